Source: an optimization exercise on an open RTL-to-GDS flow (aim: small area and a short achievable clock period). Production flows keep margins and buffers that such runs may drop.
Only simulation tests tie the RTL to the original design; equivalence was not proved.
Order is by start time. A run may have started before the one above it ended, and the first run may already hold edits.
The series may have gaps, and a smaller design here may also do less where the tests do not look.
Power is estimated from default activity; no workload was simulated.

==> flow/design.v <==
module MedianFilter#
  (parameter row = 430, col = 554)
  (input            clk,
  input signed[31:0]pixel,
  input       [7:0] data_in_0, data_in_1, data_in_2,
  input       [7:0] data_in_3, data_in_4, data_in_5,
  input       [7:0] data_in_6, data_in_7, data_in_8,
  output            done,
  output reg  [7:0]data_filtered);
  parameter angle0=0, angle1=1, angle2=2, angle3=3, 
            top_edge=4, bot_edge=5, left_edge=6, right_edge=7, 
            full_area=8;
  reg         [3:0]area;
  function [7:0] filter_3;
    input  [7:0]e_0;
    input  [7:0]e_1;
    input  [7:0]e_2;
    begin
      filter_3 = e_2;
      if(e_0 >= e_2 && e_0 <= e_1)
		    filter_3 = e_0;
		  else if(e_0 >= e_1 && e_0 <= e_2)
		    filter_3 = e_0;
	    else if(e_1 >= e_0 && e_1 <= e_2)
		    filter_3 = e_1;
	    else if(e_1 >= e_2 && e_1 <= e_0)
		    filter_3 = e_1;
	    else if(e_2 >= e_0 && e_2 <= e_1)
		    filter_3 = e_2;
	    else if(e_2 >= e_1 && e_2 <= e_0)
		    filter_3 = e_2;
    end
  endfunction
  function  [7:0] filter_9;
    input	  [7:0] e0_0;
    input	  [7:0] e0_1;
    input	  [7:0] e0_2;
    input	  [7:0] e1_0;
    input	  [7:0] e1_1;
    input	  [7:0] e1_2;
    input	  [7:0] e2_0;
    input	  [7:0] e2_1;
    input	  [7:0] e2_2;
    reg   	 [7:0] median_1;
    reg     [7:0] median_2;
    reg     [7:0] median_3;
    begin
      median_1 = filter_3(e0_0, e0_1, e0_2);
      median_2 = filter_3(e1_0, e1_1, e1_2);
      median_3 = filter_3(e2_0, e2_1, e2_2);
      filter_9 = filter_3(median_1, median_2, median_3);
    end
  endfunction 
  always@(posedge clk)
  begin
    if( pixel==0 ) 
      begin
        area = angle0;
      end
    else begin
      if( pixel==(row-1) )
        begin
          area = angle1;
        end
      else begin
        if( pixel==(row*(col-1)) )
          begin
            area = angle2;
          end
        else begin
          if( pixel==(row*col-1) )
            begin
              area = angle3;
            end
          else begin
            if( (pixel%row)==0 && pixel>0 && pixel<(row*(col-1)) )
              begin
                area = top_edge;
              end
            else begin
              if( ((pixel+1)%row)==0 && pixel>(row-1) && pixel<(row*col-1) )
                begin
                  area = bot_edge;
                end
              else begin
                if( pixel>=1 && pixel<=(row-2) )
                  begin
                   	area = left_edge;
                 	end
                else begin
                  if( pixel>=(row*(col-1)+1) && pixel<=(row*col-2) )
                    begin
                      area = right_edge;
                    end
                  else begin
                      area = full_area;
                    end
                end
              end
            end
          end
        end
      end
    end
    case (area)
      angle0:
      begin
        data_filtered = filter_9(data_in_4, data_in_4, data_in_5,
                                 data_in_4, data_in_4, data_in_5,
                                 data_in_7, data_in_7, data_in_8);
      end
      angle1:
      begin
        data_filtered = filter_9(data_in_1, data_in_1, data_in_2,
                                 data_in_4, data_in_4, data_in_5,
                                 data_in_4, data_in_4, data_in_5);
      end
      angle2:
      begin
        data_filtered = filter_9(data_in_3, data_in_4, data_in_4,
                                 data_in_3, data_in_4, data_in_4,
                                 data_in_6, data_in_7, data_in_7);
      end
      angle3:
      begin
        data_filtered = filter_9(data_in_0, data_in_1, data_in_1,
                                 data_in_3, data_in_4, data_in_4,
                                 data_in_3, data_in_4, data_in_4);
      end
      top_edge:
      begin
        data_filtered = filter_9(data_in_3, data_in_4, data_in_5,
                                 data_in_3, data_in_4, data_in_5,
                                 data_in_6, data_in_7, data_in_8);
      end
      bot_edge:
      begin
        data_filtered = filter_9(data_in_0, data_in_1, data_in_2,
                                 data_in_3, data_in_4, data_in_5,
                                 data_in_3, data_in_4, data_in_5);
      end
      left_edge:
      begin
        data_filtered = filter_9(data_in_1, data_in_1, data_in_2,
                                 data_in_4, data_in_4, data_in_5,
                                 data_in_7, data_in_7, data_in_8);
      end
      right_edge:
      begin
        data_filtered = filter_9(data_in_0, data_in_1, data_in_1,
                                 data_in_3, data_in_4, data_in_4,
                                 data_in_6, data_in_7, data_in_7);
      end
      full_area:
      begin
        data_filtered = filter_9(data_in_0, data_in_1, data_in_2,
                                 data_in_3, data_in_4, data_in_5,
                                 data_in_6, data_in_7, data_in_8);
      end
    endcase 
  end
    assign done = (pixel>=row*col-1) ? 1 : 0;           
endmodule
==> flow/run.sh <==
#!/bin/bash
# synth_recipe.tcl (not shown) runs the flow's synth.tcl, then flattens the netlist and writes it again
# the make line also repeats each setting of config.mk as NAME=value (left out here)
make -C /OpenROAD-flow-scripts/flow DESIGN_CONFIG=/design/flow/config.mk WORK_HOME=/design/flow/orfs CLKGATE_MAP_FILE= SYNTH_SCRIPT=/design/flow/synth_recipe.tcl finish
==> flow/config.mk <==
export PLATFORM = sky130hd
export DESIGN_NAME = MedianFilter
export DESIGN_NICKNAME = MedianFilter
export VERILOG_FILES = /design/flow/design.v
export SDC_FILE = /design/flow/constraint.sdc
export NUM_CORES = 4
export LEC_CHECK = 0
export CAP_MARGIN = 20
export CORE_MARGIN = 2
export CORE_UTILIZATION = 40
export SLEW_MARGIN = 20
==> flow/constraint.sdc <==
create_clock -name core_clock -period 33.0 [get_ports {clk}]
set_input_delay 6.6000 -clock core_clock [delete_from_list [all_inputs] [get_ports {clk}]]
set_output_delay 6.6000 -clock core_clock [all_outputs]
set_load 0.01 [all_outputs]
==> summary.txt, run 1 <==
Status
  – Status: timing/DRC/antenna clean

Clock network
  – CTS tree: done
  – Num CTS Buffers: 3
  – H-Tree Depth: 1
  – CTS root buf: clkbuf_16
  – Clock transition at path regs: 0.04 ns
  – Hold Buf Count CTS: 0
  – CTS max path bufs: 2
  – Clock net sink count: 8

Global route
  – Initial antenna violation count: 9
  – Gr usage total: 24.8%
  – GR Overflow Total: 0
  – Vias in the first global route: 28644
  – First-pass GRT wire length: 150 mm
  – Largest net degree at the start of global routing: 49

STA
  – Tmin final: 31.61 ns
  – Final count of negative-setup-slack endpoints: 0
  – Slew @ Worst Pin: 1.07 ns
  – Rel. slew slack: 27.7%
  – Final Hold Vio Count: 0
  – Final period util: 95.8%
  – Max-slew violations: 0
  – Fmax: 0.0316 GHz
  – Setup TNS: 0 ns

Critical path
  – Most frequent cell on the critical path: o21ai_2
  – Top delay family on crit path: compound AO/OA/AOI/OAI gates
  – Setup Crit Path Kind: in -> reg
  – Startpoint types: input port
  – Critical-path top delay cell: or4_4
  – Req. time, crit path: 33.04 ns
  – Worst Setup End Kind: flip-flop
  – WP buf/inv: 3
  – CP max stage delay: 0.60 ns
  – Crit path arrival time: 31.65 ns
  – Worst-path fanout max: 13

Die
  – Die Span Y: 267 um
  – Initial Util: 40.3%
  – Die extent in x: 267 um
  – # rows: 96
  – Die area: 0.0710 sq mm
  – Ports: 114
  – Core area: 0.0685 sq mm

Layout
  – Share of cells above drive strength 1: 16.1%
  – Synthesis-to-layout area growth: 11.5%
  – Max FFs per register: 8
  – Utilization after layout: 44.9%
  – Nets: 4407
  – Post-Layout Cell Count: 5032

Synthesis
  – Yosys warnings: 1
  – Synth Area in Compound Gates: 41.7%
  – Number of synthesized flops with an enable pin: 8
  – Synth unique cells: 178
  – Ys flop type: edfxtp_1
  – Mapped Cells: 3997
  – Largest family of logic cells by synthesized area: compound AO/OA/AOI/OAI gates
  – Async set or reset register ratio after synthesis: 0%
  – Mapped Avg Cell Area: 6.90 sq um
  – Top-count cell post-synth: nand2_1
  – Share of Yosys cell area claimed by the top area cell type: 6.99%
  – Leading area contributor after synthesis: ha_1
  – Post-synthesis xor/xnor area fraction: 9.33%
  – Ranking of synthesized cells by area: ha_1, xnor2_1, a21oi_1, nand2_1, nor2_1
  – Simple logic cell fraction of the synthesized area: 29.3%
  – Seq/Total Area, Yosys: 0.871%
  – Post-Syn Area: 0.0276 sq mm
  – Adder-cell area share of the yosys netlist: 7.92%
  – Post-synth top cells: nand2_1, nor2_1, a21oi_1
  – Seq cells post-synth: 8
  – Mux share of post-synthesis cell area: 4.62%

Route
  – Vias: 31821
  – Routed wire length: 93.3 mm
  – ANT nets after route: 0
  – Wire per inst: 18.5 um
  – Detailed Route Iter0 Violations: 2603
  – Detailed-route DRC error count: 0
  – Router iterations before antenna repair: 6
  – Via density: 6.32

Run
  – Max Cap Violations: 0

Placement
  – RePlAce Congestion: 0.944
  – Hpwl dp: 75.9 mm
  – Input/output buffers: 113
  – Placed insts: 4993

Hold path
  – Hold WC Path Type: in -> reg
==> timing repair <==
item,4_1_cts,5_1_grt
resized for setup,0,100
setup endpoints to repair,0,8
buffers inserted,0,31
==> layer usage <==
layer	routed length, um	track usage (%)	vias up
li1	-	-	15783
met1	43100	34.4	14913
met2	42500	41.4	946
met3	4760	1.80	169
met4	2790	6.51	10
met5	63	0	-
==> cells in the final DEF, fill, tap and decap left out, types with 80 or more instances in the layout <==
master and n:
nand2_1 354, nor2_1 352, a21oi_1 289, o21ai_0 246
buf_4 182, xnor2_1 179, ha_1 153, inv_1 142
nand3_1 128, nor3_1 115, clkdlybuf4s50_1 110, nand4_1 108
xor2_1 83, mux2i_1 80
==> worst min-delay path, stage by stage <==
cell,delay [ns]
clkdlybuf4s50_1,0.40
buf_4,0.19
nor2_1,0.11
o31ai_1,0.06
==> stage by stage <==
step | instance area, sq um | worst slack (ns) | hold WS (ns)
after floorplan | 27600 | 4.47 | 6.82
after global placement | 29800 | 0.594 | 7.50
after detailed placement | 29800 | 0.0688 | 7.47
after CTS | 29900 | 0.228 | 7.31
after global routing | 30700 | -0.110 | 7.33
final | 30700 | 1.39 | 7.31
==> logic make-up (layout without fill, tap and decap cells) <==
group                      after synthesis  count (layout)
and+or+nand+nor                       1553            1553
AOI/OAI and AO/OA                     1546            1546
buffers and inverters                  304             446
xor gates and xnor gates               285             285
adders and majority gates              179             179
muxes                                  121             121
DFF                                      8               8
other                                    1              12
==> path summary, 6_finish.rpt <==
kind	start	to	cells after the start
hold / removal	data_in_4[2]	data_filtered[2]	4
setup / recovery	pixel[1]	data_filtered[0]	89
==> area by class of cell <==
type,count,area [sq um]
fillers,7152,37700
multi-input cells,3692,26200
repair buffers,298,2540
well taps,882,1100
inverters,145,544
flip-flops and latches,8,240
clock buffers,3,75.1
diodes,4,10.0
Power of run 1 is not shown: default switching activity piles up to over one toggle a cycle in this logic, so the estimate is an artifact.
==> inputs of run 2 (changes only) <==
==> flow/design.v (replaced) <==
module MedianFilter#
  (parameter row = 430, col = 554)
  (input            clk,
  input signed[31:0]pixel,
  input       [7:0] data_in_0, data_in_1, data_in_2,
  input       [7:0] data_in_3, data_in_4, data_in_5,
  input       [7:0] data_in_6, data_in_7, data_in_8,
  output            done,
  output reg  [7:0]data_filtered);
  function ge8;
    input [7:0] a, b;
    integer i;
    reg g;
    begin
      g = 1'b1;
      for (i = 0; i < 8; i = i + 1)
        g = (a[i] & ~b[i]) | (a[i] & g) | (~b[i] & g);
      ge8 = g;
    end
  endfunction
  function [7:0] med3;
    input [7:0] a, b, c;
    input       mid;
    reg gab, gbc, gac, sa, sb, sc;
    begin
      gab = ge8(a, b);
      gbc = ge8(b, c);
      gac = ge8(a, c);
      sa  = ~mid & (gab ^ gac);
      sb  = mid | ~(gab ^ gbc);
      sc  = ~mid & (gac ^ gbc);
      med3 = ({8{sa}} & a) | ({8{sb}} & b) | ({8{sc}} & c);
    end
  endfunction
  wire [17:0] s = pixel[17:0];
  wire lo18 = ~pixel[31] & ~|pixel[30:18];    
  wire inimg = lo18 & (s <= 18'd238219);      
  wire fl = ~pixel[31] & ~|pixel[30:9] & (pixel[8:0] < 9'd430);
  wire fr = inimg & (s >= 18'd237790);
  wire lr = fl | fr;
  wire [8:0] w = s[7:1] + {2'b0, ~s[14:8]} + s[17:15] + s[0];
  wire z43 = (w == 9'd41) | (w == 9'd84) | (w == 9'd127) |
             (w == 9'd170) | (w == 9'd213) | (w == 9'd256);
  wire [5:0] h = s[4:1] + s[8:5] + s[12:9] + s[16:13] + s[17] + s[0];
  wire z5 = (h == 6'd0) | (h == 6'd5) | (h == 6'd10) | (h == 6'd15) |
            (h == 6'd20) | (h == 6'd25) | (h == 6'd30) | (h == 6'd35) |
            (h == 6'd40) | (h == 6'd45) | (h == 6'd50) | (h == 6'd55) |
            (h == 6'd60);
  wire tb = inimg & z43 & z5;
  wire [7:0] m0 = med3(data_in_0, data_in_1, data_in_2, lr);
  wire [7:0] m1 = med3(data_in_3, data_in_4, data_in_5, lr);
  wire [7:0] m2 = med3(data_in_6, data_in_7, data_in_8, lr);
  always @(posedge clk)
    data_filtered <= med3(m0, m1, m2, tb);
  assign done = (pixel >= row*col-1) ? 1'b1 : 1'b0;
endmodule
==> run 2 against run 1 <==
Synthesized cell count shrank 86%. Still clean on timing, DRC and antenna. Die area down 84%. Global-route usage fell by 2.0 points. Design area down 82%.
==> summary.txt, run 2 <==
Synthesis
  – Async set or reset register ratio after synthesis: 0% (unchanged)
  – Top-count cell post-synth: inv_1 (was nand2_1)
  – Synth unique cells: 105 (was 178)
  – Mapped Cells: 543 (was 3997)
  – Leading area contributor after synthesis: fa_1 (was ha_1)
  – Share of Yosys cell area claimed by the top area cell type: 6.33% (was 6.99%)
  – Post-Syn Area: 0.00411 sq mm (was 0.0276 sq mm)
  – Mapped Avg Cell Area: 7.57 sq um (was 6.90 sq um)
  – Yosys warnings: 1 (unchanged)
  – Number of synthesized flops with an enable pin: 0 (was 8)
  – Seq cells post-synth: 8 (unchanged)
  – Post-synth top cells: inv_1, a21oi_1, nand2_1 (was nand2_1, nor2_1, a21oi_1)
  – Seq/Total Area, Yosys: 3.90% (was 0.871%)
  – Ys flop type: dfxtp_1 (was edfxtp_1)
  – Ranking of synthesized cells by area: fa_1, inv_1, ha_1, a21oi_1, dfxtp_1 (was ha_1, xnor2_1, a21oi_1, nand2_1, nor2_1)

Layout
  – Synthesis-to-layout area growth: 31.1% (was 11.5%)
  – Sequential Area: 160 sq um (was 240 sq um)
  – Post-Layout Inst Area: 0.00539 sq mm (was 0.0307 sq mm)
  – Commonest non-fill, non-tap cell in the layout: clkdlybuf4s50_1 (was nand2_1)
  – Most frequent cells in the layout: clkdlybuf4s50_1, inv_1, a21oi_1 (was nand2_1, nor2_1, a21oi_1)
  – Share of cells above drive strength 1: 8.28% (was 16.1%)
  – Utilization after layout: 54.6% (was 44.9%)
  – Multi-input gate area: 0.00366 sq mm (was 0.0262 sq mm)
  – Fill cells: 959 (was 7152)
  – Antenna diodes: 0 (was 4)
  – Nets: 789 (was 4407)
  – Max FFs per register: 8 (unchanged)

Route
  – ANT nets after route: 0 (unchanged)
  – Routed wire length: 13.2 mm (was 93.3 mm)
  – Detailed-route DRC error count: 0 (unchanged)
  – Vias: 4836 (was 31821)
  – DR WL met3: 901 um (was 4.76 mm)
  – Wire per inst: 16.8 um (was 18.5 um)
  – Metal2 WL: 6.11 mm (was 42.5 mm)
  – Max layer used: met3 (was met5)
  – Detailed Route Iter0 Violations: 303 (was 2603)
  – Router iterations before antenna repair: 6 (unchanged)
  – Via density: 6.16 (was 6.32)
  – Routed metal-1 wirelength: 6.20 mm (was 43.1 mm)

Global route
  – Initial antenna violation count: 0 (was 9)
  – Largest net degree at the start of global routing: 15 (was 49)
  – GR Overflow Total: 0 (unchanged)
  – First-pass GRT wire length: 21.8 mm (was 150 mm)
  – Gr usage total: 22.8% (was 24.8%)
  – Vias in the first global route: 4528 (was 28644)

Die
  – Die Span Y: 105 um (was 267 um)
  – Core area: 0.00986 sq mm (was 0.0685 sq mm)
  – Die extent in x: 105 um (was 267 um)
  – Initial Util: 41.7% (was 40.3%)
  – # rows: 36 (was 96)
  – Ports: 114 (unchanged)
  – Die area: 0.0111 sq mm (was 0.0710 sq mm)

Critical path
  – Worst Setup End Kind: output pin (was flip-flop)
  – Startpoint types: input port (unchanged)
  – Crit path arrival time: 8.64 ns (was 31.65 ns)
  – Setup Crit Path Kind: in -> out (was in -> reg)
  – Req. time, crit path: 26.40 ns (was 33.04 ns)
  – Worst-path fanout max: 6 (was 13)

STA
  – Final count of negative-setup-slack endpoints: 0 (unchanged)
  – Tmin final: 15.24 ns (was 31.61 ns)
  – Max-slew violations: 0 (unchanged)
  – Fmax: 0.0656 GHz (was 0.0316 GHz)
  – Slew @ Worst Pin: 0.992 ns (was 1.07 ns)
  – Rel. slew slack: 33.9% (was 27.7%)
  – Final period util: 46.2% (was 95.8%)
  – Setup TNS: 0 ns (unchanged)
  – Unrepaired setup endpoints after global routing: no
  – Final Hold Vio Count: 0 (unchanged)

Clock network
  – Hold Buf Count CTS: 0 (unchanged)
  – Clock transition at path regs: 0.04 ns (about the same)
  – CTS max path bufs: 2 (unchanged)
  – CTS root buf: clkbuf_8 (was clkbuf_16)
  – H-Tree Depth: 1 (unchanged)
  – Clock net sink count: 8 (unchanged)
  – Post_cts resized: 0 (unchanged)
  – Post-CTS setup buffers: 0 (unchanged)
  – Num CTS Buffers: 3 (unchanged)
  – CTS tree: done (unchanged)

Run
  – Max Cap Violations: 0 (unchanged)

Pwr
  – P per Cell Area: 39.5 mW/mm^2
  – Leak Pwr: 0.00206 uW
  – Overall power: 213 uW
  – Worst IR drop on VDD: 0.0495 mV

Placement
  – Hpwl dp: 10.8 mm (was 75.9 mm)
  – Input/output buffers: 113 (unchanged)
  – Dpl cell area: 0.00535 sq mm (was 0.0298 sq mm)
  – RePlAce Congestion: 0.893 (was 0.944)

Hold path
  – Hold WC Path Type: in -> reg (unchanged)

Status
  – Status: timing/DRC/antenna clean (unchanged)
==> run 2: cell count changes after synthesis, moves of 81 or more <==
cell,before,now
a21oi_1,294,38
ha_1,154,17
inv_1,142,58
mux2i_1,84,3
nand2_1,354,37
nand3_1,129,12
nand4_1,108,2
nor2_1,352,30
nor3_1,122,8
o21ai_0,250,22
xnor2_1,186,10
xor2_1,89,5
==> run 2: metal layers <==
layer	global-route usage [%]	vias to the layer above
li1	-	2374
met1	33.1	2271
met2	37.7	191
met3	2.10	0
met4	2.48	0
met5	0	-
==> run 2: path summary, 6_finish.rpt <==
kind                          from          endpoint  slack, ns  depth (start not counted)
worst min-delay path  data_in_5[2]  data_filtered[2]       7.33                          3
worst max-delay path     pixel[14]              done      17.76                          6
==> run 2: cell type report <==
| type | instances | area share, % |
|---|---|---|
| Multi-Input combinational cell | 468 | 67.9 |
| Tap cell | 133 | 3.09 |
| Inverter | 59 | 4.11 |
| Sequential cell | 8 | 2.97 |
| Clock buffer | 3 | 0.766 |
| Timing Repair Buffer | 114 | 21.1 |
==> run 2: metrics by stage <==
| stage | instances | setup slack (ns) | hold slack [ns] |
|---|---|---|---|
| 6_report | 785 | 17.76 | 7.33 |
| 5_1_grt | 785 | 17.63 | 7.34 |
| 4_1_cts | 785 | 17.76 | 7.30 |
| 3_5_place_dp | 782 | 17.76 | 7.33 |
| 3_3_place_gp | 782 | 17.78 | 7.35 |
| 2_1_floorplan | 543 | 18.86 | 6.82 |
==> run 2: cells by family after synthesis <==
| group | count (synthesis) | share of synthesized area [%] |
|---|---|---|
| compound gates | 235 | 46.6 |
| simple gates | 165 | 21.8 |
| buf+inv | 67 | 7.03 |
| fa+ha+maj | 48 | 16.1 |
| xor+xnor | 16 | 3.59 |
| flops | 8 | 3.90 |
| mux | 4 | 1.00 |
==> run 2: critical path, stage by stage <==
cell	delay [ns]
clkdlybuf4s50_1	0.52
or4_4	0.59
o211a_2	0.16
a31oi_2	0.19
a21oi_1	0.10
clkdlybuf4s50_1	0.48
==> run 2: report_power, final <==
| group | switching (uW) | internal [uW] | total, uW | leakage (uW) |
|---|---|---|---|---|
| combinational | 102 | 83.4 | 185 | 0.00197 |
| clock | 3.49 | 7.87 | 11.4 | 0.0000216 |
| sequential | 1.38 | 14.9 | 16.3 | 0.0000673 |
| total | 107 | 106 | 213 | 0.00206 |
==> inputs of run 3 (changes only) <==
==> flow/flow/run.sh (new file) <==
#!/bin/bash
# Layout flow: the standard flow, except that
#  - synthesis maps the logic with an area-oriented ABC script (flow/area.abc);
#    everything else in synthesis, registers included, is as standard.sh synth does it;
#  - the port buffers are the smallest buffer, sky130_fd_sc_hd__buf_1.
# Each tool's output goes to a log file of its own in this folder.
set -euo pipefail
W=$PWD
R=$W/orfs/results/$FLOW_PLATFORM/MedianFilter/base

# 1. The standard synthesis, kept for reference.
bash standard.sh synth > 1_standard_synth.log 2>&1
cp $R/1_2_yosys.v $W/standard_1_2_yosys.v

# 2. The same synthesis with the area ABC script; it replaces 1_2_yosys.v.
MY_ABC_SCRIPT=$W/flow/area.abc make -C $FLOW_HOME DESIGN_CONFIG=$W/config.mk \
  WORK_HOME=$W/orfs CLKGATE_MAP_FILE= SYNTH_SCRIPT=$W/flow/my_synth.tcl \
  do-yosys > 2_area_synth.log 2>&1
cp $W/orfs/logs/$FLOW_PLATFORM/MedianFilter/base/1_2_yosys.log $W/2_area_synth_yosys.log

regs() { grep -E '^\s*sky130_fd_sc_hd__(df|ed|sd)[a-z0-9_]*\s' "$1" | awk '{print $1, $2}' | sort; }
if ! diff <(regs $W/standard_1_2_yosys.v) <(regs $R/1_2_yosys.v) > 3_register_check.log 2>&1; then
  echo "register mismatch" >> 3_register_check.log
  exit 1
fi

# 3. The rest of the standard flow, from 1_synth.odb to the final DEF.
BUFFER_PORTS_ARGS="-buffer_cell sky130_fd_sc_hd__buf_1" bash standard.sh finish > 4_layout.log 2>&1
==> flow/flow/area.abc (new file) <==
strash
&get -n
&fraig -x
&put
scorr
dc2
dretime
strash
&get -n
&dch -f
&nf -a
&put
==> flow/flow/my_synth.tcl (new file) <==
# The standard synthesis (synth_recipe.tcl), with ABC run on this flow's own
# script in place of ORFS's abc_speed/abc_area script.
proc synth {args} { yosys synth -nofsm -noshare {*}$args }
proc abc {args} {
  set i [lsearch -exact $args -script]
  if {$i >= 0} { lset args [expr {$i + 1}] $::env(MY_ABC_SCRIPT) }
  set j [lsearch -exact $args -D]
  if {$j >= 0} { set args [lreplace $args $j [expr {$j + 1}]] }
  yosys abc {*}$args
}
source $::env(SCRIPTS_DIR)/synth.tcl
# left out here: clear keep_hierarchy, flatten, clean up, hide names made inside functions, write 1_2_yosys.v
==> flow/standard.sh (new file) <==
#!/bin/bash
# synth_recipe.tcl (not shown) runs the flow's synth.tcl, then flattens the netlist and writes it again
# the make line also repeats each setting of config.mk as NAME=value (left out here)
make -C /OpenROAD-flow-scripts/flow DESIGN_CONFIG=/design/flow/config.mk WORK_HOME=/design/flow/orfs CLKGATE_MAP_FILE= SYNTH_SCRIPT=/design/flow/synth_recipe.tcl "${@:-finish}"
removed: flow/run.sh
==> run 3 against run 2 <==
First-iteration DRC count is 17% lower. Wire length is 30% lower. Still clean. Clock power hardly changed. Flip-flop and latch count stayed put. Sequential share of layout area is 1.5 points higher. Largest cell class unchanged.
==> summary.txt, run 3 <==
Hold path
  – Worst hold path startpoint: data_in_6[0] (was data_in_5[2])
  – Worst-case hold path end point: data_filtered[0] (was data_filtered[2])
  – Hold Path Depth: 4 (was 3)
  – Hold WC Path Type: in -> reg (unchanged)

Pwr
  – Flop pwr share: 10.2% (was 7.7%)
  – Cell Int Power: 75.9 uW (was 106 uW)
  – Leak Pwr: 0.00118 uW (was 0.00206 uW)
  – P per Cell Area: 43.7 mW/mm^2 (was 39.5 mW/mm^2)
  – Share of total power in combinational logic: 82.5% (was 87.0%)
  – Switching share of power: 51.4% (was 50.1%)
  – Overall power: 156 uW (was 213 uW)
  – Clock power share: 7.4% (was 5.3%)
  – P_sw: 80.3 uW (was 107 uW)
  – Worst IR drop on VDD: 0.0191 mV (was 0.0495 mV)

Clock network
  – Num CTS Buffers: 3 (unchanged)
  – H-Tree Depth: 1 (unchanged)
  – Post-CTS setup buffers: 0 (unchanged)
  – Clock net sink count: 8 (unchanged)
  – Clock transition at path regs: 0.04 ns (about the same)
  – Hold Buf Count CTS: 0 (unchanged)
  – Post_cts resized: 0 (unchanged)
  – CTS max path bufs: 2 (unchanged)
  – CTS root buf: clkbuf_8 (unchanged)
  – CTS tree: done (unchanged)

Layout
  – Max FFs per register: 8 (unchanged)
  – Most frequent cells in the layout: buf_1, clkinv_1, o22ai_1 (was clkdlybuf4s50_1, inv_1, a21oi_1)
  – Post-Layout Cell Count: 628 (was 785)
  – Nets: 666 (was 789)
  – Antenna diodes: 0 (unchanged)
  – Share of cells above drive strength 1: 0.756% (was 8.28%)
  – Multi-input gate area: 0.00258 sq mm (was 0.00366 sq mm)
  – Commonest non-fill, non-tap cell in the layout: buf_1 (was clkdlybuf4s50_1)
  – Fill cells: 796 (was 959)
  – Sequential Area: 160 sq um (unchanged)
  – Synthesis-to-layout area growth: 20.0% (was 31.1%)

Critical path
  – Req. time, crit path: 26.40 ns (about the same)
  – WP buf/inv: 2 (unchanged)
  – Top delay family on crit path: compound AO/OA/AOI/OAI gates (was buffers and inverters)
  – Critical-path top delay cell: a2111oi_0 (was or4_4)
  – Crit-path cells: buf_1 > a2111oi_0 > o221ai_1 > o211ai_1 > nand2_1 > nand3_1 > a21oi_1 > buf_1 (was clkdlybuf4s50_1 > or4_4 > o211a_2 > a31oi_2 > a21oi_1 > clkdlybuf4s50_1)
  – CP max stage delay: 0.51 ns (was 0.59 ns)
  – Worst-path fanout max: 5 (was 6)
  – Worst Setup End Kind: output pin (unchanged)
  – Most frequent cell on the critical path: buf_1 (was clkdlybuf4s50_1)
  – Setup Crit Path Kind: in -> out (unchanged)
  – Crit path arrival time: 8.08 ns (was 8.64 ns)
  – Startpoint types: input port (unchanged)

STA
  – Slew @ Worst Pin: 0.810 ns (was 0.992 ns)
  – Rel. slew slack: 46.0% (was 33.9%)
  – Tmin final: 14.68 ns (was 15.24 ns)
  – Final period util: 44.5% (was 46.2%)
  – Fmax: 0.0681 GHz (was 0.0656 GHz)
  – Setup TNS: 0 ns (unchanged)
  – Max-slew violations: 0 (unchanged)
  – Final count of negative-setup-slack endpoints: 0 (unchanged)
  – Final Hold Vio Count: 0 (unchanged)
  – Unrepaired setup endpoints after global routing: no (unchanged)

Synthesis
  – Post-synth top cells: clkinv_1, o22ai_1, a21oi_1 (was inv_1, a21oi_1, nand2_1)
  – Post-synthesis xor/xnor area fraction: 5.88% (was 3.59%)
  – Synth Area in Compound Gates: 46.2% (was 46.6%)
  – Simple logic cell fraction of the synthesized area: 18.7% (was 21.8%)
  – Top-count cell post-synth: clkinv_1 (was inv_1)
  – Mapped Avg Cell Area: 7.23 sq um (was 7.57 sq um)
  – Seq/Total Area, Yosys: 5.37% (was 3.90%)
  – Synth unique cells: 41 (was 105)
  – Mapped Cells: 412 (was 543)
  – Number of synthesized flops with an enable pin: 0 (unchanged)
  – Seq cells post-synth: 8 (unchanged)
  – Leading area contributor after synthesis: fa_1 (unchanged)
  – Adder-cell area share of the yosys netlist: 15.9% (was 16.1%)
  – Post-Syn Area: 0.00298 sq mm (was 0.00411 sq mm)
  – Largest family of logic cells by synthesized area: compound AO/OA/AOI/OAI gates (unchanged)
  – Yosys warnings: 1 (unchanged)
  – Share of Yosys cell area claimed by the top area cell type: 8.73% (was 6.33%)
  – Ranking of synthesized cells by area: fa_1, clkinv_1, o22ai_1, ha_1, a222oi_1 (was fa_1, inv_1, ha_1, a21oi_1, dfxtp_1)
  – Ys flop type: dfxtp_1 (unchanged)
  – Async set or reset register ratio after synthesis: 0% (unchanged)
  – Mux share of post-synthesis cell area: 0% (was 1.00%)

Route
  – Vias: 3785 (was 4836)
  – Router iterations before antenna repair: 5 (was 6)
  – Via density: 6.03 (was 6.16)
  – Wire per inst: 14.8 um (was 16.8 um)
  – Detailed-route DRC error count: 0 (unchanged)
  – Detailed Route Iter0 Violations: 252 (was 303)
  – ANT nets after route: 0 (unchanged)
  – Routed wire length: 9.30 mm (was 13.2 mm)

Global route
  – Largest net degree at the start of global routing: 20 (was 15)
  – Gr usage total: 22.8% (about the same)
  – GR Overflow Total: 0 (unchanged)
  – Vias in the first global route: 3374 (was 4528)
  – Initial antenna violation count: 0 (unchanged)
  – First-pass GRT wire length: 15.9 mm (was 21.8 mm)

Placement
  – Hpwl dp: 7.93 mm (was 10.8 mm)
  – RePlAce Congestion: 0.888 (was 0.893)
  – Placed insts: 625 (was 782)
  – Input/output buffers: 113 (unchanged)

Die
  – Core area: 0.00725 sq mm (was 0.00986 sq mm)
  – Die area: 0.00816 sq mm (was 0.0111 sq mm)
  – Die extent in x: 90.3 um (was 105 um)
  – Initial Util: 41.1% (was 41.7%)
  – Die Span Y: 90.3 um (was 105 um)
  – Ports: 114 (unchanged)
  – # rows: 31 (was 36)

Status
  – Status: timing/DRC/antenna clean (unchanged)

Run
  – Max Cap Violations: 0 (unchanged)
-- run 3: cell types whose count changed after synthesis, sizes merged, moves of 13 or more --
cell | previous run | this run
inv | 58 | 0
o221ai | 17 | 4
o21ai | 27 | 14
clkinv | 1 | 63
a221o | 2 | 19
nor2 | 30 | 14
nand2 | 39 | 17
o22ai | 12 | 35
maj3 | 18 | 0
-- run 3: how the worst max path moves through the flow --
stage              from   end  depth (start not counted)
6_report       pixel[2]  done                          8
5_1_grt        pixel[2]  done                          8
4_1_cts        pixel[2]  done                          8
3_5_place_dp   pixel[2]  done                          8
3_3_place_gp   pixel[2]  done                          8
2_1_floorplan  pixel[2]  done                          6
-- run 3: layout make-up --
| type | count | share of cell area (%) |
|---|---|---|
| flip-flops and latches | 8 | 4.48 |
| inverters | 63 | 6.61 |
| well taps | 99 | 3.46 |
| clock buffers | 3 | 1.15 |
| multi-input cells | 341 | 72.2 |
| repair buffers | 114 | 12.1 |
-- run 3: cells by family (layout without fill, tap and decap cells) --
logic type,Yosys count,in the layout
simple gates,103,103
fa+ha+maj,30,30
xor+xnor,20,20
compound gates,188,188
buf+inv,63,180
flops,8,8
-- run 3: power by group through the flow --
stage | registers, uW | clock network, uW | logic (uW)
after detailed placement | 16.2 | 0 | 127
after CTS | 16.0 | 11.9 | 127
after global routing | 16.7 | 12.5 | 145
after global placement | 15.9 | 0 | 125
final | 15.9 | 11.5 | 129
after floorplan | 18.6 | 0 | 91.2
-- run 3: worst min-delay path, stage by stage --
cell	delay, ns
buf_1	0.11
a222oi_1	0.16
clkinv_1	0.08
a221o_1	0.16
-- run 3: per-stage QoR --
stage / hold WS (ns) / utilization [%] / area, sq um / setup WS (ns)
floorplan: 6.87 / - / 2980 / 18.83
global placement: 6.99 / 48.7 / 3540 / 18.31
detailed placement: 6.99 / 48.7 / 3540 / 18.33
CTS: 6.91 / 49.3 / 3580 / 18.31
global route: 6.96 / 49.3 / 3580 / 18.07
finish: 6.92 / 49.3 / 3580 / 18.32
-- run 3: metal layers --
metal,part of all wire (%),GRT usage [%]
met5,0,0
met4,0.75,3.97
met1,47,32.6
met2,46,38.2
met3,5.6,1.59
==> inputs of run 4 (changes only) <==
==> flow/design.v (replaced) <==
module MedianFilter#
  (parameter row = 430, col = 554)
  (input            clk,
  input signed[31:0]pixel,
  input       [7:0] data_in_0, data_in_1, data_in_2,
  input       [7:0] data_in_3, data_in_4, data_in_5,
  input       [7:0] data_in_6, data_in_7, data_in_8,
  output            done,
  output reg  [7:0]data_filtered);
  function [1:0] fa;
    input a, b, c;
    fa = {~((~a & ~b) | (~a & ~c) | (~b & ~c)), ~(~a ^ b ^ c)};
  endfunction
  function gek;
    input [17:0] x;
    input [17:0] k;
    integer i;
    reg g;
    begin
      g = 1'b1;
      for (i = 0; i < 18; i = i + 1)
        g = k[i] ? (x[i] & g) : (x[i] | g);
      gek = g;
    end
  endfunction
  function ge8;
    input [7:0] a, b;
    integer i;
    reg g;
    begin
      g = 1'b1;
      for (i = 0; i < 8; i = i + 1)
        g = (a[i] & ~b[i]) | (a[i] & g) | (~b[i] & g);
      ge8 = g;
    end
  endfunction
  function [7:0] med3;
    input [7:0] a, b, c;
    input       mid;
    reg gab, gbc, gac, sa, sb, sc;
    begin
      gab = ge8(a, b);
      gbc = ge8(b, c);
      gac = ge8(a, c);
      sa  = ~mid & (gab ^ gac);
      sb  = mid | ~(gab ^ gbc);
      sc  = ~mid & (gac ^ gbc);
      med3 = ({8{sa}} & a) | ({8{sb}} & b) | ({8{sc}} & c);
    end
  endfunction
  wire [17:0] s = pixel[17:0];
  wire lo18 = ~pixel[31] & ~|pixel[30:18];      
  wire inimg = lo18 & ~gek(s, 18'd238220);      
  wire fl = ~pixel[31] & ~|pixel[30:9] & ~gek({9'd0, pixel[8:0]}, 18'd430);
  wire fr = inimg & gek(s, 18'd237790);
  wire lr = fl | fr;
  wire [1:0] l0 = fa(s[1], s[5], s[9]);
  wire [1:0] l1 = fa(s[13], s[17], s[0]);
  wire [1:0] l2 = fa(s[2], s[6], s[10]);
  wire [1:0] l3 = fa(s[3], s[7], s[11]);
  wire [1:0] l4 = fa(s[4], s[8], s[12]);
  wire [1:0] m0 = fa(l0[0], l1[0], l4[1]);
  wire [1:0] m1 = fa(l2[0], s[14], l0[1]);
  wire [1:0] m2 = fa(l3[0], s[15], l2[1]);
  wire [1:0] m3 = fa(l4[0], s[16], l3[1]);
  wire [1:0] r0 = fa(m0[0], m3[1], 1'b0);
  wire [1:0] r1 = fa(m1[0], m0[1], l1[1]);
  wire [1:0] r2 = fa(m2[0], m1[1], r1[1]);
  wire [1:0] r3 = fa(m3[0], m2[1], r2[1]);
  wire [1:0] u1 = fa(r1[0], r0[1], 1'b0);
  wire [1:0] u2 = fa(r2[0], u1[1], 1'b0);
  wire [1:0] u3 = fa(r3[0], u2[1], 1'b0);
  wire [1:0] u4 = fa(r3[1], u3[1], 1'b0);
  wire [5:0] t5 = {u4[1], u4[0], u3[0], u2[0], u1[0], r0[0]};
  wire z5 = (t5 == 6'd0) | (t5 == 6'd5) | (t5 == 6'd10) | (t5 == 6'd15) |
            (t5 == 6'd20) | (t5 == 6'd25) | (t5 == 6'd30);
  wire [1:0] p0 = fa(s[1], s[15], s[0]);
  wire [1:0] p1 = fa(s[2], s[16], p0[1]);
  wire [1:0] p2 = fa(s[3], s[17], p1[1]);
  wire [1:0] p3 = fa(s[4], 1'b0, p2[1]);
  wire [1:0] p4 = fa(s[5], 1'b0, p3[1]);
  wire [1:0] p5 = fa(s[6], 1'b0, p4[1]);
  wire [1:0] p6 = fa(s[7], 1'b0, p5[1]);
  wire [7:0] x43 = {p6[1], p6[0], p5[0], p4[0], p3[0], p2[0], p1[0], p0[0]};
  wire [1:0] q0 = fa(x43[0], ~s[8], 1'b0);
  wire [1:0] q1 = fa(x43[1], ~s[9], q0[1]);
  wire [1:0] q2 = fa(x43[2], ~s[10], q1[1]);
  wire [1:0] q3 = fa(x43[3], ~s[11], q2[1]);
  wire [1:0] q4 = fa(x43[4], ~s[12], q3[1]);
  wire [1:0] q5 = fa(x43[5], ~s[13], q4[1]);
  wire [1:0] q6 = fa(x43[6], ~s[14], q5[1]);
  wire [1:0] q7 = fa(x43[7], 1'b0, q6[1]);
  wire [8:0] w43 = {q7[1], q7[0], q6[0], q5[0], q4[0], q3[0], q2[0], q1[0], q0[0]};
  wire z43 = (w43 == 9'd41) | (w43 == 9'd84) | (w43 == 9'd127) |
             (w43 == 9'd170) | (w43 == 9'd213) | (w43 == 9'd256);
  wire tb = inimg & z43 & z5;
  wire [7:0] m0r = med3(data_in_0, data_in_1, data_in_2, lr);
  wire [7:0] m1r = med3(data_in_3, data_in_4, data_in_5, lr);
  wire [7:0] m2r = med3(data_in_6, data_in_7, data_in_8, lr);
  always @(posedge clk)
    data_filtered <= med3(m0r, m1r, m2r, tb);
  MedianFilter_done u_done (.pixel(pixel), .done(done));
endmodule
module MedianFilter_done
  (input signed [31:0] pixel,
   output              done);
  wire ge = pixel[17] & pixel[16] & pixel[15] &
            (pixel[14] | pixel[13] & (pixel[12] | pixel[11] | pixel[10] |
             pixel[9] & (pixel[8] | pixel[7] & (pixel[6] | pixel[5] | pixel[4] |
             pixel[3] & (pixel[2] | pixel[1] & pixel[0])))));
  assign done = ~pixel[31] & (|pixel[30:18] | ge);
endmodule
--- a/flow/flow/run.sh
+++ b/flow/flow/run.sh
@@ -2,6 +2,8 @@
 # Layout flow: the standard flow, except that
 #  - synthesis maps the logic with an area-oriented ABC script (flow/area.abc);
 #    everything else in synthesis, registers included, is as standard.sh synth does it;
+#  - the helper module MedianFilter_done (the done output) is mapped for speed
+#    with ORFS's own speed script, apart from the rest;
 #  - the port buffers are the smallest buffer, sky130_fd_sc_hd__buf_1.
 # Each tool's output goes to a log file of its own in this folder.
 set -euo pipefail
@@ -13,7 +15,7 @@
 cp $R/1_2_yosys.v $W/standard_1_2_yosys.v
 
 # 2. The same synthesis with the area ABC script; it replaces 1_2_yosys.v.
-MY_ABC_SCRIPT=$W/flow/area.abc make -C $FLOW_HOME DESIGN_CONFIG=$W/config.mk \
+MY_ABC_SCRIPT=$W/flow/area.abc MY_FAST_MODULE=MedianFilter_done SYNTH_KEEP_MODULES=MedianFilter_done make -C $FLOW_HOME DESIGN_CONFIG=$W/config.mk \
   WORK_HOME=$W/orfs CLKGATE_MAP_FILE= SYNTH_SCRIPT=$W/flow/my_synth.tcl \
   do-yosys > 2_area_synth.log 2>&1
 cp $W/orfs/logs/$FLOW_PLATFORM/MedianFilter/base/1_2_yosys.log $W/2_area_synth_yosys.log
==> flow/flow/my_synth.tcl (replaced) <==
# The standard synthesis (synth_recipe.tcl), except for ABC: the top module is
# mapped with this flow's area script (MY_ABC_SCRIPT), and the module named in
# MY_FAST_MODULE, if any (kept apart by SYNTH_KEEP_MODULES), with ORFS's own
# speed script and delay target.
proc synth {args} { yosys synth -nofsm -noshare {*}$args }
proc abc {args} {
  set area $args
  set i [lsearch -exact $area -script]
  lset area [expr {$i + 1}] $::env(MY_ABC_SCRIPT)
  set j [lsearch -exact $area -D]
  if {$j >= 0} { set area [lreplace $area $j [expr {$j + 1}]] }
  if {[info exists ::env(MY_FAST_MODULE)] && $::env(MY_FAST_MODULE) ne ""} {
    yosys abc {*}$args $::env(MY_FAST_MODULE)
    yosys abc {*}$area $::env(DESIGN_NAME)
  } else {
    yosys abc {*}$area
  }
}
source $::env(SCRIPTS_DIR)/synth.tcl
# left out here: clear keep_hierarchy, flatten, clean up, hide names made inside functions, write 1_2_yosys.v
--- a/flow/config.mk
+++ b/flow/config.mk
@@ -8,4 +8,5 @@
 export CAP_MARGIN = 20
 export CORE_MARGIN = 2
 export CORE_UTILIZATION = 40
+export CTS_BUF_LIST = sky130_fd_sc_hd__clkbuf_2
 export SLEW_MARGIN = 20
==> run 4 against run 3 <==
Critical path type unchanged. Cell count decreased by 4.1%. Via count decreased by 5.2%. Die area decreased by 2.5%. Combinational power about the same. Maximum frequency increased by 2.9%. First-iteration DRC count decreased by 21%.
==> summary.txt, run 4 <==
Status
  – Status: timing/DRC/antenna clean (unchanged)

Run
  – Max Cap Violations: 0 (unchanged)

Route
  – Wire per inst: 14.8 um (about the same)
  – Detailed-route DRC error count: 0 (unchanged)
  – Via density: 5.96 (was 6.03)
  – Routed wire length: 8.91 mm (was 9.30 mm)
  – ANT nets after route: 0 (unchanged)
  – Vias: 3587 (was 3785)
  – Router iterations before antenna repair: 6 (was 5)
  – Detailed Route Iter0 Violations: 200 (was 252)

Die
  – # rows: 31 (unchanged)
  – Die area: 0.00796 sq mm (was 0.00816 sq mm)
  – Die extent in x: 89.2 um (was 90.3 um)
  – Die Span Y: 89.2 um (was 90.3 um)
  – Ports: 114 (unchanged)
  – Initial Util: 40.7% (was 41.1%)
  – Core area: 0.00714 sq mm (was 0.00725 sq mm)

Synthesis
  – Post-synth top cells: clkinv_1, o22ai_1, nand2b_1 (was clkinv_1, o22ai_1, a21oi_1)
  – Share of Yosys cell area claimed by the top area cell type: 14.5% (was 8.73%)
  – Top-count cell post-synth: clkinv_1 (unchanged)
  – Yosys warnings: 1 (unchanged)
  – Ranking of synthesized cells by area: fa_1, clkinv_1, a222oi_1, o22ai_1, a221o_1 (was fa_1, clkinv_1, o22ai_1, ha_1, a222oi_1)
  – Async set or reset register ratio after synthesis: 0% (unchanged)
  – Mapped Cells: 385 (was 412)
  – Synth unique cells: 47 (was 41)
  – Seq/Total Area, Yosys: 5.51% (was 5.37%)
  – Post-Syn Area: 0.00290 sq mm (was 0.00298 sq mm)
  – Ys flop type: dfxtp_1 (unchanged)
  – Mapped Avg Cell Area: 7.54 sq um (was 7.23 sq um)
  – Leading area contributor after synthesis: fa_1 (unchanged)
  – Seq cells post-synth: 8 (unchanged)
  – Number of synthesized flops with an enable pin: 0 (unchanged)

Clock network
  – CTS max path bufs: 2 (unchanged)
  – Num CTS Buffers: 3 (unchanged)
  – H-Tree Depth: 1 (unchanged)
  – Post-CTS setup buffers: 0 (unchanged)
  – Post_cts resized: 0 (unchanged)
  – CTS tree: done (unchanged)
  – Clock net sink count: 8 (unchanged)
  – Clock transition at path regs: 0.07 ns (was 0.04 ns)
  – CTS root buf: clkbuf_2 (was clkbuf_8)
  – Hold Buf Count CTS: 0 (unchanged)

Placement
  – RePlAce Congestion: 0.881 (was 0.888)
  – Hpwl dp: 7.64 mm (was 7.93 mm)
  – Input/output buffers: 113 (unchanged)

Layout
  – Nets: 642 (was 666)
  – Antenna diodes: 0 (unchanged)
  – Most frequent cells in the layout: buf_1, clkinv_1, o22ai_1 (unchanged)
  – Utilization after layout: 48.9% (was 49.3%)
  – Fill cells: 768 (was 796)
  – Max FFs per register: 8 (unchanged)
  – Share of cells above drive strength 1: 1.59% (was 0.756%)
  – Commonest non-fill, non-tap cell in the layout: buf_1 (unchanged)
  – Synthesis-to-layout area growth: 20.1% (was 20.0%)

Critical path
  – Worst-path fanout max: 7 (was 5)
  – Crit-path cells: buf_1 > nor4_2 > o211ai_1 > a311oi_1 > nor3_1 > buf_1 (was buf_1 > a2111oi_0 > o221ai_1 > o211ai_1 > nand2_1 > nand3_1 > a21oi_1 > buf_1)
  – WP buf/inv: 2 (unchanged)
  – Setup Crit Path Kind: in -> out (unchanged)
  – Crit path arrival time: 7.67 ns (was 8.08 ns)
  – Req. time, crit path: 26.40 ns (about the same)
  – Most frequent cell on the critical path: buf_1 (unchanged)
  – Top delay family on crit path: compound AO/OA/AOI/OAI gates (unchanged)
  – CP max stage delay: 0.28 ns (was 0.51 ns)
  – Worst Setup End Kind: output pin (unchanged)
  – Startpoint types: input port (unchanged)
  – Critical-path top delay cell: nor4_2 (was a2111oi_0)

Global route
  – Gr usage total: 22.0% (was 22.8%)
  – GR Overflow Total: 0 (unchanged)
  – Vias in the first global route: 3225 (was 3374)
  – Largest net degree at the start of global routing: 20 (unchanged)
  – First-pass GRT wire length: 14.4 mm (was 15.9 mm)
  – Initial antenna violation count: 0 (unchanged)

STA
  – Final period util: 43.2% (was 44.5%)
  – Rel. slew slack: 39.6% (was 46.0%)
  – Setup TNS: 0 ns (unchanged)
  – Final Hold Vio Count: 0 (unchanged)
  – Slew @ Worst Pin: 0.906 ns (was 0.810 ns)
  – Unrepaired setup endpoints after global routing: no (unchanged)
  – Tmin final: 14.27 ns (was 14.68 ns)
  – Final count of negative-setup-slack endpoints: 0 (unchanged)
  – Fmax: 0.0701 GHz (was 0.0681 GHz)
  – Max-slew violations: 0 (unchanged)

Hold path
  – Worst hold path startpoint: data_in_0[4] (was data_in_6[0])
  – Hold WC Path Type: in -> reg (unchanged)
  – Hold Path Depth: 4 (unchanged)
  – Worst-case hold path end point: data_filtered[4] (was data_filtered[0])

Pwr
  – P per Cell Area: 43.1 mW/mm^2 (was 43.7 mW/mm^2)
  – Leak Pwr: 0.00113 uW (was 0.00118 uW)
  – Worst IR drop on VDD: 0.0217 mV (was 0.0191 mV)
-- run 4: changes by cell type in the layout (fill, tap and decap cells not counted), moves of 5 or more --
cell,delta
nand2_1,-5
a21oi_1,-19
fa_1,+8
nor3_1,+7
nand4_1,-5
nor2_1,-6
ha_1,-6
a22oi_1,-6
xnor2_1,-7
clkinv_1,+10
-- run 4: cell families after synthesis --
family / after synthesis / share of synthesized area, %
AOI/OAI and AO/OA: 161 / 42.7
xor gates and xnor gates: 13 / 3.92
adders and majority gates: 32 / 19.2
buffers and inverters: 74 / 9.56
DFF: 8 / 5.51
muxes: 1 / 0.345
and+or+nand+nor: 96 / 18.8
-- run 4: worst max-delay path by stage --
stage | start | end | slack, ns | cells after the start
5_1_grt | pixel[6] | done | 18.68 | 6
4_1_cts | pixel[6] | done | 18.73 | 6
2_1_floorplan | pixel[5] | done | 19.09 | 4
6_report | pixel[6] | done | 18.73 | 6
3_3_place_gp | pixel[6] | done | 18.75 | 6
3_5_place_dp | pixel[6] | done | 18.73 | 6
-- run 4: Yosys stat by module, one instance, submodules excluded --
| module | area, sq um | flip-flops and latches |
|---|---|---|
| MedianFilter_done | 95.1 | 0 |
| MedianFilter | 2810 | 8 |
-- run 4: layer usage --
metal | global-route usage [%] | routed length (um)
met2 | 38.7 | 4420
met3 | 1.20 | 576
met5 | 0 | 0
met4 | 2.17 | 0
met1 | 30.9 | 3920
-- run 4: final cells by class --
| class | count | area, sq um | area share, % |
|---|---|---|---|
| Multi-Input combinational cell | 303 | 2470 | 70.9 |
| Inverter | 74 | 278 | 7.96 |
| Timing Repair Buffer | 115 | 439 | 12.6 |
| Tap cell | 99 | 124 | 3.55 |
| Clock buffer | 3 | 15.0 | 0.430 |
| Sequential cell | 8 | 160 | 4.59 |
-- run 4: where the power goes --
part | switching, uW | internal, uW
registers | 1.05 | 15.2
logic | 74.8 | 53.8
clock network | 3.02 | 2.48
-- run 4: per-stage QoR --
stage	area (sq um)	std cells	hold WS (ns)	setup WS [ns]	total power, uW
2_1_floorplan	2900	385	6.87	19.09	108
3_3_place_gp	3470	599	6.99	18.75	141
3_5_place_dp	3470	599	6.99	18.73	143
4_1_cts	3490	602	6.91	18.73	150
5_1_grt	3490	602	6.93	18.68	168
6_report	3490	602	6.93	18.73	150
==> inputs of run 5 (changes only) <==
--- a/flow/design.v
+++ b/flow/design.v
@@ -54,45 +54,41 @@
   wire fl = ~pixel[31] & ~|pixel[30:9] & ~gek({9'd0, pixel[8:0]}, 18'd430);
   wire fr = inimg & gek(s, 18'd237790);
   wire lr = fl | fr;
-  wire [1:0] l0 = fa(s[1], s[5], s[9]);
-  wire [1:0] l1 = fa(s[13], s[17], s[0]);
-  wire [1:0] l2 = fa(s[2], s[6], s[10]);
-  wire [1:0] l3 = fa(s[3], s[7], s[11]);
-  wire [1:0] l4 = fa(s[4], s[8], s[12]);
-  wire [1:0] m0 = fa(l0[0], l1[0], l4[1]);
-  wire [1:0] m1 = fa(l2[0], s[14], l0[1]);
-  wire [1:0] m2 = fa(l3[0], s[15], l2[1]);
-  wire [1:0] m3 = fa(l4[0], s[16], l3[1]);
-  wire [1:0] r0 = fa(m0[0], m3[1], 1'b0);
-  wire [1:0] r1 = fa(m1[0], m0[1], l1[1]);
-  wire [1:0] r2 = fa(m2[0], m1[1], r1[1]);
-  wire [1:0] r3 = fa(m3[0], m2[1], r2[1]);
-  wire [1:0] u1 = fa(r1[0], r0[1], 1'b0);
-  wire [1:0] u2 = fa(r2[0], u1[1], 1'b0);
-  wire [1:0] u3 = fa(r3[0], u2[1], 1'b0);
-  wire [1:0] u4 = fa(r3[1], u3[1], 1'b0);
-  wire [5:0] t5 = {u4[1], u4[0], u3[0], u2[0], u1[0], r0[0]};
-  wire z5 = (t5 == 6'd0) | (t5 == 6'd5) | (t5 == 6'd10) | (t5 == 6'd15) |
-            (t5 == 6'd20) | (t5 == 6'd25) | (t5 == 6'd30);
-  wire [1:0] p0 = fa(s[1], s[15], s[0]);
-  wire [1:0] p1 = fa(s[2], s[16], p0[1]);
-  wire [1:0] p2 = fa(s[3], s[17], p1[1]);
-  wire [1:0] p3 = fa(s[4], 1'b0, p2[1]);
-  wire [1:0] p4 = fa(s[5], 1'b0, p3[1]);
-  wire [1:0] p5 = fa(s[6], 1'b0, p4[1]);
-  wire [1:0] p6 = fa(s[7], 1'b0, p5[1]);
-  wire [7:0] x43 = {p6[1], p6[0], p5[0], p4[0], p3[0], p2[0], p1[0], p0[0]};
-  wire [1:0] q0 = fa(x43[0], ~s[8], 1'b0);
-  wire [1:0] q1 = fa(x43[1], ~s[9], q0[1]);
-  wire [1:0] q2 = fa(x43[2], ~s[10], q1[1]);
-  wire [1:0] q3 = fa(x43[3], ~s[11], q2[1]);
-  wire [1:0] q4 = fa(x43[4], ~s[12], q3[1]);
-  wire [1:0] q5 = fa(x43[5], ~s[13], q4[1]);
-  wire [1:0] q6 = fa(x43[6], ~s[14], q5[1]);
-  wire [1:0] q7 = fa(x43[7], 1'b0, q6[1]);
-  wire [8:0] w43 = {q7[1], q7[0], q6[0], q5[0], q4[0], q3[0], q2[0], q1[0], q0[0]};
-  wire z43 = (w43 == 9'd41) | (w43 == 9'd84) | (w43 == 9'd127) |
-             (w43 == 9'd170) | (w43 == 9'd213) | (w43 == 9'd256);
+  wire [1:0] l0 = fa(s[1], s[5], s[9]);        
+  wire [1:0] l1 = fa(s[13], s[17], s[0]);      
+  wire [1:0] l2 = fa(s[2], s[6], s[10]);       
+  wire [1:0] l3 = fa(s[3], s[7], s[11]);       
+  wire [1:0] l4 = fa(s[4], s[8], s[12]);       
+  wire [1:0] m0 = fa(l0[0], l1[0], l4[1]);     
+  wire [1:0] m1 = fa(l2[0], s[14], l0[1]);     
+  wire [1:0] m2 = fa(l3[0], s[15], l2[1]);     
+  wire [1:0] m3 = fa(l4[0], s[16], l3[1]);     
+  wire [1:0] n1 = fa(m1[0], l1[1], m0[1]);     
+  wire [1:0] n2 = fa(m2[0], m1[1], n1[1]);     
+  wire [1:0] n3 = fa(m3[0], m2[1], n2[1]);     
+  wire [1:0] n0 = fa(m0[0], m3[1], n3[1]);     
+  wire z5 = (~n3[0] & ~n2[0] & ~n1[0] & ~n0[1] & ~n0[0]) |
+             (~n3[0] & ~n2[0] & n1[0] & n0[1] & n0[0]) |
+             (~n3[0] & n2[0] & ~n1[0] & ~n0[1] & n0[0]) |
+             (n3[0] & ~n2[0] & ~n1[0] & n0[1] & ~n0[0]) |
+             (n3[0] & ~n2[0] & n1[0] & ~n0[1] & ~n0[0]) |
+             (n3[0] & n2[0] & ~n1[0] & n0[1] & n0[0]) |
+             (n3[0] & n2[0] & n1[0] & ~n0[1] & n0[0]);
+  wire [1:0] f0 = fa(s[1], ~s[8], s[15]);      
+  wire [1:0] f1 = fa(s[2], ~s[9], s[16]);      
+  wire [1:0] f2 = fa(s[3], ~s[10], s[17]);     
+  wire [1:0] g3 = fa(s[4], ~s[11], f2[1]);     
+  wire [1:0] g4 = fa(s[5], ~s[12], g3[1]);     
+  wire [1:0] g5 = fa(s[6], ~s[13], g4[1]);     
+  wire [1:0] g6 = fa(s[7], ~s[14], g5[1]);     
+  wire [1:0] h0 = fa(f0[0], s[0], ~g6[1]);     
+  wire [1:0] h1 = fa(f1[0], f0[1], h0[1]);     
+  wire [1:0] h2 = fa(f2[0], f1[1], h1[1]);     
+  wire z43 = (~g6[0] & g5[0] & ~g4[0] & ~g3[0] & h2[1] & ~h2[0] & h1[0] & ~h0[0]) |
+              (~g6[0] & g5[0] & ~g4[0] & g3[0] & ~h2[1] & ~h2[0] & h1[0] & ~h0[0]) |
+              (g6[0] & ~g5[0] & ~g4[0] & g3[0] & h2[1] & h2[0] & ~h1[0] & h0[0]) |
+              (g6[0] & ~g5[0] & g4[0] & ~g3[0] & ~h2[1] & h2[0] & ~h1[0] & h0[0]) |
+              (g6[0] & g5[0] & g4[0] & g3[0] & h2[1] & ~h2[0] & ~h1[0] & ~h0[0]);
   wire tb = inimg & z43 & z5;
   wire [7:0] m0r = med3(data_in_0, data_in_1, data_in_2, lr);
   wire [7:0] m1r = med3(data_in_3, data_in_4, data_in_5, lr);
==> flow/flow/area.abc (replaced) <==
strash
&get -n
&fraig -x
&put
scorr
dc2
dretime
strash
&get -n
&st
&syn3
&dch -f
&nf -a -R 1000 -E 100
&put
==> run 5 against run 4 <==
Critical path type unchanged. Cell count decreased by 8.3%. Clock-buffer cell count unchanged. Design area decreased by 8.4%. Critical path depth unchanged. Critical endpoint unchanged. Global-route usage decreased by 0.63 points. Sequential share of layout area increased by 0.42 points. Sequential power increased by 2%. Non-clock buffer count decreased by 1. Synthesized area decreased by 8.7%.
==> summary.txt, run 5 <==
Die
  – Ports: 114 (unchanged)
  – Die extent in x: 85.4 um (was 89.2 um)
  – Die Span Y: 85.4 um (was 89.2 um)
  – Core area: 0.00639 sq mm (was 0.00714 sq mm)
  – Initial Util: 41.5% (was 40.7%)
  – Die area: 0.00730 sq mm (was 0.00796 sq mm)
  – # rows: 29 (was 31)

Synthesis
  – Number of synthesized flops with an enable pin: 0 (unchanged)
  – Mapped Cells: 358 (was 385)
  – Post-Syn Area: 0.00265 sq mm (was 0.00290 sq mm)
  – Synth unique cells: 36 (was 47)
  – Post-synth top cells: clkinv_1, maj3_1, nand2_1 (was clkinv_1, o22ai_1, nand2b_1)
  – Async set or reset register ratio after synthesis: 0% (unchanged)
  – Seq/Total Area, Yosys: 6.04% (was 5.51%)
  – Mapped Avg Cell Area: 7.41 sq um (was 7.54 sq um)
  – Leading area contributor after synthesis: fa_1 (unchanged)
  – Ys flop type: dfxtp_1 (unchanged)
  – Share of Yosys cell area claimed by the top area cell type: 17.4% (was 14.5%)
  – Ranking of synthesized cells by area: fa_1, maj3_1, a222oi_1, clkinv_1, dfxtp_1 (was fa_1, clkinv_1, a222oi_1, o22ai_1, a221o_1)
  – Top-count cell post-synth: clkinv_1 (unchanged)
  – Seq cells post-synth: 8 (unchanged)
  – Yosys warnings: 1 (unchanged)

Layout
  – Max FFs per register: 8 (unchanged)
  – Share of cells above drive strength 1: 1.26% (was 1.59%)
  – Commonest non-fill, non-tap cell in the layout: buf_1 (unchanged)
  – Most frequent cells in the layout: buf_1, clkinv_1, maj3_1 (was buf_1, clkinv_1, o22ai_1)
  – Utilization after layout: 50.0% (was 48.9%)
  – Synthesis-to-layout area growth: 20.5% (was 20.1%)
  – Nets: 605 (was 642)
  – Antenna diodes: 0 (unchanged)

STA
  – Unrepaired setup endpoints after global routing: no (unchanged)
  – Final count of negative-setup-slack endpoints: 0 (unchanged)
  – Fmax: 0.0702 GHz (was 0.0701 GHz)
  – Setup TNS: 0 ns (unchanged)
  – Tmin final: 14.25 ns (was 14.27 ns)
  – Rel. slew slack: 42.8% (was 39.6%)
  – Final Hold Vio Count: 0 (unchanged)
  – Slew @ Worst Pin: 0.849 ns (was 0.906 ns)
  – Final period util: 43.2% (about the same)
  – Max-slew violations: 0 (unchanged)

Status
  – Status: timing/DRC/antenna clean (unchanged)

Critical path
  – Worst Setup End Kind: output pin (unchanged)
  – Setup Crit Path Kind: in -> out (unchanged)
  – Startpoint types: input port (unchanged)
  – Req. time, crit path: 26.40 ns (about the same)
  – Crit path arrival time: 7.65 ns (was 7.67 ns)
  – Worst-path fanout max: 5 (was 7)

Clock network
  – CTS max path bufs: 2 (unchanged)
  – CTS tree: done (unchanged)
  – Post-CTS setup buffers: 0 (unchanged)
  – Hold Buf Count CTS: 0 (unchanged)
  – Clock transition at path regs: 0.09 ns (was 0.07 ns)
  – Num CTS Buffers: 3 (unchanged)
  – Post_cts resized: 0 (unchanged)
  – H-Tree Depth: 1 (unchanged)
  – Clock net sink count: 8 (unchanged)
  – CTS root buf: clkbuf_2 (unchanged)

Placement
  – RePlAce Congestion: 0.845 (was 0.881)
  – Hpwl dp: 6.92 mm (was 7.64 mm)
  – Input/output buffers: 113 (unchanged)

Global route
  – First-pass GRT wire length: 13.0 mm (was 14.4 mm)
  – Largest net degree at the start of global routing: 10 (was 20)
  – Gr usage total: 21.4% (was 22.0%)
  – GR Overflow Total: 0 (unchanged)
  – Vias in the first global route: 2978 (was 3225)
  – Initial antenna violation count: 0 (unchanged)

Route
  – Detailed-route DRC error count: 0 (unchanged)
  – Router iterations before antenna repair: 6 (unchanged)
  – Vias: 3209 (was 3587)
  – Detailed Route Iter0 Violations: 181 (was 200)
  – Via density: 5.81 (was 5.96)
  – Wire per inst: 14.1 um (was 14.8 um)
  – ANT nets after route: 0 (unchanged)
  – Routed wire length: 7.79 mm (was 8.91 mm)

Hold path
  – Hold WC Path Type: in -> reg (unchanged)

Pwr
  – Worst IR drop on VDD: 0.0207 mV (was 0.0217 mV)
  – Leak Pwr: 0.000999 uW (was 0.00113 uW)
  – P per Cell Area: 40.7 mW/mm^2 (was 43.1 mW/mm^2)

Run
  – Max Cap Violations: 0 (unchanged)
run 5: changes by cell type after synthesis, sizes merged, moves of 9 or more:
| cell | delta |
|---|---|
| nor2 | +17 |
| maj3 | +33 |
| nand2 | +17 |
| ha | -11 |
| a22oi | -9 |
| o22ai | -19 |
| nor2b | -15 |
| nand2b | -18 |
| a221o | -12 |
| o21ai | +9 |
| a221oi | -12 |
run 5: worst paths after layout:
check | startpoint | to | slack, ns | cells after the start
worst max-delay path | pixel[6] | done | 18.75 | 6
worst min-delay path | data_in_7[0] | data_filtered[0] | 6.79 | 3
run 5: cell families after synthesis:
| kind of cell | synth area share, % |
|---|---|
| xor gates and xnor gates | 3.96 |
| buffers and inverters | 9.48 |
| adders and majority gates | 29.8 |
| DFF | 6.04 |
| and+or+nand+nor | 15.4 |
| AOI/OAI and AO/OA | 35.3 |
run 5: critical path, cell delays in order:
cell and delay, ns:
buf_1 0.16, nor4_2 0.28, o211ai_1 0.13, a311oi_1 0.27, nor3_1 0.08, buf_1 0.13
run 5: final cells by class:
cell class	count	area, sq um
Multi-Input combinational cell	283	2240
Inverter	67	251
Tap cell	77	96.3
Timing Repair Buffer	114	432
Fill cell	650	3190
Clock buffer	3	15.0
Sequential cell	8	160
run 5: layer usage:
metal  global-route usage (%)  share of wire, %
met2                     40.8                51
met4                     2.16              0.58
met5                        0                 0
met3                     3.31               6.7
met1                     25.9                42
run 5: Yosys stat by module, one instance, submodules excluded:
module / times used / cell area (sq um)
MedianFilter: 1 / 2560
MedianFilter_done: 1 / 95.1
run 5: where the power goes:
group | internal [uW] | leakage [uW] | switching [uW]
Sequential | 15.1 | 0.0000673 | 1.57
Clock | 2.48 | 0.0000125 | 3.77
Combinational | 43.2 | 0.000920 | 64.0
run 5: metrics by stage:
stage               power [uW]  instance area, sq um  std cells  hold WS [ns]  setup slack [ns]
floorplan                 93.2                  2650        358          6.85             19.09
global placement           123                  3180        549          7.00             18.77
detailed placement         124                  3180        549          7.00             18.75
CTS                        130                  3200        552          6.79             18.75
global route               145                  3200        552          6.86             18.64
finish                     130                  3200        552          6.79             18.75
==> inputs of run 6 (changes only) <==
--- a/flow/config.mk
+++ b/flow/config.mk
@@ -7,6 +7,6 @@
 export LEC_CHECK = 0
 export CAP_MARGIN = 20
 export CORE_MARGIN = 2
-export CORE_UTILIZATION = 40
+export CORE_UTILIZATION = 65
 export CTS_BUF_LIST = sky130_fd_sc_hd__clkbuf_2
 export SLEW_MARGIN = 20
==> run 6 against run 5 <==
Sequential share of layout area is 0.054 points higher. Clock-buffer cell count unchanged. Design area decreased by 1.1%. Die area shrank 37%. Combinational power hardly changed. Synthesized area unchanged. Cell count decreased by 4.9%. Via count up 4.3%. Power increased by 0.11%. Wire length increased by 0.27%. Worst hold slack better by 0.016 ns. Critical endpoint unchanged.
==> summary.txt, run 6 <==
Status
  – Status: timing/DRC/antenna clean (unchanged)

STA
  – Fmax: 0.0701 GHz (was 0.0702 GHz)
  – WHS: 6.81 ns (was 6.79 ns)
  – Setup TNS: 0 ns (unchanged)
  – Final Hold Vio Count: 0 (unchanged)
  – Final period util: 43.2% (about the same)
  – Final count of negative-setup-slack endpoints: 0 (unchanged)
  – Max-slew violations: 0 (unchanged)
  – Rel. slew slack: 31.2% (was 42.8%)
  – Unrepaired setup endpoints after global routing: no (unchanged)
  – Tmin final: 14.26 ns (was 14.25 ns)
  – Slew @ Worst Pin: 1.02 ns (was 0.849 ns)
  – Setup ws final: 18.74 ns (was 18.75 ns)

Critical path
  – Critical-path top delay cell: a311oi_1 (was nor4_2)
  – Setup Crit Path Kind: in -> out (unchanged)
  – WP buf/inv: 2 (unchanged)
  – Worst Setup End Kind: output pin (unchanged)
  – CP max stage delay: 0.28 ns (about the same)
  – Top delay family on crit path: compound AO/OA/AOI/OAI gates (unchanged)
  – Crit path arrival time: 7.66 ns (was 7.65 ns)
  – Req. time, crit path: 26.40 ns (about the same)
  – Most frequent cell on the critical path: buf_1 (unchanged)
  – Crit-path cells: buf_1 > nor4_2 > o211ai_1 > a311oi_1 > nor3_1 > buf_1 (unchanged)
  – Worst-path fanout max: 5 (unchanged)
  – Startpoint types: input port (unchanged)

Clock network
  – Post-CTS setup buffers: 0 (unchanged)
  – H-Tree Depth: 1 (unchanged)
  – CTS max path bufs: 2 (unchanged)
  – Num CTS Buffers: 3 (unchanged)
  – Hold Buf Count CTS: 0 (unchanged)
  – CTS tree: done (unchanged)
  – Clock transition at path regs: 0.09 ns (about the same)
  – Post_cts resized: 0 (unchanged)
  – CTS root buf: clkbuf_2 (unchanged)
  – Clock net sink count: 8 (unchanged)

Layout
  – Commonest non-fill, non-tap cell in the layout: buf_1 (unchanged)
  – Nets: 605 (unchanged)
  – Synthesis-to-layout area growth: 19.2% (was 20.5%)
  – Utilization after layout: 79.6% (was 50.0%)
  – Max FFs per register: 8 (unchanged)
  – Antenna diodes: 0 (unchanged)
  – Share of cells above drive strength 1: 1.26% (unchanged)
  – Most frequent cells in the layout: buf_1, clkinv_1, maj3_1 (unchanged)
  – Fill cells: 305 (was 650)
  – Sequential Area: 160 sq um (unchanged)
  – Multi-input gate area: 0.00224 sq mm (unchanged)

Placement
  – Post-Place Setup Slack: 18.73 ns (was 18.75 ns)
  – Input/output buffers: 113 (unchanged)
  – RePlAce Congestion: 0.953 (was 0.845)
  – Hpwl dp: 6.68 mm (was 6.92 mm)

Pwr
  – P per Cell Area: 41.2 mW/mm^2 (was 40.7 mW/mm^2)
  – Cell Int Power: 61.0 uW (was 60.8 uW)
  – Flop pwr share: 12.8% (about the same)
  – Leak Pwr: 0.000999 uW (unchanged)
  – Share of total power in combinational logic: 82.5% (was 82.4%)
  – Clock power share: 4.7% (was 4.8%)
  – P_sw: 69.3 uW (about the same)
  – Worst IR drop on VDD: 0.0491 mV (was 0.0207 mV)
  – Switching share of power: 53.2% (was 53.3%)

Synthesis
  – Post-Syn Area: 0.00265 sq mm (unchanged)
  – Top-count cell post-synth: clkinv_1 (unchanged)
  – Seq cells post-synth: 8 (unchanged)
  – Number of synthesized flops with an enable pin: 0 (unchanged)
  – Post-synth top cells: clkinv_1, maj3_1, nand2_1 (unchanged)
  – Async set or reset register ratio after synthesis: 0% (unchanged)
  – Share of Yosys cell area claimed by the top area cell type: 17.4% (unchanged)
  – Yosys warnings: 1 (unchanged)
  – Ranking of synthesized cells by area: fa_1, maj3_1, a222oi_1, clkinv_1, dfxtp_1 (unchanged)
  – Seq/Total Area, Yosys: 6.04% (unchanged)
  – Synth unique cells: 36 (unchanged)
  – Mapped Cells: 358 (unchanged)
  – Mapped Avg Cell Area: 7.41 sq um (unchanged)
  – Ys flop type: dfxtp_1 (unchanged)
  – Leading area contributor after synthesis: fa_1 (unchanged)

Route
  – Max layer used: met4 (unchanged)
  – Detailed Route Iter0 Violations: 501 (was 181)
  – Routed wire length: 7.81 mm (was 7.79 mm)
  – DR WL met3: 645 um (was 520 um)
  – Via density: 6.37 (was 5.81)
  – Metal2 WL: 3.93 mm (about the same)
  – Wire per inst: 14.9 um (was 14.1 um)
  – Vias: 3346 (was 3209)
  – Detailed-route DRC error count: 0 (unchanged)
  – Routed metal-1 wirelength: 3.12 mm (was 3.29 mm)
  – ANT nets after route: 0 (unchanged)
  – Router iterations before antenna repair: 8 (was 6)

Run
  – Max Cap Violations: 0 (unchanged)

Global route
  – Initial antenna violation count: 0 (unchanged)
  – Largest net degree at the start of global routing: 10 (unchanged)
  – GR Overflow Total: 0 (unchanged)
  – Gr usage total: 33.4% (was 21.4%)
  – First-pass GRT wire length: 12.0 mm (was 13.0 mm)
  – Vias in the first global route: 2819 (was 2978)

Die
  – # rows: 23 (was 29)
  – Die area: 0.00461 sq mm (was 0.00730 sq mm)
  – Die Span Y: 67.9 um (was 85.4 um)
  – Initial Util: 66.8% (was 41.5%)
  – Die extent in x: 67.9 um (was 85.4 um)
  – Ports: 114 (unchanged)
  – Core area: 0.00397 sq mm (was 0.00639 sq mm)

Hold path
  – Hold WC Path Type: in -> reg (unchanged)
run 6: cell counts in the layout (fill, tap and decap cells not counted):
No cell type changed its count.
run 6: final cells by class:
class                   instances  share of cell area [%]
multi-input cells             283                    70.9
repair buffers                114                    13.7
inverters                      67                    7.95
flip-flops and latches          8                    5.07
well taps                      50                    1.98
clock buffers                   3                   0.475
run 6: per-module statistics from Yosys, one instance, submodules excluded:
module	copies in the design	cells
MedianFilter	1	343
MedianFilter_done	1	15
run 6: stage by stage:
step / cells / area, sq um / total power, uW
finish: 525 / 3160 / 130
global route: 525 / 3160 / 144
CTS: 525 / 3160 / 129
detailed placement: 522 / 3150 / 122
global placement: 522 / 3150 / 119
floorplan: 358 / 2650 / 93.2
run 6: cells by family after synthesis:
group,synth area share [%]
compound gates,35.3
simple gates,15.4
fa+ha+maj,29.8
buf+inv,9.48
flops,6.04
xor+xnor,3.96
run 6: power groups by stage:
stage / registers, uW / clock network [uW] / logic [uW]
CTS: 16.7 / 5.93 / 106
global placement: 16.7 / 0 / 102
detailed placement: 16.8 / 0 / 105
finish: 16.7 / 6.06 / 107
global route: 16.9 / 6.37 / 120
floorplan: 19.0 / 0 / 74.2
run 6: metal layers:
layer  vias to the layer above  GRT usage [%]
li1                       1620              -
met1                      1526           41.8
met2                       180           60.2
met3                        20           5.59
met4                         0           7.00
met5                         -              0
run 6: path summary, 6_finish.rpt:
check  depth (start not counted)               end  slack, ns         start
max                            6              done      18.74      pixel[6]
min                            3  data_filtered[5]       6.81  data_in_7[5]
==> inputs of run 7 (changes only) <==
--- a/flow/flow/run.sh
+++ b/flow/flow/run.sh
@@ -4,6 +4,8 @@
 #    everything else in synthesis, registers included, is as standard.sh synth does it;
 #  - the helper module MedianFilter_done (the done output) is mapped for speed
 #    with ORFS's own speed script, apart from the rest;
+#  - after synthesis, full adders are flipped where that saves inverters
+#    (flow/fa_polarity.py), kept only if Yosys proves the result equivalent;
 #  - the port buffers are the smallest buffer, sky130_fd_sc_hd__buf_1.
 # Each tool's output goes to a log file of its own in this folder.
 set -euo pipefail
@@ -26,5 +28,21 @@
   exit 1
 fi
 
+# 2b. Full-adder polarity (a full adder is self-dual), checked by a SAT proof.
+YOSYS=$FLOW_HOME/../tools/install/yosys/bin/yosys
+[[ -x $YOSYS ]] || YOSYS=yosys
+cp $R/1_2_yosys.v $W/area_1_2_yosys.v
+if python3 $W/flow/fa_polarity.py $W/area_1_2_yosys.v $W/pol_1_2_yosys.v > 4_fa_polarity.log 2>&1; then
+  sed -e "s#@LIB@#$FLOW_HOME/platforms/$FLOW_PLATFORM/lib/sky130_fd_sc_hd__tt_025C_1v80.lib#" \
+      -e "s#@GOLD@#$W/area_1_2_yosys.v#" -e "s#@GATE@#$W/pol_1_2_yosys.v#" \
+      $W/flow/equiv.ys.in > $W/equiv.ys
+  if $YOSYS -s $W/equiv.ys > 5_fa_polarity_equiv.log 2>&1; then
+    cp $W/pol_1_2_yosys.v $R/1_2_yosys.v
+    echo "fa_polarity: netlist replaced" >> 4_fa_polarity.log
+  else
+    echo "fa_polarity: not proven, netlist kept" >> 4_fa_polarity.log
+  fi
+fi
+
 # 3. The rest of the standard flow, from 1_synth.odb to the final DEF.
-BUFFER_PORTS_ARGS="-buffer_cell sky130_fd_sc_hd__buf_1" bash standard.sh finish > 4_layout.log 2>&1
+BUFFER_PORTS_ARGS="-buffer_cell sky130_fd_sc_hd__buf_1" bash standard.sh finish > 6_layout.log 2>&1
==> flow/flow/equiv.ys.in (new file) <==
read_liberty -ignore_miss_func @LIB@
read_verilog @GOLD@
rename MedianFilter gold
read_verilog @GATE@
rename MedianFilter gate
flatten
proc
miter -equiv -flatten -make_assert -ignore_gold_x gold gate miter
hierarchy -top miter
flatten
opt -fast
sat -verify -prove-asserts -tempinduct -set-init-undef -seq 1 miter
==> flow/flow/fa_polarity.py (new file) <==
"""Flip full adders in a mapped netlist to save inverters.

A full adder is self-dual: fa(~a, ~b, ~c) = ~fa(a, b, c). So an adder cell
may be given the complements of its inputs if its outputs' consumers are
given the complements of its outputs; the cell itself does not change. This
script picks, for the sky130 fa cells of a flat Yosys netlist, the set to
treat that way that needs the fewest inverters, rewires the nets around
them and their inverters accordingly, and writes the netlist back. Nets that
reach a port through inverters are left alone.
usage: fa_polarity.py in.v out.v
"""
import re, sys, random

INV_NEW = "sky130_fd_sc_hd__clkinv_1"
OUT_PINS = {"X", "Y", "Q", "Q_N", "COUT", "SUM", "HI", "LO"}


def is_inv(t):
    return "__inv_" in t or "__clkinv_" in t


def main(src, dst):
    text = open(src).read()
    m = re.search(r"\bmodule\b.*?;", text, re.S)
    head_end = m.end()
    end = text.rindex("endmodule")
    body = text[head_end:end]
    stmts = [s.strip() for s in body.split(";")]
    decls, cells = [], []
    oports, iports = set(), set()
    for s in stmts:
        if not s:
            continue
        mm = re.match(r"(sky130_fd_sc_hd__\w+)\s+(\\\S+|\S+)\s*\((.*)\)\s*$", s, re.S)
        if mm:
            pins = {p: n.strip() for p, n in re.findall(r"\.(\w+)\(([^()]*)\)", mm.group(3))}
            cells.append([mm.group(1), mm.group(2), pins])
            continue
        if s.startswith("assign"):
            sys.exit("fa_polarity: assign statements are not handled")
        decls.append(s)
        dm = re.match(r"(input|output|inout)\s*(\[(\d+):(\d+)\])?\s*(\S+)$", s)
        if dm:
            names = [dm.group(5)] if not dm.group(2) else [
                "%s[%d]" % (dm.group(5), i)
                for i in range(min(int(dm.group(3)), int(dm.group(4))),
                               max(int(dm.group(3)), int(dm.group(4))) + 1)]
            (oports if dm.group(1) == "output" else iports).update(names)
            if dm.group(2):
                (oports if dm.group(1) == "output" else iports).add(dm.group(5))
    drv, cons = {}, {}
    for i, (t, nm, pins) in enumerate(cells):
        for p, n in pins.items():
            if p in OUT_PINS:
                drv[n] = (i, p)
            else:
                cons.setdefault(n, []).append((i, p))
    def root(n):
        par = 0
        seen = 0
        while n in drv and is_inv(cells[drv[n][0]][0]) and seen < 50:
            n = cells[drv[n][0]][2]["A"]
            par ^= 1
            seen += 1
        return n, par
    fas = [i for i, c in enumerate(cells) if "__fa_" in c[0]]
    fidx = {c: k for k, c in enumerate(fas)}
    # every net, grouped by root
    nets = set(drv) | set(cons)
    byroot = {}
    for n in nets:
        r, par = root(n)
        byroot.setdefault(r, []).append((n, par))
    roots = []
    for r, members in byroot.items():
        touches_fa = (r in drv and drv[r][0] in fidx) or any(
            cells[i][0].find("__fa_") >= 0 for n, _ in members for i, _ in cons.get(n, []))
        if not touches_fa:
            continue
        if any(n in oports for n, _ in members) or r in oports:
            continue
        if re.match(r"1'b[01]$", r):
            continue
        reqs = []
        for n, par in members:
            for i, p in cons.get(n, []):
                if is_inv(cells[i][0]):
                    continue
                reqs.append((i, p, par, fidx.get(i)))
        prov = fidx[drv[r][0]] if r in drv and drv[r][0] in fidx else None
        invs = [drv[n][0] for n, par in members if n in drv and is_inv(cells[drv[n][0]][0])]
        roots.append((r, reqs, prov, invs))
    if not fas or not roots:
        open(dst, "w").write(text)
        print("fa_polarity: nothing to do")
        return
    def cost(f):
        c = 0
        for r, reqs, prov, invs in roots:
            pv = f[prov] if prov is not None else 0
            for i, p, par, fa in reqs:
                if par ^ pv ^ (f[fa] if fa is not None else 0):
                    c += 1
                    break
        return c
    n = len(fas)
    zero = [0] * n
    base = cost(zero)
    now = sum(len(set(x[3])) for x in roots)
    best, bestc = zero[:], base
    rnd = random.Random(7)
    for restart in range(200):
        f = zero[:] if restart == 0 else [rnd.randint(0, 1) for _ in range(n)]
        c = cost(f)
        improved = True
        while improved:
            improved = False
            for i in range(n):
                f[i] ^= 1
                c2 = cost(f)
                if c2 < c:
                    c, improved = c2, True
                else:
                    f[i] ^= 1
        if c < bestc:
            best, bestc = f[:], c
    print("fa_polarity: %d adders, inverters on adder nets %d (%d if merged), %d after flipping %d"
          % (n, now, base, bestc, sum(best)))
    if bestc >= now:
        open(dst, "w").write(text)
        return
    # rewire
    dead = set()
    newcells = []
    newwires = []
    k = 0
    for r, reqs, prov, invs in roots:
        dead.update(invs)
        pv = best[prov] if prov is not None else 0
        neg = None
        for i, p, par, fa in reqs:
            need = par ^ pv ^ (best[fa] if fa is not None else 0)
            if need:
                if neg is None:
                    neg = "_fapol%d_" % k
                    newwires.append(neg)
                    newcells.append([INV_NEW, "_fapol_inv%d_" % k, {"A": r, "Y": neg}])
                    k += 1
                cells[i][2][p] = neg
            else:
                cells[i][2][p] = r
    out = [text[:head_end], "\n"]
    for d in decls:
        out.append("  %s;\n" % d)
    for w in newwires:
        out.append("  wire %s;\n" % w)
    for i, (t, nm, pins) in enumerate(cells + newcells):
        if i in dead:
            continue
        pl = ",\n".join("    .%s(%s)" % (p, v) for p, v in pins.items())
        out.append("  %s %s (\n%s\n  );\n" % (t, nm, pl))
    out.append("endmodule\n")
    open(dst, "w").write("".join(out))

main(sys.argv[1], sys.argv[2])
--- a/flow/config.mk
+++ b/flow/config.mk
@@ -7,6 +7,6 @@
 export LEC_CHECK = 0
 export CAP_MARGIN = 20
 export CORE_MARGIN = 2
-export CORE_UTILIZATION = 65
+export CORE_UTILIZATION = 40
 export CTS_BUF_LIST = sky130_fd_sc_hd__clkbuf_2
 export SLEW_MARGIN = 20
==> run 7 against run 6 <==
Still clean on timing, DRC and antenna. Flip-flop and latch count unchanged. Synthesized area decreased by 1.1%. Synthesized cell count decreased by 2.2%. Non-clock buffer count increased by 1. Global-route usage decreased by 12 points. Combinational power about the same. Design area increased by 0.36%. Critical endpoint unchanged.
==> summary.txt, run 7 <==
STA
  – Final count of negative-setup-slack endpoints: 0 (unchanged)
  – Final Hold Vio Count: 0 (unchanged)
  – Setup TNS: 0 ns (unchanged)
  – Rel. slew slack: 43.8% (was 31.2%)
  – Unrepaired setup endpoints after global routing: no (unchanged)
  – Tmin final: 14.22 ns (was 14.26 ns)
  – Final period util: 43.1% (was 43.2%)
  – Slew @ Worst Pin: 0.843 ns (was 1.02 ns)
  – Max-slew violations: 0 (unchanged)
  – WHS: 6.80 ns (was 6.81 ns)
  – Fmax: 0.0703 GHz (was 0.0701 GHz)

Layout
  – Nets: 598 (was 605)
  – Post-Layout Inst Area: 0.00317 sq mm (was 0.00316 sq mm)
  – Synthesis-to-layout area growth: 21.0% (was 19.2%)
  – Commonest non-fill, non-tap cell in the layout: buf_1 (unchanged)
  – Utilization after layout: 50.0% (was 79.6%)
  – Share of cells above drive strength 1: 1.50% (was 1.26%)
  – Max FFs per register: 8 (unchanged)
  – Fill cells: 652 (was 305)
  – Multi-input gate area: 0.00224 sq mm (unchanged)
  – Most frequent cells in the layout: buf_1, clkinv_1, maj3_1 (unchanged)
  – Sequential Area: 160 sq um (unchanged)
  – Antenna diodes: 0 (unchanged)

Placement
  – Hpwl dp: 6.77 mm (was 6.68 mm)
  – RePlAce Congestion: 0.875 (was 0.953)
  – Dpl cell area: 0.00316 sq mm (was 0.00315 sq mm)
  – Input/output buffers: 113 (unchanged)

Die
  – Die extent in x: 85.0 um (was 67.9 um)
  – Core area: 0.00635 sq mm (was 0.00397 sq mm)
  – # rows: 29 (was 23)
  – Die area: 0.00722 sq mm (was 0.00461 sq mm)
  – Die Span Y: 85.0 um (was 67.9 um)
  – Initial Util: 41.3% (was 66.8%)
  – Ports: 114 (unchanged)

Hold path
  – Worst-case hold path end point: data_filtered[0] (was data_filtered[5])
  – Worst hold path startpoint: data_in_7[0] (was data_in_7[5])
  – Hold Path Depth: 3 (unchanged)
  – Hold WC Path Type: in -> reg (unchanged)

Clock network
  – Clock net sink count: 8 (unchanged)
  – H-Tree Depth: 1 (unchanged)
  – Num CTS Buffers: 3 (unchanged)
  – CTS tree: done (unchanged)
  – Hold Buf Count CTS: 0 (unchanged)
  – CTS max path bufs: 2 (unchanged)
  – Post-CTS setup buffers: 0 (unchanged)
  – CTS root buf: clkbuf_2 (unchanged)
  – Post_cts resized: 0 (unchanged)
  – Clock transition at path regs: 0.08 ns (was 0.09 ns)

Route
  – Via density: 5.91 (was 6.37)
  – Vias: 3221 (was 3346)
  – Router iterations before antenna repair: 8 (unchanged)
  – Routed wire length: 7.71 mm (was 7.81 mm)
  – Detailed-route DRC error count: 0 (unchanged)
  – Detailed Route Iter0 Violations: 331 (was 501)
  – ANT nets after route: 0 (unchanged)
  – Wire per inst: 14.2 um (was 14.9 um)

Global route
  – Largest net degree at the start of global routing: 10 (unchanged)
  – Gr usage total: 21.8% (was 33.4%)
  – GR Overflow Total: 0 (unchanged)
  – Vias in the first global route: 2987 (was 2819)
  – Initial antenna violation count: 0 (unchanged)
  – First-pass GRT wire length: 13.4 mm (was 12.0 mm)

Critical path
  – Startpoint types: input port (unchanged)
  – Setup Crit Path Kind: in -> out (unchanged)
  – Worst-path fanout max: 5 (unchanged)
  – Req. time, crit path: 26.40 ns (about the same)
  – Crit path arrival time: 7.62 ns (was 7.66 ns)
  – Worst Setup End Kind: output pin (unchanged)

Pwr
  – Worst IR drop on VDD: 0.0312 mV (was 0.0491 mV)
  – Leak Pwr: 0.000988 uW (was 0.000999 uW)
  – P per Cell Area: 40.5 mW/mm^2 (was 41.2 mW/mm^2)

Synthesis
  – Mapped Avg Cell Area: 7.49 sq um (was 7.41 sq um)
  – Yosys warnings: 1 (unchanged)
  – Mapped Cells: 350 (was 358)
  – Post-Syn Area: 0.00262 sq mm (was 0.00265 sq mm)

Run
  – Max Cap Violations: 0 (unchanged)

Status
  – Status: timing/DRC/antenna clean (unchanged)
==> run 7: how the worst max path moves through the flow <==
stage / from / slack, ns / endpoint
finish: pixel[6] / 18.78 / done
global route: pixel[6] / 18.68 / done
CTS: pixel[3] / 18.76 / done
detailed placement: pixel[6] / 18.76 / done
global placement: pixel[3] / 18.78 / done
floorplan: pixel[5] / 19.09 / done
==> run 7: layer usage <==
layer / part of all wire, % / vias to the layer above / track usage [%]
li1: - / 1596 / -
met1: 45 / 1479 / 30.3
met2: 46 / 129 / 36.9
met3: 7.1 / 17 / 3.79
met4: 1.2 / 0 / 1.88
met5: 0 / - / 0
==> run 7: where the power goes <==
group          internal, uW  total (uW)  switching (uW)
logic                  43.4         105            61.9
clock network          2.48        6.19            3.72
registers              15.1        16.9            1.78
==> run 7: metrics by stage <==
step	std cells	power, uW	setup WS (ns)
after floorplan	350	93.0	19.09
after global placement	542	122	18.78
after detailed placement	542	122	18.76
after CTS	545	129	18.76
after global routing	545	144	18.68
final	545	128	18.78
==> run 7: critical path, cell delays in order <==
cell      delay [ns]
buf_1           0.16
nor4_2          0.27
o211ai_1        0.12
a311oi_1        0.26
nor3_1          0.07
buf_1           0.13
==> run 7: layout make-up <==
cell class | count | area share [%]
Sequential cell | 8 | 5.05
Inverter | 59 | 6.98
Multi-Input combinational cell | 283 | 70.6
Timing Repair Buffer | 115 | 13.8
Clock buffer | 3 | 0.473
Tap cell | 77 | 3.04
==> inputs of run 8 (changes only) <==
==> flow/flow/area.abc (replaced) <==
strash
&get -n
&fraig -x
&put
scorr
dc2
dretime
strash
&get -n
&st
&syn3
&dch -f
&nf -a -R 1000 -E 100
&st
&syn3
&dch -f
&nf -a -R 1000 -E 100
&put
==> run 8 against run 7 <==
Still clean. Cell count shrank 2.0%. Non-clock buffer count shrank 1. Power grew 0.89%. Critical endpoint unchanged.
==> summary.txt, run 8 <==
Status
  – Status: timing/DRC/antenna clean (unchanged)

Critical path
  – Top delay family on crit path: buffers and inverters (was compound AO/OA/AOI/OAI gates)
  – Req. time, crit path: 26.40 ns (about the same)
  – Startpoint types: input port (unchanged)
  – WP buf/inv: 3 (was 2)
  – Worst-path fanout max: 5 (unchanged)
  – Critical-path top delay cell: buf_1 (was nor4_2)
  – Most frequent cell on the critical path: buf_1 (unchanged)
  – Setup Crit Path Kind: in -> out (unchanged)
  – Crit-path cells: buf_1 > clkinv_1 > o211ai_1 > a311oi_1 > nor3_1 > buf_1 (was buf_1 > nor4_2 > o211ai_1 > a311oi_1 > nor3_1 > buf_1)
  – Crit path arrival time: 7.69 ns (was 7.62 ns)
  – Worst Setup End Kind: output pin (unchanged)
  – CP max stage delay: 0.25 ns (was 0.27 ns)
  – Setup crit start: pixel[3] (was pixel[6])

Route
  – ANT nets after route: 0 (unchanged)
  – Via density: 5.96 (was 5.91)
  – Routed wire length: 7.59 mm (was 7.71 mm)
  – Vias: 3182 (was 3221)
  – Detailed Route Iter0 Violations: 220 (was 331)
  – Wire per inst: 14.2 um (about the same)
  – Router iterations before antenna repair: 5 (was 8)
  – Detailed-route DRC error count: 0 (unchanged)

Clock network
  – Post_cts resized: 0 (unchanged)
  – Num CTS Buffers: 3 (unchanged)
  – H-Tree Depth: 1 (unchanged)
  – Post-CTS setup buffers: 0 (unchanged)
  – Hold Buf Count CTS: 0 (unchanged)
  – CTS tree: done (unchanged)
  – CTS max path bufs: 2 (unchanged)
  – CTS root buf: clkbuf_2 (unchanged)
  – Clock transition at path regs: 0.07 ns (was 0.08 ns)
  – Clock net sink count: 8 (unchanged)

STA
  – Fmax: 0.0700 GHz (was 0.0703 GHz)
  – Unrepaired setup endpoints after global routing: no (unchanged)
  – Rel. slew slack: 33.4% (was 43.8%)
  – Final count of negative-setup-slack endpoints: 0 (unchanged)
  – Final Hold Vio Count: 0 (unchanged)
  – WHS: 6.80 ns (about the same)
  – Setup ws final: 18.71 ns (was 18.78 ns)
  – Tmin final: 14.29 ns (was 14.22 ns)
  – Setup TNS: 0 ns (unchanged)
  – Slew @ Worst Pin: 0.992 ns (was 0.843 ns)
  – Max-slew violations: 0 (unchanged)
  – Final period util: 43.3% (was 43.1%)

Synthesis
  – Mapped Avg Cell Area: 7.63 sq um (was 7.49 sq um)
  – Mapped Cells: 340 (was 350)
  – Yosys warnings: 1 (unchanged)
  – Post-Syn Area: 0.00259 sq mm (was 0.00262 sq mm)

Pwr
  – Overall power: 129 uW (was 128 uW)
  – Worst IR drop on VDD: 0.0288 mV (was 0.0312 mV)
  – Leak Pwr: 0.000950 uW (was 0.000988 uW)
  – P per Cell Area: 41.3 mW/mm^2 (was 40.5 mW/mm^2)

Die
  – Ports: 114 (unchanged)
  – Initial Util: 41.1% (was 41.3%)
  – Die extent in x: 84.5 um (was 85.0 um)
  – Die area: 0.00715 sq mm (was 0.00722 sq mm)
  – Die Span Y: 84.5 um (was 85.0 um)
  – # rows: 29 (unchanged)
  – Core area: 0.00631 sq mm (was 0.00635 sq mm)

Global route
  – GR Overflow Total: 0 (unchanged)
  – Largest net degree at the start of global routing: 11 (was 10)
  – Gr usage total: 21.4% (was 21.8%)
  – Vias in the first global route: 2968 (was 2987)
  – First-pass GRT wire length: 13.1 mm (was 13.4 mm)
  – Initial antenna violation count: 0 (unchanged)

Hold path
  – Worst hold path startpoint: data_in_7[0] (unchanged)
  – Hold WC Path Type: in -> reg (unchanged)

Layout
  – Nets: 587 (was 598)
  – Antenna diodes: 0 (unchanged)
  – Share of cells above drive strength 1: 1.31% (was 1.50%)
  – Commonest non-fill, non-tap cell in the layout: buf_1 (unchanged)
  – Fill cells: 684 (was 652)
  – Synthesis-to-layout area growth: 20.9% (was 21.0%)
  – Post-Layout Inst Area: 0.00314 sq mm (was 0.00317 sq mm)
  – Max FFs per register: 8 (unchanged)
  – Most frequent cells in the layout: buf_1, clkinv_1, maj3_1 (unchanged)

Run
  – Max Cap Violations: 0 (unchanged)

Placement
  – Dpl cell area: 0.00312 sq mm (was 0.00316 sq mm)
  – Input/output buffers: 113 (unchanged)
  – RePlAce Congestion: 0.861 (was 0.875)
  – Post-Place Setup Slack: 18.72 ns (was 18.76 ns)
  – Hpwl dp: 6.74 mm (was 6.77 mm)
run 8: per-layer routing:
| metal | global-route usage (%) | wire length (um) | vias up |
|---|---|---|---|
| met4 | 4.18 | 53 | 0 |
| met1 | 31.6 | 3680 | 1490 |
| met5 | 0 | 0 | - |
| met3 | 1.57 | 408 | 6 |
| li1 | - | - | 1593 |
| met2 | 34.5 | 3450 | 93 |
run 8: final cells by class:
type                    instances  area, sq um  area share, %
flip-flops and latches          8          160           5.10
repair buffers                114          432           13.8
well taps                      77         96.3           3.07
clock buffers                   3         15.0          0.478
inverters                      63          236           7.54
multi-input cells             269         2200           70.1
run 8: stage by stage:
stage,utilization (%),cells
2_1_floorplan,-,340
3_3_place_gp,49.5,531
3_5_place_dp,49.5,531
4_1_cts,49.7,534
5_1_grt,49.7,534
6_report,49.7,534
run 8: path summary, 6_finish.rpt:
check	endpoint	slack (ns)	cells past startpoint
worst max-delay path	done	18.71	6
worst min-delay path	data_filtered[0]	6.80	3
run 8: report_power, final:
| part | internal [uW] | switching (uW) | leakage, uW |
|---|---|---|---|
| clock | 2.48 | 3.00 | 0.0000125 |
| sequential | 15.1 | 1.30 | 0.0000673 |
| combinational | 43.8 | 63.9 | 0.000870 |
==> inputs of run 9 (changes only) <==
--- a/flow/config.mk
+++ b/flow/config.mk
@@ -9,4 +9,5 @@
 export CORE_MARGIN = 2
 export CORE_UTILIZATION = 40
 export CTS_BUF_LIST = sky130_fd_sc_hd__clkbuf_2
+export GPL_TIMING_DRIVEN = 0
 export SLEW_MARGIN = 20
==> run 9 against run 8 <==
Worst setup slack got worse by 0.033 ns. Wire length grew 3.2%. Clock power decreased by 2%. Synthesized area unchanged. Sequential power about the same. Critical path type unchanged. Largest cell class unchanged.
==> summary.txt, run 9 <==
Clock network
  – Post-CTS setup buffers: 0 (unchanged)
  – CTS tree: done (unchanged)
  – Num CTS Buffers: 3 (unchanged)
  – Post_cts resized: 0 (unchanged)
  – Hold Buf Count CTS: 0 (unchanged)
  – Clock transition at path regs: 0.07 ns (about the same)
  – CTS root buf: clkbuf_2 (unchanged)
  – H-Tree Depth: 1 (unchanged)
  – Clock net sink count: 8 (unchanged)
  – CTS max path bufs: 2 (unchanged)

Route
  – DR WL met3: 430 um (was 408 um)
  – Detailed Route Iter0 Violations: 232 (was 220)
  – ANT nets after route: 0 (unchanged)
  – Router iterations before antenna repair: 5 (unchanged)
  – Max layer used: met4 (unchanged)
  – Routed wire length: 7.84 mm (was 7.59 mm)
  – Routed metal-1 wirelength: 3.78 mm (was 3.68 mm)
  – Detailed-route DRC error count: 0 (unchanged)
  – Metal2 WL: 3.57 mm (was 3.45 mm)
  – Via density: 6.00 (was 5.96)
  – Wire per inst: 14.7 um (was 14.2 um)
  – Vias: 3197 (was 3182)

Die
  – Initial Util: 41.1% (unchanged)
  – Ports: 114 (unchanged)
  – Die Span Y: 84.5 um (unchanged)
  – Die extent in x: 84.5 um (unchanged)
  – Die area: 0.00715 sq mm (unchanged)
  – # rows: 29 (unchanged)
  – Core area: 0.00631 sq mm (unchanged)

Critical path
  – WP buf/inv: 3 (unchanged)
  – Top delay family on crit path: buffers and inverters (unchanged)
  – Req. time, crit path: 26.40 ns (about the same)
  – Startpoint types: input port (unchanged)
  – Crit path arrival time: 7.73 ns (was 7.69 ns)
  – Most frequent cell on the critical path: buf_1 (unchanged)
  – Worst path depth: 6 (unchanged)
  – Critical-path top delay cell: buf_1 (unchanged)
  – Setup Crit Path Kind: in -> out (unchanged)
  – Crit-path cells: buf_1 > clkinv_1 > o211ai_1 > a311oi_1 > nor3_1 > buf_1 (unchanged)
  – CP max stage delay: 0.24 ns (was 0.25 ns)
  – Worst-path fanout max: 5 (unchanged)
  – Worst Setup End Kind: output pin (unchanged)

Placement
  – RePlAce Congestion: 0.908 (was 0.861)
  – Hpwl dp: 6.82 mm (was 6.74 mm)
  – Input/output buffers: 113 (unchanged)
  – Placed insts: 530 (was 531)

STA
  – Fmax: 0.0698 GHz (was 0.0700 GHz)
  – Setup TNS: 0 ns (unchanged)
  – Final period util: 43.4% (was 43.3%)
  – Max-slew violations: 0 (unchanged)
  – Slew @ Worst Pin: 1.02 ns (was 0.992 ns)
  – Rel. slew slack: 31.3% (was 33.4%)
  – Unrepaired setup endpoints after global routing: no (unchanged)
  – Tmin final: 14.33 ns (was 14.29 ns)
  – Final Hold Vio Count: 0 (unchanged)
  – Final count of negative-setup-slack endpoints: 0 (unchanged)

Global route
  – Vias in the first global route: 2870 (was 2968)
  – GR Overflow Total: 0 (unchanged)
  – Largest net degree at the start of global routing: 16 (was 11)
  – Gr usage total: 21.4% (about the same)
  – First-pass GRT wire length: 13.1 mm (about the same)
  – Initial antenna violation count: 0 (unchanged)

Layout
  – Synthesis-to-layout area growth: 20.8% (was 20.9%)
  – Nets: 586 (was 587)
  – Max FFs per register: 8 (unchanged)
  – Share of cells above drive strength 1: 1.32% (was 1.31%)
  – Most frequent cells in the layout: buf_1, clkinv_1, maj3_1 (unchanged)
  – Post-Layout Cell Count: 533 (was 534)
  – Commonest non-fill, non-tap cell in the layout: buf_1 (unchanged)
  – Antenna diodes: 0 (unchanged)

Status
  – Status: timing/DRC/antenna clean (unchanged)

Hold path
  – Hold Path Depth: 3 (unchanged)
  – Hold WC Path Type: in -> reg (unchanged)

Synthesis
  – Mapped Cells: 340 (unchanged)
  – Mapped Avg Cell Area: 7.63 sq um (unchanged)
  – Post-Syn Area: 0.00259 sq mm (unchanged)
  – Yosys warnings: 1 (unchanged)

Run
  – Max Cap Violations: 0 (unchanged)

Pwr
  – P per Cell Area: 41.4 mW/mm^2 (was 41.3 mW/mm^2)
  – Leak Pwr: 0.000944 uW (was 0.000950 uW)
  – Worst IR drop on VDD: 0.0286 mV (was 0.0288 mV)
## run 9: cell types whose count changed in the layout (fill, tap and decap cells not counted)
cell / previous run / this run
a21oi_1: 14 / 13
a21oi_2: 0 / 1
buf_4: 1 / 0
## run 9: per-stage QoR
step | setup slack, ns | instance area [sq um] | total power (uW) | hold WS (ns) | util, %
6_report | 18.67 | 3130 | 130 | 6.81 | 49.6
2_1_floorplan | 19.09 | 2590 | 93.1 | 6.83 | -
5_1_grt | 18.59 | 3130 | 145 | 6.89 | 49.6
4_1_cts | 18.71 | 3130 | 130 | 6.79 | 49.6
3_3_place_gp | 18.74 | 3120 | 122 | 7.00 | 49.3
3_5_place_dp | 18.72 | 3120 | 124 | 7.00 | 49.4
## run 9: worst min-delay path: stages
cell and delay (ns):
buf_1 0.10, a222oi_1 0.12, o21ai_0 0.17
## run 9: power breakdown
group	leakage, uW	internal (uW)	switching (uW)
registers	0.0000673	15.0	1.10
clock network	0.0000125	2.47	2.89
logic	0.000864	43.9	64.2
total	0.000944	61.5	68.2
## run 9: cell type report
cell class	instances	area [sq um]
Tap cell	77	96.3
Sequential cell	8	160
Inverter	63	236
Fill cell	692	3180
Multi-Input combinational cell	269	2200
Timing Repair Buffer	113	424
Clock buffer	3	15.0
## run 9: final timing paths
check | start | end | slack, ns
worst max-delay path | pixel[3] | done | 18.67
worst min-delay path | data_in_7[0] | data_filtered[0] | 6.81
## run 9: layer usage
layer	vias up	track usage [%]
met5	-	0
met4	0	5.19
met3	6	0.983
met2	121	33.9
met1	1488	32.0
li1	1582	-
==> inputs of run 10 (changes only) <==
--- a/flow/flow/run.sh
+++ b/flow/flow/run.sh
@@ -45,4 +45,4 @@
 fi
 
 # 3. The rest of the standard flow, from 1_synth.odb to the final DEF.
-BUFFER_PORTS_ARGS="-buffer_cell sky130_fd_sc_hd__buf_1" bash standard.sh finish > 6_layout.log 2>&1
+SETUP_SLACK_MARGIN=19.5 BUFFER_PORTS_ARGS="-buffer_cell sky130_fd_sc_hd__buf_1" bash standard.sh finish > 6_layout.log 2>&1
--- a/flow/config.mk
+++ b/flow/config.mk
@@ -9,5 +9,4 @@
 export CORE_MARGIN = 2
 export CORE_UTILIZATION = 40
 export CTS_BUF_LIST = sky130_fd_sc_hd__clkbuf_2
-export GPL_TIMING_DRIVEN = 0
 export SLEW_MARGIN = 20
==> run 10 against run 9 <==
Flip-flop and latch count did not move. Die area unchanged. Synthesized area unchanged. Worst hold slack improved by 0.082 ns. Utilization grew 1.1 points. Critical path depth is the same. Cell count is 0.56% higher. Largest power group unchanged.
==> summary.txt, run 10 <==
Clock network
  – CTS root buf: clkbuf_2 (unchanged)
  – H-Tree Depth: 1 (unchanged)
  – Num CTS Buffers: 3 (unchanged)
  – CTS max path bufs: 2 (unchanged)
  – Hold Buf Count CTS: 0 (unchanged)
  – CTS tree: done (unchanged)
  – Clock net sink count: 8 (unchanged)
  – Clock transition at path regs: 0.07 ns (about the same)

STA
  – Max-slew violations: 0 (unchanged)
  – Setup ws final: 18.83 ns (was 18.67 ns)
  – Setup TNS: 0 ns (unchanged)
  – Fmax: 0.0705 GHz (was 0.0698 GHz)
  – Final Hold Vio Count: 0 (unchanged)
  – Final period util: 43.0% (was 43.4%)
  – Unrepaired setup endpoints after global routing: yes (was no)
  – Final count of negative-setup-slack endpoints: 0 (unchanged)
  – Slew @ Worst Pin: 0.977 ns (was 1.02 ns)
  – Rel. slew slack: 34.5% (was 31.3%)
  – Tmin final: 14.17 ns (was 14.33 ns)

Route
  – ANT nets after route: 0 (unchanged)
  – Router iterations before antenna repair: 5 (unchanged)
  – Detailed-route DRC error count: 0 (unchanged)
  – Metal2 WL: 3.53 mm (was 3.57 mm)
  – Max layer used: met4 (unchanged)
  – Via density: 5.96 (was 6.00)
  – Routed metal-1 wirelength: 3.74 mm (was 3.78 mm)
  – Wire per inst: 14.4 um (was 14.7 um)
  – Detailed Route Iter0 Violations: 216 (was 232)
  – Vias: 3192 (was 3197)
  – Routed wire length: 7.71 mm (was 7.84 mm)
  – DR WL met3: 400 um (was 430 um)

Pwr
  – Cell Int Power: 62.7 uW (was 61.5 uW)
  – Leak Pwr: 0.000993 uW (was 0.000944 uW)
  – Worst IR drop on VDD: 0.0213 mV (was 0.0286 mV)
  – Clock power share: 4.1% (about the same)
  – P_sw: 69.3 uW (was 68.2 uW)
  – Flop pwr share: 12.5% (about the same)
  – P per Cell Area: 41.2 mW/mm^2 (was 41.4 mW/mm^2)
  – Switching share of power: 52.5% (was 52.6%)
  – Share of total power in combinational logic: 83.4% (about the same)

Die
  – Ports: 114 (unchanged)
  – # rows: 29 (unchanged)
  – Initial Util: 41.1% (unchanged)
  – Die area: 0.00715 sq mm (unchanged)
  – Die Span Y: 84.5 um (unchanged)
  – Core area: 0.00631 sq mm (unchanged)
  – Die extent in x: 84.5 um (unchanged)

Hold path
  – Worst hold path startpoint: data_in_5[1] (was data_in_7[0])
  – Hold WC Path Type: in -> reg (unchanged)

Synthesis
  – Yosys warnings: 1 (unchanged)
  – Mapped Cells: 340 (unchanged)
  – Mapped Avg Cell Area: 7.63 sq um (unchanged)
  – Post-Syn Area: 0.00259 sq mm (unchanged)

Global route
  – Gr usage total: 21.2% (was 21.4%)
  – GR Overflow Total: 0 (unchanged)
  – Vias in the first global route: 2941 (was 2870)
  – Initial antenna violation count: 0 (unchanged)
  – First-pass GRT wire length: 13.0 mm (was 13.1 mm)
  – Largest net degree at the start of global routing: 10 (was 16)

Layout
  – Most frequent cells in the layout: buf_1, clkinv_1, maj3_1 (unchanged)
  – Synthesis-to-layout area growth: 23.6% (was 20.8%)
  – Nets: 589 (was 586)
  – Antenna diodes: 0 (unchanged)
  – Share of cells above drive strength 1: 4.14% (was 1.32%)
  – Commonest non-fill, non-tap cell in the layout: buf_1 (unchanged)
  – Max FFs per register: 8 (unchanged)

Critical path
  – Crit-path cells: buf_1 > nor4_1 > nand4_1 > a311oi_1 > nor3_1 > buf_2 (was buf_1 > clkinv_1 > o211ai_1 > a311oi_1 > nor3_1 > buf_1)
  – Req. time, crit path: 26.40 ns (about the same)
  – CP max stage delay: 0.28 ns (was 0.24 ns)
  – Worst Setup End Kind: output pin (unchanged)
  – Startpoint types: input port (unchanged)
  – WP buf/inv: 2 (was 3)
  – Worst-path fanout max: 2 (was 5)
  – Setup Crit Path Kind: in -> out (unchanged)
  – Setup crit start: pixel[19] (was pixel[3])
  – Top delay family on crit path: simple AND/OR/NAND/NOR gates (was buffers and inverters)
  – Critical-path top delay cell: nor4_1 (was buf_1)
  – Crit path arrival time: 7.57 ns (was 7.73 ns)

Run
  – Max Cap Violations: 0 (unchanged)

Placement
  – Input/output buffers: 113 (unchanged)
  – Hpwl dp: 6.73 mm (was 6.82 mm)
  – Post-Place Setup Slack: 18.74 ns (was 18.72 ns)
  – RePlAce Congestion: 0.866 (was 0.908)

Status
  – Status: timing/DRC/antenna clean (unchanged)
[run 10: cell types whose count changed in the layout (fill, tap and decap cells not counted), sizes merged]
cell | before | now
buf | 113 | 115
clkbuf | 3 | 4
[run 10: metal layers]
layer  vias to the layer above  global-route usage (%)
li1                       1592                       -
met1                      1488                    30.6
met2                       108                    35.8
met3                         4                    1.08
met4                         0                    3.32
met5                         -                       0
[run 10: final cells by class]
class / count / area [sq um]
Timing Repair Buffer: 116 / 473
Clock buffer: 3 / 15.0
Fill cell: 638 / 3110
Inverter: 63 / 236
Sequential cell: 8 / 160
Multi-Input combinational cell: 269 / 2230
Tap cell: 77 / 96.3
[run 10: worst paths after layout]
kind | endpoint | slack (ns) | cells past startpoint
min | data_filtered[1] | 6.89 | 5
max | done | 18.83 | 6
[run 10: through the flow]
stage / hold WS [ns] / std cells / total power, uW / area, sq um / utilization (%)
finish: 6.89 / 536 / 132 / 3210 / 50.8
global route: 6.91 / 536 / 147 / 3210 / 50.8
CTS: 6.82 / 534 / 130 / 3170 / 50.2
detailed placement: 7.00 / 531 / 124 / 3120 / 49.5
global placement: 7.00 / 531 / 122 / 3120 / 49.5
floorplan: 6.83 / 340 / 93.1 / 2590 / -
[run 10: what timing repair did]
item	CTS	global route
gates resized for setup	13	6
buffers inserted	0	2
pin swaps	6	7
endpoints found under the setup margin	1	9
[run 10: power by group through the flow]
stage	clock network [uW]	registers (uW)	logic, uW
floorplan	0	19.0	74.1
global placement	0	16.6	105
detailed placement	0	16.8	107
CTS	5.66	16.6	108
global route	6.04	17.0	124
finish	5.42	16.5	110
==> inputs of run 11 (changes only) <==
--- a/flow/design.v
+++ b/flow/design.v
@@ -100,9 +100,5 @@
 module MedianFilter_done
   (input signed [31:0] pixel,
    output              done);
-  wire ge = pixel[17] & pixel[16] & pixel[15] &
-            (pixel[14] | pixel[13] & (pixel[12] | pixel[11] | pixel[10] |
-             pixel[9] & (pixel[8] | pixel[7] & (pixel[6] | pixel[5] | pixel[4] |
-             pixel[3] & (pixel[2] | pixel[1] & pixel[0])))));
-  assign done = ~pixel[31] & (|pixel[30:18] | ge);
+  assign done = ~pixel[31] & (pixel[30:0] >= 31'd238219);
 endmodule
--- a/flow/flow/run.sh
+++ b/flow/flow/run.sh
@@ -45,4 +45,4 @@
 fi
 
 # 3. The rest of the standard flow, from 1_synth.odb to the final DEF.
-SETUP_SLACK_MARGIN=19.5 BUFFER_PORTS_ARGS="-buffer_cell sky130_fd_sc_hd__buf_1" bash standard.sh finish > 6_layout.log 2>&1
+BUFFER_PORTS_ARGS="-buffer_cell sky130_fd_sc_hd__buf_1" bash standard.sh finish > 6_layout.log 2>&1
--- a/flow/flow/fa_polarity.py
+++ b/flow/flow/fa_polarity.py
@@ -83,10 +83,15 @@
             continue
         reqs = []
         for n, par in members:
+            chain = []
+            x = n
+            while x in drv and is_inv(cells[drv[x][0]][0]):
+                chain.append(drv[x][0])
+                x = cells[drv[x][0]][2]["A"]
             for i, p in cons.get(n, []):
                 if is_inv(cells[i][0]):
                     continue
-                reqs.append((i, p, par, fidx.get(i)))
+                reqs.append((i, p, par, fidx.get(i), frozenset(chain)))
         prov = fidx[drv[r][0]] if r in drv and drv[r][0] in fidx else None
         invs = [drv[n][0] for n, par in members if n in drv and is_inv(cells[drv[n][0]][0])]
         roots.append((r, reqs, prov, invs))
@@ -94,19 +99,33 @@
         open(dst, "w").write(text)
         print("fa_polarity: nothing to do")
         return
+    # A root driven by an adder has all its consumers rewired. For any other
+    # root, only the adder pins whose adder flips are rewired (to the root or
+    # to one new inverter); the rest keep the inverters they have, so logic
+    # outside the adders (the done output's, say) keeps its own drivers.
     def cost(f):
         c = 0
         for r, reqs, prov, invs in roots:
-            pv = f[prov] if prov is not None else 0
-            for i, p, par, fa in reqs:
-                if par ^ pv ^ (f[fa] if fa is not None else 0):
-                    c += 1
-                    break
+            if prov is not None:
+                pv = f[prov]
+                for i, p, par, fa, ch in reqs:
+                    if par ^ pv ^ (f[fa] if fa is not None else 0):
+                        c += 1
+                        break
+            else:
+                kept = set()
+                new = 0
+                for i, p, par, fa, ch in reqs:
+                    if fa is not None and f[fa]:
+                        new |= par ^ 1
+                    else:
+                        kept |= ch
+                c += len(kept) + new
         return c
     n = len(fas)
     zero = [0] * n
     base = cost(zero)
-    now = sum(len(set(x[3])) for x in roots)
+    now = cost(zero)
     best, bestc = zero[:], base
     rnd = random.Random(7)
     for restart in range(200):
@@ -135,10 +154,19 @@
     newwires = []
     k = 0
     for r, reqs, prov, invs in roots:
-        dead.update(invs)
         pv = best[prov] if prov is not None else 0
+        if prov is not None:
+            dead.update(invs)
+        else:
+            kept = set()
+            for i, p, par, fa, ch in reqs:
+                if not (fa is not None and best[fa]):
+                    kept |= ch
+            dead.update(set(invs) - kept)
         neg = None
-        for i, p, par, fa in reqs:
+        for i, p, par, fa, ch in reqs:
+            if prov is None and not (fa is not None and best[fa]):
+                continue
             need = par ^ pv ^ (best[fa] if fa is not None else 0)
             if need:
                 if neg is None:
@@ -151,13 +179,15 @@
                 cells[i][2][p] = r
     out = [text[:head_end], "\n"]
     for d in decls:
-        out.append("  %s;\n" % d)
+        out.append("  %s%s;\n" % (d, " " if d.split()[-1].startswith("\\") else ""))
     for w in newwires:
         out.append("  wire %s;\n" % w)
     for i, (t, nm, pins) in enumerate(cells + newcells):
         if i in dead:
             continue
-        pl = ",\n".join("    .%s(%s)" % (p, v) for p, v in pins.items())
+        # an escaped name ends at white space
+        pl = ",\n".join("    .%s(%s%s)" % (p, v, " " if v.startswith("\\") else "")
+                        for p, v in pins.items())
         out.append("  %s %s (\n%s\n  );\n" % (t, nm, pl))
     out.append("endmodule\n")
     open(dst, "w").write("".join(out))
--- a/flow/flow/my_synth.tcl
+++ b/flow/flow/my_synth.tcl
@@ -1,9 +1,10 @@
 # The standard synthesis (synth_recipe.tcl), except for ABC: the top module is
 # mapped with this flow's area script (MY_ABC_SCRIPT), and the module named in
 # MY_FAST_MODULE, if any (kept apart by SYNTH_KEEP_MODULES), with ORFS's own
-# speed script and delay target.
+# speed script and delay target, and then again on its own (see below).
 proc synth {args} { yosys synth -nofsm -noshare {*}$args }
 proc abc {args} {
+  set ::orfs_abc_args $args
   set area $args
   set i [lsearch -exact $area -script]
   lset area [expr {$i + 1}] $::env(MY_ABC_SCRIPT)
@@ -17,4 +18,21 @@
   }
 }
 source $::env(SCRIPTS_DIR)/synth.tcl
+
+# The fast module once more, on its own from the RTL with Yosys's generic
+# synthesis and ORFS's speed script, as ORFS's coarse mapping of its compare
+# leaves ABC a slower structure; its netlist replaces the one above.
+if {[info exists ::env(MY_FAST_MODULE)] && $::env(MY_FAST_MODULE) ne ""} {
+  set fastnet $::env(OBJECTS_DIR)/fast_module.v
+  yosys design -push
+  yosys read_verilog -sv {*}$::env(VERILOG_FILES)
+  yosys hierarchy -top $::env(MY_FAST_MODULE)
+  yosys synth -flatten -top $::env(MY_FAST_MODULE) -nofsm -noshare
+  yosys abc {*}$::orfs_abc_args
+  yosys opt_clean -purge
+  yosys write_verilog -noattr -noexpr $fastnet
+  yosys design -pop
+  yosys delete $::env(MY_FAST_MODULE)
+  yosys read_verilog $fastnet
+}
 # left out here: clear keep_hierarchy, flatten, clean up, hide names made inside functions, write 1_2_yosys.v
==> run 11 against run 10 <==
First-iteration DRC count rose by 0.93%. Synthesized cell count rose by 1.8%. Wire length rose by 0.18%. Flip-flop and latch count did not move. Sequential power barely moved. Global-route usage barely moved. Highest routed layer unchanged.
==> summary.txt, run 11 <==
STA
  – Rel. slew slack: 44.7% (was 34.5%)
  – Setup TNS: 0 ns (unchanged)
  – Final period util: 43.2% (was 43.0%)
  – Max-slew violations: 0 (unchanged)
  – Fmax: 0.0702 GHz (was 0.0705 GHz)
  – WHS: 6.80 ns (was 6.89 ns)
  – Tmin final: 14.25 ns (was 14.17 ns)
  – Final Hold Vio Count: 0 (unchanged)
  – Slew @ Worst Pin: 0.825 ns (was 0.977 ns)
  – Unrepaired setup endpoints after global routing: no (was yes)
  – Final count of negative-setup-slack endpoints: 0 (unchanged)

Route
  – Detailed Route Iter0 Violations: 218 (was 216)
  – Vias: 3230 (was 3192)
  – Detailed-route DRC error count: 0 (unchanged)
  – ANT nets after route: 0 (unchanged)
  – Via density: 5.98 (was 5.96)
  – Wire per inst: 14.3 um (was 14.4 um)
  – Router iterations before antenna repair: 9 (was 5)
  – Routed wire length: 7.73 mm (was 7.71 mm)

Critical path
  – Setup Crit Path Kind: in -> out (unchanged)
  – Worst-path fanout max: 7 (was 2)
  – Req. time, crit path: 26.40 ns (about the same)
  – Worst Setup End Kind: output pin (unchanged)
  – Crit path arrival time: 7.65 ns (was 7.57 ns)
  – Startpoint types: input port (unchanged)

Clock network
  – CTS tree: done (unchanged)
  – CTS max path bufs: 2 (unchanged)
  – Clock net sink count: 8 (unchanged)
  – Num CTS Buffers: 3 (unchanged)
  – Hold Buf Count CTS: 0 (unchanged)
  – Clock transition at path regs: 0.07 ns (about the same)
  – H-Tree Depth: 1 (unchanged)
  – CTS root buf: clkbuf_2 (unchanged)
  – Post-CTS setup buffers: 0 (unchanged)
  – Post_cts resized: 0 (was 13)

Layout
  – Post-Layout Cell Count: 540 (was 536)
  – Post-Layout Inst Area: 0.00315 sq mm (was 0.00321 sq mm)
  – Max FFs per register: 8 (unchanged)
  – Synthesis-to-layout area growth: 20.8% (was 23.6%)
  – Most frequent cells in the layout: buf_1, clkinv_1, maj3_1 (unchanged)
  – Commonest non-fill, non-tap cell in the layout: buf_1 (unchanged)
  – Fill cells: 648 (was 638)
  – Sequential Area: 160 sq um (unchanged)
  – Antenna diodes: 0 (unchanged)
  – Nets: 593 (was 589)
  – Multi-input gate area: 0.00221 sq mm (was 0.00223 sq mm)
  – Share of cells above drive strength 1: 0.864% (was 4.14%)

Global route
  – Initial antenna violation count: 0 (unchanged)
  – Gr usage total: 21.2% (about the same)
  – Largest net degree at the start of global routing: 16 (was 10)
  – First-pass GRT wire length: 13.0 mm (about the same)
  – Vias in the first global route: 3021 (was 2941)
  – GR Overflow Total: 0 (unchanged)

Synthesis
  – Mapped Cells: 346 (was 340)
  – Post-Syn Area: 0.00261 sq mm (was 0.00259 sq mm)
  – Mapped Avg Cell Area: 7.55 sq um (was 7.63 sq um)
  – Yosys warnings: 1 (unchanged)

Status
  – Status: timing/DRC/antenna clean (unchanged)

Hold path
  – Worst hold path startpoint: data_in_7[0] (was data_in_5[1])
  – Hold WC Path Type: in -> reg (unchanged)
  – Hold Path Depth: 3 (was 5)
  – Worst-case hold path end point: data_filtered[0] (was data_filtered[1])

Die
  – Core area: 0.00631 sq mm (unchanged)
  – Initial Util: 41.4% (was 41.1%)
  – # rows: 29 (unchanged)
  – Die area: 0.00719 sq mm (was 0.00715 sq mm)
  – Ports: 114 (unchanged)
  – Die Span Y: 84.8 um (was 84.5 um)
  – Die extent in x: 84.8 um (was 84.5 um)

Pwr
  – Leak Pwr: 0.000968 uW (was 0.000993 uW)
  – P per Cell Area: 40.5 mW/mm^2 (was 41.2 mW/mm^2)
  – Worst IR drop on VDD: 0.0196 mV (was 0.0213 mV)
  – Overall power: 128 uW (was 132 uW)

Placement
  – Dpl cell area: 0.00314 sq mm (was 0.00312 sq mm)
  – Placed insts: 537 (was 531)
  – Hpwl dp: 6.73 mm (about the same)
  – Input/output buffers: 113 (unchanged)
  – RePlAce Congestion: 0.979 (was 0.866)

Run
  – Max Cap Violations: 0 (unchanged)
## run 11: final cells by class
cell class	instances	area share [%]
repair buffers	114	13.7
clock buffers	3	0.476
multi-input cells	273	70.0
flip-flops and latches	8	5.08
well taps	77	3.05
inverters	65	7.74
## run 11: worst max-delay path by stage
stage                         start  endpoint  slack, ns
after global routing      pixel[13]      done      18.65
final                     pixel[13]      done      18.75
after CTS                 pixel[13]      done      18.75
after floorplan            pixel[1]      done      19.18
after detailed placement  pixel[13]      done      18.75
after global placement     pixel[1]      done      18.78
## run 11: metrics by stage
step	setup slack [ns]	utilization (%)
finish	18.75	50.0
global route	18.65	50.0
CTS	18.75	50.0
detailed placement	18.75	49.7
global placement	18.78	49.7
floorplan	19.18	-
## run 11: layer usage
metal	track usage, %	vias to the layer above	part of all wire [%]
li1	-	1604	-
met1	29.4	1479	46
met2	36.2	143	46
met3	2.56	4	7.8
met4	3.17	0	0.40
met5	0	-	0
## run 11: worst max-delay path, cell delays in order
cell      delay (ns)
buf_1           0.33
nand2_1         0.09
nor3_1          0.15
nand3_1         0.10
a211oi_1        0.20
buf_1           0.18
## run 11: power breakdown
group	total (uW)	switching (uW)	leakage (uW)	internal, uW
Combinational	106	61.9	0.000888	43.8
Clock	5.52	3.04	0.0000125	2.48
Sequential	16.4	1.39	0.0000673	15.1
Total	128	66.3	0.000968	61.4
==> inputs of run 12 (changes only) <==
--- a/flow/design.v
+++ b/flow/design.v
@@ -28,9 +28,9 @@
     integer i;
     reg g;
     begin
-      g = 1'b1;
-      for (i = 0; i < 8; i = i + 1)
-        g = (a[i] & ~b[i]) | (a[i] & g) | (~b[i] & g);
+      g = a[0] | ~b[0];
+      for (i = 1; i < 8; i = i + 1)
+        g = ~((~a[i] & b[i]) | (~a[i] & ~g) | (b[i] & ~g));
       ge8 = g;
     end
   endfunction
@@ -100,5 +100,9 @@
 module MedianFilter_done
   (input signed [31:0] pixel,
    output              done);
-  assign done = ~pixel[31] & (pixel[30:0] >= 31'd238219);
+  wire ge = pixel[17] & pixel[16] & pixel[15] &
+            (pixel[14] | pixel[13] & (pixel[12] | pixel[11] | pixel[10] |
+             pixel[9] & (pixel[8] | pixel[7] & (pixel[6] | pixel[5] | pixel[4] |
+             pixel[3] & (pixel[2] | pixel[1] & pixel[0])))));
+  assign done = ~pixel[31] & (|pixel[30:18] | ge);
 endmodule
==> flow/flow/my_synth.tcl (replaced) <==
# The standard synthesis (synth_recipe.tcl), except for ABC: the top module is
# mapped with this flow's area script (MY_ABC_SCRIPT), and the module named in
# MY_FAST_MODULE, if any (kept apart by SYNTH_KEEP_MODULES), with ORFS's own
# speed script and delay target.
proc synth {args} { yosys synth -nofsm -noshare {*}$args }
proc abc {args} {
  set area $args
  set i [lsearch -exact $area -script]
  lset area [expr {$i + 1}] $::env(MY_ABC_SCRIPT)
  set j [lsearch -exact $area -D]
  if {$j >= 0} { set area [lreplace $area $j [expr {$j + 1}]] }
  if {[info exists ::env(MY_FAST_MODULE)] && $::env(MY_FAST_MODULE) ne ""} {
    yosys abc {*}$args $::env(MY_FAST_MODULE)
    yosys abc {*}$area $::env(DESIGN_NAME)
  } else {
    yosys abc {*}$area
  }
}
source $::env(SCRIPTS_DIR)/synth.tcl
# left out here: clear keep_hierarchy, flatten, clean up, hide names made inside functions, write 1_2_yosys.v
==> run 12 against run 11 <==
Sequential power about the same. Wire length rose by 2.9%. Die area down 0.68%. Non-clock buffer count shrank 1. Sequential share of layout area is essentially flat. Combinational power barely moved. Utilization fell by 0.42 points. Maximum frequency decreased by 0.39%. Flip-flop and latch count did not move. Highest routed layer unchanged. Clock-buffer cell count stayed put. Global-route usage is 0.51 points higher. Synthesized area down 0.72%.
==> summary.txt, run 12 <==
Synthesis
  – Mapped Cells: 345 (was 346)
  – Yosys warnings: 1 (unchanged)
  – Post-Syn Area: 0.00259 sq mm (was 0.00261 sq mm)
  – Mapped Avg Cell Area: 7.51 sq um (was 7.55 sq um)

Die
  – Core area: 0.00631 sq mm (unchanged)
  – Ports: 114 (unchanged)
  – Die extent in x: 84.5 um (was 84.8 um)
  – Initial Util: 41.1% (was 41.4%)
  – Die Span Y: 84.5 um (was 84.8 um)
  – Die area: 0.00714 sq mm (was 0.00719 sq mm)
  – # rows: 29 (unchanged)

STA
  – Final period util: 43.4% (was 43.2%)
  – Slew @ Worst Pin: 0.939 ns (was 0.825 ns)
  – Tmin final: 14.31 ns (was 14.25 ns)
  – Rel. slew slack: 36.7% (was 44.7%)
  – Final Hold Vio Count: 0 (unchanged)
  – Fmax: 0.0699 GHz (was 0.0702 GHz)
  – Unrepaired setup endpoints after global routing: no (unchanged)
  – Setup TNS: 0 ns (unchanged)
  – Final count of negative-setup-slack endpoints: 0 (unchanged)
  – Max-slew violations: 0 (unchanged)

Route
  – Wire per inst: 14.8 um (was 14.3 um)
  – Router iterations before antenna repair: 7 (was 9)
  – Via density: 5.98 (about the same)
  – Detailed-route DRC error count: 0 (unchanged)
  – Vias: 3216 (was 3230)
  – ANT nets after route: 0 (unchanged)
  – Detailed Route Iter0 Violations: 256 (was 218)
  – Routed wire length: 7.95 mm (was 7.73 mm)

Clock network
  – H-Tree Depth: 1 (unchanged)
  – CTS max path bufs: 2 (unchanged)
  – Hold Buf Count CTS: 0 (unchanged)
  – Post_cts resized: 0 (unchanged)
  – CTS root buf: clkbuf_2 (unchanged)
  – Num CTS Buffers: 3 (unchanged)
  – Clock transition at path regs: 0.07 ns (about the same)
  – Post-CTS setup buffers: 0 (unchanged)
  – CTS tree: done (unchanged)
  – Clock net sink count: 8 (unchanged)

Global route
  – Vias in the first global route: 3016 (was 3021)
  – Met2 Use GR: 37.2% (was 36.2%)
  – First-pass GRT wire length: 13.4 mm (was 13.0 mm)
  – Initial antenna violation count: 0 (unchanged)
  – Busiest grt layer: met2 (unchanged)
  – Largest net degree at the start of global routing: 14 (was 16)
  – Met3 Resource Use GR: 0.885% (was 2.56%)
  – Gr usage total: 21.7% (was 21.2%)
  – GR Overflow Total: 0 (unchanged)
  – Met1 Resource Use GR: 31.6% (was 29.4%)

Layout
  – Fill cells: 681 (was 648)
  – Antenna diodes: 0 (unchanged)
  – Post-Layout Cell Count: 538 (was 540)
  – Synthesis-to-layout area growth: 20.7% (was 20.8%)
  – Max FFs per register: 8 (unchanged)
  – Most frequent cells in the layout: buf_1, clkinv_1, maj3_1 (unchanged)
  – Share of cells above drive strength 1: 1.08% (was 0.864%)
  – Commonest non-fill, non-tap cell in the layout: buf_1 (unchanged)
  – Utilization after layout: 49.5% (was 50.0%)
  – Nets: 591 (was 593)

Critical path
  – Startpoint types: input port (unchanged)
  – CP max stage delay: 0.31 ns (was 0.33 ns)
  – Req. time, crit path: 26.40 ns (about the same)
  – Crit-path cells: buf_1 > nor4_2 > o211ai_1 > a311oi_1 > nor3_1 > buf_1 (was buf_1 > nand2_1 > nor3_1 > nand3_1 > a211oi_1 > buf_1)
  – Critical-path top delay cell: nor4_2 (was buf_1)
  – Crit path arrival time: 7.71 ns (was 7.65 ns)
  – Worst Setup End Kind: output pin (unchanged)
  – Most frequent cell on the critical path: buf_1 (unchanged)
  – Worst-path fanout max: 5 (was 7)
  – Setup Crit Path Kind: in -> out (unchanged)

Pwr
  – Leak Pwr: 0.000941 uW (was 0.000968 uW)
  – Worst IR drop on VDD: 0.0391 mV (was 0.0196 mV)
  – P per Cell Area: 41.4 mW/mm^2 (was 40.5 mW/mm^2)

Status
  – Status: timing/DRC/antenna clean (unchanged)

Hold path
  – Hold WC Path Type: in -> reg (unchanged)

Placement
  – Placed insts: 535 (was 537)
  – Hpwl dp: 6.78 mm (was 6.73 mm)
  – Input/output buffers: 113 (unchanged)
  – RePlAce Congestion: 0.895 (was 0.979)

Run
  – Max Cap Violations: 0 (unchanged)
-- run 12: changes by cell type in the layout (fill, tap and decap cells not counted), moves of 6 or more --
cell	change
o21ai_0	+8
a221oi_1	-6
a22oi_1	+6
nand2_1	-6
o22ai_1	+6
-- run 12: area by class of cell --
| class | count | area (sq um) | share of cell area (%) |
|---|---|---|---|
| clock buffers | 3 | 15.0 | 0.480 |
| inverters | 67 | 251 | 8.04 |
| multi-input cells | 270 | 2180 | 69.7 |
| flip-flops and latches | 8 | 160 | 5.12 |
| well taps | 77 | 96.3 | 3.08 |
| repair buffers | 113 | 424 | 13.6 |
-- run 12: worst max-delay path: cells and delay by family --
family,cells,cell delay (ns)
AOI/OAI and AO/OA,2,0.43
buffers and inverters,2,0.28
and+or+nand+nor,2,0.39
-- run 12: path summary, 6_finish.rpt --
path,from,to,slack (ns),cells after the start
min,data_in_8[0],data_filtered[0],6.83,3
max,pixel[5],done,18.69,6
-- run 12: report_power, final --
group / internal, uW / leakage, uW / switching (uW) / total (uW)
clock network: 2.48 / 0.0000125 / 3.13 / 5.61
logic: 43.1 / 0.000861 / 64.7 / 108
registers: 15.1 / 0.0000673 / 1.10 / 16.2
-- run 12: per-stage QoR --
stage | setup slack, ns | area (sq um) | hold WS [ns] | total power (uW)
final | 18.69 | 3130 | 6.83 | 130
after detailed placement | 18.69 | 3110 | 6.99 | 124
after global placement | 18.75 | 3110 | 6.99 | 122
after CTS | 18.67 | 3130 | 6.82 | 130
after global routing | 18.58 | 3130 | 6.82 | 143
after floorplan | 19.09 | 2590 | 6.83 | 92.3
-- run 12: layer usage --
layer	wire length (um)	vias up
li1	-	1599
met1	3730	1487
met2	3740	128
met3	481	2
met4	7	0
met5	0	-
==> inputs of run 13 (changes only) <==
--- a/flow/config.mk
+++ b/flow/config.mk
@@ -5,8 +5,9 @@
 export SDC_FILE = /design/flow/constraint.sdc
 export NUM_CORES = 4
 export LEC_CHECK = 0
-export CAP_MARGIN = 20
+export CAP_MARGIN = 0
 export CORE_MARGIN = 2
 export CORE_UTILIZATION = 40
 export CTS_BUF_LIST = sky130_fd_sc_hd__clkbuf_2
-export SLEW_MARGIN = 20
+export GPL_TIMING_DRIVEN = 0
+export SLEW_MARGIN = 0
==> run 13 against run 12 <==
Critical path depth unchanged. Global-route usage down 0.091 points. Combinational power about the same. Power down 0.59%. Critical path type unchanged.
==> summary.txt, run 13 <==
Synthesis
  – Mapped Cells: 345 (unchanged)
  – Yosys warnings: 1 (unchanged)
  – Mapped Avg Cell Area: 7.51 sq um (unchanged)
  – Post-Syn Area: 0.00259 sq mm (unchanged)

Placement
  – Post-Place Setup Slack: 18.71 ns (was 18.69 ns)
  – Placed insts: 535 (unchanged)
  – RePlAce Congestion: 0.900 (was 0.895)
  – Dpl cell area: 0.00311 sq mm (unchanged)
  – Hpwl dp: 6.75 mm (was 6.78 mm)
  – Input/output buffers: 113 (unchanged)

Pwr
  – Leak Pwr: 0.000941 uW (unchanged)
  – Flop pwr share: 12.5% (about the same)
  – Clock power share: 4.3% (about the same)
  – P per Cell Area: 41.2 mW/mm^2 (was 41.4 mW/mm^2)
  – Cell Int Power: 60.5 uW (was 60.7 uW)
  – Switching share of power: 53.0% (was 53.2%)
  – P_sw: 68.3 uW (was 68.9 uW)
  – Share of total power in combinational logic: 83.2% (was 83.1%)
  – Worst IR drop on VDD: 0.0378 mV (was 0.0391 mV)

STA
  – Final Hold Vio Count: 0 (unchanged)
  – Setup ws final: 18.70 ns (was 18.69 ns)
  – Setup TNS: 0 ns (unchanged)
  – Unrepaired setup endpoints after global routing: no (unchanged)
  – Rel. slew slack: 37.4% (was 36.7%)
  – Tmin final: 14.30 ns (was 14.31 ns)
  – Slew @ Worst Pin: 0.930 ns (was 0.939 ns)
  – Max-slew violations: 0 (unchanged)
  – WHS: 6.81 ns (was 6.83 ns)
  – Fmax: 0.0699 GHz (about the same)
  – Final count of negative-setup-slack endpoints: 0 (unchanged)
  – Final period util: 43.3% (was 43.4%)

Layout
  – Synthesis-to-layout area growth: 20.7% (unchanged)
  – Most frequent cells in the layout: buf_1, clkinv_1, maj3_1 (unchanged)
  – Commonest non-fill, non-tap cell in the layout: buf_1 (unchanged)
  – Max FFs per register: 8 (unchanged)
  – Post-Layout Inst Area: 0.00313 sq mm (unchanged)
  – Share of cells above drive strength 1: 1.08% (unchanged)
  – Post-Layout Cell Count: 538 (unchanged)
  – Antenna diodes: 0 (unchanged)
  – Nets: 591 (unchanged)

Die
  – Core area: 0.00631 sq mm (unchanged)
  – # rows: 29 (unchanged)
  – Initial Util: 41.1% (unchanged)
  – Ports: 114 (unchanged)
  – Die extent in x: 84.5 um (unchanged)
  – Die Span Y: 84.5 um (unchanged)
  – Die area: 0.00714 sq mm (unchanged)

Clock network
  – Hold Buf Count CTS: 0 (unchanged)
  – Post_cts resized: 0 (unchanged)
  – CTS max path bufs: 2 (unchanged)
  – Num CTS Buffers: 3 (unchanged)
  – Post-CTS setup buffers: 0 (unchanged)
  – CTS root buf: clkbuf_2 (unchanged)
  – CTS tree: done (unchanged)
  – Clock net sink count: 8 (unchanged)
  – H-Tree Depth: 1 (unchanged)
  – Clock transition at path regs: 0.07 ns (about the same)

Critical path
  – Startpoint types: input port (unchanged)
  – Worst Setup End Kind: output pin (unchanged)
  – Setup Crit Path Kind: in -> out (unchanged)
  – Req. time, crit path: 26.40 ns (about the same)
  – Setup crit start: pixel[5] (unchanged)
  – Crit path to: done (unchanged)
  – Worst-path fanout max: 5 (unchanged)
  – Crit path arrival time: 7.70 ns (was 7.71 ns)

Route
  – Wire per inst: 14.6 um (was 14.8 um)
  – Detailed-route DRC error count: 0 (unchanged)
  – Detailed Route Iter0 Violations: 245 (was 256)
  – ANT nets after route: 0 (unchanged)
  – Vias: 3212 (was 3216)
  – Routed wire length: 7.85 mm (was 7.95 mm)
  – Router iterations before antenna repair: 8 (was 7)
  – Via density: 5.97 (was 5.98)

Run
  – Max Cap Violations: 0 (unchanged)

Global route
  – Largest net degree at the start of global routing: 14 (unchanged)
  – Vias in the first global route: 2954 (was 3016)
  – Initial antenna violation count: 0 (unchanged)
  – GR Overflow Total: 0 (unchanged)
  – First-pass GRT wire length: 13.4 mm (about the same)
  – Gr usage total: 21.6% (was 21.7%)

Hold path
  – Hold WC Path Type: in -> reg (unchanged)
  – Hold Path Depth: 3 (unchanged)

Status
  – Status: timing/DRC/antenna clean (unchanged)
run 13: area by class of cell:
type / instances / area [sq um]
fill: 680 / 3190
multi-input combinational: 270 / 2180
timing repair buffer: 113 / 424
inverter: 67 / 251
sequential: 8 / 160
tap: 77 / 96.3
clock buffer: 3 / 15.0
run 13: per-layer routing:
metal	vias up	part of all wire, %	track usage (%)
li1	1590	-	-
met1	1502	47	32.4
met2	118	47	35.9
met3	2	5.8	1.38
met4	0	0.013	1.44
met5	-	0	0
run 13: how the worst min path moves through the flow:
| stage | endpoint | from |
|---|---|---|
| after floorplan | data_filtered[0] | data_in_7[0] |
| after global placement | data_filtered[2] | data_filtered[2] |
| after detailed placement | data_filtered[6] | data_filtered[6] |
| after CTS | data_filtered[0] | data_in_8[0] |
| after global routing | data_filtered[0] | data_in_8[0] |
| final | data_filtered[0] | data_in_8[0] |
run 13: metrics by stage:
stage / power, uW / utilization, %
2_1_floorplan: 92.3 / -
5_1_grt: 144 / 49.5
4_1_cts: 128 / 49.5
3_5_place_dp: 122 / 49.3
3_3_place_gp: 121 / 49.3
6_report: 129 / 49.5
run 13: critical path, stage by stage:
cell      delay [ns]
buf_1           0.15
nor4_2          0.29
o211ai_1        0.12
a311oi_1        0.32
nor3_1          0.08
buf_1           0.13
run 13: power by group through the flow:
stage	clock, uW	sequential [uW]	combinational [uW]
floorplan	0	19.1	73.2
CTS	5.66	16.1	107
global placement	0	16.4	105
detailed placement	0	16.3	106
finish	5.53	16.1	107
global route	6.28	16.6	121
==> inputs of run 14 (changes only) <==
==> flow/config.mk (replaced) <==
export PLATFORM = sky130hd
export DESIGN_NAME = MedianFilter
export DESIGN_NICKNAME = MedianFilter
export VERILOG_FILES = /design/flow/design.v
export SDC_FILE = /design/flow/constraint.sdc
export NUM_CORES = 4
export LEC_CHECK = 0
export CAP_MARGIN = 20
export CORE_MARGIN = 2
export CORE_UTILIZATION = 40
export CTS_BUF_LIST = sky130_fd_sc_hd__clkbuf_2
export CTS_CLUSTER_DIAMETER = 200
export CTS_CLUSTER_SIZE = 10
export SLEW_MARGIN = 20
==> run 14 against run 13 <==
Global-route usage shrank 0.093 points. Critical path type unchanged. Cell count stayed put. Synthesized area is the same. Via count did not move. Combinational power is essentially flat. Power grew 0.85%. Highest routed layer unchanged. Non-clock buffer count is the same.
==> summary.txt, run 14 <==
Clock network
  – CTS root buf: clkbuf_2 (unchanged)
  – Clock net sink count: 8 (unchanged)
  – Post-CTS setup buffers: 0 (unchanged)
  – Hold Buf Count CTS: 0 (unchanged)
  – Num CTS Buffers: 3 (unchanged)
  – Post_cts resized: 0 (unchanged)
  – CTS tree: done (unchanged)
  – H-Tree Depth: 1 (unchanged)
  – CTS max path bufs: 2 (unchanged)
  – Clock transition at path regs: 0.07 ns (about the same)

Die
  – Core area: 0.00631 sq mm (unchanged)
  – Die area: 0.00714 sq mm (unchanged)
  – Initial Util: 41.1% (unchanged)
  – Die Span Y: 84.5 um (unchanged)
  – Die extent in x: 84.5 um (unchanged)
  – # rows: 29 (unchanged)
  – Ports: 114 (unchanged)

Route
  – Routed wire length: 8.06 mm (was 7.85 mm)
  – Detailed-route DRC error count: 0 (unchanged)
  – ANT nets after route: 0 (unchanged)
  – Router iterations before antenna repair: 5 (was 8)
  – Wire per inst: 15.0 um (was 14.6 um)
  – Via density: 5.97 (unchanged)
  – Detailed Route Iter0 Violations: 293 (was 245)
  – Vias: 3212 (unchanged)

Global route
  – First-pass GRT wire length: 13.2 mm (was 13.4 mm)
  – Met2 Use GR: 35.5% (was 35.9%)
  – Vias in the first global route: 2882 (was 2954)
  – Largest net degree at the start of global routing: 14 (unchanged)
  – Gr usage total: 21.5% (was 21.6%)
  – GR Overflow Total: 0 (unchanged)
  – Met3 Resource Use GR: 0.885% (was 1.38%)
  – Met1 Resource Use GR: 32.3% (was 32.4%)
  – Busiest grt layer: met2 (unchanged)
  – Initial antenna violation count: 0 (unchanged)

Layout
  – Sequential Area: 160 sq um (unchanged)
  – Share of cells above drive strength 1: 1.08% (unchanged)
  – Multi-input gate area: 0.00218 sq mm (unchanged)
  – Most frequent cells in the layout: buf_1, clkinv_1, maj3_1 (unchanged)
  – Antenna diodes: 0 (unchanged)
  – Fill cells: 671 (was 680)
  – Nets: 591 (unchanged)
  – Commonest non-fill, non-tap cell in the layout: buf_1 (unchanged)
  – Max FFs per register: 8 (unchanged)
  – Utilization after layout: 49.5% (unchanged)
  – Post-Layout Inst Area: 0.00313 sq mm (unchanged)
  – Synthesis-to-layout area growth: 20.7% (unchanged)

Hold path
  – Hold WC Path Type: in -> reg (unchanged)
  – Hold Path Depth: 3 (unchanged)
  – Worst-case hold path end point: data_filtered[0] (unchanged)
  – Worst hold path startpoint: data_in_8[0] (unchanged)

STA
  – Max-slew violations: 0 (unchanged)
  – Unrepaired setup endpoints after global routing: no (unchanged)
  – Final Hold Vio Count: 0 (unchanged)
  – Setup TNS: 0 ns (unchanged)
  – Rel. slew slack: 35.3% (was 37.4%)
  – Slew @ Worst Pin: 0.961 ns (was 0.930 ns)
  – Tmin final: 14.29 ns (was 14.30 ns)
  – Final period util: 43.3% (about the same)
  – Fmax: 0.0700 GHz (was 0.0699 GHz)
  – Final count of negative-setup-slack endpoints: 0 (unchanged)

Critical path
  – Most frequent cell on the critical path: buf_1 (unchanged)
  – Req. time, crit path: 26.40 ns (about the same)
  – Crit-path cells: buf_1 > nor4_2 > o211ai_1 > a311oi_1 > nor3_1 > buf_1 (unchanged)
  – Worst Setup End Kind: output pin (unchanged)
  – Startpoint types: input port (unchanged)
  – Crit path arrival time: 7.69 ns (was 7.70 ns)
  – Setup Crit Path Kind: in -> out (unchanged)
  – Critical-path top delay cell: nor4_2 (was a311oi_1)
  – CP max stage delay: 0.29 ns (was 0.32 ns)
  – Worst-path fanout max: 5 (unchanged)

Synthesis
  – Mapped Avg Cell Area: 7.51 sq um (unchanged)
  – Post-Syn Area: 0.00259 sq mm (unchanged)
  – Yosys warnings: 1 (unchanged)
  – Mapped Cells: 345 (unchanged)

Placement
  – RePlAce Congestion: 0.893 (was 0.900)
  – Dpl cell area: 0.00311 sq mm (unchanged)
  – Input/output buffers: 113 (unchanged)
  – Hpwl dp: 6.89 mm (was 6.75 mm)

Run
  – Max Cap Violations: 0 (unchanged)

Pwr
  – Leak Pwr: 0.000941 uW (unchanged)
  – Overall power: 130 uW (was 129 uW)
  – Worst IR drop on VDD: 0.0347 mV (was 0.0378 mV)
  – P per Cell Area: 41.5 mW/mm^2 (was 41.2 mW/mm^2)

Status
  – Status: timing/DRC/antenna clean (unchanged)
-- run 14: cell counts in the layout (fill, tap and decap cells not counted) --
Identical to the previous run, type by type.
-- run 14: final cells by class --
cell class              count  share of cell area, %
multi-input cells         270                   69.7
clock buffers               3                  0.480
flip-flops and latches      8                   5.12
well taps                  77                   3.08
inverters                  67                   8.04
repair buffers            113                   13.6
-- run 14: how the worst max path moves through the flow --
stage,start,endpoint,slack [ns],depth (start not counted)
finish,pixel[5],done,18.71,6
global route,pixel[5],done,18.59,6
CTS,pixel[5],done,18.71,6
detailed placement,pixel[5],done,18.72,6
global placement,pixel[5],done,18.74,6
floorplan,pixel[5],done,19.09,4
-- run 14: critical path, delay by kind of cell --
family	cells	cell delay (ns)
AO/OA/AOI/OAI	2	0.43
buffers and inverters	2	0.28
AND/OR/NAND/NOR	2	0.37
-- run 14: power breakdown --
part | leakage (uW) | internal, uW | switching [uW]
sequential | 0.0000673 | 15.1 | 1.03
clock | 0.0000125 | 2.48 | 2.92
combinational | 0.000861 | 43.1 | 65.3
total | 0.000941 | 60.7 | 69.3
-- run 14: through the flow --
stage               std cells  setup slack (ns)  hold slack [ns]
floorplan                 345             19.09             6.83
global placement          535             18.74             6.99
detailed placement        535             18.72             6.99
CTS                       538             18.71             6.82
global route              538             18.59             6.84
finish                    538             18.71             6.84
-- run 14: layer usage --
layer  up-vias  part of all wire [%]  routed length [um]
li1       1587                     -                   -
met1      1499                    47                3770
met2       122                    48                3830
met3         4                   5.5                 442
met4         0                  0.22                  18
met5         -                     0                   0

[port drivers added, routing unchanged]
How much do the figures lean on ideal ports? The routed layouts below were timed once more, with nothing changed but the port constraints. Step 1 assumes that a clkbuf_16 drives the clock port and a buf_2 every other input. Step 2, shift: input delay + t, output delay - t, t = (earliest + latest rising clock arrival at the registers) / 2. This alone moves slack from input paths to output paths. Three values: ideal ports, drivers, drivers and shift; two values: the first two.
run	t (ns)	setup WS [ns]	worst setup path at the end
run 1	0.269	1.391 / 1.387 / 1.118	input to register
run 2	0.240	17.761 / 17.732 / 17.732	input to output
run 3	0.249	18.320 / 18.298 / 18.298	input to output
run 4	0.241	18.734 / 18.715 / 18.715	input to output
run 5	0.262	18.750 / 18.728 / 18.728	input to output
run 6	0.257	18.740 / 18.715 / 18.715	input to output
run 7	0.267	18.784 / 18.764 / 18.764	input to output
run 8	0.244	18.705 / 18.684 / 18.684	input to output
run 9	0.240	18.672 / 18.650 / 18.650	input to output
run 10	0.239	18.826 / 18.804 / 18.804	input to output
run 11	0.242	18.751 / 18.725 / 18.725	input to output
run 12	0.246	18.694 / 18.674 / 18.674	input to output
run 13	0.241	18.702 / 18.682 / 18.682	input to output
run 14	0.237	18.714 / 18.694 / 18.694	input to output
After both steps setup and hold are still met in every run listed. The setup slack of run 1, which loses most, moves by -0.004 ns with the drivers and by -0.273 ns with both steps.
